What follows belongs to an exercise in optimizing a design on an open flow for small area; a production flow would make more cautious choices. Function was checked by simulation only, so behaviour that the tests miss may differ from the original. The runs stand in the order in which they began. Some may have run side by side, so a run need not build on the results above it, and the first need not be the original design. The series may have gaps, and a smaller design here may also do less where the tests do not look.

<file path="flow/config.mk">
export PLATFORM = sky130hd
export DESIGN_NAME = Processor_Top
export DESIGN_NICKNAME = Processor_Top
export VERILOG_FILES = /design/flow/design.v
export SDC_FILE = /design/flow/constraint.sdc
export NUM_CORES = 8
export LEC_CHECK = 0
export CAP_MARGIN = 20
export CORE_MARGIN = 2
export CORE_UTILIZATION = 40
export SLEW_MARGIN = 20
</file>
<file path="flow/constraint.sdc">
create_clock -name core_clock -period 25.0 [get_ports {clock}]
set_input_delay 5.0000 -clock core_clock [delete_from_list [all_inputs] [get_ports {clock}]]
set_output_delay 5.0000 -clock core_clock [all_outputs]
set_load 0.01 [all_outputs]
</file>
<file path="flow/run.sh">
#!/bin/bash
# synth_recipe.tcl (not shown) runs the flow's synth.tcl, then flattens the netlist and writes it again
# the make line also repeats each setting of config.mk as NAME=value (left out here)
make -C /OpenROAD-flow-scripts/flow DESIGN_CONFIG=/design/flow/config.mk WORK_HOME=/design/flow/orfs CLKGATE_MAP_FILE= SYNTH_SCRIPT=/design/flow/synth_recipe.tcl finish
</file>
<file path="flow/design.v">
module Instruction_Fetch_Unit(
    input clock,
    input reset_n,
    input [31:0] jump_address,
    input branch_condition,
    input [31:0] instruction_word,
    output [31:0] instruction_address,
    output [31:0] current_instruction,
    output [31:0] next_instruction_addr
);
    reg [31:0] program_counter;
    wire [31:0] subsequent_pc = branch_condition ? jump_address : (program_counter + 32'd4);
    assign next_instruction_addr = program_counter + 32'd4;
    always @(posedge clock or negedge reset_n) begin
        if (!reset_n) begin
            program_counter <= 32'h00000000;   
        end else begin
            program_counter <= subsequent_pc;   
        end
    end
    assign instruction_address = program_counter;
    assign current_instruction = instruction_word;
endmodule
module Instruction_Decoder(
    input [31:0] instr,
    input [31:0] next_pc,
    output reg [5:0] op,
    output reg [4:0] src1, src2, dest, shift_amt,
    output reg [5:0] func,
    output reg [15:0] immediate,
    output reg [25:0] jump_target,
    output reg write_reg,
    output reg read_mem,
    output reg write_mem,
    output reg branch_en,
    output reg jump_en,
    output reg use_imm,
    output reg [3:0] alu_ctrl,
    output reg mem_to_reg_en,
    output reg float_op,
    output reg reg_dest_sel,
    output reg [1:0] jump_src_sel,
    output reg fp_to_int,
    output reg int_to_fp
);
always @(*) begin
    write_reg = 0;
    read_mem = 0;
    write_mem = 0;
    branch_en = 0;
    jump_en = 0;
    use_imm = 0;
    alu_ctrl = 4'b0000;
    mem_to_reg_en = 0;
    float_op = 0;
    reg_dest_sel = 0;
    jump_src_sel = 2'b00;
    fp_to_int = 0;
    int_to_fp = 0;
    op = instr[31:26];
    src1 = instr[25:21];
    src2 = instr[20:16];
    dest = instr[15:11];
    shift_amt = instr[10:6];
    func = instr[5:0];
    immediate = instr[15:0];
    jump_target = instr[25:0];
    case(op)
        6'b000000: begin
            case(func)
                6'b100000: begin  
                    write_reg = 1;
                    reg_dest_sel = 1;
                    alu_ctrl = 4'b0001;
                end
                6'b100010: begin  
                    write_reg = 1;
                    reg_dest_sel = 1;
                    alu_ctrl = 4'b0010;
                end
                6'b100001: begin  
                    write_reg = 1;
                    reg_dest_sel = 1;
                    alu_ctrl = 4'b0001;
                end
                6'b100011: begin  
                    write_reg = 1;
                    reg_dest_sel = 1;
                    alu_ctrl = 4'b0010;
                end
                6'b111100: begin  
                    write_reg = 1;
                    reg_dest_sel = 1;
                    alu_ctrl = 4'b0011;
                end
                6'b111101: begin  
                    write_reg = 1;
                    reg_dest_sel = 1;
                    alu_ctrl = 4'b0100;
                end
                6'b011000: begin  
                    write_reg = 1;
                    reg_dest_sel = 1;
                    alu_ctrl = 4'b0101;
                end
                6'b100100: begin  
                    write_reg = 1;
                    reg_dest_sel = 1;
                    alu_ctrl = 4'b0110;
                end
                6'b100101: begin  
                    write_reg = 1;
                    reg_dest_sel = 1;
                    alu_ctrl = 4'b0111;
                end
                6'b100111: begin  
                    write_reg = 1;
                    reg_dest_sel = 1;
                    alu_ctrl = 4'b1000;
                end
                6'b100110: begin  
                    write_reg = 1;
                    reg_dest_sel = 1;
                    alu_ctrl = 4'b1001;
                end
                6'b101010: begin  
                    write_reg = 1;
                    reg_dest_sel = 1;
                    alu_ctrl = 4'b1010;
                end
                6'b101011: begin  
                    write_reg = 1;
                    reg_dest_sel = 1;
                    alu_ctrl = 4'b1011;
                end
                6'b000000: begin  
                    write_reg = 1;
                    reg_dest_sel = 1;
                    alu_ctrl = 4'b1110;
                end
                6'b000010: begin  
                    write_reg = 1;
                    reg_dest_sel = 1;
                    alu_ctrl = 4'b1111;
                end
                6'b000011: begin  
                    write_reg = 1;
                    reg_dest_sel = 1;
                    alu_ctrl = 4'b1111;
                end
                6'b000100: begin  
                    write_reg = 1;
                    reg_dest_sel = 1;
                    alu_ctrl = 4'b1110;
                end
                6'b001000: begin  
                    jump_en = 1;
                    jump_src_sel = 2'b10;
                end
            endcase
        end
        6'b001000: begin  
            write_reg = 1;
            use_imm = 1;
            alu_ctrl = 4'b0001;
        end
        6'b001001: begin  
            write_reg = 1;
            use_imm = 1;
            alu_ctrl = 4'b0001;
        end
        6'b001100: begin  
            write_reg = 1;
            use_imm = 1;
            alu_ctrl = 4'b0110;
        end
        6'b001101: begin  
            write_reg = 1;
            use_imm = 1;
            alu_ctrl = 4'b0111;
        end
        6'b001110: begin  
            write_reg = 1;
            use_imm = 1;
            alu_ctrl = 4'b1001;
        end
        6'b100000: begin  
            write_reg = 1;
            use_imm = 1;
            read_mem = 1;
            mem_to_reg_en = 1;
            alu_ctrl = 4'b0001;
        end
        6'b101000: begin  
            use_imm = 1;
            write_mem = 1;
            alu_ctrl = 4'b0001;
        end
        6'b001111: begin  
            write_reg = 1;
            use_imm = 1;
            alu_ctrl = 4'b1100;
        end
        6'b000100: begin  
            branch_en = 1;
        end
        6'b000101: begin  
            branch_en = 1;
        end
        6'b000110: begin  
            branch_en = 1;
        end
        6'b000111: begin  
            branch_en = 1;
        end
        6'b001000: begin  
            branch_en = 1;
        end
        6'b001001: begin  
            branch_en = 1;
        end
        6'b001010: begin  
            branch_en = 1;
        end
        6'b001011: begin  
            branch_en = 1;
        end
        6'b000010: begin  
            jump_en = 1;
        end
        6'b000011: begin  
            jump_en = 1;
            write_reg = 1;
        end
        6'b110000: begin  
            float_op = 1;
            write_reg = 1;
            alu_ctrl = 4'b0001;
        end
        6'b110001: begin  
            float_op = 1;
            write_reg = 1;
            alu_ctrl = 4'b0010;
        end
        6'b110010: begin  
            float_op = 1;
            alu_ctrl = 4'b0011;
        end
        6'b110011: begin  
            float_op = 1;
            alu_ctrl = 4'b0100;
        end
        6'b110100: begin  
            float_op = 1;
            alu_ctrl = 4'b0101;
        end
        6'b110101: begin  
            float_op = 1;
            write_reg = 1;
            alu_ctrl = 4'b0110;
        end
        6'b110110: begin  
            float_op = 1;
            write_reg = 1;
            fp_to_int = 1;
        end
        6'b110111: begin  
            float_op = 1;
            int_to_fp = 1;
        end
    endcase
end
endmodule
module Register_File_Unit(
    input clock,
    input reset_signal,
    input [4:0] int_read_addr1,
    input [4:0] int_read_addr2,
    output reg [31:0] int_read_data1,
    output reg [31:0] int_read_data2,
    input [4:0] int_write_addr,
    input [31:0] int_write_data,
    input int_write_enable,
    input [4:0] fp_read_addr1,
    input [4:0] fp_read_addr2,
    output reg [31:0] fp_read_data1,
    output reg [31:0] fp_read_data2,
    input [4:0] fp_write_addr,
    input [31:0] fp_write_data,
    input fp_write_enable,
    input gpr_to_fpr_en,     
    input fpr_to_gpr_en,     
    input [4:0] move_reg_num   
);
    reg [1023:0] integer_registers;   
    reg [1023:0] float_registers;     
    wire [31:0] int_raw1 = integer_registers[int_read_addr1*32 +: 32];
    always @(*) begin
        int_read_data1 = (int_read_addr1 == 0) ? 32'b0 : int_raw1;
        int_read_data2 = (int_read_addr2 == 0) ? 32'b0 : integer_registers[int_read_addr2*32 +: 32];
        fp_read_data1 = float_registers[fp_read_addr1*32 +: 32];
        fp_read_data2 = float_registers[fp_read_addr2*32 +: 32];
    end
    wire int_we = (int_write_enable && int_write_addr != 0) || (fpr_to_gpr_en && move_reg_num != 0);
    wire [4:0] int_wa = (fpr_to_gpr_en && move_reg_num != 0) ? move_reg_num : int_write_addr;
    wire [31:0] int_wd = (fpr_to_gpr_en && move_reg_num != 0) ? fp_read_data1 : int_write_data;
    wire fp_we = fp_write_enable || gpr_to_fpr_en;
    wire [4:0] fp_wa = gpr_to_fpr_en ? move_reg_num : fp_write_addr;
    wire [31:0] fp_wd = gpr_to_fpr_en ? int_raw1 : fp_write_data;
    genvar g;
    generate
        for (g = 0; g < 32; g = g + 1) begin : regs
            always @(posedge clock or posedge reset_signal) begin
                if (reset_signal)
                    integer_registers[g*32 +: 32] <= (g == 29) ? 32'h80000000 :
                                                     (g == 28) ? 32'h10008000 : 32'h00000000;
                else if (int_we && int_wa == g)
                    integer_registers[g*32 +: 32] <= int_wd;
            end
            always @(posedge clock or posedge reset_signal) begin
                if (reset_signal)
                    float_registers[g*32 +: 32] <= 32'h00000000;
                else if (fp_we && fp_wa == g)
                    float_registers[g*32 +: 32] <= fp_wd;
            end
        end
    endgenerate
endmodule
module ALU_Unit (
    input wire [31:0] operand_A,
    input wire [31:0] operand_B,
    input wire [3:0] operation_code,
    input wire is_float,
    output reg [31:0] result
);
    always @(*) begin
        case(operation_code)
            4'b0001: result = operand_A + operand_B;        
            4'b0010: result = operand_A - operand_B;        
            4'b0011: result = $signed(operand_A) * $signed(operand_B);  
            4'b0100: result = operand_A * operand_B;        
            4'b0101: result = operand_A * operand_B;        
            4'b0110: result = operand_A & operand_B;        
            4'b0111: result = operand_A | operand_B;        
            4'b1000: result = ~(operand_A | operand_B);     
            4'b1001: result = operand_A ^ operand_B;        
            4'b1010: result = ($signed(operand_A) < $signed(operand_B)) ? 32'd1 : 32'd0;  
            4'b1011: result = (operand_A < operand_B) ? 32'd1 : 32'd0;  
            4'b1100: result = {operand_B[15:0], 16'b0};     
            4'b1110: result = operand_B << operand_A[4:0];  
            4'b1111: result = operand_B >> operand_A[4:0];  
            default: result = 32'b0;
        endcase
    end
endmodule
module FPU (
    input [31:0] src1,
    input [31:0] src2,
    input [3:0] fpu_control,
    output reg [31:0] fpu_result,
    output reg status_flag,
    output reg exception,
    output reg overflow_flag,
    output reg underflow_flag
);
    reg equal_flag, less_flag, less_equal_flag, greater_flag, greater_equal_flag;
    reg [31:0] add_out, sub_out;
    localparam MIN_EXP = 8'b00000000;
    localparam MAX_EXP = 8'b11111111;
    wire op1_sign = src1[31];
    wire op2_sign = src2[31];
    wire [7:0] op1_exp = src1[30:23];
    wire [7:0] op2_exp = src2[30:23];
    wire [23:0] op1_mant = (op1_exp == 0) ? {1'b0, src1[22:0]} : {1'b1, src1[22:0]};
    wire [23:0] op2_mant = (op2_exp == 0) ? {1'b0, src2[22:0]} : {1'b1, src2[22:0]};
    always @(*) begin
        equal_flag = (src1 == src2);
        less_flag = ($signed({op1_sign, op1_exp, op1_mant}) < 
                   $signed({op2_sign, op2_exp, op2_mant}));
        less_equal_flag = less_flag | equal_flag;
        greater_flag = !less_equal_flag;
        greater_equal_flag = !less_flag;
    end
    function [31:0] pack_float_result;
        input sign;
        input [7:0] exponent;
        input [24:0] mantissa;
        begin
            if (exponent == 0 || exponent >= MAX_EXP) begin
                pack_float_result = {sign, MAX_EXP, 23'b0};
            end else begin
                pack_float_result = {sign, exponent, mantissa[22:0]};
            end
        end
    endfunction
    always @(*) begin
        reg [24:0] aligned_larger, aligned_smaller;
        reg [7:0] final_exp, add_exp, sub_exp;
        reg result_sign_bit;
        reg [24:0] computed_mantissa;
        if (op1_exp > op2_exp) begin
            aligned_larger = {1'b0, op1_mant};
            aligned_smaller = {1'b0, op2_mant} >> (op1_exp - op2_exp);
            final_exp = op1_exp;
        end else begin
            aligned_larger = {1'b0, op2_mant};
            aligned_smaller = {1'b0, op1_mant} >> (op2_exp - op1_exp);
            final_exp = op2_exp;
        end
        if (op1_sign == op2_sign) begin
            computed_mantissa = aligned_larger + aligned_smaller;
            result_sign_bit = op1_sign;
        end else begin
            if (aligned_larger > aligned_smaller) begin
                computed_mantissa = aligned_larger - aligned_smaller;
                result_sign_bit = op1_sign;
            end else begin
                computed_mantissa = aligned_smaller - aligned_larger;
                result_sign_bit = op2_sign;
            end
        end
        add_exp = final_exp;
        if (computed_mantissa[24]) begin
            computed_mantissa = computed_mantissa >> 1;
            add_exp = add_exp + 1;
        end
        add_out = pack_float_result(result_sign_bit, add_exp, computed_mantissa);
        if (op1_sign != op2_sign) begin
            computed_mantissa = aligned_larger + aligned_smaller;
            result_sign_bit = op1_sign;
        end else begin
            if (aligned_larger > aligned_smaller) begin
                computed_mantissa = aligned_larger - aligned_smaller;
                result_sign_bit = op1_sign;
            end else begin
                computed_mantissa = aligned_smaller - aligned_larger;
                result_sign_bit = ~op1_sign;
            end
        end
        sub_exp = final_exp;
        if (computed_mantissa[24]) begin
            computed_mantissa = computed_mantissa >> 1;
            sub_exp = sub_exp + 1;
        end
        sub_out = pack_float_result(result_sign_bit, sub_exp, computed_mantissa);
    end
    always @(*) begin
        fpu_result = 32'b0;
        status_flag = 1'b0;
        exception = 1'b0;
        overflow_flag = 1'b0;
        underflow_flag = 1'b0;
        case (fpu_control)
            4'b0000: fpu_result = src1;                   
            4'b0001: fpu_result = add_out;                
            4'b0010: fpu_result = sub_out;                
            4'b0011: status_flag = equal_flag;            
            4'b0100: status_flag = less_flag;             
            4'b0101: status_flag = less_equal_flag;       
            4'b0110: status_flag = greater_equal_flag;    
            4'b0111: status_flag = greater_flag;          
            4'b1000: fpu_result = src2;                   
            default: exception = 1'b1;                    
        endcase
    end
endmodule
module Branch_Control(
    input [31:0] reg_src1_val,
    input [31:0] reg_src2_val,
    input [31:0] immediate_val,
    input [5:0] operation,
    output reg branch_decision,
    output [31:0] jump_address
);
    assign jump_address = {{14{immediate_val[15]}}, immediate_val, 2'b00};
    wire signed [31:0] signed_val1 = reg_src1_val;
    wire signed [31:0] signed_val2 = reg_src2_val;
    wire [31:0] unsigned_val1 = reg_src1_val;
    wire [31:0] unsigned_val2 = reg_src2_val;
    always @(*) begin
        case(operation)
            6'b000100: branch_decision = (reg_src1_val == reg_src2_val);   
            6'b000101: branch_decision = (reg_src1_val != reg_src2_val);   
            6'b000110: branch_decision = (signed_val1 > signed_val2);     
            6'b000111: branch_decision = (signed_val1 >= signed_val2);    
            6'b001000: branch_decision = (signed_val1 < signed_val2);     
            6'b001001: branch_decision = (signed_val1 <= signed_val2);    
            6'b001010: branch_decision = (unsigned_val1 < unsigned_val2);  
            6'b001011: branch_decision = (unsigned_val1 > unsigned_val2);  
            default: branch_decision = 1'b0;
        endcase
    end
endmodule
module Processor_Top(
    input clock,
    input reset_n,
    output [31:0] instr_addr,
    input [31:0] instr_data,
    output dmem_we,
    output [31:0] dmem_wdata,
    input [31:0] dmem_rdata,
    output [31:0] alu_output,
    output [31:0] current_instruction,
    output [31:0] next_pc_value,
    output branch_active
);
    wire [31:0] reg_data1, reg_data2, jump_target_addr;
    wire [15:0] immediate_value;
    wire [31:0] sign_ext_imm = {{16{immediate_value[15]}}, immediate_value};
    wire [31:0] fp_reg_data1, fp_reg_data2, fp_result;
    wire [31:0] mem_output, wb_data;
    wire [4:0] src_reg1, src_reg2, dest_reg, shift_amount;
    wire [5:0] opcode_field, function_field;
    wire reg_write_en, mem_read_en, mem_write_en;
    wire branch_en, jump_en, alu_src_sel;
    wire [3:0] alu_control, fpu_control;
    wire float_operation, mem_to_reg_sel;
    wire fp_condition_code;
    wire gpr_to_fpr_en, fpr_to_gpr_en;
    Instruction_Fetch_Unit IFU (
        .clock(clock),
        .reset_n(reset_n),
        .jump_address(jump_target_addr),
        .branch_condition(branch_active || jump_en),
        .instruction_word(instr_data),
        .instruction_address(instr_addr),
        .current_instruction(current_instruction),
        .next_instruction_addr(next_pc_value)
    );
    Instruction_Decoder ID (
        .instr(current_instruction),
        .next_pc(next_pc_value),
        .op(opcode_field),
        .src1(src_reg1),
        .src2(src_reg2),
        .dest(dest_reg),
        .shift_amt(shift_amount),
        .func(function_field),
        .immediate(immediate_value),
        .write_reg(reg_write_en),
        .read_mem(mem_read_en),
        .write_mem(mem_write_en),
        .branch_en(branch_en),
        .jump_en(jump_en),
        .use_imm(alu_src_sel),
        .alu_ctrl(alu_control),
        .mem_to_reg_en(mem_to_reg_sel),
        .float_op(float_operation),
        .fp_to_int(fpr_to_gpr_en),
        .int_to_fp(gpr_to_fpr_en)
    );
    Register_File_Unit RFU (
        .clock(clock),
        .reset_signal(!reset_n),
        .int_read_addr1(src_reg1),
        .int_read_addr2(src_reg2),
        .int_read_data1(reg_data1),
        .int_read_data2(reg_data2),
        .int_write_addr(dest_reg),
        .int_write_data(wb_data),
        .int_write_enable(reg_write_en && !float_operation),
        .fp_read_addr1(src_reg1),
        .fp_read_addr2(src_reg2),
        .fp_read_data1(fp_reg_data1),
        .fp_read_data2(fp_reg_data2),
        .fp_write_addr(dest_reg),
        .fp_write_data(fp_result),
        .fp_write_enable(reg_write_en && float_operation),
        .gpr_to_fpr_en(gpr_to_fpr_en),
        .fpr_to_gpr_en(fpr_to_gpr_en),
        .move_reg_num(dest_reg)
    );
    ALU_Unit main_alu (
        .operand_A(reg_data1),
        .operand_B(alu_src_sel ? sign_ext_imm : reg_data2),
        .operation_code(alu_control),
        .is_float(float_operation),
        .result(alu_output)
    );
    FPU floating_point_unit (
        .src1(fp_reg_data1),
        .src2(fp_reg_data2),
        .fpu_control(alu_control),
        .fpu_result(fp_result),
        .status_flag(fp_condition_code)
    );
    assign dmem_we = mem_write_en;
    assign dmem_wdata = reg_data2;
    assign mem_output = dmem_rdata;
    Branch_Control branch_ctl (
        .reg_src1_val(reg_data1),
        .reg_src2_val(reg_data2),
        .immediate_val(immediate_value),
        .operation(opcode_field),
        .branch_decision(branch_active),
        .jump_address(jump_target_addr)
    );
    assign wb_data = (float_operation && !fpr_to_gpr_en && !gpr_to_fpr_en) ? 
                    fp_result : 
                    (mem_to_reg_sel ? mem_output : alu_output);
endmodule
</file>
==> summary.txt, run 1 <==
Layout
  – Ratio of cells with drive above 1 in the final layout: 15.98%
  – Fill cell count: 35,560
  – Multi-input gate area: just under 90,000 µm²
  – Synthesis-to-finish area growth: 10.16%
  – Reg area: 52,000 µm²
  – Final net count: 15,758

Timing
  – Unrepaired setup endpoints after global routing: no
  – Final WS setup: 2.727 ns
  – Final setup fails: 0
  – Min cycle time layout: 22.27 ns
  – Max-slew violations: 0
  – Final period utilization: 89.09%
  – Worst-Margin Slew: ~1.3 ns
  – Final Hold Viols: 0
  – Max Clock Skew: 0.1101 ns
  – Slew headroom: roughly 15%
  – Highest Clock Rate: 44.90 MHz
  – Setup TNS: 0 ns

GRT
  – Number of global-route vias before repair: 120,797
  – Overall global routing resource usage: 32.61%
  – GRT Residual Overflow: 0
  – First-pass GRT wire length: 896,700 µm
  – Maximum number of pins on one net before global-route repair: 180
  – Initial antenna violation count: 25

Detailed routing
  – WL per Instance: between 30 and 40 µm
  – Detailed Routing Iterations Pass 1: 10
  – Initial DRC count: 16,281
  – Antenna Nets Post-Route: 0
  – # DRC: 0
  – Vias: 123,069
  – Routed Wire Length: 624,500 µm
  – Drt via density: between 6 and 7

Place
  – Routability Congestion: 1.079
  – Post-DP HPWL: 431,300 µm
  – IO buf count: 223
  – Worst slack, placed: between 2 and 3 ns

Clock tree
  – H-tree Lvls: 4
  – Clock root buffer master: clkbuf_16
  – CTS buffer count: between 200 and 250
  – Reg clk slew, reported paths: about 0.060 ns
  – CTS tree: done
  – Clk sink count: 2,078
  – Worst-Skew Late Latency: slightly below 1 ns
  – Resize count post-CTS: 0
  – Number of setup buffers added after CTS: 0
  – CTS max path bufs: 4
  – Hold Buf Count CTS: 0

Setup path
  – CP endpoint kind: output pin
  – CP Max Fanout: 17
  – Max incr delay on CP: 0.82 ns
  – Startpoint types: input port
  – WS Path Type: input port to output pin
  – Slowest CP cell: inv_1
  – CP required: 20.00 ns
  – CP arrival: 17.27 ns
  – Critical path's top delay family: adder cells
  – CP Buf/Inv Count: 11
  – Cell mode on critical path: fa_1

Job
  – Max Cap Viol: 0

Synth
  – Simple-gate share of the synthesized area: 11.54%
  – Post-synth cell types: 126
  – FF+latch count, synth: 2,078
  – Post-synth top area cell: dfrtp_1
  – Area fraction of the dominant cell type after synthesis: 34.71%
  – Synth Area in Compound Gates: 13.94%
  – Xor and xnor area share after synthesis: 1.348%
  – Most frequent cells after synthesis: 2,628 x nand2_1, 2,075 x dfrtp_1, 1,807 x o21ai_0, 1,096 x mux4_2, 967 x nor2_1
  – Sequential element share of the synthesized area: about a third
  – Main combinational cell family by area after synthesis: multiplexers
  – Count leader, synth: nand2_1
  – Post-synth EDFFs: 0
  – Warnings, synthesis: 7
  – Multiplexer share of the synthesized area: 20.61%
  – Ys async rst share: 100.0%
  – Largest cells by area after synthesis: dfrtp_1 35%, mux4_2 17%, fa_1 7.6%
  – Gate Count Post-Synth: approximately 15,000
  – Cell Area, Synth: around 150,000 µm²
  – Mapped Avg Cell Area: 9.920 µm²
  – Adder-Cell Fraction of Synth Area: 11.23%
  – Synth Flop Type: dfrtp_1

Die
  – Die area: 378,900 µm²
  – Io pins: 228
  – Core area: between 300,000 and 400,000 µm²
  – Die Ht: 615.6 µm
  – Rows: 224
  – Die width: 615.6 µm
  – Initial Util: 40.19%

Hold path
  – Hold Crit Class: flop to flop

Outcome
  – Status: finished clean
-- cell type report --
cell class | instances | share of cell area (%)
Multi-Input combinational cell | 10696 | 53.88
Sequential cell | 2078 | 31.56
Clock buffer | 328 | 4.050
Tap cell | 4972 | 3.775
Timing Repair Buffer | 677 | 3.600
Inverter | 1009 | 2.304
Clock inverter | 94 | 0.7980
Antenna cell | 26 | 0.03948
-- layer usage --
metal	wire, µm	GRT usage (%)	vias up
met1	239800	42.49	62106
met2	269100	48.42	6987
met3	69580	9.010	1766
met4	45820	19.67	24
li1	-	-	52186
met5	255	0	-
-- sequential cells by signal, indices dropped and copies added (netlist names) --
register,count
RFU.float_registers,1024
RFU.integer_registers,1024
IFU.program_counter,30
-- worst paths after layout --
path                                          startpoint                    endpoint  slack (ns)  depth (start not counted)
worst min-delay path            RFU.integer_registers[2]    RFU.integer_registers[2]        0.39                          0
worst max-delay path                      instr_data[31]              alu_output[27]        2.73                         35
worst max register to register  RFU.float_registers[119]    RFU.float_registers[294]       11.53                         32
min in group asynchronous                        reset_n    RFU.float_registers[211]        4.07                          1
worst min register to register  RFU.integer_registers[2]    RFU.integer_registers[2]        0.39                          0
max in group asynchronous                        reset_n  RFU.integer_registers[330]       16.14                          6
-- placed cells by master, fill, tap and decap left out, types with 109 or more instances in the layout --
cell type,Yosys,layout
inv_1,966,964
nand3_1,141,140
ha_1,436,435
dfrtp_1,2075,2075
nand2_1,2628,2565
mux2i_1,455,448
o21ai_0,1807,1797
o21ai_1,214,208
buf_4,79,432
mux4_2,1096,1096
nor2_1,967,948
nor3_1,117,109
clkbuf_16,0,230
xnor2_1,163,163
a21oi_1,582,571
mux2_2,111,111
clkdlybuf4s50_1,0,212
fa_1,566,566
-- cell families (layout without fill, tap and decap cells) --
family	after synthesis	after routing
and+or+nand+nor	4235	4235
buffers and inverters	2310	2108
other	1	30
AOI/OAI and AO/OA	3557	3557
DFF	2078	2078
muxes	1677	1677
adders and majority gates	1004	1004
xor gates and xnor gates	219	219
-- metrics by stage --
stage | hold WS (ns) | instance area (µm²) | utilization, % | std cells
final | 0.3928 | 164800 | 44.27 | 19880
after global routing | 0.4102 | 164700 | 44.26 | 19859
after CTS | 0.3967 | 164600 | 44.22 | 19847
after detailed placement | 0.3827 | 156600 | 42.08 | 19425
after global placement | 0.3779 | 156600 | 42.06 | 19422
after floorplan | 0.4413 | 149600 | - | 15084
Power of run 1 is not shown: the default activity estimate is doubtful for this run.
--- run 2: outline of the changes from run 1 ---
flow/design.v: 601 -> 2345 lines; modules unchanged: 0
  Instruction_Fetch_Unit: edited, 23 -> 24 lines
  Instruction_Decoder: edited, 250 -> 68 lines
  Register_File_Unit: edited, 55 -> 61 lines
  RF_Dec5: new, 3 lines
  RF_En: new, 4 lines
  RF_WMux: new, 3 lines
  RF_Rd31: new, 12 lines
  RF_Rd32: new, 17 lines
  RF_Or11n: new, 7 lines
  RF_Aoi222: new, 3 lines
  RF_Nand2: new, 3 lines
  RF_Nand3: new, 3 lines
  RF_Nand4: new, 3 lines
  RF_Or3: new, 3 lines
  ALU_Unit: edited, 27 -> 33 lines
  Mul32lo: new, 1338 lines, shown in part
  Booth_Enc: new, 7 lines
  Cell_FA: new, 3 lines
  Cell_HA: new, 3 lines
  Cell_Xor2: new, 3 lines
  Cell_Oai22: new, 3 lines
  Cell_Xnor2: new, 3 lines
  Cell_Nand2: new, 3 lines
  Cell_Nor2: new, 3 lines
  Cell_Inv: new, 3 lines
  Add32: new, 187 lines, not shown
  ALU_Add32c: new, 207 lines, not shown
  Add_HA: new, 3 lines
  Add_AO21: new, 3 lines
  Add_And2: new, 3 lines
  and 11 more new or edited modules, 11 of them shown
==> module Instruction_Fetch_Unit as of run 2 <==
module Instruction_Fetch_Unit(
    input clock,
    input reset_n,
    input take,
    input [15:0] target,
    output [31:0] pc,
    output [31:0] pc_plus4
);
    reg [29:0] pc_q;
    wire [29:0] inc;
    wire [30:0] c;
    assign c[0] = 1'b1;
    genvar i;
    generate
        for (i = 0; i < 30; i = i + 1) begin : r
            Add_HA u (.a(pc_q[i]), .b(c[i]), .s(inc[i]), .co(c[i+1]));
        end
    endgenerate
    always @(posedge clock or negedge reset_n)
        if (!reset_n) pc_q <= 30'd0;
        else pc_q <= take ? {14'd0, target} : inc;
    assign pc = {pc_q, 2'b00};
    assign pc_plus4 = {inc, 2'b00};
endmodule
==> module Instruction_Decoder as of run 2 <==
module Instruction_Decoder(
    input [31:0] instr,
    output int_we,       
    output fp_we,        
    output use_imm,
    output jump,         
    output w_mem, w_mfc1, w_mtc1, w_fpu, w_zero,
    output c_add, c_sub, c_mul, c_and, c_or, c_nor, c_xor, c_slt, c_sltu, c_lui, c_sll, c_srl,
    output fp_sub,
    output store
);
    wire [5:0] op = instr[31:26];
    wire [5:0] fn = instr[5:0];
    wire rtype = (op == 6'h00);
    wire r_add  = rtype & (fn == 6'h20 | fn == 6'h21);
    wire r_sub  = rtype & (fn == 6'h22 | fn == 6'h23);
    wire r_mul  = rtype & (fn == 6'h3c | fn == 6'h3d | fn == 6'h18);
    wire r_and  = rtype & (fn == 6'h24);
    wire r_or   = rtype & (fn == 6'h25);
    wire r_nor  = rtype & (fn == 6'h27);
    wire r_xor  = rtype & (fn == 6'h26);
    wire r_slt  = rtype & (fn == 6'h2a);
    wire r_sltu = rtype & (fn == 6'h2b);
    wire r_sll  = rtype & (fn == 6'h00 | fn == 6'h04);
    wire r_srl  = rtype & (fn == 6'h02 | fn == 6'h03);
    wire r_jr   = rtype & (fn == 6'h08);
    wire o_addi = (op == 6'h08) | (op == 6'h09);
    wire o_andi = (op == 6'h0c);
    wire o_ori  = (op == 6'h0d);
    wire o_xori = (op == 6'h0e);
    wire o_lui  = (op == 6'h0f);
    wire o_lw   = (op == 6'h20);
    wire o_sw   = (op == 6'h28);
    wire o_j    = (op == 6'h02);
    wire o_jal  = (op == 6'h03);
    wire o_adds = (op == 6'h30);
    wire o_subs = (op == 6'h31);
    wire o_cmps = (op == 6'h32) | (op == 6'h33) | (op == 6'h34);
    wire o_movs = (op == 6'h35);
    wire o_mfc1 = (op == 6'h36);
    wire o_mtc1 = (op == 6'h37);
    assign c_add  = r_add | o_addi | o_lw | o_sw | o_adds;
    assign c_sub  = r_sub | o_subs;
    assign c_mul  = r_mul | o_cmps;
    assign c_and  = r_and | o_andi | o_movs;
    assign c_or   = r_or | o_ori;
    assign c_nor  = r_nor;
    assign c_xor  = r_xor | o_xori;
    assign c_slt  = r_slt;
    assign c_sltu = r_sltu;
    assign c_lui  = o_lui;
    assign c_sll  = r_sll;
    assign c_srl  = r_srl;
    assign use_imm = o_addi | o_andi | o_ori | o_xori | o_lui | o_lw | o_sw;
    wire r_write = r_add | r_sub | r_mul | r_and | r_or | r_nor | r_xor |
                   r_slt | r_sltu | r_sll | r_srl;
    assign int_we = (instr[15:11] != 5'd0) &
                    (r_write | o_addi | o_andi | o_ori | o_xori | o_lui | o_lw | o_jal | o_mfc1);
    assign fp_we  = o_adds | o_subs | o_movs | o_mfc1 | o_mtc1;
    assign jump   = o_j | o_jal | r_jr;
    assign w_mem  = o_lw;
    assign w_mfc1 = o_mfc1;
    assign w_mtc1 = o_mtc1;
    assign w_fpu  = o_adds | o_subs;
    assign w_zero = o_movs;
    assign fp_sub = op[0];
    assign store  = o_sw;
endmodule
==> module Register_File_Unit as of run 2 <==
module Register_File_Unit(
    input clock,
    input reset_n,
    input [4:0] rs, rt, rd,
    input int_we,
    input fp_we,
    input [31:0] wdata,
    output [31:0] rs_val,
    output [31:0] rt_val,
    output [31:0] fs_val,
    output [31:0] ft_val
);
    wire rst = ~reset_n;
    wire [31:0] sel_s, sel_t, sel_d;
    RF_Dec5 dec_s (.a(rs), .y(sel_s));
    RF_Dec5 dec_t (.a(rt), .y(sel_t));
    RF_Dec5 dec_d (.a(rd), .y(sel_d));
    wire [31:0] wd = wdata & {32{reset_n}};
    wire [31:0] wd28 = wd | {3'd0, rst, 12'd0, rst, 15'd0};    
    wire [31:0] wd29 = wd | {rst, 31'd0};                     
    reg [31:0] ir [1:31];
    reg [31:0] fr [0:31];
    wire [1023:0] ir_flat, fr_flat;
    assign ir_flat[31:0] = 32'd0;
    genvar g, b;
    generate
        for (g = 1; g < 32; g = g + 1) begin : gi
            wire en, enn;
            wire [31:0] nxt;
            RF_En we_i (.rst(rst), .we(int_we), .sel(sel_d[g]), .en(en), .enn(enn));
            for (b = 0; b < 32; b = b + 1) begin : gb
                RF_WMux m (.q(ir[g][b]),
                           .d((g == 29) ? wd29[b] : (g == 28) ? wd28[b] : wd[b]),
                           .en(en), .enn(enn), .y(nxt[b]));
            end
            always @(posedge clock) ir[g] <= nxt;
            assign ir_flat[32*g +: 32] = ir[g];
        end
        for (g = 0; g < 32; g = g + 1) begin : gf
            wire en, enn;
            wire [31:0] nxt;
            RF_En we_f (.rst(rst), .we(fp_we), .sel(sel_d[g]), .en(en), .enn(enn));
            for (b = 0; b < 32; b = b + 1) begin : gb
                RF_WMux m (.q(fr[g][b]), .d(wd[b]), .en(en), .enn(enn), .y(nxt[b]));
            end
            always @(posedge clock) fr[g] <= nxt;
            assign fr_flat[32*g +: 32] = fr[g];
        end
        for (b = 0; b < 32; b = b + 1) begin : rdb
            wire [31:0] ci, cf;
            for (g = 0; g < 32; g = g + 1) begin : col
                assign ci[g] = ir_flat[32*g + b];
                assign cf[g] = fr_flat[32*g + b];
            end
            RF_Rd31 rp_s (.sel(sel_s), .d(ci), .y(rs_val[b]));
            RF_Rd31 rp_t (.sel(sel_t), .d(ci), .y(rt_val[b]));
            RF_Rd32 rp_fs (.sel(sel_s), .d(cf), .y(fs_val[b]));
            RF_Rd32 rp_ft (.sel(sel_t), .d(cf), .y(ft_val[b]));
        end
    endgenerate
endmodule
==> module RF_Dec5 as of run 2 <==
module RF_Dec5(input [4:0] a, output [31:0] y);
    assign y = 32'd1 << a;
endmodule
==> module RF_En as of run 2 <==
module RF_En(input rst, input we, input sel, output en, output enn);
    assign en = rst | (we & sel);
    assign enn = ~en;
endmodule
==> module RF_WMux as of run 2 <==
module RF_WMux(input q, input d, input en, input enn, output y);
    assign y = (en & d) | (enn & q);
endmodule
==> module RF_Rd31 as of run 2 <==
module RF_Rd31(input [31:0] sel, input [31:0] d, output y);
    wire [10:0] g;
    genvar k;
    generate
        for (k = 0; k < 10; k = k + 1) begin : a
            RF_Aoi222 u (.a1(sel[3*k+1]), .a2(d[3*k+1]), .b1(sel[3*k+2]), .b2(d[3*k+2]),
                         .c1(sel[3*k+3]), .c2(d[3*k+3]), .y(g[k]));
        end
    endgenerate
    RF_Nand2 u10 (.a(sel[31]), .b(d[31]), .y(g[10]));
    RF_Or11n o (.g(g), .y(y));
endmodule
==> module RF_Rd32 as of run 2 <==
module RF_Rd32(input [31:0] sel, input [31:0] d, output y);
    wire [11:0] g;
    genvar k;
    generate
        for (k = 0; k < 10; k = k + 1) begin : a
            RF_Aoi222 u (.a1(sel[3*k]), .a2(d[3*k]), .b1(sel[3*k+1]), .b2(d[3*k+1]),
                         .c1(sel[3*k+2]), .c2(d[3*k+2]), .y(g[k]));
        end
    endgenerate
    RF_Nand2 u10 (.a(sel[30]), .b(d[30]), .y(g[10]));
    RF_Nand2 u11 (.a(sel[31]), .b(d[31]), .y(g[11]));
    wire h0, h1, h2;
    RF_Nand4 n0 (.a(g[0]), .b(g[1]), .c(g[2]), .d(g[3]), .y(h0));
    RF_Nand4 n1 (.a(g[4]), .b(g[5]), .c(g[6]), .d(g[7]), .y(h1));
    RF_Nand4 n2 (.a(g[8]), .b(g[9]), .c(g[10]), .d(g[11]), .y(h2));
    RF_Or3 o (.a(h0), .b(h1), .c(h2), .y(y));
endmodule
==> module RF_Or11n as of run 2 <==
module RF_Or11n(input [10:0] g, output y);
    wire h0, h1, h2;
    RF_Nand4 n0 (.a(g[0]), .b(g[1]), .c(g[2]), .d(g[3]), .y(h0));
    RF_Nand4 n1 (.a(g[4]), .b(g[5]), .c(g[6]), .d(g[7]), .y(h1));
    RF_Nand3 n2 (.a(g[8]), .b(g[9]), .c(g[10]), .y(h2));
    RF_Or3 o (.a(h0), .b(h1), .c(h2), .y(y));
endmodule
==> module RF_Aoi222 as of run 2 <==
module RF_Aoi222(input a1, input a2, input b1, input b2, input c1, input c2, output y);
    assign y = ~((a1 & a2) | (b1 & b2) | (c1 & c2));
endmodule
==> module RF_Nand2 as of run 2 <==
module RF_Nand2(input a, input b, output y);
    assign y = ~(a & b);
endmodule
==> module RF_Nand3 as of run 2 <==
module RF_Nand3(input a, input b, input c, output y);
    assign y = ~(a & b & c);
endmodule
==> module RF_Nand4 as of run 2 <==
module RF_Nand4(input a, input b, input c, input d, output y);
    assign y = ~(a & b & c & d);
endmodule
==> module RF_Or3 as of run 2 <==
module RF_Or3(input a, input b, input c, output y);
    assign y = a | b | c;
endmodule
==> module ALU_Unit as of run 2 <==
module ALU_Unit (
    input [31:0] a,           
    input [31:0] b,           
    input [15:0] imm,
    input use_imm,
    input lt_s, lt_u,
    input c_add, c_sub, c_mul, c_and, c_or, c_nor, c_xor, c_slt, c_sltu, c_lui, c_sll, c_srl,
    output [31:0] result
);
    wire [31:0] bi = use_imm ? {{16{imm[15]}}, imm} : b;
    wire [31:0] bs = bi ^ {32{c_sub}};
    wire [31:0] sum, p, g;
    ALU_Add32c add (.a(a), .b(bs), .ci(c_sub), .s(sum), .p(p), .g(g));
    wire [31:0] o = p | g;                   
    function [31:0] rev32(input [31:0] x);
        integer k;
        for (k = 0; k < 32; k = k + 1) rev32[k] = x[31-k];
    endfunction
    wire shift = c_sll | c_srl;
    wire [31:0] mx = c_srl ? rev32(b) : b;
    wire [31:0] my = shift ? (32'd1 << a[4:0]) : a;
    wire [31:0] prod;
    Mul32lo mul (.x(mx), .y(my), .p(prod));
    assign result = ({32{c_add | c_sub}} & sum) |
                    ({32{c_mul | c_sll}} & prod) |
                    ({32{c_srl}} & rev32(prod)) |
                    ({32{c_and}} & g) |
                    ({32{c_or}} & o) |
                    ({32{c_nor}} & ~o) |
                    ({32{c_xor}} & p) |
                    {31'd0, (c_slt & lt_s) | (c_sltu & lt_u)} |
                    ({32{c_lui}} & {imm, 16'd0});
endmodule
==> module Mul32lo as of run 2, first 35 of 1338 lines <==
module Mul32lo(input [31:0] x, input [31:0] y, output [31:0] p);
    wire [31:0] xn;
    genvar i;
    generate for (i = 0; i < 32; i = i + 1) begin : inv
        Cell_Inv u (.a(x[i]), .y(xn[i]));
    end endgenerate
    wire b0_onen, b0_twon, b0_neg;
    Booth_Enc be0 (.y2(y[1]), .y1(y[0]), .y0(1'b0), .onen(b0_onen), .twon(b0_twon), .neg(b0_neg));
    wire t0_0, pp0_0;
    Cell_Nor2 gn0_0 (.a(b0_onen), .b(xn[0]), .y(t0_0));
    Cell_Xor2 gx0_0 (.a(t0_0), .b(b0_neg), .y(pp0_0));
    wire t0_1, pp0_1;
    Cell_Oai22 ga0_1 (.a1(b0_onen), .a2(xn[1]), .b1(b0_twon), .b2(xn[0]), .y(t0_1));
    Cell_Xor2 gx0_1 (.a(t0_1), .b(b0_neg), .y(pp0_1));
    wire t0_2, pp0_2;
    Cell_Oai22 ga0_2 (.a1(b0_onen), .a2(xn[2]), .b1(b0_twon), .b2(xn[1]), .y(t0_2));
    Cell_Xor2 gx0_2 (.a(t0_2), .b(b0_neg), .y(pp0_2));
    wire t0_3, pp0_3;
    Cell_Oai22 ga0_3 (.a1(b0_onen), .a2(xn[3]), .b1(b0_twon), .b2(xn[2]), .y(t0_3));
    Cell_Xor2 gx0_3 (.a(t0_3), .b(b0_neg), .y(pp0_3));
    wire t0_4, pp0_4;
    Cell_Oai22 ga0_4 (.a1(b0_onen), .a2(xn[4]), .b1(b0_twon), .b2(xn[3]), .y(t0_4));
    Cell_Xor2 gx0_4 (.a(t0_4), .b(b0_neg), .y(pp0_4));
    wire t0_5, pp0_5;
    Cell_Oai22 ga0_5 (.a1(b0_onen), .a2(xn[5]), .b1(b0_twon), .b2(xn[4]), .y(t0_5));
    Cell_Xor2 gx0_5 (.a(t0_5), .b(b0_neg), .y(pp0_5));
    wire t0_6, pp0_6;
    Cell_Oai22 ga0_6 (.a1(b0_onen), .a2(xn[6]), .b1(b0_twon), .b2(xn[5]), .y(t0_6));
    Cell_Xor2 gx0_6 (.a(t0_6), .b(b0_neg), .y(pp0_6));
    wire t0_7, pp0_7;
    Cell_Oai22 ga0_7 (.a1(b0_onen), .a2(xn[7]), .b1(b0_twon), .b2(xn[6]), .y(t0_7));
    Cell_Xor2 gx0_7 (.a(t0_7), .b(b0_neg), .y(pp0_7));
    wire t0_8, pp0_8;
    Cell_Oai22 ga0_8 (.a1(b0_onen), .a2(xn[8]), .b1(b0_twon), .b2(xn[7]), .y(t0_8));
    Cell_Xor2 gx0_8 (.a(t0_8), .b(b0_neg), .y(pp0_8));
==> module Booth_Enc as of run 2 <==
module Booth_Enc(input y2, input y1, input y0, output onen, output twon, output neg);
    wire t;
    Cell_Xnor2 u1 (.a(y1), .b(y0), .y(onen));
    Cell_Xor2 u2 (.a(y2), .b(y1), .y(t));
    Cell_Nand2 u3 (.a(t), .b(onen), .y(twon));      
    assign neg = y2;
endmodule
==> module Cell_FA as of run 2 <==
module Cell_FA(input a, input b, input c, output s, output co);
    assign {co, s} = a + b + c;
endmodule
==> module Cell_HA as of run 2 <==
module Cell_HA(input a, input b, output s, output co);
    assign {co, s} = a + b;
endmodule
==> module Cell_Xor2 as of run 2 <==
module Cell_Xor2(input a, input b, output y);
    assign y = a ^ b;
endmodule
==> module Cell_Oai22 as of run 2 <==
module Cell_Oai22(input a1, input a2, input b1, input b2, output y);
    assign y = ~((a1 | a2) & (b1 | b2));
endmodule
==> module Cell_Xnor2 as of run 2 <==
module Cell_Xnor2(input a, input b, output y);
    assign y = ~(a ^ b);
endmodule
==> module Cell_Nand2 as of run 2 <==
module Cell_Nand2(input a, input b, output y);
    assign y = ~(a & b);
endmodule
==> module Cell_Nor2 as of run 2 <==
module Cell_Nor2(input a, input b, output y);
    assign y = ~(a | b);
endmodule
==> module Cell_Inv as of run 2 <==
module Cell_Inv(input a, output y);
    assign y = ~a;
endmodule
==> module Add_HA as of run 2 <==
module Add_HA(input a, input b, output s, output co);
    assign {co, s} = a + b;
endmodule
==> module Add_AO21 as of run 2 <==
module Add_AO21(input a1, input a2, input b1, output y);
    assign y = (a1 & a2) | b1;
endmodule
==> module Add_And2 as of run 2 <==
module Add_And2(input a, input b, output y);
    assign y = a & b;
endmodule
==> module Add_Xor2 as of run 2 <==
module Add_Xor2(input a, input b, output y);
    assign y = a ^ b;
endmodule
==> module FPU as of run 2 <==
module FPU (
    input [31:0] a,
    input [31:0] b,
    input is_sub,
    output [31:0] y
);
    wire s1 = a[31], s2 = b[31];
    wire swap, swapn;                        
    FP_Gt31 cmp (.a(b[30:0]), .b(a[30:0]), .gt(swap), .gtn(swapn));
    wire [30:0] big, sml;
    genvar i;
    generate
        for (i = 0; i < 31; i = i + 1) begin : sw
            FP_Mux2 mb (.s(swap), .sn(swapn), .a1(b[i]), .a0(a[i]), .y(big[i]));
            FP_Mux2 ms (.s(swap), .sn(swapn), .a1(a[i]), .a0(b[i]), .y(sml[i]));
        end
    endgenerate
    wire [7:0] eb = big[30:23], es = sml[30:23];
    wire [23:0] mb = {|eb, big[22:0]};
    wire [23:0] ms = {|es, sml[22:0]};
    wire [7:0] d;
    FP_Sub8 dsub (.a(eb), .b(es), .d(d));
    wire [23:0] ma;
    FP_Shr24 sh (.x(ms), .d(d), .y(ma));
    wire eff_sub = s1 ^ s2 ^ is_sub;
    wire [24:0] m;
    FP_AddSub25 add (.a(mb), .b(ma), .sub(eff_sub), .s(m));
    wire sign = s1 ^ (eff_sub & (d == 8'd0) & swapn);
    wire [7:0] e = eb + {7'd0, m[24]};
    wire inf = (e == 8'd0) | (e == 8'hff);
    wire hi = m[24] & ~inf, hin = ~m[24] & ~inf;
    wire [22:0] f;
    generate
        for (i = 0; i < 23; i = i + 1) begin : nf
            FP_Mux2 mn (.s(hi), .sn(hin), .a1(m[i+1]), .a0(m[i]), .y(f[i]));
        end
    endgenerate
    assign y = {sign, e | {8{inf}}, f};
endmodule
==> module FP_Gt31 as of run 2 <==
module FP_Gt31(input [30:0] a, input [30:0] b, output gt, output gtn);
    assign gt = a > b;
    assign gtn = ~gt;
endmodule
==> module FP_Sub8 as of run 2 <==
module FP_Sub8(input [7:0] a, input [7:0] b, output [7:0] d);
    assign d = a - b;
endmodule
==> module FP_Mux2 as of run 2 <==
module FP_Mux2(input s, input sn, input a1, input a0, output y);
    assign y = (s & a1) | (sn & a0);
endmodule
==> module FP_And2 as of run 2 <==
module FP_And2(input a, input b, output y);
    assign y = a & b;
endmodule
==> module FP_Shr24 as of run 2 <==
module FP_Shr24(input [23:0] x, input [7:0] d, output [23:0] y);
    wire kill = d[7] | d[6] | d[5] | (d[4] & d[3]);
    wire [4:0] s, sn;
    assign s[3:0] = d[3:0];
    assign sn[3:0] = ~d[3:0];
    assign s[4] = d[4] & ~kill;
    assign sn[4] = ~d[4] & ~kill;
    wire [23:0] l [0:5];
    assign l[0] = x;
    genvar k, i;
    generate
        for (k = 0; k < 5; k = k + 1) begin : lv
            for (i = 0; i < 24; i = i + 1) begin : b
                if (i + (1 << k) < 24) begin : m
                    FP_Mux2 u (.s(s[k]), .sn(sn[k]), .a1(l[k][i + (1 << k)]), .a0(l[k][i]), .y(l[k+1][i]));
                end else begin : z
                    FP_And2 u (.a(sn[k]), .b(l[k][i]), .y(l[k+1][i]));
                end
            end
        end
    endgenerate
    assign y = l[5];
endmodule
==> module FP_AddSub25 as of run 2 <==
module FP_AddSub25(input [23:0] a, input [23:0] b, input sub, output [24:0] s);
    wire co;
    FP_Add24c add (.a(a), .b(b ^ {24{sub}}), .ci(sub), .s(s[23:0]), .co(co));
    assign s[24] = co & ~sub;
endmodule
==> module FP_Add24c as of run 2 <==
module FP_Add24c(input [23:0] a, input [23:0] b, input ci, output [23:0] s, output co);
    wire [23:0] p0, g0;
    genvar i;
    generate for (i = 0; i < 24; i = i + 1) begin : pg
        Add_HA u (.a(a[i]), .b(b[i]), .s(p0[i]), .co(g0[i]));
    end endgenerate
    Add_Xor2 x0 (.a(p0[0]), .b(ci), .y(s[0]));
    wire G1;
    Add_AO21 c1 (.a1(p0[0]), .a2(ci), .b1(g0[0]), .y(G1));
    Add_Xor2 x1 (.a(p0[1]), .b(G1), .y(s[1]));
    wire G31;
    Add_AO21 c31 (.a1(p0[1]), .a2(G1), .b1(g0[1]), .y(G31));
    Add_Xor2 x2 (.a(p0[2]), .b(G31), .y(s[2]));
    wire P2;
    Add_And2 d2 (.a(p0[2]), .b(p0[1]), .y(P2));
    wire G2;
    Add_AO21 c2 (.a1(p0[2]), .a2(g0[1]), .b1(g0[2]), .y(G2));
    wire G13;
    Add_AO21 c13 (.a1(P2), .a2(G1), .b1(G2), .y(G13));
    Add_Xor2 x3 (.a(p0[3]), .b(G13), .y(s[3]));
    wire G32;
    Add_AO21 c32 (.a1(p0[3]), .a2(G13), .b1(g0[3]), .y(G32));
    Add_Xor2 x4 (.a(p0[4]), .b(G32), .y(s[4]));
    wire P3;
    Add_And2 d3 (.a(p0[4]), .b(p0[3]), .y(P3));
    wire G3;
    Add_AO21 c3 (.a1(p0[4]), .a2(g0[3]), .b1(g0[4]), .y(G3));
    wire G26;
    Add_AO21 c26 (.a1(P3), .a2(G13), .b1(G3), .y(G26));
    Add_Xor2 x5 (.a(p0[5]), .b(G26), .y(s[5]));
    wire G33;
    Add_AO21 c33 (.a1(p0[5]), .a2(G26), .b1(g0[5]), .y(G33));
    Add_Xor2 x6 (.a(p0[6]), .b(G33), .y(s[6]));
    wire P4;
    Add_And2 d4 (.a(p0[6]), .b(p0[5]), .y(P4));
    wire P14;
    Add_And2 d14 (.a(P4), .b(P3), .y(P14));
    wire G4;
    Add_AO21 c4 (.a1(p0[6]), .a2(g0[5]), .b1(g0[6]), .y(G4));
    wire G14;
    Add_AO21 c14 (.a1(P4), .a2(G3), .b1(G4), .y(G14));
    wire G19;
    Add_AO21 c19 (.a1(P14), .a2(G13), .b1(G14), .y(G19));
    Add_Xor2 x7 (.a(p0[7]), .b(G19), .y(s[7]));
    wire G34;
    Add_AO21 c34 (.a1(p0[7]), .a2(G19), .b1(g0[7]), .y(G34));
    Add_Xor2 x8 (.a(p0[8]), .b(G34), .y(s[8]));
    wire P5;
    Add_And2 d5 (.a(p0[8]), .b(p0[7]), .y(P5));
    wire G5;
    Add_AO21 c5 (.a1(p0[8]), .a2(g0[7]), .b1(g0[8]), .y(G5));
    wire G27;
    Add_AO21 c27 (.a1(P5), .a2(G19), .b1(G5), .y(G27));
    Add_Xor2 x9 (.a(p0[9]), .b(G27), .y(s[9]));
    wire G35;
    Add_AO21 c35 (.a1(p0[9]), .a2(G27), .b1(g0[9]), .y(G35));
    Add_Xor2 x10 (.a(p0[10]), .b(G35), .y(s[10]));
    wire P6;
    Add_And2 d6 (.a(p0[10]), .b(p0[9]), .y(P6));
    wire P15;
    Add_And2 d15 (.a(P6), .b(P5), .y(P15));
    wire G6;
    Add_AO21 c6 (.a1(p0[10]), .a2(g0[9]), .b1(g0[10]), .y(G6));
    wire G15;
    Add_AO21 c15 (.a1(P6), .a2(G5), .b1(G6), .y(G15));
    wire G24;
    Add_AO21 c24 (.a1(P15), .a2(G19), .b1(G15), .y(G24));
    Add_Xor2 x11 (.a(p0[11]), .b(G24), .y(s[11]));
    wire G36;
    Add_AO21 c36 (.a1(p0[11]), .a2(G24), .b1(g0[11]), .y(G36));
    Add_Xor2 x12 (.a(p0[12]), .b(G36), .y(s[12]));
    wire P7;
    Add_And2 d7 (.a(p0[12]), .b(p0[11]), .y(P7));
    wire G7;
    Add_AO21 c7 (.a1(p0[12]), .a2(g0[11]), .b1(g0[12]), .y(G7));
    wire G28;
    Add_AO21 c28 (.a1(P7), .a2(G24), .b1(G7), .y(G28));
    Add_Xor2 x13 (.a(p0[13]), .b(G28), .y(s[13]));
    wire G37;
    Add_AO21 c37 (.a1(p0[13]), .a2(G28), .b1(g0[13]), .y(G37));
    Add_Xor2 x14 (.a(p0[14]), .b(G37), .y(s[14]));
    wire P8;
    Add_And2 d8 (.a(p0[14]), .b(p0[13]), .y(P8));
    wire P16;
    Add_And2 d16 (.a(P8), .b(P7), .y(P16));
    wire P20;
    Add_And2 d20 (.a(P16), .b(P15), .y(P20));
    wire G8;
    Add_AO21 c8 (.a1(p0[14]), .a2(g0[13]), .b1(g0[14]), .y(G8));
    wire G16;
    Add_AO21 c16 (.a1(P8), .a2(G7), .b1(G8), .y(G16));
    wire G20;
    Add_AO21 c20 (.a1(P16), .a2(G15), .b1(G16), .y(G20));
    wire G22;
    Add_AO21 c22 (.a1(P20), .a2(G19), .b1(G20), .y(G22));
    Add_Xor2 x15 (.a(p0[15]), .b(G22), .y(s[15]));
    wire G38;
    Add_AO21 c38 (.a1(p0[15]), .a2(G22), .b1(g0[15]), .y(G38));
    Add_Xor2 x16 (.a(p0[16]), .b(G38), .y(s[16]));
    wire P9;
    Add_And2 d9 (.a(p0[16]), .b(p0[15]), .y(P9));
    wire G9;
    Add_AO21 c9 (.a1(p0[16]), .a2(g0[15]), .b1(g0[16]), .y(G9));
    wire G29;
    Add_AO21 c29 (.a1(P9), .a2(G22), .b1(G9), .y(G29));
    Add_Xor2 x17 (.a(p0[17]), .b(G29), .y(s[17]));
    wire G39;
    Add_AO21 c39 (.a1(p0[17]), .a2(G29), .b1(g0[17]), .y(G39));
    Add_Xor2 x18 (.a(p0[18]), .b(G39), .y(s[18]));
    wire P10;
    Add_And2 d10 (.a(p0[18]), .b(p0[17]), .y(P10));
    wire P17;
    Add_And2 d17 (.a(P10), .b(P9), .y(P17));
    wire G10;
    Add_AO21 c10 (.a1(p0[18]), .a2(g0[17]), .b1(g0[18]), .y(G10));
    wire G17;
    Add_AO21 c17 (.a1(P10), .a2(G9), .b1(G10), .y(G17));
    wire G25;
    Add_AO21 c25 (.a1(P17), .a2(G22), .b1(G17), .y(G25));
    Add_Xor2 x19 (.a(p0[19]), .b(G25), .y(s[19]));
    wire G40;
    Add_AO21 c40 (.a1(p0[19]), .a2(G25), .b1(g0[19]), .y(G40));
    Add_Xor2 x20 (.a(p0[20]), .b(G40), .y(s[20]));
    wire P11;
    Add_And2 d11 (.a(p0[20]), .b(p0[19]), .y(P11));
    wire G11;
    Add_AO21 c11 (.a1(p0[20]), .a2(g0[19]), .b1(g0[20]), .y(G11));
    wire G30;
    Add_AO21 c30 (.a1(P11), .a2(G25), .b1(G11), .y(G30));
    Add_Xor2 x21 (.a(p0[21]), .b(G30), .y(s[21]));
    wire G41;
    Add_AO21 c41 (.a1(p0[21]), .a2(G30), .b1(g0[21]), .y(G41));
    Add_Xor2 x22 (.a(p0[22]), .b(G41), .y(s[22]));
    wire P12;
    Add_And2 d12 (.a(p0[22]), .b(p0[21]), .y(P12));
    wire P18;
    Add_And2 d18 (.a(P12), .b(P11), .y(P18));
    wire P21;
    Add_And2 d21 (.a(P18), .b(P17), .y(P21));
    wire G12;
    Add_AO21 c12 (.a1(p0[22]), .a2(g0[21]), .b1(g0[22]), .y(G12));
    wire G18;
    Add_AO21 c18 (.a1(P12), .a2(G11), .b1(G12), .y(G18));
    wire G21;
    Add_AO21 c21 (.a1(P18), .a2(G17), .b1(G18), .y(G21));
    wire G23;
    Add_AO21 c23 (.a1(P21), .a2(G22), .b1(G21), .y(G23));
    Add_Xor2 x23 (.a(p0[23]), .b(G23), .y(s[23]));
    wire G42;
    Add_AO21 c42 (.a1(p0[23]), .a2(G23), .b1(g0[23]), .y(G42));
    assign co = G42;
endmodule
==> module Branch_Control as of run 2 <==
module Branch_Control(
    input [31:0] a,
    input [31:0] b,
    input [5:0] op,
    output lt_s,
    output lt_u,
    output reg taken
);
    wire eq = (a == b);
    assign lt_u = a < b;
    assign lt_s = $signed(a) < $signed(b);
    always @(*) begin
        case (op)
            6'h04: taken = eq;
            6'h05: taken = ~eq;
            6'h06: taken = ~lt_s & ~eq;
            6'h07: taken = ~lt_s;
            6'h08: taken = lt_s;
            6'h09: taken = lt_s | eq;
            6'h0a: taken = lt_u;
            6'h0b: taken = ~lt_u & ~eq;
            default: taken = 1'b0;
        endcase
    end
endmodule
==> module Processor_Top as of run 2 <==
module Processor_Top(
    input clock,
    input reset_n,
    output [31:0] instr_addr,
    input [31:0] instr_data,
    output dmem_we,
    output [31:0] dmem_wdata,
    input [31:0] dmem_rdata,
    output [31:0] alu_output,
    output [31:0] current_instruction,
    output [31:0] next_pc_value,
    output branch_active
);
    wire [31:0] ins = instr_data;
    wire [4:0] rs = ins[25:21];
    wire [4:0] rt = ins[20:16];
    wire [4:0] rd = ins[15:11];
    wire [15:0] imm = ins[15:0];
    wire int_we, fp_we, use_imm, jump;
    wire w_mem, w_mfc1, w_mtc1, w_fpu, w_zero;
    wire c_add, c_sub, c_mul, c_and, c_or, c_nor, c_xor, c_slt, c_sltu, c_lui, c_sll, c_srl;
    wire fp_sub;
    wire [2:0] br_kind;
    Instruction_Decoder ID (
        .instr(ins),
        .int_we(int_we), .fp_we(fp_we), .use_imm(use_imm), .jump(jump),
        .w_mem(w_mem), .w_mfc1(w_mfc1), .w_mtc1(w_mtc1), .w_fpu(w_fpu), .w_zero(w_zero),
        .c_add(c_add), .c_sub(c_sub), .c_mul(c_mul), .c_and(c_and), .c_or(c_or),
        .c_nor(c_nor), .c_xor(c_xor), .c_slt(c_slt), .c_sltu(c_sltu), .c_lui(c_lui),
        .c_sll(c_sll), .c_srl(c_srl), .fp_sub(fp_sub), .store(dmem_we)
    );
    wire [31:0] rs_val, rt_val, fs_val, ft_val, wdata;
    Register_File_Unit RF (
        .clock(clock), .reset_n(reset_n),
        .rs(rs), .rt(rt), .rd(rd),
        .int_we(int_we), .fp_we(fp_we), .wdata(wdata),
        .rs_val(rs_val), .rt_val(rt_val), .fs_val(fs_val), .ft_val(ft_val)
    );
    wire lt_s, lt_u, eq;
    ALU_Unit ALU (
        .a(rs_val), .b(rt_val), .imm(imm), .use_imm(use_imm),
        .lt_s(lt_s), .lt_u(lt_u),
        .c_add(c_add), .c_sub(c_sub), .c_mul(c_mul), .c_and(c_and), .c_or(c_or),
        .c_nor(c_nor), .c_xor(c_xor), .c_slt(c_slt), .c_sltu(c_sltu), .c_lui(c_lui),
        .c_sll(c_sll), .c_srl(c_srl),
        .result(alu_output)
    );
    wire [31:0] fpu_y;
    FPU FP (.a(fs_val), .b(ft_val), .is_sub(fp_sub), .y(fpu_y));
    Branch_Control BC (
        .a(rs_val), .b(rt_val), .op(ins[31:26]),
        .lt_s(lt_s), .lt_u(lt_u), .taken(branch_active)
    );
    assign wdata = w_mem  ? dmem_rdata :
                   w_mfc1 ? fs_val :
                   w_mtc1 ? rs_val :
                   w_fpu  ? fpu_y :
                   w_zero ? 32'd0 : alu_output;
    assign dmem_wdata = rt_val;
    assign current_instruction = ins;
    Instruction_Fetch_Unit IFU (
        .clock(clock), .reset_n(reset_n),
        .take(branch_active | jump), .target(imm),
        .pc(instr_addr), .pc_plus4(next_pc_value)
    );
endmodule
--- a/flow/config.mk
+++ b/flow/config.mk
@@ -9,3 +9,7 @@
 export CORE_MARGIN = 2
 export CORE_UTILIZATION = 40
+export CTS_BUF_LIST = sky130_fd_sc_hd__clkbuf_8
+export CTS_CLUSTER_DIAMETER = 60
+export CTS_CLUSTER_SIZE = 16
 export SLEW_MARGIN = 20
+export SYNTH_HIERARCHICAL = 1
==> run 2 against run 1 <==
Compared with the run above:
- wire length is 17% lower
- utilization is 1.2 points higher
- via count down 18%
- area after synthesis shrank 33%
- worst hold slack gained 0.11 ns
- non-clock buffer count shrank 77
- critical path type unchanged
- largest cell class unchanged
==> summary.txt, run 2 <==
GRT
  – First-pass GRT wire length: 722,000 µm
  – Number of global-route vias before repair: ~94,000
  – Overall global routing resource usage: around 38%
  – GRT Residual Overflow: 0
  – Initial antenna violation count: 42
  – Maximum number of pins on one net before global-route repair: 76

Clock tree
  – Clock root buffer master: clkbuf_8
  – Reg clk slew, reported paths: 0.08 ns
  – Clk sink count: about 2,000
  – CTS max path bufs: 3
  – Hold Buf Count CTS: 0
  – CTS buffer count: 161
  – Worst-Skew Late Latency: ~1.1 ns
  – H-tree Lvls: 4
  – Number of setup buffers added after CTS: 0
  – CTS tree: done
  – Resize count post-CTS: 0

Layout
  – Multi-input gate area: 58,890 µm²
  – Commonest cells after routing, fill and taps aside: 2,220 x a22o_1, 2,016 x dfxtp_1, 1,295 x a222oi_1
  – Final net count: 10,124
  – Reg area: just over 40,000 µm²
  – Fin cells: 13,055
  – Fill cell count: 23,171
  – Largest registers: RF.fr (1024), RF.ir (992), IFU.pc_q (30)
  – Top reg by flops: RF.fr
  – Ratio of cells with drive above 1 in the final layout: a little under a tenth
  – Max reg flops: 1,024
  – Most common cell after layout, fill and taps aside: a22o_1
  – Synthesis-to-finish area growth: 12.96%

Hold path
  – Hold Crit Class: flop to flop

Timing
  – Final setup fails: 0
  – Slew headroom: 19.50%
  – Final Hold Viols: 0
  – Setup TNS: 0 ns
  – Final period utilization: 88.56%
  – Max Clock Skew: 0.09973 ns
  – Final WS setup: 2.861 ns
  – Max-slew violations: 0
  – Highest Clock Rate: ~45 MHz
  – Min cycle time layout: 22.14 ns
  – Unrepaired setup endpoints after global routing: no
  – Hold slack: ~0.50 ns
  – Worst-Margin Slew: roughly 1.2 ns

Synth
  – Mapped Avg Cell Area: 11.09 µm²
  – Warnings, synthesis: 15
  – Cell Area, Synth: approximately 100,000 µm²
  – Gate Count Post-Synth: roughly 9,000

Die
  – Die width: 504.1 µm
  – Rows: 183
  – Die area: 254,100 µm²
  – Die Ht: 504.1 µm
  – Initial Util: 40.23%
  – Core area: 248,700 µm²
  – Io pins: 228

Outcome
  – Status: finished clean

Setup path
  – Max incr delay on CP: about 1.0 ns
  – CP arrival: 17.14 ns
  – Cell mode on critical path: fa_1
  – CP Max Fanout: 46
  – Slowest CP cell: clkdlybuf4s50_1
  – Startpoint types: input port
  – WS Path Type: input port to output pin
  – CP endpoint kind: output pin
  – CP required: 20.00 ns

Detailed routing
  – Routed Wire Length: 518,800 µm
  – Initial DRC count: about 22,000
  – Antenna Nets Post-Route: 0
  – Vias: slightly above 100k
  – WL per Instance: 39.74 µm
  – Detailed Routing Iterations Pass 1: 13
  – Drt via density: between 7 and 8
  – # DRC: 0

Place
  – Post-DP HPWL: 320,200 µm
  – IO buf count: 223
  – Worst slack, placed: around 3.3 ns
  – Routability Congestion: 1.039
  – Placed cell count: 12,791

Job
  – Max Cap Viol: 0
[run 2: per-layer routing]
layer	global-route usage, %	vias to the layer above	part of all wire [%]
met5	0	-	0.043
met4	30.92	30	9.5
met3	11.84	1799	14
met2	53.90	9001	40
met1	48.51	49809	36
li1	-	40605	-
[run 2: path summary, 6_finish.rpt]
kind | from | endpoint | slack [ns] | depth (start not counted)
setup / recovery | instr_data[22] | alu_output[2] | 2.86 | 32
hold / removal | RF.ir[31][16] | RF.ir[31][16] | 0.50 | 1
setup reg to reg | RF.fr[12][13] | RF.ir[11][10] | 10.96 | 41
hold reg to reg | RF.ir[31][16] | RF.ir[31][16] | 0.50 | 1
max in group asynchronous | reset_n | IFU.pc_q[13] | 20.47 | 2
min in group asynchronous | reset_n | IFU.pc_q[16] | 4.09 | 2
[run 2: through the flow]
stage,util (%),instance area (µm²)
floorplan,-,100100
global placement,44.11,109700
detailed placement,44.14,109800
CTS,45.38,112900
global route,45.43,113000
finish,45.45,113000
[run 2: cell type report]
cell class              instances  area share [%]
multi-input cells            6694           52.11
flip-flops and latches       2046           36.38
repair buffers                600           4.610
well taps                    3330           3.687
clock buffers                 174           2.119
clock inverters                64          0.6222
inverters                     125          0.4218
diodes                         22         0.04871
[run 2: critical path, delay by kind of cell]
family	cells	cell delay [ns]
buf+inv	6	3.44
simple gates	10	3.69
xor+xnor	3	0.58
compound gates	7	1.72
fa+ha+maj	6	2.65
Power of run 2 is not shown: the default activity estimate is doubtful for this run.
==> run 3: changes to the inputs <==
--- a/flow/design.v
+++ b/flow/design.v
@@ -220,4 +220,8 @@
     input lt_s, lt_u,
     input c_add, c_sub, c_mul, c_and, c_or, c_nor, c_xor, c_slt, c_sltu, c_lui, c_sll, c_srl,
+    input fp,
+    input [23:0] fp_ms,
+    input [7:0] fp_d,
+    output [23:0] fp_ma,
     output [31:0] result
 );
@@ -231,9 +235,16 @@
         for (k = 0; k < 32; k = k + 1) rev32[k] = x[31-k];
     endfunction
+    function [23:0] rev24(input [23:0] x);
+        integer k;
+        for (k = 0; k < 24; k = k + 1) rev24[k] = x[23-k];
+    endfunction
     wire shift = c_sll | c_srl;
-    wire [31:0] mx = c_srl ? rev32(b) : b;
-    wire [31:0] my = shift ? (32'd1 << a[4:0]) : a;
+    wire [31:0] mx = fp ? {8'd0, rev24(fp_ms)} : c_srl ? rev32(b) : b;
+    wire [4:0] amt = fp ? fp_d[4:0] : a[4:0];
+    wire far = fp & (fp_d[7:5] != 3'd0);     
+    wire [31:0] my = (shift | fp) ? ((32'd1 << amt) & {32{~far}}) : a;
     wire [31:0] prod;
     Mul32lo mul (.x(mx), .y(my), .p(prod));
+    assign fp_ma = rev24(prod[23:0]);
     assign result = ({32{c_add | c_sub}} & sum) |
                     ({32{c_mul | c_sll}} & prod) |
@@ -2025,5 +2036,8 @@
     input [31:0] b,
     input is_sub,
-    output [31:0] y
+    output [31:0] y,
+    output [23:0] ms,
+    output [7:0] d,
+    input [23:0] ma
 );
     wire s1 = a[31], s2 = b[31];
@@ -2040,9 +2054,6 @@
     wire [7:0] eb = big[30:23], es = sml[30:23];
     wire [23:0] mb = {|eb, big[22:0]};
-    wire [23:0] ms = {|es, sml[22:0]};
-    wire [7:0] d;
+    assign ms = {|es, sml[22:0]};
     FP_Sub8 dsub (.a(eb), .b(es), .d(d));
-    wire [23:0] ma;
-    FP_Shr24 sh (.x(ms), .d(d), .y(ma));
     wire eff_sub = s1 ^ s2 ^ is_sub;
     wire [24:0] m;
@@ -2070,30 +2081,4 @@
     assign y = (s & a1) | (sn & a0);
 endmodule
-module FP_And2(input a, input b, output y);
-    assign y = a & b;
-endmodule
-module FP_Shr24(input [23:0] x, input [7:0] d, output [23:0] y);
-    wire kill = d[7] | d[6] | d[5] | (d[4] & d[3]);
-    wire [4:0] s, sn;
-    assign s[3:0] = d[3:0];
-    assign sn[3:0] = ~d[3:0];
-    assign s[4] = d[4] & ~kill;
-    assign sn[4] = ~d[4] & ~kill;
-    wire [23:0] l [0:5];
-    assign l[0] = x;
-    genvar k, i;
-    generate
-        for (k = 0; k < 5; k = k + 1) begin : lv
-            for (i = 0; i < 24; i = i + 1) begin : b
-                if (i + (1 << k) < 24) begin : m
-                    FP_Mux2 u (.s(s[k]), .sn(sn[k]), .a1(l[k][i + (1 << k)]), .a0(l[k][i]), .y(l[k+1][i]));
-                end else begin : z
-                    FP_And2 u (.a(sn[k]), .b(l[k][i]), .y(l[k+1][i]));
-                end
-            end
-        end
-    endgenerate
-    assign y = l[5];
-endmodule
 module FP_AddSub25(input [23:0] a, input [23:0] b, input sub, output [24:0] s);
     wire co;
@@ -2317,6 +2302,9 @@
     );
     wire lt_s, lt_u, eq;
+    wire [23:0] fp_ms, fp_ma;
+    wire [7:0] fp_d;
     ALU_Unit ALU (
         .a(rs_val), .b(rt_val), .imm(imm), .use_imm(use_imm),
+        .fp(w_fpu), .fp_ms(fp_ms), .fp_d(fp_d), .fp_ma(fp_ma),
         .lt_s(lt_s), .lt_u(lt_u),
         .c_add(c_add), .c_sub(c_sub), .c_mul(c_mul), .c_and(c_and), .c_or(c_or),
@@ -2326,5 +2314,6 @@
     );
     wire [31:0] fpu_y;
-    FPU FP (.a(fs_val), .b(ft_val), .is_sub(fp_sub), .y(fpu_y));
+    FPU FP (.a(fs_val), .b(ft_val), .is_sub(fp_sub), .y(fpu_y),
+            .ms(fp_ms), .d(fp_d), .ma(fp_ma));
     Branch_Control BC (
         .a(rs_val), .b(rt_val), .op(ins[31:26]),
==> flow/flow/run.sh (new file) <==
#!/bin/bash
# Own layout flow: the standard flow (standard.sh, with its standard
# synthesis unchanged) with three layout settings changed:
#  - port buffers are sky130_fd_sc_hd__buf_1 cells (every port still gets one);
#  - the clock tree is built without dummy loads, in clusters of at most 16
#    sinks within 60 um, from clkbuf_8 cells;
#  - after global routing, gates off the critical paths are downsized
#    (repair_timing -recover_power).
# Each tool's full log is in orfs/logs/ as the standard flow writes it; make's
# own output goes to flow_make.log.
set -euo pipefail
export BUFFER_PORTS_ARGS="-buffer_cell sky130_fd_sc_hd__buf_1"
export CTS_ARGS="-sink_clustering_enable -repair_clock_nets -dont_use_dummy_load -sink_clustering_size 16 -sink_clustering_max_diameter 60 -buf_list sky130_fd_sc_hd__clkbuf_8"
export RECOVER_POWER=100
bash standard.sh > flow_make.log 2>&1
==> flow/standard.sh (new file) <==
#!/bin/bash
# synth_recipe.tcl (not shown) runs the flow's synth.tcl, then flattens the netlist and writes it again
# the make line also repeats each setting of config.mk as NAME=value (left out here)
make -C /OpenROAD-flow-scripts/flow DESIGN_CONFIG=/design/flow/config.mk WORK_HOME=/design/flow/orfs CLKGATE_MAP_FILE= SYNTH_SCRIPT=/design/flow/synth_recipe.tcl "${@:-finish}"
removed: flow/run.sh
==> run 3 against run 2 <==
Compared with the run above:
- now fails the layout checks on capacitance limit, slew limit
- final area down 1.4%
- register-to-register slack lost 4.4 ns
- critical path depth grew 13
- synthesized cell count down 0.14%
- via count up 1.1%
- clock skew is 0.037 ns higher
- setup slack worse by 2.5 ns
- utilization is 0.50 points lower
- final cell count up 0.28%
- largest cell class unchanged
- area after synthesis decreased by 0.65%
- worst hold slack worse by 0.0052 ns
- fmax shrank 10%
==> summary.txt, run 3 <==
Outcome
  – Status: complete, but fails checks
  – SO Viols: capacitance limit, slew limit

Timing
  – Max-slew violations: between 150 and 200
  – Min cycle time layout: 24.65 ns
  – Max Clock Skew: ~0.14 ns
  – Hold slack: 0.4952 ns
  – Worst-Margin Slew: 3.143 ns
  – Final setup fails: 0
  – Final Hold Viols: 0
  – Highest Clock Rate: 40.57 MHz
  – Final period utilization: between 90% and 100%
  – Slew headroom: -109.5%

Setup path
  – CP arrival: a little under 20 ns
  – Slowest CP cell: or3b_1
  – CP required: 20.00 ns
  – Startpoint types: input port
  – WS Path Type: input port to output pin
  – CP endpoint kind: output pin
  – R2R Setup Slk: 6.58 ns
  – CP Max Fanout: 41
  – Max incr delay on CP: 0.76 ns

Detailed routing
  – # DRC: 0
  – Initial DRC count: around 23,000
  – WL per Instance: about 40 µm
  – Detailed Routing Iterations Pass 1: 17
  – Routed Wire Length: 531,300 µm
  – Drt via density: approximately 7.8
  – Vias: around 100k
  – Antenna Nets Post-Route: 0

Clock tree
  – CTS max path bufs: 3
  – Worst-Skew Late Latency: 1.04 ns
  – Clock root buffer master: clkbuf_8
  – CTS buffer count: 167
  – H-tree Lvls: 4
  – CTS tree: done
  – Hold Buf Count CTS: 0
  – Clk sink count: 2,046
  – Reg clk slew, reported paths: 0.07 ns

Die
  – Core area: approximately 250,000 µm²
  – Rows: 183
  – Die area: 252,500 µm²
  – Initial Util: 40.08%
  – Die Ht: 502.5 µm
  – Die width: 502.5 µm
  – Io pins: 228

Place
  – Routability Congestion: 1.059
  – Placed cell count: ~13,000
  – IO buf count: 223
  – Post-placement cell area: 108,800 µm²
  – Post-DP HPWL: 333,200 µm

Layout
  – Final net count: slightly above 10,000
  – Final Instance Area: roughly 110,000 µm²
  – Most common cell after layout, fill and taps aside: a22o_1
  – Fin cells: roughly 13,000
  – Commonest cells after routing, fill and taps aside: 2,133 x a22o_1, 2,016 x dfxtp_1, 1,282 x a222oi_1
  – Max reg flops: about 1,000
  – Top reg by flops: RF.fr
  – Largest registers: RF.fr (1024), RF.ir (992), IFU.pc_q (30)
  – Synthesis-to-finish area growth: 12.13%
  – Ratio of cells with drive above 1 in the final layout: 8.977%

GRT
  – Number of global-route vias before repair: around 95,000
  – GRT Residual Overflow: 0
  – Maximum number of pins on one net before global-route repair: 89
  – Overall global routing resource usage: 39.62%
  – Initial antenna violation count: 56
  – First-pass GRT wire length: ~730,000 µm

Synth
  – Gate Count Post-Synth: 9,009
  – Mapped Avg Cell Area: 11.03 µm²
  – Warnings, synthesis: 14
  – Cell Area, Synth: 99,400 µm²

Job
  – Max Cap Viol: 8

Hold path
  – Hold Crit Class: flop to flop
[run 3: metal layers]
layer	vias to the layer above	track usage, %	routed length, µm
met2	9631	55.52	210800
met3	1961	13.36	82090
met4	28	30.46	49480
met1	50188	49.81	188800
met5	-	0.01903	189
li1	40563	-	-
[run 3: per-stage QoR]
stage | setup TNS [ns] | utilization, % | worst slack, ns
after global placement | 0 | 43.86 | 0.5572
after CTS | 0 | 44.81 | 0.4074
after detailed placement | 0 | 43.89 | 0.4326
after global routing | -0.006052 | 44.93 | -0.006052
final | 0 | 44.94 | 0.3495
after floorplan | 0 | - | 0.2798
[run 3: final cells by class]
cell class                      count  area, µm²
Antenna cell                       48      120.1
Clock buffer                      167       2298
Fill cell                       23231     136500
Inverter                          122      465.4
Multi-Input combinational cell   6684      58370
Sequential cell                  2046      41110
Tap cell                         3330       4167
Timing Repair Buffer              695       4913
[run 3: worst max-delay path, delay by kind of cell]
kind / cells / cell delay, ns
xor+xnor: 3 / 1.21
fa+ha+maj: 8 / 3.33
simple gates: 11 / 3.64
compound gates: 17 / 4.49
buf+inv: 6 / 1.90
[run 3: worst paths after layout]
| check | depth (start not counted) | end | start |
|---|---|---|---|
| worst max-delay path | 45 | alu_output[0] | instr_data[17] |
| worst min-delay path | 1 | RF.ir[23][11] | RF.ir[23][11] |
| worst max register to register | 59 | RF.fr[4][21] | RF.fr[21][25] |
| worst min register to register | 1 | RF.ir[23][11] | RF.ir[23][11] |
| max in group asynchronous | 3 | IFU.pc_q[3] | reset_n |
| min in group asynchronous | 3 | IFU.pc_q[25] | reset_n |
[run 3: what timing repair did]
item | 4_1_cts | 5_1_grt
setup buffers | 0 | 21
setup endpoints to repair | 0 | 12
gates resized for setup | 0 | 6
Power of run 3 is not shown: the default activity estimate is doubtful for this run.
==> run 4: too many edits to list; what changed since run 3 <==
flow/design.v: 2334 -> 2252 lines; modules unchanged: 26
  Instruction_Fetch_Unit: edited, 24 -> 31 lines
  IF_AO22: new, 3 lines
  IF_And2: new, 3 lines
  Register_File_Unit: edited, 61 -> 66 lines
  RF_Dec5E: new, 3 lines
  ALU_Unit: edited, 44 -> 40 lines
  ALU_AO22: new, 3 lines
  Mul32lo: edited, 1338 -> 1005 lines, shown in part
  Rad4_Enc: new, 5 lines
  Cell_HAn: new, 4 lines
  Cell_Aoi222: new, 3 lines
  Add32c: new, 205 lines
  FPU: edited, 39 -> 39 lines
  FP_And2: new, 3 lines
  FP_Shr24: new, 23 lines
  Processor_Top: edited, 70 -> 77 lines
  WB_Aoi222: new, 3 lines
  WB_Nand2: new, 3 lines
  removed: Booth_Enc, Cell_HA, Cell_Xor2, Cell_Oai22, Cell_Nand2, Cell_Nor2, Cell_Inv
==> module Instruction_Fetch_Unit as of run 4 <==
module Instruction_Fetch_Unit(
    input clock,
    input reset_n,
    input take,
    input [15:0] target,
    output [31:0] pc,
    output [31:0] pc_plus4
);
    reg [29:0] pc_q;
    wire [29:0] inc, nxt;
    wire [30:0] c;
    assign c[0] = 1'b1;
    wire load = take;                        
    wire count = ~take;                      
    genvar i;
    generate
        for (i = 0; i < 30; i = i + 1) begin : r
            Add_HA u (.a(pc_q[i]), .b(c[i]), .s(inc[i]), .co(c[i+1]));
            if (i < 16) begin : m
                IF_AO22 s (.a1(load), .a2(target[i]), .b1(count), .b2(inc[i]), .y(nxt[i]));
            end else begin : z
                IF_And2 s (.a(count), .b(inc[i]), .y(nxt[i]));
            end
        end
    endgenerate
    always @(posedge clock or negedge reset_n)
        if (!reset_n) pc_q <= 30'd0;
        else pc_q <= nxt;
    assign pc = {pc_q, 2'b00};
    assign pc_plus4 = {inc, 2'b00};
endmodule
==> module IF_AO22 as of run 4 <==
module IF_AO22(input a1, input a2, input b1, input b2, output y);
    assign y = (a1 & a2) | (b1 & b2);
endmodule
==> module IF_And2 as of run 4 <==
module IF_And2(input a, input b, output y);
    assign y = a & b;
endmodule
==> module Register_File_Unit, changes in run 4 <==
@@ -13,8 +13,13 @@
     wire rst = ~reset_n;
     wire [31:0] sel_s, sel_t, sel_d;
-    RF_Dec5 dec_s (.a(rs), .y(sel_s));
-    RF_Dec5 dec_t (.a(rt), .y(sel_t));
+    RF_Dec5E dec_s (.a(rs), .en(reset_n), .y(sel_s));
+    RF_Dec5E dec_t (.a(rt), .en(reset_n), .y(sel_t));
     RF_Dec5 dec_d (.a(rd), .y(sel_d));
-    wire [31:0] wd = wdata & {32{reset_n}};
+    wire [31:0] rs_raw, rt_raw;
+    wire s28 = rst & (rs == 5'd28), s29 = rst & (rs == 5'd29);
+    wire t28 = rst & (rt == 5'd28), t29 = rst & (rt == 5'd29);
+    assign rs_val = rs_raw | {s29, 2'd0, s28, 12'd0, s28, 15'd0};
+    assign rt_val = rt_raw | {t29, 2'd0, t28, 12'd0, t28, 15'd0};
+    wire [31:0] wd = wdata;                 
     wire [31:0] wd28 = wd | {3'd0, rst, 12'd0, rst, 15'd0};    
     wire [31:0] wd29 = wd | {rst, 31'd0};                     
@@ -53,6 +58,6 @@
                 assign cf[g] = fr_flat[32*g + b];
             end
-            RF_Rd31 rp_s (.sel(sel_s), .d(ci), .y(rs_val[b]));
-            RF_Rd31 rp_t (.sel(sel_t), .d(ci), .y(rt_val[b]));
+            RF_Rd31 rp_s (.sel(sel_s), .d(ci), .y(rs_raw[b]));
+            RF_Rd31 rp_t (.sel(sel_t), .d(ci), .y(rt_raw[b]));
             RF_Rd32 rp_fs (.sel(sel_s), .d(cf), .y(fs_val[b]));
             RF_Rd32 rp_ft (.sel(sel_t), .d(cf), .y(ft_val[b]));
==> module RF_Dec5E as of run 4 <==
module RF_Dec5E(input [4:0] a, input en, output [31:0] y);
    assign y = {31'd0, en} << a;
endmodule
==> module ALU_Unit as of run 4 <==
module ALU_Unit (
    input [31:0] a,           
    input [31:0] b,           
    input [15:0] imm,
    input use_imm,
    input lt_s, lt_u,
    input c_add, c_sub, c_mul, c_and, c_or, c_nor, c_xor, c_slt, c_sltu, c_lui, c_sll, c_srl,
    output [31:0] result
);
    wire [31:0] bi = use_imm ? {{16{imm[15]}}, imm} : b;
    wire [31:0] bs = bi ^ {32{c_sub}};
    wire [31:0] sum, p, g;
    ALU_Add32c add (.a(a), .b(bs), .ci(c_sub), .s(sum), .p(p), .g(g));
    wire [31:0] o = p | g;                   
    function [31:0] rev32(input [31:0] x);
        integer k;
        for (k = 0; k < 32; k = k + 1) rev32[k] = x[31-k];
    endfunction
    wire shift = c_sll | c_srl;
    wire [31:0] mx;
    wire nsrl = ~c_srl;
    genvar i;
    generate
        for (i = 0; i < 32; i = i + 1) begin : xm
            ALU_AO22 u (.a1(c_srl), .a2(b[31-i]), .b1(nsrl), .b2(b[i]), .y(mx[i]));
        end
    endgenerate
    wire [31:0] my = shift ? (32'd1 << a[4:0]) : a;
    wire [31:0] prod;
    Mul32lo mul (.x(mx), .y(my), .p(prod));
    assign result = ({32{c_add | c_sub}} & sum) |
                    ({32{c_mul | c_sll}} & prod) |
                    ({32{c_srl}} & rev32(prod)) |
                    ({32{c_and}} & g) |
                    ({32{c_or}} & o) |
                    ({32{c_nor}} & ~o) |
                    ({32{c_xor}} & p) |
                    {31'd0, (c_slt & lt_s) | (c_sltu & lt_u)} |
                    ({32{c_lui}} & {imm, 16'd0});
endmodule
==> module ALU_AO22 as of run 4 <==
module ALU_AO22(input a1, input a2, input b1, input b2, output y);
    assign y = (a1 & a2) | (b1 & b2);
endmodule
==> module Mul32lo as of run 4, first 32 of 1005 lines <==
module Mul32lo(input [31:0] x, input [31:0] y, output [31:0] p);
    wire [31:0] x3;
    Add32 x3add (.a(x), .b({x[30:0], 1'b0}), .s(x3));
    wire r0_1, r0_2, r0_3;
    Rad4_Enc re0 (.y1(y[1]), .y0(y[0]), .s1(r0_1), .s2(r0_2), .s3(r0_3));
    wire pn0_0;
    Cell_Aoi222 g0_0 (.a1(r0_1), .a2(x[0]), .b1(r0_2), .b2(1'b0), .c1(r0_3), .c2(x3[0]), .y(pn0_0));
    wire pn0_1;
    Cell_Aoi222 g0_1 (.a1(r0_1), .a2(x[1]), .b1(r0_2), .b2(x[0]), .c1(r0_3), .c2(x3[1]), .y(pn0_1));
    wire pn0_2;
    Cell_Aoi222 g0_2 (.a1(r0_1), .a2(x[2]), .b1(r0_2), .b2(x[1]), .c1(r0_3), .c2(x3[2]), .y(pn0_2));
    wire pn0_3;
    Cell_Aoi222 g0_3 (.a1(r0_1), .a2(x[3]), .b1(r0_2), .b2(x[2]), .c1(r0_3), .c2(x3[3]), .y(pn0_3));
    wire pn0_4;
    Cell_Aoi222 g0_4 (.a1(r0_1), .a2(x[4]), .b1(r0_2), .b2(x[3]), .c1(r0_3), .c2(x3[4]), .y(pn0_4));
    wire pn0_5;
    Cell_Aoi222 g0_5 (.a1(r0_1), .a2(x[5]), .b1(r0_2), .b2(x[4]), .c1(r0_3), .c2(x3[5]), .y(pn0_5));
    wire pn0_6;
    Cell_Aoi222 g0_6 (.a1(r0_1), .a2(x[6]), .b1(r0_2), .b2(x[5]), .c1(r0_3), .c2(x3[6]), .y(pn0_6));
    wire pn0_7;
    Cell_Aoi222 g0_7 (.a1(r0_1), .a2(x[7]), .b1(r0_2), .b2(x[6]), .c1(r0_3), .c2(x3[7]), .y(pn0_7));
    wire pn0_8;
    Cell_Aoi222 g0_8 (.a1(r0_1), .a2(x[8]), .b1(r0_2), .b2(x[7]), .c1(r0_3), .c2(x3[8]), .y(pn0_8));
    wire pn0_9;
    Cell_Aoi222 g0_9 (.a1(r0_1), .a2(x[9]), .b1(r0_2), .b2(x[8]), .c1(r0_3), .c2(x3[9]), .y(pn0_9));
    wire pn0_10;
    Cell_Aoi222 g0_10 (.a1(r0_1), .a2(x[10]), .b1(r0_2), .b2(x[9]), .c1(r0_3), .c2(x3[10]), .y(pn0_10));
    wire pn0_11;
    Cell_Aoi222 g0_11 (.a1(r0_1), .a2(x[11]), .b1(r0_2), .b2(x[10]), .c1(r0_3), .c2(x3[11]), .y(pn0_11));
    wire pn0_12;
    Cell_Aoi222 g0_12 (.a1(r0_1), .a2(x[12]), .b1(r0_2), .b2(x[11]), .c1(r0_3), .c2(x3[12]), .y(pn0_12));
    wire pn0_13;
==> module Rad4_Enc as of run 4 <==
module Rad4_Enc(input y1, input y0, output s1, output s2, output s3);
    assign s1 = y0 & ~y1;
    assign s2 = ~y0 & y1;
    assign s3 = y0 & y1;
endmodule
==> module Cell_HAn as of run 4 <==
module Cell_HAn(input a, input b, output s, output co);
    assign s = ~(a ^ b);
    assign co = a | b;
endmodule
==> module Cell_Aoi222 as of run 4 <==
module Cell_Aoi222(input a1, input a2, input b1, input b2, input c1, input c2, output y);
    assign y = ~((a1 & a2) | (b1 & b2) | (c1 & c2));
endmodule
==> module Add32c as of run 4 <==
module Add32c(input [31:0] a, input [31:0] b, input ci, output [31:0] s);
    wire [31:0] p0, g0;
    genvar i;
    generate for (i = 0; i < 32; i = i + 1) begin : pg
        Add_HA u (.a(a[i]), .b(b[i]), .s(p0[i]), .co(g0[i]));
    end endgenerate
    Add_Xor2 x0 (.a(p0[0]), .b(ci), .y(s[0]));
    wire G1;
    Add_AO21 c1 (.a1(p0[0]), .a2(ci), .b1(g0[0]), .y(G1));
    Add_Xor2 x1 (.a(p0[1]), .b(G1), .y(s[1]));
    wire G43;
    Add_AO21 c43 (.a1(p0[1]), .a2(G1), .b1(g0[1]), .y(G43));
    Add_Xor2 x2 (.a(p0[2]), .b(G43), .y(s[2]));
    wire P2;
    Add_And2 d2 (.a(p0[2]), .b(p0[1]), .y(P2));
    wire G2;
    Add_AO21 c2 (.a1(p0[2]), .a2(g0[1]), .b1(g0[2]), .y(G2));
    wire G17;
    Add_AO21 c17 (.a1(P2), .a2(G1), .b1(G2), .y(G17));
    Add_Xor2 x3 (.a(p0[3]), .b(G17), .y(s[3]));
    wire G44;
    Add_AO21 c44 (.a1(p0[3]), .a2(G17), .b1(g0[3]), .y(G44));
    Add_Xor2 x4 (.a(p0[4]), .b(G44), .y(s[4]));
    wire P3;
    Add_And2 d3 (.a(p0[4]), .b(p0[3]), .y(P3));
    wire G3;
    Add_AO21 c3 (.a1(p0[4]), .a2(g0[3]), .b1(g0[4]), .y(G3));
    wire G36;
    Add_AO21 c36 (.a1(P3), .a2(G17), .b1(G3), .y(G36));
    Add_Xor2 x5 (.a(p0[5]), .b(G36), .y(s[5]));
    wire G45;
    Add_AO21 c45 (.a1(p0[5]), .a2(G36), .b1(g0[5]), .y(G45));
    Add_Xor2 x6 (.a(p0[6]), .b(G45), .y(s[6]));
    wire P4;
    Add_And2 d4 (.a(p0[6]), .b(p0[5]), .y(P4));
    wire P18;
    Add_And2 d18 (.a(P4), .b(P3), .y(P18));
    wire G4;
    Add_AO21 c4 (.a1(p0[6]), .a2(g0[5]), .b1(g0[6]), .y(G4));
    wire G18;
    Add_AO21 c18 (.a1(P4), .a2(G3), .b1(G4), .y(G18));
    wire G25;
    Add_AO21 c25 (.a1(P18), .a2(G17), .b1(G18), .y(G25));
    Add_Xor2 x7 (.a(p0[7]), .b(G25), .y(s[7]));
    wire G46;
    Add_AO21 c46 (.a1(p0[7]), .a2(G25), .b1(g0[7]), .y(G46));
    Add_Xor2 x8 (.a(p0[8]), .b(G46), .y(s[8]));
    wire P5;
    Add_And2 d5 (.a(p0[8]), .b(p0[7]), .y(P5));
    wire G5;
    Add_AO21 c5 (.a1(p0[8]), .a2(g0[7]), .b1(g0[8]), .y(G5));
    wire G37;
    Add_AO21 c37 (.a1(P5), .a2(G25), .b1(G5), .y(G37));
    Add_Xor2 x9 (.a(p0[9]), .b(G37), .y(s[9]));
    wire G47;
    Add_AO21 c47 (.a1(p0[9]), .a2(G37), .b1(g0[9]), .y(G47));
    Add_Xor2 x10 (.a(p0[10]), .b(G47), .y(s[10]));
    wire P6;
    Add_And2 d6 (.a(p0[10]), .b(p0[9]), .y(P6));
    wire P19;
    Add_And2 d19 (.a(P6), .b(P5), .y(P19));
    wire G6;
    Add_AO21 c6 (.a1(p0[10]), .a2(g0[9]), .b1(g0[10]), .y(G6));
    wire G19;
    Add_AO21 c19 (.a1(P6), .a2(G5), .b1(G6), .y(G19));
    wire G33;
    Add_AO21 c33 (.a1(P19), .a2(G25), .b1(G19), .y(G33));
    Add_Xor2 x11 (.a(p0[11]), .b(G33), .y(s[11]));
    wire G48;
    Add_AO21 c48 (.a1(p0[11]), .a2(G33), .b1(g0[11]), .y(G48));
    Add_Xor2 x12 (.a(p0[12]), .b(G48), .y(s[12]));
    wire P7;
    Add_And2 d7 (.a(p0[12]), .b(p0[11]), .y(P7));
    wire G7;
    Add_AO21 c7 (.a1(p0[12]), .a2(g0[11]), .b1(g0[12]), .y(G7));
    wire G38;
    Add_AO21 c38 (.a1(P7), .a2(G33), .b1(G7), .y(G38));
    Add_Xor2 x13 (.a(p0[13]), .b(G38), .y(s[13]));
    wire G49;
    Add_AO21 c49 (.a1(p0[13]), .a2(G38), .b1(g0[13]), .y(G49));
    Add_Xor2 x14 (.a(p0[14]), .b(G49), .y(s[14]));
    wire P8;
    Add_And2 d8 (.a(p0[14]), .b(p0[13]), .y(P8));
    wire P20;
    Add_And2 d20 (.a(P8), .b(P7), .y(P20));
    wire P26;
    Add_And2 d26 (.a(P20), .b(P19), .y(P26));
    wire G8;
    Add_AO21 c8 (.a1(p0[14]), .a2(g0[13]), .b1(g0[14]), .y(G8));
    wire G20;
    Add_AO21 c20 (.a1(P8), .a2(G7), .b1(G8), .y(G20));
    wire G26;
    Add_AO21 c26 (.a1(P20), .a2(G19), .b1(G20), .y(G26));
    wire G29;
    Add_AO21 c29 (.a1(P26), .a2(G25), .b1(G26), .y(G29));
    Add_Xor2 x15 (.a(p0[15]), .b(G29), .y(s[15]));
    wire G50;
    Add_AO21 c50 (.a1(p0[15]), .a2(G29), .b1(g0[15]), .y(G50));
    Add_Xor2 x16 (.a(p0[16]), .b(G50), .y(s[16]));
    wire P9;
    Add_And2 d9 (.a(p0[16]), .b(p0[15]), .y(P9));
    wire G9;
    Add_AO21 c9 (.a1(p0[16]), .a2(g0[15]), .b1(g0[16]), .y(G9));
    wire G39;
    Add_AO21 c39 (.a1(P9), .a2(G29), .b1(G9), .y(G39));
    Add_Xor2 x17 (.a(p0[17]), .b(G39), .y(s[17]));
    wire G51;
    Add_AO21 c51 (.a1(p0[17]), .a2(G39), .b1(g0[17]), .y(G51));
    Add_Xor2 x18 (.a(p0[18]), .b(G51), .y(s[18]));
    wire P10;
    Add_And2 d10 (.a(p0[18]), .b(p0[17]), .y(P10));
    wire P21;
    Add_And2 d21 (.a(P10), .b(P9), .y(P21));
    wire G10;
    Add_AO21 c10 (.a1(p0[18]), .a2(g0[17]), .b1(g0[18]), .y(G10));
    wire G21;
    Add_AO21 c21 (.a1(P10), .a2(G9), .b1(G10), .y(G21));
    wire G34;
    Add_AO21 c34 (.a1(P21), .a2(G29), .b1(G21), .y(G34));
    Add_Xor2 x19 (.a(p0[19]), .b(G34), .y(s[19]));
    wire G52;
    Add_AO21 c52 (.a1(p0[19]), .a2(G34), .b1(g0[19]), .y(G52));
    Add_Xor2 x20 (.a(p0[20]), .b(G52), .y(s[20]));
    wire P11;
    Add_And2 d11 (.a(p0[20]), .b(p0[19]), .y(P11));
    wire G11;
    Add_AO21 c11 (.a1(p0[20]), .a2(g0[19]), .b1(g0[20]), .y(G11));
    wire G40;
    Add_AO21 c40 (.a1(P11), .a2(G34), .b1(G11), .y(G40));
    Add_Xor2 x21 (.a(p0[21]), .b(G40), .y(s[21]));
    wire G53;
    Add_AO21 c53 (.a1(p0[21]), .a2(G40), .b1(g0[21]), .y(G53));
    Add_Xor2 x22 (.a(p0[22]), .b(G53), .y(s[22]));
    wire P12;
    Add_And2 d12 (.a(p0[22]), .b(p0[21]), .y(P12));
    wire P22;
    Add_And2 d22 (.a(P12), .b(P11), .y(P22));
    wire P27;
    Add_And2 d27 (.a(P22), .b(P21), .y(P27));
    wire G12;
    Add_AO21 c12 (.a1(p0[22]), .a2(g0[21]), .b1(g0[22]), .y(G12));
    wire G22;
    Add_AO21 c22 (.a1(P12), .a2(G11), .b1(G12), .y(G22));
    wire G27;
    Add_AO21 c27 (.a1(P22), .a2(G21), .b1(G22), .y(G27));
    wire G32;
    Add_AO21 c32 (.a1(P27), .a2(G29), .b1(G27), .y(G32));
    Add_Xor2 x23 (.a(p0[23]), .b(G32), .y(s[23]));
    wire G54;
    Add_AO21 c54 (.a1(p0[23]), .a2(G32), .b1(g0[23]), .y(G54));
    Add_Xor2 x24 (.a(p0[24]), .b(G54), .y(s[24]));
    wire P13;
    Add_And2 d13 (.a(p0[24]), .b(p0[23]), .y(P13));
    wire G13;
    Add_AO21 c13 (.a1(p0[24]), .a2(g0[23]), .b1(g0[24]), .y(G13));
    wire G41;
    Add_AO21 c41 (.a1(P13), .a2(G32), .b1(G13), .y(G41));
    Add_Xor2 x25 (.a(p0[25]), .b(G41), .y(s[25]));
    wire G55;
    Add_AO21 c55 (.a1(p0[25]), .a2(G41), .b1(g0[25]), .y(G55));
    Add_Xor2 x26 (.a(p0[26]), .b(G55), .y(s[26]));
    wire P14;
    Add_And2 d14 (.a(p0[26]), .b(p0[25]), .y(P14));
    wire P23;
    Add_And2 d23 (.a(P14), .b(P13), .y(P23));
    wire G14;
    Add_AO21 c14 (.a1(p0[26]), .a2(g0[25]), .b1(g0[26]), .y(G14));
    wire G23;
    Add_AO21 c23 (.a1(P14), .a2(G13), .b1(G14), .y(G23));
    wire G35;
    Add_AO21 c35 (.a1(P23), .a2(G32), .b1(G23), .y(G35));
    Add_Xor2 x27 (.a(p0[27]), .b(G35), .y(s[27]));
    wire G56;
    Add_AO21 c56 (.a1(p0[27]), .a2(G35), .b1(g0[27]), .y(G56));
    Add_Xor2 x28 (.a(p0[28]), .b(G56), .y(s[28]));
    wire P15;
    Add_And2 d15 (.a(p0[28]), .b(p0[27]), .y(P15));
    wire G15;
    Add_AO21 c15 (.a1(p0[28]), .a2(g0[27]), .b1(g0[28]), .y(G15));
    wire G42;
    Add_AO21 c42 (.a1(P15), .a2(G35), .b1(G15), .y(G42));
    Add_Xor2 x29 (.a(p0[29]), .b(G42), .y(s[29]));
    wire G57;
    Add_AO21 c57 (.a1(p0[29]), .a2(G42), .b1(g0[29]), .y(G57));
    Add_Xor2 x30 (.a(p0[30]), .b(G57), .y(s[30]));
    wire P16;
    Add_And2 d16 (.a(p0[30]), .b(p0[29]), .y(P16));
    wire P24;
    Add_And2 d24 (.a(P16), .b(P15), .y(P24));
    wire P28;
    Add_And2 d28 (.a(P24), .b(P23), .y(P28));
    wire P30;
    Add_And2 d30 (.a(P28), .b(P27), .y(P30));
    wire G16;
    Add_AO21 c16 (.a1(p0[30]), .a2(g0[29]), .b1(g0[30]), .y(G16));
    wire G24;
    Add_AO21 c24 (.a1(P16), .a2(G15), .b1(G16), .y(G24));
    wire G28;
    Add_AO21 c28 (.a1(P24), .a2(G23), .b1(G24), .y(G28));
    wire G30;
    Add_AO21 c30 (.a1(P28), .a2(G27), .b1(G28), .y(G30));
    wire G31;
    Add_AO21 c31 (.a1(P30), .a2(G29), .b1(G30), .y(G31));
    Add_Xor2 x31 (.a(p0[31]), .b(G31), .y(s[31]));
endmodule
==> module FPU, changes in run 4 <==
@@ -3,8 +3,5 @@
     input [31:0] b,
     input is_sub,
-    output [31:0] y,
-    output [23:0] ms,
-    output [7:0] d,
-    input [23:0] ma
+    output [31:0] y
 );
     wire s1 = a[31], s2 = b[31];
@@ -21,6 +18,9 @@
     wire [7:0] eb = big[30:23], es = sml[30:23];
     wire [23:0] mb = {|eb, big[22:0]};
-    assign ms = {|es, sml[22:0]};
+    wire [23:0] ms = {|es, sml[22:0]};
+    wire [7:0] d;
     FP_Sub8 dsub (.a(eb), .b(es), .d(d));
+    wire [23:0] ma;
+    FP_Shr24 sh (.x(ms), .d(d), .y(ma));
     wire eff_sub = s1 ^ s2 ^ is_sub;
     wire [24:0] m;
==> module FP_And2 as of run 4 <==
module FP_And2(input a, input b, output y);
    assign y = a & b;
endmodule
==> module FP_Shr24 as of run 4 <==
module FP_Shr24(input [23:0] x, input [7:0] d, output [23:0] y);
    wire kill = d[7] | d[6] | d[5] | (d[4] & d[3]);
    wire [4:0] s, sn;
    assign s[3:0] = d[3:0];
    assign sn[3:0] = ~d[3:0];
    assign s[4] = d[4] & ~kill;
    assign sn[4] = ~d[4] & ~kill;
    wire [23:0] l [0:5];
    assign l[0] = x;
    genvar k, i;
    generate
        for (k = 0; k < 5; k = k + 1) begin : lv
            for (i = 0; i < 24; i = i + 1) begin : b
                if (i + (1 << k) < 24) begin : m
                    FP_Mux2 u (.s(s[k]), .sn(sn[k]), .a1(l[k][i + (1 << k)]), .a0(l[k][i]), .y(l[k+1][i]));
                end else begin : z
                    FP_And2 u (.a(sn[k]), .b(l[k][i]), .y(l[k+1][i]));
                end
            end
        end
    endgenerate
    assign y = l[5];
endmodule
==> module Processor_Top, changes in run 4 <==
@@ -38,9 +38,6 @@
     );
     wire lt_s, lt_u, eq;
-    wire [23:0] fp_ms, fp_ma;
-    wire [7:0] fp_d;
     ALU_Unit ALU (
         .a(rs_val), .b(rt_val), .imm(imm), .use_imm(use_imm),
-        .fp(w_fpu), .fp_ms(fp_ms), .fp_d(fp_d), .fp_ma(fp_ma),
         .lt_s(lt_s), .lt_u(lt_u),
         .c_add(c_add), .c_sub(c_sub), .c_mul(c_mul), .c_and(c_and), .c_or(c_or),
@@ -50,15 +47,25 @@
     );
     wire [31:0] fpu_y;
-    FPU FP (.a(fs_val), .b(ft_val), .is_sub(fp_sub), .y(fpu_y),
-            .ms(fp_ms), .d(fp_d), .ma(fp_ma));
+    FPU FP (.a(fs_val), .b(ft_val), .is_sub(fp_sub), .y(fpu_y));
     Branch_Control BC (
         .a(rs_val), .b(rt_val), .op(ins[31:26]),
         .lt_s(lt_s), .lt_u(lt_u), .taken(branch_active)
     );
-    assign wdata = w_mem  ? dmem_rdata :
-                   w_mfc1 ? fs_val :
-                   w_mtc1 ? rs_val :
-                   w_fpu  ? fpu_y :
-                   w_zero ? 32'd0 : alu_output;
+    wire s_mem = w_mem & reset_n;
+    wire s_mfc1 = w_mfc1 & reset_n;
+    wire s_mtc1 = w_mtc1 & reset_n;
+    wire s_fpu = w_fpu & reset_n;
+    wire s_alu = ~(w_mem | w_mfc1 | w_mtc1 | w_fpu | w_zero) & reset_n;
+    genvar i;
+    generate
+        for (i = 0; i < 32; i = i + 1) begin : wb
+            wire g0, g1;
+            WB_Aoi222 u0 (.a1(s_mem), .a2(dmem_rdata[i]), .b1(s_mfc1), .b2(fs_val[i]),
+                          .c1(s_mtc1), .c2(rs_val[i]), .y(g0));
+            WB_Aoi222 u1 (.a1(s_fpu), .a2(fpu_y[i]), .b1(s_alu), .b2(alu_output[i]),
+                          .c1(1'b0), .c2(1'b0), .y(g1));
+            WB_Nand2 u2 (.a(g0), .b(g1), .y(wdata[i]));
+        end
+    endgenerate
     assign dmem_wdata = rt_val;
     assign current_instruction = ins;
==> module WB_Aoi222 as of run 4 <==
module WB_Aoi222(input a1, input a2, input b1, input b2, input c1, input c2, output y);
    assign y = ~((a1 & a2) | (b1 & b2) | (c1 & c2));
endmodule
==> module WB_Nand2 as of run 4 <==
module WB_Nand2(input a, input b, output y);
    assign y = ~(a & b);
endmodule
==> flow/flow/run.sh (replaced) <==
#!/bin/bash
# Own layout flow: the standard flow (standard.sh, with its standard
# synthesis unchanged) with two layout settings changed:
#  - output ports are buffered with sky130_fd_sc_hd__buf_1 cells (they drive
#    only the port load); input ports get sky130_fd_sc_hd__buf_2 cells,
#    inserted right after global placement by flow/post_gp.tcl. Every port
#    still gets a buffer.
#  - the clock tree is built from clkbuf_8 cells in clusters of at most 16
#    sinks within 60 um, without dummy loads.
# Each tool's full log is in orfs/logs/ as the standard flow writes it; make's
# own output goes to flow_make.log in this folder.
set -euo pipefail
export BUFFER_PORTS_ARGS="-outputs -buffer_cell sky130_fd_sc_hd__buf_1"
export POST_GLOBAL_PLACE_TCL="$(pwd)/flow/post_gp.tcl"
export CTS_ARGS="-sink_clustering_enable -repair_clock_nets -dont_use_dummy_load -sink_clustering_size 16 -sink_clustering_max_diameter 60 -buf_list sky130_fd_sc_hd__clkbuf_8"
bash standard.sh > flow_make.log 2>&1
==> flow/flow/post_gp.tcl (new file) <==
# Sourced by the standard flow after global placement (POST_GLOBAL_PLACE_TCL):
# the outputs got their port buffers before global placement; here every
# input port gets its buffer, a sky130_fd_sc_hd__buf_2 (the resizer's repair
# that follows sizes up or adds buffers where a port's fanout needs more).
buffer_ports -inputs -buffer_cell sky130_fd_sc_hd__buf_2
==> run 4 against run 3 <==
Compared with the run above:
- now clean on timing, DRC and antenna
- setup slack improved by 2.5 ns
- fmax increased by 11%
- final cell count decreased by 2.3%
- count of clock-buffer cells in the layout decreased by 7
- first-iteration DRC count increased by 14%
- non-clock buffer count decreased by 133
==> summary.txt, run 4 <==
Timing
  – Final setup fails: 0
  – Final WS setup: 2.806 ns
  – Unrepaired setup endpoints after global routing: no
  – Final Hold Viols: 0
  – Min cycle time layout: approximately 22 ns
  – Slew headroom: between 10% and 20%
  – Max-slew violations: 0
  – Worst-Margin Slew: 1.234 ns
  – Final period utilization: 88.78%
  – Highest Clock Rate: between 40 and 50 MHz
  – Max Clock Skew: 0.1214 ns
  – Setup TNS: 0 ns

Setup path
  – Slowest CP cell: xor2_1
  – R2R Setup Slk: 10.80 ns
  – R2R Path Start: RF.fr[15][13]
  – CP Max Fanout: 46
  – CP required: about 20 ns
  – FF-to-FF path depth: 40
  – CP arrival: 17.19 ns
  – CP endpoint kind: output pin
  – Startpoint types: input port
  – Worst reg2reg endpoint: RF.ir[28][15]
  – WS Path Type: input port to output pin
  – Cell mode on critical path: a21o_1
  – Max incr delay on CP: 0.95 ns

Layout
  – Ratio of cells with drive above 1 in the final layout: slightly below 9%
  – Fin util: between 40% and 50%
  – Largest registers: RF.fr (1024), RF.ir (992), IFU.pc_q (30)
  – Commonest cells after routing, fill and taps aside: 2,270 x a22o_1, 2,016 x dfxtp_1, 1,631 x a222oi_1
  – Most common cell after layout, fill and taps aside: a22o_1
  – Fin cells: 12,794
  – Top reg by flops: RF.fr
  – Synthesis-to-finish area growth: 10.66%
  – Final net count: 9,946
  – Max reg flops: 1,024

Detailed routing
  – Initial DRC count: 26,762
  – WL per Instance: between 40 and 50 µm
  – Vias: slightly above 100k
  – # DRC: 0
  – Detailed Routing Iterations Pass 1: 17
  – Routed Wire Length: 524,900 µm
  – Drt via density: 8.094
  – Antenna Nets Post-Route: 0

Synth
  – Mapped Avg Cell Area: 11.30 µm²
  – Warnings, synthesis: 15
  – Cell Area, Synth: 99,370 µm²
  – Gate Count Post-Synth: 8,791

Clock tree
  – CTS buffer count: 160
  – Number of setup buffers added after CTS: 0
  – Resize count post-CTS: 0
  – Worst-Skew Late Latency: 1.02 ns
  – CTS tree: done
  – Clock root buffer master: clkbuf_8
  – Reg clk slew, reported paths: 0.08 ns
  – H-tree Lvls: 4
  – Clk sink count: just over 2,000
  – CTS max path bufs: 3
  – Hold Buf Count CTS: 0

GRT
  – GRT Residual Overflow: 0
  – Number of global-route vias before repair: 97,097
  – Initial antenna violation count: 38
  – Maximum number of pins on one net before global-route repair: 78
  – First-pass GRT wire length: approximately 730,000 µm
  – Overall global routing resource usage: 39.27%

Die
  – Core area: 246,400 µm²
  – Die width: 502.4 µm
  – Rows: roughly 180
  – Die area: 252,400 µm²
  – Io pins: around 230
  – Initial Util: ~40%
  – Die Ht: about 500 µm

Outcome
  – Status: finished clean

Hold path
  – Hold Crit Class: flop to flop
  – Hold Crit Depth: 1
  – Hold Startpoint: RF.fr[28][6]
  – WHS Endpoint: RF.fr[28][6]

Job
  – Max Cap Viol: 0

Place
  – Worst slack, placed: roughly 3.4 ns
  – Post-DP HPWL: 316,700 µm
  – IO buf count: between 200 and 250
  – Placed cell count: 12,595
==> run 4: worst max path at each step <==
stage / end / slack [ns] / depth (start not counted) / from
after CTS: alu_output[1] / 3.38 / 36 / instr_data[17]
after floorplan: alu_output[1] / 2.90 / 36 / instr_data[30]
after detailed placement: alu_output[1] / 3.41 / 36 / instr_data[17]
after global placement: alu_output[1] / 3.62 / 35 / instr_data[17]
final: alu_output[9] / 2.81 / 34 / reset_n
after global routing: alu_output[1] / 2.76 / 35 / reset_n
==> run 4: area by class of cell <==
class | instances | area (µm²)
fill | 22924 | 136400
multi-input combinational | 6553 | 58420
sequential | 2046 | 41110
tap | 3312 | 4144
timing repair buffer | 562 | 3517
clock buffer | 160 | 2202
inverter | 124 | 473.0
antenna | 37 | 92.59
==> run 4: routing by layer <==
layer,GRT usage [%],part of all wire [%],vias up,wire length (µm)
li1,-,-,40603,-
met1,49.81,36,50588,186600
met2,54.03,39,10109,205900
met3,13.44,16,2229,82630
met4,30.77,9.4,24,49350
met5,0.4378,0.063,-,333
==> run 4: worst max-delay path: cells and delay by family <==
kind	cells	cell delay (ns)
AO/OA/AOI/OAI	13	3.01
buffers and inverters	5	1.89
AND/OR/NAND/NOR	8	2.86
XOR/XNOR	2	1.65
adder cells (fa/ha/maj)	6	2.64
==> run 4: stage by stage <==
| stage | cell area, µm² | hold slack (ns) |
|---|---|---|
| 3_3_place_gp | 107300 | 0.4724 |
| 4_1_cts | 109800 | 0.4988 |
| 2_1_floorplan | 99740 | 0.4599 |
| 5_1_grt | 109900 | 0.5109 |
| 3_5_place_dp | 107600 | 0.4749 |
| 6_report | 110000 | 0.5019 |
Power of run 4 is not shown: the default activity estimate is doubtful for this run.
==> run 5: changes to the inputs <==
==> flow/run.sh (new file) <==
#!/bin/bash
# synth_recipe.tcl (not shown) runs the flow's synth.tcl, then flattens the netlist and writes it again
# the make line also repeats each setting of config.mk as NAME=value (left out here)
make -C /OpenROAD-flow-scripts/flow DESIGN_CONFIG=/design/flow/config.mk WORK_HOME=/design/flow/orfs CLKGATE_MAP_FILE= SYNTH_SCRIPT=/design/flow/synth_recipe.tcl finish
removed: flow/flow/run.sh
removed: flow/flow/post_gp.tcl
removed: flow/standard.sh
==> run 5 against run 4 <==
Compared with the run above:
- flip-flop and latch count did not move
- largest cell class unchanged
- highest routed layer unchanged
- wire length barely moved
- area after synthesis did not move
==> summary.txt, run 5 <==
Timing
  – Unrepaired setup endpoints after global routing: no
  – Hold slack: between 0.5 and 0.6 ns
  – Max-slew violations: 0
  – Max Clock Skew: 0.07619 ns
  – Highest Clock Rate: approximately 43 MHz
  – Final setup fails: 0
  – Setup TNS: 0 ns
  – Worst-Margin Slew: 1.201 ns
  – Slew headroom: 19.78%
  – Final Hold Viols: 0
  – Min cycle time layout: between 20 and 25 ns
  – Final period utilization: 92.75%

Detailed routing
  – Routed Wire Length: 524,600 µm
  – Antenna Nets Post-Route: 0
  – WL per Instance: about 41 µm
  – Drt via density: ~8.0
  – # DRC: 0
  – Vias: a little over 100k
  – Initial DRC count: 26,467
  – Detailed Routing Iterations Pass 1: 15

Layout
  – Top reg by flops: RF.fr
  – Multi-input gate area: about 60,000 µm²
  – Largest registers: RF.fr (1024), RF.ir (992), IFU.pc_q (30)
  – Reg area: a little over 40,000 µm²
  – Commonest cells after routing, fill and taps aside: 2,270 x a22o_1, 2,016 x dfxtp_1, 1,631 x a222oi_1
  – Fill cell count: 22,897
  – Fin cells: 12,868
  – Ratio of cells with drive above 1 in the final layout: approximately 8.7%
  – Final net count: about 10,000
  – Final Instance Area: around 110,000 µm²
  – Most common cell after layout, fill and taps aside: a22o_1
  – Synthesis-to-finish area growth: 12.78%
  – Max reg flops: 1,024

Setup path
  – Crit. Startpoint: instr_data[18]
  – Max incr delay on CP: between 0.7 and 0.8 ns
  – Cell mode on critical path: a21o_1
  – WS Path Type: input port to output pin
  – CP arrival: 18.19 ns
  – CP Max Fanout: 33
  – Startpoint types: input port
  – R2R Path Start: RF.fr[12][27]
  – CP required: about 20 ns
  – Slowest CP cell: a22o_1
  – CP endpoint kind: output pin

GRT
  – Maximum number of pins on one net before global-route repair: 82
  – Initial antenna violation count: between 40 and 50
  – GRT Residual Overflow: 0
  – First-pass GRT wire length: roughly 730,000 µm
  – Number of global-route vias before repair: 97,187
  – Overall global routing resource usage: 39.40%

Die
  – Initial Util: 40.33%
  – Rows: 182
  – Die width: 502.4 µm
  – Io pins: about 230
  – Die Ht: 502.4 µm
  – Core area: approximately 250,000 µm²
  – Die area: 252,400 µm²

Clock tree
  – Clock root buffer master: clkbuf_8
  – CTS max path bufs: 3
  – Number of setup buffers added after CTS: 0
  – CTS buffer count: about 160
  – Reg clk slew, reported paths: 0.10 ns
  – Hold Buf Count CTS: 0
  – Worst-Skew Late Latency: 1.03 ns
  – H-tree Lvls: 4
  – CTS tree: done
  – Clk sink count: 2,046
  – Resize count post-CTS: 0

Synth
  – Cell Area, Synth: 99,370 µm²
  – Warnings, synthesis: 15
  – Gate Count Post-Synth: 8,791
  – Mapped Avg Cell Area: 11.30 µm²

Place
  – Post-placement cell area: between 100,000 and 150,000 µm²
  – Placed cell count: about 13,000
  – Post-DP HPWL: 316,700 µm
  – Routability Congestion: between 0.9 and 1
  – IO buf count: 223

Job
  – Max Cap Viol: 0

Hold path
  – Hold Startpoint: RF.fr[25][20]
  – Hold Crit Class: flop to flop

Outcome
  – Status: finished clean
[run 5: changes by cell type in the layout (fill, tap and decap cells not counted), sizes merged]
| cell | delta |
|---|---|
| clkbuf | +8 |
| bufinv | +6 |
| inv | +30 |
| buf | -215 |
| clkinvlp | +7 |
| clkinv | +17 |
| diode | -1 |
| clkdlybuf4s50 | +222 |
[run 5: per-layer routing]
metal / vias to the layer above / part of all wire [%] / wire length (µm) / GRT usage [%]
li1: 40653 / - / - / -
met4: 12 / 9.2 / 48300 / 29.55
met3: 2249 / 16 / 82320 / 12.93
met2: 9965 / 40 / 208900 / 55.14
met1: 50516 / 35 / 185000 / 50.09
met5: - / 0.014 / 74 / 0.07613
[run 5: path summary, 6_finish.rpt]
path                                  to  slack, ns  cells past startpoint
max in group asynchronous   IFU.pc_q[23]      20.04                      2
min                        RF.fr[25][20]       0.51                      1
min in group asynchronous   IFU.pc_q[12]       4.43                      2
min reg2reg                RF.fr[25][20]       0.51                      1
max                        alu_output[1]       1.81                     36
max reg2reg                RF.ir[18][21]      10.98                     39
[run 5: cell type report]
type                    instances  share of cell area, %
well taps                    3312                  3.698
multi-input cells            6553                  52.15
clock buffers                 168                  2.063
inverters                     124                 0.4220
diodes                         36                0.08039
flip-flops and latches       2046                  36.68
repair buffers                569                  4.336
clock inverters                60                 0.5661
[run 5: worst max-delay path: cells and delay by family]
| kind | cells | cell delay [ns] |
|---|---|---|
| simple gates | 10 | 3.35 |
| compound gates | 12 | 3.23 |
| buf+inv | 5 | 2.45 |
| xor+xnor | 2 | 0.94 |
| fa+ha+maj | 7 | 3.16 |
[run 5: per-stage QoR]
step	utilization [%]	worst slack, ns
after floorplan	-	2.897
after global placement	44.24	2.375
after detailed placement	44.24	2.386
after CTS	45.43	2.360
after global routing	45.46	1.601
final	45.48	1.812
Power of run 5 is not shown: the default activity estimate is doubtful for this run.
==> run 6: changes to the inputs <==
--- a/flow/design.v
+++ b/flow/design.v
@@ -283,5 +283,5 @@
     Rad4_Enc re0 (.y1(y[1]), .y0(y[0]), .s1(r0_1), .s2(r0_2), .s3(r0_3));
     wire pn0_0;
-    Cell_Aoi222 g0_0 (.a1(r0_1), .a2(x[0]), .b1(r0_2), .b2(1'b0), .c1(r0_3), .c2(x3[0]), .y(pn0_0));
+    Cell_Nand2 g0_0 (.a(y[0]), .b(x[0]), .y(pn0_0));
     wire pn0_1;
     Cell_Aoi222 g0_1 (.a1(r0_1), .a2(x[1]), .b1(r0_2), .b2(x[0]), .c1(r0_3), .c2(x3[1]), .y(pn0_1));
@@ -349,5 +349,5 @@
     Rad4_Enc re1 (.y1(y[3]), .y0(y[2]), .s1(r1_1), .s2(r1_2), .s3(r1_3));
     wire pn1_0;
-    Cell_Aoi222 g1_0 (.a1(r1_1), .a2(x[0]), .b1(r1_2), .b2(1'b0), .c1(r1_3), .c2(x3[0]), .y(pn1_0));
+    Cell_Nand2 g1_0 (.a(y[2]), .b(x[0]), .y(pn1_0));
     wire pn1_1;
     Cell_Aoi222 g1_1 (.a1(r1_1), .a2(x[1]), .b1(r1_2), .b2(x[0]), .c1(r1_3), .c2(x3[1]), .y(pn1_1));
@@ -411,5 +411,5 @@
     Rad4_Enc re2 (.y1(y[5]), .y0(y[4]), .s1(r2_1), .s2(r2_2), .s3(r2_3));
     wire pn2_0;
-    Cell_Aoi222 g2_0 (.a1(r2_1), .a2(x[0]), .b1(r2_2), .b2(1'b0), .c1(r2_3), .c2(x3[0]), .y(pn2_0));
+    Cell_Nand2 g2_0 (.a(y[4]), .b(x[0]), .y(pn2_0));
     wire pn2_1;
     Cell_Aoi222 g2_1 (.a1(r2_1), .a2(x[1]), .b1(r2_2), .b2(x[0]), .c1(r2_3), .c2(x3[1]), .y(pn2_1));
@@ -469,5 +469,5 @@
     Rad4_Enc re3 (.y1(y[7]), .y0(y[6]), .s1(r3_1), .s2(r3_2), .s3(r3_3));
     wire pn3_0;
-    Cell_Aoi222 g3_0 (.a1(r3_1), .a2(x[0]), .b1(r3_2), .b2(1'b0), .c1(r3_3), .c2(x3[0]), .y(pn3_0));
+    Cell_Nand2 g3_0 (.a(y[6]), .b(x[0]), .y(pn3_0));
     wire pn3_1;
     Cell_Aoi222 g3_1 (.a1(r3_1), .a2(x[1]), .b1(r3_2), .b2(x[0]), .c1(r3_3), .c2(x3[1]), .y(pn3_1));
@@ -523,5 +523,5 @@
     Rad4_Enc re4 (.y1(y[9]), .y0(y[8]), .s1(r4_1), .s2(r4_2), .s3(r4_3));
     wire pn4_0;
-    Cell_Aoi222 g4_0 (.a1(r4_1), .a2(x[0]), .b1(r4_2), .b2(1'b0), .c1(r4_3), .c2(x3[0]), .y(pn4_0));
+    Cell_Nand2 g4_0 (.a(y[8]), .b(x[0]), .y(pn4_0));
     wire pn4_1;
     Cell_Aoi222 g4_1 (.a1(r4_1), .a2(x[1]), .b1(r4_2), .b2(x[0]), .c1(r4_3), .c2(x3[1]), .y(pn4_1));
@@ -573,5 +573,5 @@
     Rad4_Enc re5 (.y1(y[11]), .y0(y[10]), .s1(r5_1), .s2(r5_2), .s3(r5_3));
     wire pn5_0;
-    Cell_Aoi222 g5_0 (.a1(r5_1), .a2(x[0]), .b1(r5_2), .b2(1'b0), .c1(r5_3), .c2(x3[0]), .y(pn5_0));
+    Cell_Nand2 g5_0 (.a(y[10]), .b(x[0]), .y(pn5_0));
     wire pn5_1;
     Cell_Aoi222 g5_1 (.a1(r5_1), .a2(x[1]), .b1(r5_2), .b2(x[0]), .c1(r5_3), .c2(x3[1]), .y(pn5_1));
@@ -619,5 +619,5 @@
     Rad4_Enc re6 (.y1(y[13]), .y0(y[12]), .s1(r6_1), .s2(r6_2), .s3(r6_3));
     wire pn6_0;
-    Cell_Aoi222 g6_0 (.a1(r6_1), .a2(x[0]), .b1(r6_2), .b2(1'b0), .c1(r6_3), .c2(x3[0]), .y(pn6_0));
+    Cell_Nand2 g6_0 (.a(y[12]), .b(x[0]), .y(pn6_0));
     wire pn6_1;
     Cell_Aoi222 g6_1 (.a1(r6_1), .a2(x[1]), .b1(r6_2), .b2(x[0]), .c1(r6_3), .c2(x3[1]), .y(pn6_1));
@@ -661,5 +661,5 @@
     Rad4_Enc re7 (.y1(y[15]), .y0(y[14]), .s1(r7_1), .s2(r7_2), .s3(r7_3));
     wire pn7_0;
-    Cell_Aoi222 g7_0 (.a1(r7_1), .a2(x[0]), .b1(r7_2), .b2(1'b0), .c1(r7_3), .c2(x3[0]), .y(pn7_0));
+    Cell_Nand2 g7_0 (.a(y[14]), .b(x[0]), .y(pn7_0));
     wire pn7_1;
     Cell_Aoi222 g7_1 (.a1(r7_1), .a2(x[1]), .b1(r7_2), .b2(x[0]), .c1(r7_3), .c2(x3[1]), .y(pn7_1));
@@ -699,5 +699,5 @@
     Rad4_Enc re8 (.y1(y[17]), .y0(y[16]), .s1(r8_1), .s2(r8_2), .s3(r8_3));
     wire pn8_0;
-    Cell_Aoi222 g8_0 (.a1(r8_1), .a2(x[0]), .b1(r8_2), .b2(1'b0), .c1(r8_3), .c2(x3[0]), .y(pn8_0));
+    Cell_Nand2 g8_0 (.a(y[16]), .b(x[0]), .y(pn8_0));
     wire pn8_1;
     Cell_Aoi222 g8_1 (.a1(r8_1), .a2(x[1]), .b1(r8_2), .b2(x[0]), .c1(r8_3), .c2(x3[1]), .y(pn8_1));
@@ -733,5 +733,5 @@
     Rad4_Enc re9 (.y1(y[19]), .y0(y[18]), .s1(r9_1), .s2(r9_2), .s3(r9_3));
     wire pn9_0;
-    Cell_Aoi222 g9_0 (.a1(r9_1), .a2(x[0]), .b1(r9_2), .b2(1'b0), .c1(r9_3), .c2(x3[0]), .y(pn9_0));
+    Cell_Nand2 g9_0 (.a(y[18]), .b(x[0]), .y(pn9_0));
     wire pn9_1;
     Cell_Aoi222 g9_1 (.a1(r9_1), .a2(x[1]), .b1(r9_2), .b2(x[0]), .c1(r9_3), .c2(x3[1]), .y(pn9_1));
@@ -763,5 +763,5 @@
     Rad4_Enc re10 (.y1(y[21]), .y0(y[20]), .s1(r10_1), .s2(r10_2), .s3(r10_3));
     wire pn10_0;
-    Cell_Aoi222 g10_0 (.a1(r10_1), .a2(x[0]), .b1(r10_2), .b2(1'b0), .c1(r10_3), .c2(x3[0]), .y(pn10_0));
+    Cell_Nand2 g10_0 (.a(y[20]), .b(x[0]), .y(pn10_0));
     wire pn10_1;
     Cell_Aoi222 g10_1 (.a1(r10_1), .a2(x[1]), .b1(r10_2), .b2(x[0]), .c1(r10_3), .c2(x3[1]), .y(pn10_1));
@@ -789,5 +789,5 @@
     Rad4_Enc re11 (.y1(y[23]), .y0(y[22]), .s1(r11_1), .s2(r11_2), .s3(r11_3));
     wire pn11_0;
-    Cell_Aoi222 g11_0 (.a1(r11_1), .a2(x[0]), .b1(r11_2), .b2(1'b0), .c1(r11_3), .c2(x3[0]), .y(pn11_0));
+    Cell_Nand2 g11_0 (.a(y[22]), .b(x[0]), .y(pn11_0));
     wire pn11_1;
     Cell_Aoi222 g11_1 (.a1(r11_1), .a2(x[1]), .b1(r11_2), .b2(x[0]), .c1(r11_3), .c2(x3[1]), .y(pn11_1));
@@ -811,5 +811,5 @@
     Rad4_Enc re12 (.y1(y[25]), .y0(y[24]), .s1(r12_1), .s2(r12_2), .s3(r12_3));
     wire pn12_0;
-    Cell_Aoi222 g12_0 (.a1(r12_1), .a2(x[0]), .b1(r12_2), .b2(1'b0), .c1(r12_3), .c2(x3[0]), .y(pn12_0));
+    Cell_Nand2 g12_0 (.a(y[24]), .b(x[0]), .y(pn12_0));
     wire pn12_1;
     Cell_Aoi222 g12_1 (.a1(r12_1), .a2(x[1]), .b1(r12_2), .b2(x[0]), .c1(r12_3), .c2(x3[1]), .y(pn12_1));
@@ -829,5 +829,5 @@
     Rad4_Enc re13 (.y1(y[27]), .y0(y[26]), .s1(r13_1), .s2(r13_2), .s3(r13_3));
     wire pn13_0;
-    Cell_Aoi222 g13_0 (.a1(r13_1), .a2(x[0]), .b1(r13_2), .b2(1'b0), .c1(r13_3), .c2(x3[0]), .y(pn13_0));
+    Cell_Nand2 g13_0 (.a(y[26]), .b(x[0]), .y(pn13_0));
     wire pn13_1;
     Cell_Aoi222 g13_1 (.a1(r13_1), .a2(x[1]), .b1(r13_2), .b2(x[0]), .c1(r13_3), .c2(x3[1]), .y(pn13_1));
@@ -843,5 +843,5 @@
     Rad4_Enc re14 (.y1(y[29]), .y0(y[28]), .s1(r14_1), .s2(r14_2), .s3(r14_3));
     wire pn14_0;
-    Cell_Aoi222 g14_0 (.a1(r14_1), .a2(x[0]), .b1(r14_2), .b2(1'b0), .c1(r14_3), .c2(x3[0]), .y(pn14_0));
+    Cell_Nand2 g14_0 (.a(y[28]), .b(x[0]), .y(pn14_0));
     wire pn14_1;
     Cell_Aoi222 g14_1 (.a1(r14_1), .a2(x[1]), .b1(r14_2), .b2(x[0]), .c1(r14_3), .c2(x3[1]), .y(pn14_1));
@@ -853,9 +853,10 @@
     Rad4_Enc re15 (.y1(y[31]), .y0(y[30]), .s1(r15_1), .s2(r15_2), .s3(r15_3));
     wire pn15_0;
-    Cell_Aoi222 g15_0 (.a1(r15_1), .a2(x[0]), .b1(r15_2), .b2(1'b0), .c1(r15_3), .c2(x3[0]), .y(pn15_0));
+    Cell_Nand2 g15_0 (.a(y[30]), .b(x[0]), .y(pn15_0));
     wire pn15_1;
     Cell_Aoi222 g15_1 (.a1(r15_1), .a2(x[1]), .b1(r15_2), .b2(x[0]), .c1(r15_3), .c2(x3[1]), .y(pn15_1));
     wire s1, c2;
-    Cell_FA ha2 (.a(pn0_26), .b(pn1_24), .c(1'b1), .s(s1), .co(c2));    
+    Cell_Xnor2 ha2 (.a(pn0_26), .b(pn1_24), .y(s1));    
+    Cell_Or2 hb2 (.a(pn0_26), .b(pn1_24), .y(c2));
     wire s3, c4;
     Cell_FA fa4 (.a(pn0_27), .b(pn1_25), .c(pn2_23), .s(s3), .co(c4));
@@ -863,5 +864,6 @@
     Cell_FA fa6 (.a(pn0_28), .b(pn1_26), .c(pn2_24), .s(s5), .co(c6));
     wire s7, c8;
-    Cell_FA ha8 (.a(pn3_22), .b(pn4_20), .c(1'b1), .s(s7), .co(c8));    
+    Cell_Xnor2 ha8 (.a(pn3_22), .b(pn4_20), .y(s7));    
+    Cell_Or2 hb8 (.a(pn3_22), .b(pn4_20), .y(c8));
     wire s9, c10;
     Cell_FA fa10 (.a(pn0_29), .b(pn1_27), .c(pn2_25), .s(s9), .co(c10));
@@ -873,5 +875,6 @@
     Cell_FA fa16 (.a(pn3_24), .b(pn4_22), .c(pn5_20), .s(s15), .co(c16));
     wire s17, c18;
-    Cell_FA ha18 (.a(pn6_18), .b(pn7_16), .c(1'b1), .s(s17), .co(c18));    
+    Cell_Xnor2 ha18 (.a(pn6_18), .b(pn7_16), .y(s17));    
+    Cell_Or2 hb18 (.a(pn6_18), .b(pn7_16), .y(c18));
     wire s19, c20;    
     Cell_FA fa20 (.a(pn0_31), .b(pn1_29), .c(pn2_27), .s(s19), .co(c20));
@@ -881,5 +884,6 @@
     Cell_FA fa24 (.a(pn6_19), .b(pn7_17), .c(pn8_15), .s(s23), .co(c24));
     wire s25, c26;
-    Cell_FA ha26 (.a(pn0_18), .b(pn1_16), .c(1'b1), .s(s25), .co(c26));    
+    Cell_Xnor2 ha26 (.a(pn0_18), .b(pn1_16), .y(s25));    
+    Cell_Or2 hb26 (.a(pn0_18), .b(pn1_16), .y(c26));
     wire s27, c28;
     Cell_FA fa28 (.a(pn0_19), .b(pn1_17), .c(pn2_15), .s(s27), .co(c28));
@@ -887,5 +891,6 @@
     Cell_FA fa30 (.a(pn0_20), .b(pn1_18), .c(pn2_16), .s(s29), .co(c30));
     wire s31, c32;
-    Cell_FA ha32 (.a(pn3_14), .b(pn4_12), .c(1'b1), .s(s31), .co(c32));    
+    Cell_Xnor2 ha32 (.a(pn3_14), .b(pn4_12), .y(s31));    
+    Cell_Or2 hb32 (.a(pn3_14), .b(pn4_12), .y(c32));
     wire s33, c34;
     Cell_FA fa34 (.a(pn0_21), .b(pn1_19), .c(pn2_17), .s(s33), .co(c34));
@@ -897,5 +902,6 @@
     Cell_FA fa40 (.a(pn3_16), .b(pn4_14), .c(pn5_12), .s(s39), .co(c40));
     wire s41, c42;
-    Cell_FA ha42 (.a(pn6_10), .b(pn7_8), .c(1'b1), .s(s41), .co(c42));    
+    Cell_Xnor2 ha42 (.a(pn6_10), .b(pn7_8), .y(s41));    
+    Cell_Or2 hb42 (.a(pn6_10), .b(pn7_8), .y(c42));
     wire s43, c44;
     Cell_FA fa44 (.a(pn0_23), .b(pn1_21), .c(pn2_19), .s(s43), .co(c44));
@@ -911,5 +917,6 @@
     Cell_FA fa54 (.a(pn6_12), .b(pn7_10), .c(pn8_8), .s(s53), .co(c54));
     wire s55, c56;
-    Cell_FA ha56 (.a(pn9_6), .b(pn10_4), .c(1'b1), .s(s55), .co(c56));    
+    Cell_Xnor2 ha56 (.a(pn9_6), .b(pn10_4), .y(s55));    
+    Cell_Or2 hb56 (.a(pn9_6), .b(pn10_4), .y(c56));
     wire s57, c58;
     Cell_FA fa58 (.a(pn0_25), .b(pn1_23), .c(pn2_21), .s(s57), .co(c58));
@@ -969,5 +976,6 @@
     Cell_FA fa112 (.a(c18), .b(s19), .c(s21), .s(s111), .co(c112));
     wire s113, c114;
-    Cell_FA ha114 (.a(pn0_12), .b(pn1_10), .c(1'b1), .s(s113), .co(c114));    
+    Cell_Xnor2 ha114 (.a(pn0_12), .b(pn1_10), .y(s113));    
+    Cell_Or2 hb114 (.a(pn0_12), .b(pn1_10), .y(c114));
     wire s115, c116;
     Cell_FA fa116 (.a(pn0_13), .b(pn1_11), .c(pn2_9), .s(s115), .co(c116));
@@ -975,5 +983,6 @@
     Cell_FA fa118 (.a(pn0_14), .b(pn1_12), .c(pn2_10), .s(s117), .co(c118));
     wire s119, c120;
-    Cell_FA ha120 (.a(pn3_8), .b(pn4_6), .c(1'b1), .s(s119), .co(c120));    
+    Cell_Xnor2 ha120 (.a(pn3_8), .b(pn4_6), .y(s119));    
+    Cell_Or2 hb120 (.a(pn3_8), .b(pn4_6), .y(c120));
     wire s121, c122;
     Cell_FA fa122 (.a(pn0_15), .b(pn1_13), .c(pn2_11), .s(s121), .co(c122));
@@ -985,5 +994,6 @@
     Cell_FA fa128 (.a(pn3_10), .b(pn4_8), .c(pn5_6), .s(s127), .co(c128));
     wire s129, c130;
-    Cell_FA ha130 (.a(pn6_4), .b(pn7_2), .c(1'b1), .s(s129), .co(c130));    
+    Cell_Xnor2 ha130 (.a(pn6_4), .b(pn7_2), .y(s129));    
+    Cell_Or2 hb130 (.a(pn6_4), .b(pn7_2), .y(c130));
     wire s131, c132;
     Cell_FA fa132 (.a(pn0_17), .b(pn1_15), .c(pn2_13), .s(s131), .co(c132));
@@ -1077,5 +1087,6 @@
     Cell_FA fa220 (.a(s107), .b(s109), .c(s111), .s(s219), .co(c220));
     wire s221, c222;
-    Cell_FA ha222 (.a(pn0_8), .b(pn1_6), .c(1'b1), .s(s221), .co(c222));    
+    Cell_Xnor2 ha222 (.a(pn0_8), .b(pn1_6), .y(s221));    
+    Cell_Or2 hb222 (.a(pn0_8), .b(pn1_6), .y(c222));
     wire s223, c224;
     Cell_FA fa224 (.a(pn0_9), .b(pn1_7), .c(pn2_5), .s(s223), .co(c224));
@@ -1083,5 +1094,6 @@
     Cell_FA fa226 (.a(pn0_10), .b(pn1_8), .c(pn2_6), .s(s225), .co(c226));
     wire s227, c228;
-    Cell_FA ha228 (.a(pn3_4), .b(pn4_2), .c(1'b1), .s(s227), .co(c228));    
+    Cell_Xnor2 ha228 (.a(pn3_4), .b(pn4_2), .y(s227));    
+    Cell_Or2 hb228 (.a(pn3_4), .b(pn4_2), .y(c228));
     wire s229, c230;
     Cell_FA fa230 (.a(pn0_11), .b(pn1_9), .c(pn2_7), .s(s229), .co(c230));
@@ -1169,5 +1181,6 @@
     Cell_FA fa312 (.a(s215), .b(s217), .c(s219), .s(s311), .co(c312));
     wire s313, c314;
-    Cell_FA ha314 (.a(pn0_6), .b(pn1_4), .c(1'b1), .s(s313), .co(c314));    
+    Cell_Xnor2 ha314 (.a(pn0_6), .b(pn1_4), .y(s313));    
+    Cell_Or2 hb314 (.a(pn0_6), .b(pn1_4), .y(c314));
     wire s315, c316;
     Cell_FA fa316 (.a(pn0_7), .b(pn1_5), .c(pn2_3), .s(s315), .co(c316));
@@ -1221,5 +1234,6 @@
     Cell_FA fa364 (.a(c306), .b(c308), .c(s309), .s(s363), .co(c364));
     wire s365, c366;
-    Cell_FA ha366 (.a(pn0_4), .b(pn1_2), .c(1'b1), .s(s365), .co(c366));    
+    Cell_Xnor2 ha366 (.a(pn0_4), .b(pn1_2), .y(s365));    
+    Cell_Or2 hb366 (.a(pn0_4), .b(pn1_2), .y(c366));
     wire s367, c368;
     Cell_FA fa368 (.a(pn0_5), .b(pn1_3), .c(pn2_1), .s(s367), .co(c368));
@@ -1290,11 +1304,13 @@
     assign {co, s} = a + b + c;
 endmodule
-module Cell_HAn(input a, input b, output s, output co);
-    assign s = ~(a ^ b);
-    assign co = a | b;
-endmodule
 module Cell_Xnor2(input a, input b, output y);
     assign y = ~(a ^ b);
 endmodule
+module Cell_Or2(input a, input b, output y);
+    assign y = a | b;
+endmodule
+module Cell_Nand2(input a, input b, output y);
+    assign y = ~(a & b);
+endmodule
 module Cell_Aoi222(input a1, input a2, input b1, input b2, input c1, input c2, output y);
     assign y = ~((a1 & a2) | (b1 & b2) | (c1 & c2));
@@ -2232,6 +2248,5 @@
             WB_Aoi222 u0 (.a1(s_mem), .a2(dmem_rdata[i]), .b1(s_mfc1), .b2(fs_val[i]),
                           .c1(s_mtc1), .c2(rs_val[i]), .y(g0));
-            WB_Aoi222 u1 (.a1(s_fpu), .a2(fpu_y[i]), .b1(s_alu), .b2(alu_output[i]),
-                          .c1(1'b0), .c2(1'b0), .y(g1));
+            WB_Aoi22 u1 (.a1(s_fpu), .a2(fpu_y[i]), .b1(s_alu), .b2(alu_output[i]), .y(g1));
             WB_Nand2 u2 (.a(g0), .b(g1), .y(wdata[i]));
         end
@@ -2248,4 +2263,7 @@
     assign y = ~((a1 & a2) | (b1 & b2) | (c1 & c2));
 endmodule
+module WB_Aoi22(input a1, input a2, input b1, input b2, output y);
+    assign y = ~((a1 & a2) | (b1 & b2));
+endmodule
 module WB_Nand2(input a, input b, output y);
     assign y = ~(a & b);
==> flow/flow/run.sh (new file) <==
#!/bin/bash
# Own layout flow: the standard flow (standard.sh, with its standard
# synthesis unchanged) with two layout settings changed:
#  - output ports are buffered with sky130_fd_sc_hd__buf_1 cells (they drive
#    only the port load); input ports get sky130_fd_sc_hd__buf_2 cells,
#    inserted right after global placement by flow/post_gp.tcl. Every port
#    still gets a buffer.
#  - the clock tree is built from clkbuf_8 cells in clusters of at most 16
#    sinks within 60 um, without dummy loads.
# Each tool's full log is in orfs/logs/ as the standard flow writes it; make's
# own output goes to flow_make.log in this folder.
set -euo pipefail
export BUFFER_PORTS_ARGS="-outputs -buffer_cell sky130_fd_sc_hd__buf_1"
export POST_GLOBAL_PLACE_TCL="$(pwd)/flow/post_gp.tcl"
export CTS_ARGS="-sink_clustering_enable -repair_clock_nets -dont_use_dummy_load -sink_clustering_size 16 -sink_clustering_max_diameter 60 -buf_list sky130_fd_sc_hd__clkbuf_8"
bash standard.sh > flow_make.log 2>&1
==> flow/flow/post_gp.tcl (new file) <==
# Sourced by the standard flow after global placement (POST_GLOBAL_PLACE_TCL):
# the outputs got their port buffers before global placement; here every
# input port gets its buffer, a sky130_fd_sc_hd__buf_2 (the resizer's repair
# that follows sizes up or adds buffers where a port's fanout needs more).
buffer_ports -inputs -buffer_cell sky130_fd_sc_hd__buf_2
==> flow/standard.sh (new file) <==
#!/bin/bash
# synth_recipe.tcl (not shown) runs the flow's synth.tcl, then flattens the netlist and writes it again
# the make line also repeats each setting of config.mk as NAME=value (left out here)
make -C /OpenROAD-flow-scripts/flow DESIGN_CONFIG=/design/flow/config.mk WORK_HOME=/design/flow/orfs CLKGATE_MAP_FILE= SYNTH_SCRIPT=/design/flow/synth_recipe.tcl "${@:-finish}"
removed: flow/run.sh
==> run 6 against run 5 <==
Compared with the run above:
- die area decreased by 0.10%
- synthesized cell count grew 0.14%
- fmax up 5.0%
- flip-flop and latch count did not move
- still clean on timing, DRC and antenna
- area after synthesis down 0.10%
- first-iteration DRC count grew 3.6%
==> summary.txt, run 6 <==
Outcome
  – Status: finished clean

Synth
  – Gate Count Post-Synth: 8,803
  – Warnings, synthesis: 15
  – Mapped Avg Cell Area: 11.28 µm²
  – Cell Area, Synth: 99,270 µm²

Clock tree
  – CTS max path bufs: 3
  – Clk sink count: 2,046
  – Resize count post-CTS: 0
  – Worst-Skew Late Latency: 1.08 ns
  – Clock root buffer master: clkbuf_8
  – CTS tree: done
  – Hold Buf Count CTS: 0
  – CTS buffer count: 159
  – H-tree Lvls: 4
  – Number of setup buffers added after CTS: 0
  – Reg clk slew, reported paths: around 0.060 ns

Setup path
  – CP Max Fanout: 36
  – Slowest CP cell: buf_4
  – R2R Path Start: RF.fr[15][8]
  – Worst reg2reg endpoint: RF.fr[15][3]
  – Startpoint types: input port
  – CP arrival: 17.09 ns
  – R2R Setup Slk: 10.88 ns
  – Max incr delay on CP: 0.69 ns
  – CP required: 20.00 ns
  – CP endpoint kind: output pin
  – FF-to-FF path depth: 40
  – Cell mode on critical path: a21o_1
  – WS Path Type: input port to output pin

Timing
  – Setup TNS: 0 ns
  – Highest Clock Rate: ~45 MHz
  – Final period utilization: 88.36%
  – Max-slew violations: 0
  – Final WS setup: 2.910 ns
  – Unrepaired setup endpoints after global routing: no
  – Max Clock Skew: 0.1386 ns
  – Worst-Margin Slew: 1.296 ns
  – Hold slack: 0.4996 ns
  – Final Hold Viols: 0
  – Min cycle time layout: 22.09 ns
  – Final setup fails: 0
  – Slew headroom: 13.63%

Layout
  – Fin cells: 12,729
  – Synthesis-to-finish area growth: 10.45%
  – Final net count: 9,855
  – Largest registers: RF.fr (1024), RF.ir (992), IFU.pc_q (30)
  – Ratio of cells with drive above 1 in the final layout: 9.170%
  – Max reg flops: slightly above 1,000
  – Commonest cells after routing, fill and taps aside: 2,270 x a22o_1, 2,016 x dfxtp_1, 1,583 x a222oi_1
  – Top reg by flops: RF.fr
  – Most common cell after layout, fill and taps aside: a22o_1

Die
  – Io pins: 228
  – Core area: 246,400 µm²
  – Initial Util: 40.29%
  – Die area: 252,200 µm²
  – Die width: 502.2 µm
  – Rows: 182
  – Die Ht: 502.2 µm

Hold path
  – Hold Crit Class: flop to flop
  – Hold Startpoint: RF.ir[31][23]
  – Hold Crit Depth: 1
  – WHS Endpoint: RF.ir[31][23]

Place
  – Placed cell count: 12,517
  – Worst slack, placed: 3.339 ns
  – IO buf count: approximately 220
  – Post-DP HPWL: 323,400 µm

Detailed routing
  – Initial DRC count: 27,433
  – Vias: around 100k
  – Routed Wire Length: about 540,000 µm
  – Drt via density: 8.227
  – Detailed Routing Iterations Pass 1: 22
  – # DRC: 0
  – Antenna Nets Post-Route: 0
  – WL per Instance: roughly 43 µm

GRT
  – Overall global routing resource usage: 40.98%
  – GRT Residual Overflow: 0
  – First-pass GRT wire length: about 750,000 µm
  – Maximum number of pins on one net before global-route repair: 87
  – Number of global-route vias before repair: 97,288
  – Initial antenna violation count: 55

Job
  – Max Cap Viol: 0
## run 6: worst max-delay path by stage
| stage | slack, ns | startpoint | to |
|---|---|---|---|
| 6_report | 2.91 | reset_n | alu_output[1] |
| 5_1_grt | 2.81 | reset_n | alu_output[1] |
| 4_1_cts | 3.33 | reset_n | alu_output[1] |
| 3_5_place_dp | 3.34 | reset_n | alu_output[1] |
| 3_3_place_gp | 3.77 | instr_data[17] | alu_output[0] |
| 2_1_floorplan | 2.89 | instr_data[30] | alu_output[1] |
## run 6: cell type report
class | count | area (µm²)
fillers | 23128 | 136800
clock buffers | 159 | 2188
diodes | 49 | 122.6
flip-flops and latches | 2046 | 41110
inverters | 124 | 473.0
multi-input cells | 6473 | 57930
repair buffers | 566 | 3671
well taps | 3312 | 4144
## run 6: routing by layer
layer / routed length, µm / global-route usage [%]
met3: 92150 / 17.01
met2: 208400 / 55.12
met5: 222 / 0.2701
met1: 188400 / 50.70
met4: 55040 / 33.10
## run 6: worst max-delay path: cells and delay by family
kind                       cells  cell delay, ns
AOI/OAI and AO/OA             15            3.36
xor gates and xnor gates       2            0.80
adders and majority gates      7            3.10
buffers and inverters          6            2.13
and+or+nand+nor                7            2.58
## run 6: stage by stage
step	utilization (%)	area, µm²
after floorplan	-	99290
after global placement	43.38	106900
after detailed placement	43.52	107200
after CTS	44.41	109400
after global routing	44.47	109600
final	44.50	109600
Power of run 6 is not shown: the default activity estimate is doubtful for this run.
==> run 7: changes to the inputs <==
--- a/flow/design.v
+++ b/flow/design.v
@@ -116,17 +116,9 @@
     output [31:0] ft_val
 );
-    wire rst = ~reset_n;
     wire [31:0] sel_s, sel_t, sel_d;
-    RF_Dec5E dec_s (.a(rs), .en(reset_n), .y(sel_s));
-    RF_Dec5E dec_t (.a(rt), .en(reset_n), .y(sel_t));
+    RF_Dec5 dec_s (.a(rs), .y(sel_s));
+    RF_Dec5 dec_t (.a(rt), .y(sel_t));
     RF_Dec5 dec_d (.a(rd), .y(sel_d));
-    wire [31:0] rs_raw, rt_raw;
-    wire s28 = rst & (rs == 5'd28), s29 = rst & (rs == 5'd29);
-    wire t28 = rst & (rt == 5'd28), t29 = rst & (rt == 5'd29);
-    assign rs_val = rs_raw | {s29, 2'd0, s28, 12'd0, s28, 15'd0};
-    assign rt_val = rt_raw | {t29, 2'd0, t28, 12'd0, t28, 15'd0};
-    wire [31:0] wd = wdata;                 
-    wire [31:0] wd28 = wd | {3'd0, rst, 12'd0, rst, 15'd0};    
-    wire [31:0] wd29 = wd | {rst, 31'd0};                     
+    wire [31:0] wd = wdata;
     reg [31:0] ir [1:31];
     reg [31:0] fr [0:31];
@@ -138,11 +130,11 @@
             wire en, enn;
             wire [31:0] nxt;
-            RF_En we_i (.rst(rst), .we(int_we), .sel(sel_d[g]), .en(en), .enn(enn));
+            RF_En we_i (.we(int_we), .sel(sel_d[g]), .en(en), .enn(enn));
             for (b = 0; b < 32; b = b + 1) begin : gb
-                RF_WMux m (.q(ir[g][b]),
-                           .d((g == 29) ? wd29[b] : (g == 28) ? wd28[b] : wd[b]),
-                           .en(en), .enn(enn), .y(nxt[b]));
+                RF_WMux m (.q(ir[g][b]), .d(wd[b]), .en(en), .enn(enn), .y(nxt[b]));
             end
-            always @(posedge clock) ir[g] <= nxt;
+            always @(posedge clock or negedge reset_n)
+                if (!reset_n) ir[g] <= (g == 29) ? 32'h80000000 : (g == 28) ? 32'h10008000 : 32'd0;
+                else ir[g] <= nxt;
             assign ir_flat[32*g +: 32] = ir[g];
         end
@@ -150,9 +142,11 @@
             wire en, enn;
             wire [31:0] nxt;
-            RF_En we_f (.rst(rst), .we(fp_we), .sel(sel_d[g]), .en(en), .enn(enn));
+            RF_En we_f (.we(fp_we), .sel(sel_d[g]), .en(en), .enn(enn));
             for (b = 0; b < 32; b = b + 1) begin : gb
                 RF_WMux m (.q(fr[g][b]), .d(wd[b]), .en(en), .enn(enn), .y(nxt[b]));
             end
-            always @(posedge clock) fr[g] <= nxt;
+            always @(posedge clock or negedge reset_n)
+                if (!reset_n) fr[g] <= 32'd0;
+                else fr[g] <= nxt;
             assign fr_flat[32*g +: 32] = fr[g];
         end
@@ -163,6 +157,6 @@
                 assign cf[g] = fr_flat[32*g + b];
             end
-            RF_Rd31 rp_s (.sel(sel_s), .d(ci), .y(rs_raw[b]));
-            RF_Rd31 rp_t (.sel(sel_t), .d(ci), .y(rt_raw[b]));
+            RF_Rd31 rp_s (.sel(sel_s), .d(ci), .y(rs_val[b]));
+            RF_Rd31 rp_t (.sel(sel_t), .d(ci), .y(rt_val[b]));
             RF_Rd32 rp_fs (.sel(sel_s), .d(cf), .y(fs_val[b]));
             RF_Rd32 rp_ft (.sel(sel_t), .d(cf), .y(ft_val[b]));
@@ -173,9 +167,6 @@
     assign y = 32'd1 << a;
 endmodule
-module RF_Dec5E(input [4:0] a, input en, output [31:0] y);
-    assign y = {31'd0, en} << a;
-endmodule
-module RF_En(input rst, input we, input sel, output en, output enn);
-    assign en = rst | (we & sel);
+module RF_En(input we, input sel, output en, output enn);
+    assign en = we & sel;
     assign enn = ~en;
 endmodule
@@ -283,5 +274,5 @@
     Rad4_Enc re0 (.y1(y[1]), .y0(y[0]), .s1(r0_1), .s2(r0_2), .s3(r0_3));
     wire pn0_0;
-    Cell_Nand2 g0_0 (.a(y[0]), .b(x[0]), .y(pn0_0));
+    Cell_Aoi222 g0_0 (.a1(r0_1), .a2(x[0]), .b1(r0_2), .b2(1'b0), .c1(r0_3), .c2(x3[0]), .y(pn0_0));
     wire pn0_1;
     Cell_Aoi222 g0_1 (.a1(r0_1), .a2(x[1]), .b1(r0_2), .b2(x[0]), .c1(r0_3), .c2(x3[1]), .y(pn0_1));
@@ -349,5 +340,5 @@
     Rad4_Enc re1 (.y1(y[3]), .y0(y[2]), .s1(r1_1), .s2(r1_2), .s3(r1_3));
     wire pn1_0;
-    Cell_Nand2 g1_0 (.a(y[2]), .b(x[0]), .y(pn1_0));
+    Cell_Aoi222 g1_0 (.a1(r1_1), .a2(x[0]), .b1(r1_2), .b2(1'b0), .c1(r1_3), .c2(x3[0]), .y(pn1_0));
     wire pn1_1;
     Cell_Aoi222 g1_1 (.a1(r1_1), .a2(x[1]), .b1(r1_2), .b2(x[0]), .c1(r1_3), .c2(x3[1]), .y(pn1_1));
@@ -411,5 +402,5 @@
     Rad4_Enc re2 (.y1(y[5]), .y0(y[4]), .s1(r2_1), .s2(r2_2), .s3(r2_3));
     wire pn2_0;
-    Cell_Nand2 g2_0 (.a(y[4]), .b(x[0]), .y(pn2_0));
+    Cell_Aoi222 g2_0 (.a1(r2_1), .a2(x[0]), .b1(r2_2), .b2(1'b0), .c1(r2_3), .c2(x3[0]), .y(pn2_0));
     wire pn2_1;
     Cell_Aoi222 g2_1 (.a1(r2_1), .a2(x[1]), .b1(r2_2), .b2(x[0]), .c1(r2_3), .c2(x3[1]), .y(pn2_1));
@@ -469,5 +460,5 @@
     Rad4_Enc re3 (.y1(y[7]), .y0(y[6]), .s1(r3_1), .s2(r3_2), .s3(r3_3));
     wire pn3_0;
-    Cell_Nand2 g3_0 (.a(y[6]), .b(x[0]), .y(pn3_0));
+    Cell_Aoi222 g3_0 (.a1(r3_1), .a2(x[0]), .b1(r3_2), .b2(1'b0), .c1(r3_3), .c2(x3[0]), .y(pn3_0));
     wire pn3_1;
     Cell_Aoi222 g3_1 (.a1(r3_1), .a2(x[1]), .b1(r3_2), .b2(x[0]), .c1(r3_3), .c2(x3[1]), .y(pn3_1));
@@ -523,5 +514,5 @@
     Rad4_Enc re4 (.y1(y[9]), .y0(y[8]), .s1(r4_1), .s2(r4_2), .s3(r4_3));
     wire pn4_0;
-    Cell_Nand2 g4_0 (.a(y[8]), .b(x[0]), .y(pn4_0));
+    Cell_Aoi222 g4_0 (.a1(r4_1), .a2(x[0]), .b1(r4_2), .b2(1'b0), .c1(r4_3), .c2(x3[0]), .y(pn4_0));
     wire pn4_1;
     Cell_Aoi222 g4_1 (.a1(r4_1), .a2(x[1]), .b1(r4_2), .b2(x[0]), .c1(r4_3), .c2(x3[1]), .y(pn4_1));
@@ -573,5 +564,5 @@
     Rad4_Enc re5 (.y1(y[11]), .y0(y[10]), .s1(r5_1), .s2(r5_2), .s3(r5_3));
     wire pn5_0;
-    Cell_Nand2 g5_0 (.a(y[10]), .b(x[0]), .y(pn5_0));
+    Cell_Aoi222 g5_0 (.a1(r5_1), .a2(x[0]), .b1(r5_2), .b2(1'b0), .c1(r5_3), .c2(x3[0]), .y(pn5_0));
     wire pn5_1;
     Cell_Aoi222 g5_1 (.a1(r5_1), .a2(x[1]), .b1(r5_2), .b2(x[0]), .c1(r5_3), .c2(x3[1]), .y(pn5_1));
@@ -619,5 +610,5 @@
     Rad4_Enc re6 (.y1(y[13]), .y0(y[12]), .s1(r6_1), .s2(r6_2), .s3(r6_3));
     wire pn6_0;
-    Cell_Nand2 g6_0 (.a(y[12]), .b(x[0]), .y(pn6_0));
+    Cell_Aoi222 g6_0 (.a1(r6_1), .a2(x[0]), .b1(r6_2), .b2(1'b0), .c1(r6_3), .c2(x3[0]), .y(pn6_0));
     wire pn6_1;
     Cell_Aoi222 g6_1 (.a1(r6_1), .a2(x[1]), .b1(r6_2), .b2(x[0]), .c1(r6_3), .c2(x3[1]), .y(pn6_1));
@@ -661,5 +652,5 @@
     Rad4_Enc re7 (.y1(y[15]), .y0(y[14]), .s1(r7_1), .s2(r7_2), .s3(r7_3));
     wire pn7_0;
-    Cell_Nand2 g7_0 (.a(y[14]), .b(x[0]), .y(pn7_0));
+    Cell_Aoi222 g7_0 (.a1(r7_1), .a2(x[0]), .b1(r7_2), .b2(1'b0), .c1(r7_3), .c2(x3[0]), .y(pn7_0));
     wire pn7_1;
     Cell_Aoi222 g7_1 (.a1(r7_1), .a2(x[1]), .b1(r7_2), .b2(x[0]), .c1(r7_3), .c2(x3[1]), .y(pn7_1));
@@ -699,5 +690,5 @@
     Rad4_Enc re8 (.y1(y[17]), .y0(y[16]), .s1(r8_1), .s2(r8_2), .s3(r8_3));
     wire pn8_0;
-    Cell_Nand2 g8_0 (.a(y[16]), .b(x[0]), .y(pn8_0));
+    Cell_Aoi222 g8_0 (.a1(r8_1), .a2(x[0]), .b1(r8_2), .b2(1'b0), .c1(r8_3), .c2(x3[0]), .y(pn8_0));
     wire pn8_1;
     Cell_Aoi222 g8_1 (.a1(r8_1), .a2(x[1]), .b1(r8_2), .b2(x[0]), .c1(r8_3), .c2(x3[1]), .y(pn8_1));
@@ -733,5 +724,5 @@
     Rad4_Enc re9 (.y1(y[19]), .y0(y[18]), .s1(r9_1), .s2(r9_2), .s3(r9_3));
     wire pn9_0;
-    Cell_Nand2 g9_0 (.a(y[18]), .b(x[0]), .y(pn9_0));
+    Cell_Aoi222 g9_0 (.a1(r9_1), .a2(x[0]), .b1(r9_2), .b2(1'b0), .c1(r9_3), .c2(x3[0]), .y(pn9_0));
     wire pn9_1;
     Cell_Aoi222 g9_1 (.a1(r9_1), .a2(x[1]), .b1(r9_2), .b2(x[0]), .c1(r9_3), .c2(x3[1]), .y(pn9_1));
@@ -763,5 +754,5 @@
     Rad4_Enc re10 (.y1(y[21]), .y0(y[20]), .s1(r10_1), .s2(r10_2), .s3(r10_3));
     wire pn10_0;
-    Cell_Nand2 g10_0 (.a(y[20]), .b(x[0]), .y(pn10_0));
+    Cell_Aoi222 g10_0 (.a1(r10_1), .a2(x[0]), .b1(r10_2), .b2(1'b0), .c1(r10_3), .c2(x3[0]), .y(pn10_0));
     wire pn10_1;
     Cell_Aoi222 g10_1 (.a1(r10_1), .a2(x[1]), .b1(r10_2), .b2(x[0]), .c1(r10_3), .c2(x3[1]), .y(pn10_1));
@@ -789,5 +780,5 @@
     Rad4_Enc re11 (.y1(y[23]), .y0(y[22]), .s1(r11_1), .s2(r11_2), .s3(r11_3));
     wire pn11_0;
-    Cell_Nand2 g11_0 (.a(y[22]), .b(x[0]), .y(pn11_0));
+    Cell_Aoi222 g11_0 (.a1(r11_1), .a2(x[0]), .b1(r11_2), .b2(1'b0), .c1(r11_3), .c2(x3[0]), .y(pn11_0));
     wire pn11_1;
     Cell_Aoi222 g11_1 (.a1(r11_1), .a2(x[1]), .b1(r11_2), .b2(x[0]), .c1(r11_3), .c2(x3[1]), .y(pn11_1));
@@ -811,5 +802,5 @@
     Rad4_Enc re12 (.y1(y[25]), .y0(y[24]), .s1(r12_1), .s2(r12_2), .s3(r12_3));
     wire pn12_0;
-    Cell_Nand2 g12_0 (.a(y[24]), .b(x[0]), .y(pn12_0));
+    Cell_Aoi222 g12_0 (.a1(r12_1), .a2(x[0]), .b1(r12_2), .b2(1'b0), .c1(r12_3), .c2(x3[0]), .y(pn12_0));
     wire pn12_1;
     Cell_Aoi222 g12_1 (.a1(r12_1), .a2(x[1]), .b1(r12_2), .b2(x[0]), .c1(r12_3), .c2(x3[1]), .y(pn12_1));
@@ -829,5 +820,5 @@
     Rad4_Enc re13 (.y1(y[27]), .y0(y[26]), .s1(r13_1), .s2(r13_2), .s3(r13_3));
     wire pn13_0;
-    Cell_Nand2 g13_0 (.a(y[26]), .b(x[0]), .y(pn13_0));
+    Cell_Aoi222 g13_0 (.a1(r13_1), .a2(x[0]), .b1(r13_2), .b2(1'b0), .c1(r13_3), .c2(x3[0]), .y(pn13_0));
     wire pn13_1;
     Cell_Aoi222 g13_1 (.a1(r13_1), .a2(x[1]), .b1(r13_2), .b2(x[0]), .c1(r13_3), .c2(x3[1]), .y(pn13_1));
@@ -843,5 +834,5 @@
     Rad4_Enc re14 (.y1(y[29]), .y0(y[28]), .s1(r14_1), .s2(r14_2), .s3(r14_3));
     wire pn14_0;
-    Cell_Nand2 g14_0 (.a(y[28]), .b(x[0]), .y(pn14_0));
+    Cell_Aoi222 g14_0 (.a1(r14_1), .a2(x[0]), .b1(r14_2), .b2(1'b0), .c1(r14_3), .c2(x3[0]), .y(pn14_0));
     wire pn14_1;
     Cell_Aoi222 g14_1 (.a1(r14_1), .a2(x[1]), .b1(r14_2), .b2(x[0]), .c1(r14_3), .c2(x3[1]), .y(pn14_1));
@@ -853,10 +844,9 @@
     Rad4_Enc re15 (.y1(y[31]), .y0(y[30]), .s1(r15_1), .s2(r15_2), .s3(r15_3));
     wire pn15_0;
-    Cell_Nand2 g15_0 (.a(y[30]), .b(x[0]), .y(pn15_0));
+    Cell_Aoi222 g15_0 (.a1(r15_1), .a2(x[0]), .b1(r15_2), .b2(1'b0), .c1(r15_3), .c2(x3[0]), .y(pn15_0));
     wire pn15_1;
     Cell_Aoi222 g15_1 (.a1(r15_1), .a2(x[1]), .b1(r15_2), .b2(x[0]), .c1(r15_3), .c2(x3[1]), .y(pn15_1));
     wire s1, c2;
-    Cell_Xnor2 ha2 (.a(pn0_26), .b(pn1_24), .y(s1));    
-    Cell_Or2 hb2 (.a(pn0_26), .b(pn1_24), .y(c2));
+    Cell_FA ha2 (.a(pn0_26), .b(pn1_24), .c(1'b1), .s(s1), .co(c2));    
     wire s3, c4;
     Cell_FA fa4 (.a(pn0_27), .b(pn1_25), .c(pn2_23), .s(s3), .co(c4));
@@ -864,6 +854,5 @@
     Cell_FA fa6 (.a(pn0_28), .b(pn1_26), .c(pn2_24), .s(s5), .co(c6));
     wire s7, c8;
-    Cell_Xnor2 ha8 (.a(pn3_22), .b(pn4_20), .y(s7));    
-    Cell_Or2 hb8 (.a(pn3_22), .b(pn4_20), .y(c8));
+    Cell_FA ha8 (.a(pn3_22), .b(pn4_20), .c(1'b1), .s(s7), .co(c8));    
     wire s9, c10;
     Cell_FA fa10 (.a(pn0_29), .b(pn1_27), .c(pn2_25), .s(s9), .co(c10));
@@ -875,6 +864,5 @@
     Cell_FA fa16 (.a(pn3_24), .b(pn4_22), .c(pn5_20), .s(s15), .co(c16));
     wire s17, c18;
-    Cell_Xnor2 ha18 (.a(pn6_18), .b(pn7_16), .y(s17));    
-    Cell_Or2 hb18 (.a(pn6_18), .b(pn7_16), .y(c18));
+    Cell_FA ha18 (.a(pn6_18), .b(pn7_16), .c(1'b1), .s(s17), .co(c18));    
     wire s19, c20;    
     Cell_FA fa20 (.a(pn0_31), .b(pn1_29), .c(pn2_27), .s(s19), .co(c20));
@@ -884,6 +872,5 @@
     Cell_FA fa24 (.a(pn6_19), .b(pn7_17), .c(pn8_15), .s(s23), .co(c24));
     wire s25, c26;
-    Cell_Xnor2 ha26 (.a(pn0_18), .b(pn1_16), .y(s25));    
-    Cell_Or2 hb26 (.a(pn0_18), .b(pn1_16), .y(c26));
+    Cell_FA ha26 (.a(pn0_18), .b(pn1_16), .c(1'b1), .s(s25), .co(c26));    
     wire s27, c28;
     Cell_FA fa28 (.a(pn0_19), .b(pn1_17), .c(pn2_15), .s(s27), .co(c28));
@@ -891,6 +878,5 @@
     Cell_FA fa30 (.a(pn0_20), .b(pn1_18), .c(pn2_16), .s(s29), .co(c30));
     wire s31, c32;
-    Cell_Xnor2 ha32 (.a(pn3_14), .b(pn4_12), .y(s31));    
-    Cell_Or2 hb32 (.a(pn3_14), .b(pn4_12), .y(c32));
+    Cell_FA ha32 (.a(pn3_14), .b(pn4_12), .c(1'b1), .s(s31), .co(c32));    
     wire s33, c34;
     Cell_FA fa34 (.a(pn0_21), .b(pn1_19), .c(pn2_17), .s(s33), .co(c34));
@@ -902,6 +888,5 @@
     Cell_FA fa40 (.a(pn3_16), .b(pn4_14), .c(pn5_12), .s(s39), .co(c40));
     wire s41, c42;
-    Cell_Xnor2 ha42 (.a(pn6_10), .b(pn7_8), .y(s41));    
-    Cell_Or2 hb42 (.a(pn6_10), .b(pn7_8), .y(c42));
+    Cell_FA ha42 (.a(pn6_10), .b(pn7_8), .c(1'b1), .s(s41), .co(c42));    
     wire s43, c44;
     Cell_FA fa44 (.a(pn0_23), .b(pn1_21), .c(pn2_19), .s(s43), .co(c44));
@@ -917,6 +902,5 @@
     Cell_FA fa54 (.a(pn6_12), .b(pn7_10), .c(pn8_8), .s(s53), .co(c54));
     wire s55, c56;
-    Cell_Xnor2 ha56 (.a(pn9_6), .b(pn10_4), .y(s55));    
-    Cell_Or2 hb56 (.a(pn9_6), .b(pn10_4), .y(c56));
+    Cell_FA ha56 (.a(pn9_6), .b(pn10_4), .c(1'b1), .s(s55), .co(c56));    
     wire s57, c58;
     Cell_FA fa58 (.a(pn0_25), .b(pn1_23), .c(pn2_21), .s(s57), .co(c58));
@@ -976,6 +960,5 @@
     Cell_FA fa112 (.a(c18), .b(s19), .c(s21), .s(s111), .co(c112));
     wire s113, c114;
-    Cell_Xnor2 ha114 (.a(pn0_12), .b(pn1_10), .y(s113));    
-    Cell_Or2 hb114 (.a(pn0_12), .b(pn1_10), .y(c114));
+    Cell_FA ha114 (.a(pn0_12), .b(pn1_10), .c(1'b1), .s(s113), .co(c114));    
     wire s115, c116;
     Cell_FA fa116 (.a(pn0_13), .b(pn1_11), .c(pn2_9), .s(s115), .co(c116));
@@ -983,6 +966,5 @@
     Cell_FA fa118 (.a(pn0_14), .b(pn1_12), .c(pn2_10), .s(s117), .co(c118));
     wire s119, c120;
-    Cell_Xnor2 ha120 (.a(pn3_8), .b(pn4_6), .y(s119));    
-    Cell_Or2 hb120 (.a(pn3_8), .b(pn4_6), .y(c120));
+    Cell_FA ha120 (.a(pn3_8), .b(pn4_6), .c(1'b1), .s(s119), .co(c120));    
     wire s121, c122;
     Cell_FA fa122 (.a(pn0_15), .b(pn1_13), .c(pn2_11), .s(s121), .co(c122));
@@ -994,6 +976,5 @@
     Cell_FA fa128 (.a(pn3_10), .b(pn4_8), .c(pn5_6), .s(s127), .co(c128));
     wire s129, c130;
-    Cell_Xnor2 ha130 (.a(pn6_4), .b(pn7_2), .y(s129));    
-    Cell_Or2 hb130 (.a(pn6_4), .b(pn7_2), .y(c130));
+    Cell_FA ha130 (.a(pn6_4), .b(pn7_2), .c(1'b1), .s(s129), .co(c130));    
     wire s131, c132;
     Cell_FA fa132 (.a(pn0_17), .b(pn1_15), .c(pn2_13), .s(s131), .co(c132));
@@ -1087,6 +1068,5 @@
     Cell_FA fa220 (.a(s107), .b(s109), .c(s111), .s(s219), .co(c220));
     wire s221, c222;
-    Cell_Xnor2 ha222 (.a(pn0_8), .b(pn1_6), .y(s221));    
-    Cell_Or2 hb222 (.a(pn0_8), .b(pn1_6), .y(c222));
+    Cell_FA ha222 (.a(pn0_8), .b(pn1_6), .c(1'b1), .s(s221), .co(c222));    
     wire s223, c224;
     Cell_FA fa224 (.a(pn0_9), .b(pn1_7), .c(pn2_5), .s(s223), .co(c224));
@@ -1094,6 +1074,5 @@
     Cell_FA fa226 (.a(pn0_10), .b(pn1_8), .c(pn2_6), .s(s225), .co(c226));
     wire s227, c228;
-    Cell_Xnor2 ha228 (.a(pn3_4), .b(pn4_2), .y(s227));    
-    Cell_Or2 hb228 (.a(pn3_4), .b(pn4_2), .y(c228));
+    Cell_FA ha228 (.a(pn3_4), .b(pn4_2), .c(1'b1), .s(s227), .co(c228));    
     wire s229, c230;
     Cell_FA fa230 (.a(pn0_11), .b(pn1_9), .c(pn2_7), .s(s229), .co(c230));
@@ -1181,6 +1160,5 @@
     Cell_FA fa312 (.a(s215), .b(s217), .c(s219), .s(s311), .co(c312));
     wire s313, c314;
-    Cell_Xnor2 ha314 (.a(pn0_6), .b(pn1_4), .y(s313));    
-    Cell_Or2 hb314 (.a(pn0_6), .b(pn1_4), .y(c314));
+    Cell_FA ha314 (.a(pn0_6), .b(pn1_4), .c(1'b1), .s(s313), .co(c314));    
     wire s315, c316;
     Cell_FA fa316 (.a(pn0_7), .b(pn1_5), .c(pn2_3), .s(s315), .co(c316));
@@ -1234,6 +1212,5 @@
     Cell_FA fa364 (.a(c306), .b(c308), .c(s309), .s(s363), .co(c364));
     wire s365, c366;
-    Cell_Xnor2 ha366 (.a(pn0_4), .b(pn1_2), .y(s365));    
-    Cell_Or2 hb366 (.a(pn0_4), .b(pn1_2), .y(c366));
+    Cell_FA ha366 (.a(pn0_4), .b(pn1_2), .c(1'b1), .s(s365), .co(c366));    
     wire s367, c368;
     Cell_FA fa368 (.a(pn0_5), .b(pn1_3), .c(pn2_1), .s(s367), .co(c368));
@@ -1304,13 +1281,11 @@
     assign {co, s} = a + b + c;
 endmodule
+module Cell_HAn(input a, input b, output s, output co);
+    assign s = ~(a ^ b);
+    assign co = a | b;
+endmodule
 module Cell_Xnor2(input a, input b, output y);
     assign y = ~(a ^ b);
 endmodule
-module Cell_Or2(input a, input b, output y);
-    assign y = a | b;
-endmodule
-module Cell_Nand2(input a, input b, output y);
-    assign y = ~(a & b);
-endmodule
 module Cell_Aoi222(input a1, input a2, input b1, input b2, input c1, input c2, output y);
     assign y = ~((a1 & a2) | (b1 & b2) | (c1 & c2));
@@ -2248,5 +2223,6 @@
             WB_Aoi222 u0 (.a1(s_mem), .a2(dmem_rdata[i]), .b1(s_mfc1), .b2(fs_val[i]),
                           .c1(s_mtc1), .c2(rs_val[i]), .y(g0));
-            WB_Aoi22 u1 (.a1(s_fpu), .a2(fpu_y[i]), .b1(s_alu), .b2(alu_output[i]), .y(g1));
+            WB_Aoi222 u1 (.a1(s_fpu), .a2(fpu_y[i]), .b1(s_alu), .b2(alu_output[i]),
+                          .c1(1'b0), .c2(1'b0), .y(g1));
             WB_Nand2 u2 (.a(g0), .b(g1), .y(wdata[i]));
         end
@@ -2263,7 +2239,4 @@
     assign y = ~((a1 & a2) | (b1 & b2) | (c1 & c2));
 endmodule
-module WB_Aoi22(input a1, input a2, input b1, input b2, output y);
-    assign y = ~((a1 & a2) | (b1 & b2));
-endmodule
 module WB_Nand2(input a, input b, output y);
     assign y = ~(a & b);
==> flow/run.sh (new file) <==
#!/bin/bash
# synth_recipe.tcl (not shown) runs the flow's synth.tcl, then flattens the netlist and writes it again
# the make line also repeats each setting of config.mk as NAME=value (left out here)
make -C /OpenROAD-flow-scripts/flow DESIGN_CONFIG=/design/flow/config.mk WORK_HOME=/design/flow/orfs CLKGATE_MAP_FILE= SYNTH_SCRIPT=/design/flow/synth_recipe.tcl finish
removed: flow/flow/run.sh
removed: flow/flow/post_gp.tcl
removed: flow/standard.sh
==> run 7 against run 6 <==
Compared with the run above:
- register-to-register slack improved by 0.18 ns
- die area rose by 9.4%
- clock skew fell by 0.00065 ns
- flip-flop and latch count did not move
- wire length rose by 6.9%
- via count rose by 3.1%
- final cell count rose by 3.7%
- critical path type unchanged
- final area rose by 12%
- still clean
==> summary.txt, run 7 <==
Setup path
  – CP endpoint kind: output pin
  – Startpoint types: input port
  – Slowest CP cell: nor2_4
  – CP Max Fanout: 27
  – Cell mode on critical path: a21o_1
  – R2R Setup Slk: 11.06 ns
  – CP arrival: between 15 and 20 ns
  – Max incr delay on CP: 0.95 ns
  – Crit. Startpoint: instr_data[19]
  – R2R Path Start: RF.fr[21][16]
  – WS Path Type: input port to output pin
  – CP required: 20.00 ns

Detailed routing
  – Vias: 107,987
  – Initial DRC count: 28,384
  – Detailed Routing Iterations Pass 1: 23
  – Routed Wire Length: 581,500 µm
  – Antenna Nets Post-Route: 0
  – Top routing layer in use: met5
  – Met2 WL: 229,300 µm
  – Drt via density: about 8.2
  – Met3 wire length: about 95,000 µm
  – Detailed-routing wirelength on met1: 198,600 µm
  – WL per Instance: 44.06 µm
  – # DRC: 0

Die
  – Die area: 275,900 µm²
  – Io pins: ~230
  – Core area: about 270,000 µm²
  – Die Ht: 525.3 µm
  – Rows: between 150 and 200
  – Initial Util: 40.18%
  – Die width: 525.3 µm

Timing
  – Max Clock Skew: 0.1379 ns
  – Min cycle time layout: roughly 23 ns
  – Slew headroom: 17.36%
  – Final WS setup: 1.786 ns
  – Worst-Margin Slew: 1.240 ns
  – Unrepaired setup endpoints after global routing: no
  – Max-slew violations: 0
  – Final setup fails: 0
  – Final period utilization: 92.86%
  – Final Hold Viols: 0
  – Setup TNS: 0 ns
  – Hold slack: 0.5298 ns
  – Highest Clock Rate: 43.08 MHz

Clock tree
  – Resize count post-CTS: 0
  – CTS max path bufs: 3
  – Number of setup buffers added after CTS: 0
  – Worst-Skew Late Latency: 1.17 ns
  – CTS buffer count: 167
  – Hold Buf Count CTS: 0
  – CTS tree: done
  – H-tree Lvls: 4
  – Clk sink count: a little over 2,000
  – Reg clk slew, reported paths: 0.10 ns
  – Clock root buffer master: clkbuf_8

Layout
  – Top reg by flops: RF.fr
  – Most common cell after layout, fill and taps aside: a22o_1
  – Ratio of cells with drive above 1 in the final layout: 8.914%
  – Commonest cells after routing, fill and taps aside: 2,270 x a22o_1, 2,043 x dfrtp_1, 1,631 x a222oi_1
  – Largest registers: RF.fr (1024), RF.ir (992), IFU.pc_q (30)
  – Max reg flops: 1,024
  – Final net count: ~10,000
  – Fill cell count: about 25,000
  – Synthesis-to-finish area growth: 12.49%

Place
  – Worst slack, placed: 2.200 ns
  – Post-DP HPWL: 347,100 µm
  – Routability Congestion: between 0.9 and 1
  – IO buf count: 223

Synth
  – Cell Area, Synth: 108,700 µm²
  – Mapped Avg Cell Area: between 10 and 15 µm²
  – Warnings, synthesis: 15
  – Gate Count Post-Synth: 8,717

Hold path
  – Hold Crit Class: flop to flop
  – Hold Startpoint: RF.ir[26][7]

Outcome
  – Status: finished clean

GRT
  – Maximum number of pins on one net before global-route repair: ~180
  – GRT Residual Overflow: 0
  – Overall global routing resource usage: 40.35%
  – Initial antenna violation count: 60
  – Number of global-route vias before repair: 103,597
  – First-pass GRT wire length: approximately 800,000 µm

Job
  – Max Cap Viol: 0
## run 7: area by class of cell
type / instances / area (µm²) / area share, %
inverter: 123 / 461.7 / 0.3776
clock inverter: 86 / 1006 / 0.8227
multi-input combinational: 6538 / 57420 / 46.96
clock buffer: 177 / 2436 / 1.992
timing repair buffer: 588 / 5101 / 4.172
tap: 3570 / 4467 / 3.653
sequential: 2046 / 51200 / 41.88
antenna: 70 / 175.2 / 0.1433
## run 7: stage by stage
step           instances  util [%]  cell area (µm²)
5_1_grt            13168     45.17           122200
3_3_place_gp       12859     43.82           118500
3_5_place_dp       12861     43.83           118600
4_1_cts            13124     45.10           122000
6_report           13198     45.20           122300
2_1_floorplan       8816         -           109100
## run 7: path summary, 6_finish.rpt
path | end | cells after the start
min in group asynchronous | RF.fr[0][12] | 1
setup / recovery | alu_output[29] | 33
hold reg to reg | RF.ir[26][7] | 1
hold / removal | RF.ir[26][7] | 1
max in group asynchronous | RF.ir[19][11] | 6
setup reg to reg | RF.ir[2][9] | 40
## run 7: worst max-delay path, delay by kind of cell
family                     cells  cell delay, ns
and+or+nand+nor                8            3.60
adders and majority gates      7            3.18
AOI/OAI and AO/OA             12            3.14
buffers and inverters          4            2.13
xor gates and xnor gates       2            1.10
## run 7: metal layers
metal / vias up / track usage (%)
li1: 40631 / -
met1: 53953 / 49.49
met2: 10742 / 54.24
met3: 2635 / 17.46
met4: 26 / 33.30
met5: - / 1.074
Power of run 7 is not shown: the default activity estimate is doubtful for this run.

## re-timing with driven ports
How much do the figures lean on ideal ports? The routed layouts below were timed once more, with nothing changed but the port constraints. Step 1 sets driving cells, clkbuf_16 on the clock port and buf_2 on the other inputs (assumed; they add their load-dependent delay and slew). Step 2 also shifts input and output timing later by t, the mid clock arrival at the registers, as if the neighbouring blocks saw the same clock. Slacks: no drivers / after step 1 / after step 2; pairs: no drivers / after step 1.
| run | shift t [ns] | slack for setup (ns) | clock arrival spread, ns | cell pins on the clock port's net |
|---|---|---|---|---|
| run 1 | 1.038 | 2.727 / 2.684 / 2.684 | 0.111 / 0.111 | 1 |
| run 2 | 1.117 | 2.861 / 2.830 / 2.830 | 0.100 / 0.100 | 1 |
| run 3 | 1.060 | 0.350 / 0.326 / 0.326 | 0.136 / 0.136 | 1 |
| run 4 | 1.046 | 2.806 / 2.772 / 2.772 | 0.122 / 0.121 | 1 |
| run 5 | 1.090 | 1.812 / 1.788 / 1.788 | 0.077 / 0.076 | 1 |
| run 6 | 1.093 | 2.910 / 2.886 / 2.886 | 0.139 / 0.138 | 1 |
| run 7 | 1.193 | 1.786 / 1.762 / 1.762 | 0.138 / 0.138 | 1 |
For run 1, which loses most, drivers alone change the setup slack by -0.043 ns; drivers and shift together by -0.043 ns.
